Source: an optimization exercise on an open RTL-to-GDS flow (aim: small area). Production flows keep margins and buffers that such runs may drop. Where RTL was checked, it was by simulation tests only, not by an equivalence proof against the original. Order is by start time. A run may have started before the one above it ended, and the first run may already hold edits. Some runs may be left out. An edit can pass the tests and still lose a function that they never use. The RTL of runs 6, 7, 14 and 22 was laid out without a check of its function. The clock port is modelled as an ideal driver; clocking choices that lean on that would not hold on a real chip. No activity file was given, so power comes from the tool's default toggle rates.

File: flow/run.sh
#!/bin/bash
# synth_recipe.tcl (not shown) runs the flow's synth.tcl, then flattens the netlist and writes it again
# the make line also repeats each setting of config.mk as NAME=value (left out here)
make -C /OpenROAD-flow-scripts/flow DESIGN_CONFIG=/design/flow/config.mk WORK_HOME=/design/flow/orfs CLKGATE_MAP_FILE= SYNTH_SCRIPT=/design/flow/synth_recipe.tcl finish
File: flow/config.mk
export PLATFORM = sky130hd
export DESIGN_NAME = TOP_image_and_mouse
export DESIGN_NICKNAME = TOP_image_and_mouse
export VERILOG_FILES = /design/flow/design.v
export SDC_FILE = /design/flow/constraint.sdc
export NUM_CORES = 4
export LEC_CHECK = 0
export CAP_MARGIN = 20
export CORE_MARGIN = 2
export CORE_UTILIZATION = 40
export SLEW_MARGIN = 20
File: flow/constraint.sdc
create_clock -name core_clock -period 10.0 [get_ports {clk}]
set_input_delay 2.0000 -clock core_clock [delete_from_list [all_inputs] [get_ports {clk}]]
set_output_delay 2.0000 -clock core_clock [all_outputs]
set_load 0.01 [all_outputs]
File: flow/design.v
`timescale 1ns / 1ps
module edge_detector_n (clk, reset_p, cp, p_edge, n_edge);
    input clk, reset_p, cp;
    output   p_edge, n_edge;
    reg ff_cur, ff_old;       
    always @ (posedge clk, posedge reset_p) begin
            if(reset_p) begin
                ff_cur <= 0;
                ff_old <= 0;
            end
            else begin
                ff_cur <= cp;                   
                ff_old <= ff_cur;
            end
    end
    assign p_edge = ({ff_cur, ff_old} == 2'b10) ? 1: 0;
    assign n_edge = ({ff_cur, ff_old} == 2'b01) ? 1: 0;
endmodule
module edge_detector_p (clk, reset_p, cp, p_edge, n_edge);
input clk, reset_p, cp;
output   p_edge, n_edge;
 reg ff_cur, ff_old;       
    always @ (posedge clk, posedge reset_p) begin
            if(reset_p) begin
                ff_cur <= 0;
                ff_old <= 0;
            end
            else begin
                ff_cur <= cp;                   
                ff_old <= ff_cur;
            end
    end
    assign p_edge = ({ff_cur, ff_old} == 2'b10) ? 1: 0;
     assign n_edge = ({ff_cur, ff_old} == 2'b01) ? 1: 0;
endmodule
`timescale 1ns / 1ps
module pixel_clock_generator (
    input clk, reset_p,
    output pixel_clock_pulse);
    parameter SYSCLK_FREQ = 100_000_000;
    parameter TARGET_FREQ =  25_000_000;
    localparam DIVIDER_VALUE = SYSCLK_FREQ / TARGET_FREQ;
    reg [6:0] count_sysclk;
    wire cp_div_100;
    always @ (posedge clk, posedge reset_p) begin
        if (reset_p) count_sysclk <= 0;
        else begin
            if (count_sysclk >= (DIVIDER_VALUE - 1) ) begin 
                count_sysclk <= 0;
                end
            else begin
                count_sysclk <= count_sysclk +1;
            end
        end
    end
    assign cp_div_100 = (count_sysclk < (DIVIDER_VALUE / 2) ) ? 0 : 1;
    edge_detector_n  edge_usec (.clk(clk), .reset_p(reset_p), .cp(cp_div_100), .n_edge(pixel_clock_pulse));
endmodule
`timescale 1ns / 1ps
module h_sync_generator(
    input clk, reset_p,
    input p_clk_cp,
    output reg Hsync, H_display_on,
    output [9:0] count_h);
    parameter H_ACTIVE = 10'd640;
    parameter H_FRONT_PORCH = 10'd656;
    parameter H_SYNC = 10'd752;
    parameter H_BACK_PORCH = 10'd800;
    reg [9:0] count;
    reg [9:0] n_count;
    reg n_Hsync, n_H_display_on;
    always @(*) begin
        n_count = count;
        n_Hsync = Hsync;
        n_H_display_on = H_display_on;
        if (n_count >= H_BACK_PORCH) begin
            n_count = 0;
        end
        else begin
            n_count = n_count +1;
        end
        if (n_count < H_ACTIVE) begin
            n_Hsync = 1;
            n_H_display_on = 1;
        end
        else if (n_count < H_FRONT_PORCH) begin
            n_Hsync = 1;
            n_H_display_on = 0;
        end
        else if (n_count < H_SYNC) begin
            n_Hsync = 0;
            n_H_display_on = 0;
        end
        else if (n_count < H_BACK_PORCH) begin
            n_Hsync = 1;
            n_H_display_on = 0;
        end
    end
    always @ (posedge clk, posedge reset_p) begin
        if(reset_p) begin
            count <= 10'd799;
            Hsync <= 1;
            H_display_on <= 0;
        end
        else if (p_clk_cp) begin
            count <= n_count;
            Hsync <= n_Hsync;
            H_display_on <= n_H_display_on;
        end
    end
    assign count_h = (count < H_ACTIVE) ? count : 0;
endmodule
`timescale 1ns / 1ps
module v_sync_generator(
    input clk, reset_p,
    input h_sync_cp,
    output reg Vsync, V_display_on,
    output [9:0] count_v);
    parameter V_ACTIVE = 10'd480;
    parameter V_FRONT_PORCH = 10'd491;
    parameter V_SYNC = 10'd493;
    parameter V_BACK_PORCH = 10'd524;
    reg [9:0] count;
    reg [9:0] n_count;
    reg n_Vsync, n_V_display_on;
    always @(*) begin
        n_count = count;
        n_Vsync = Vsync;
        n_V_display_on = V_display_on;
        if (n_count >= V_BACK_PORCH) begin
            n_count = 0;
        end
        else begin
            n_count = n_count +1;
        end
        if (n_count < V_ACTIVE) begin
            n_Vsync = 1;
            n_V_display_on = 1;
        end
        else if (n_count < V_FRONT_PORCH) begin
            n_Vsync = 1;
            n_V_display_on = 0;
        end
        else if (n_count < V_SYNC) begin
            n_Vsync = 0;
            n_V_display_on = 0;
        end
        else if (n_count < V_BACK_PORCH) begin
            n_Vsync = 1;
            n_V_display_on = 0;
        end
    end
    always @ (posedge clk, posedge reset_p) begin
        if(reset_p) begin
            count <= 523;
            Vsync <= 1;
            V_display_on <= 0;
        end
        else if (h_sync_cp) begin
            count <= n_count;
            Vsync <= n_Vsync;
            V_display_on <= n_V_display_on;
        end
    end
    assign count_v = (count < V_ACTIVE) ? count : 0;
endmodule
`timescale 1ns / 1ps
module VGA_controller(
    input clk, reset_p,
    input pixel_clock_pulse,
    input [3:0] in_vgaRed, in_vgaGreen, in_vgaBlue,
    output  Hsync, Vsync, out_display_on,
    output reg [3:0] out_vgaRed, out_vgaGreen, out_vgaBlue,
    output [9:0] count_h, count_v
    );
    wire H_display_on, V_display_on;
    wire h_sync_nedge;
    edge_detector_n edge_usec (.clk(clk), .reset_p(reset_p), .cp(Hsync), .n_edge(h_sync_nedge));
    h_sync_generator h_sync_module(
                            .clk(clk), .reset_p(reset_p),
                            .p_clk_cp(pixel_clock_pulse),
                            .Hsync(Hsync), .H_display_on(H_display_on),
                            .count_h (count_h) );
    v_sync_generator v_sync_module(
                            .clk(clk), .reset_p(reset_p),
                            .h_sync_cp(h_sync_nedge),
                            .Vsync(Vsync), .V_display_on(V_display_on),
                            .count_v (count_v) );
    always @(posedge clk, posedge reset_p) begin
        if (reset_p) begin
            out_vgaRed  <= 0; 
            out_vgaGreen <= 0;
            out_vgaBlue <= 0;            
        end
        else begin
            if(out_display_on) begin
                out_vgaRed  <= in_vgaRed; 
                out_vgaGreen <= in_vgaGreen;
                out_vgaBlue <= in_vgaBlue;
            end
            else begin
                out_vgaRed  <= 0; 
                out_vgaGreen <= 0;
                out_vgaBlue <= 0;                 
            end
        end    
    end
    assign out_display_on = H_display_on && V_display_on;
endmodule
module pixel_coord_converter
    (input [9:0] addr_x, addr_y,
     output [9:0] addr_x_scaler, addr_y_scaler);
    parameter scale_factor = 2;
    localparam bit_shift = $clog2(scale_factor);
    assign addr_x_scaler = addr_x>>bit_shift;
    assign addr_y_scaler = addr_y>>bit_shift;
endmodule
`timescale 1ns / 1ps
module BRAM_320x240_controller(
    input clk, reset_p,
    input write_enable,
    input [9:0] porta_addr_x, porta_addr_y,
    input [3:0] porta_vgaRed, porta_vgaGreen, porta_vgaBlue,
    input [9:0] portb_addr_x, portb_addr_y,
    output [3:0] portb_vgaRed, portb_vgaGreen, portb_vgaBlue,
    output fb_we,
    output [16:0] fb_waddr,
    output [11:0] fb_wdata,
    output [16:0] fb_raddr,
    input  [11:0] fb_rdata
);
    wire [9:0] portb_addr_x_oneahead =  portb_addr_x[8:0] + 1;
    wire [16:0] porta_addr_1d = {porta_addr_y[7:0], porta_addr_x[8:0]};
    wire [16:0] portb_addr_1d = {portb_addr_y[7:0], portb_addr_x_oneahead[8:0]};    
    assign fb_we    = write_enable;
    assign fb_waddr = porta_addr_1d;
    assign fb_wdata = {porta_vgaRed, porta_vgaGreen, porta_vgaBlue};
    assign fb_raddr = portb_addr_1d;
    assign {portb_vgaRed, portb_vgaGreen, portb_vgaBlue} = fb_rdata;
endmodule
`timescale 1ns / 1ps
module UART_rx_byte(
    input clk, reset_p,
    input uart_rx,
    output reg [7:0] byte_out,
    output reg busy
    );
    parameter BAUDRATE = 9600;
    localparam SYSCLK_HZ = 100_000_000;
    localparam SYSCLK_COUNT_PER_BITS = SYSCLK_HZ / BAUDRATE;
    wire uart_rx_pedge, uart_rx_nedge;
    edge_detector_p uart_rx_edge_detector(
        clk, reset_p, 
        uart_rx, 
        uart_rx_pedge, 
        uart_rx_nedge
    );
    parameter ST_IDLE = 3'b0001;         
    parameter ST_START = 3'b0010;
    parameter ST_DATA = 3'b0100;
    reg [2:0] state, next_state;
    always @(posedge clk or posedge reset_p) begin
        if (reset_p) state <= ST_IDLE;
        else state <= next_state;
    end
    reg [3:0] bit_count;
    reg [15:0] baud_count;
    reg [2:0] n_next_state;
    reg [7:0] n_byte_out;
    reg n_busy;
    reg [3:0] n_bit_count;
    reg [15:0] n_baud_count;
    always @(*) begin
        n_next_state = next_state;
        n_byte_out = byte_out;
        n_busy = busy;
        n_bit_count = bit_count;
        n_baud_count = baud_count;
        case (state)
            ST_IDLE: begin
                n_busy = 0;
                if (uart_rx_nedge) begin
                    n_next_state = ST_START;
                end
            end
            ST_START: begin
                n_busy = 1;
                n_baud_count = n_baud_count + 1;
                if (n_baud_count == SYSCLK_COUNT_PER_BITS) begin
                    n_baud_count = 0;
                    n_next_state = ST_DATA;
                end
            end
            ST_DATA: begin
                n_busy = 1;
                n_baud_count = n_baud_count + 1;
                if (n_baud_count >= SYSCLK_COUNT_PER_BITS) begin           
                    n_baud_count = 0;
                    n_bit_count = n_bit_count + 1;
                end
                if (n_bit_count >= 8) begin        
                    n_next_state = ST_IDLE;
                    n_baud_count = 0;
                    n_bit_count = 0;
                end
                if (n_baud_count == SYSCLK_COUNT_PER_BITS >> 1) begin     
                    n_byte_out = {uart_rx, n_byte_out[7:1]};
                end
            end
            default: ;
        endcase
    end
    always @(posedge clk or posedge reset_p) begin
        if (reset_p) begin
            next_state <= ST_IDLE;
            byte_out <= 0;
            busy <= 0;
            bit_count <= 0;
            baud_count <= 0;
        end
        else begin
            next_state <= n_next_state;
            byte_out <= n_byte_out;
            busy <= n_busy;
            bit_count <= n_bit_count;
            baud_count <= n_baud_count;
        end
    end 
endmodule
`timescale 1ns / 1ps
module UART_Rx_pixel_data_addr_and_rgb(
    input clk, reset_p,
    input uart_rx,
    output reg write_enable,
    output [9:0] pixel_addr_x, pixel_addr_y,
    output [3:0] pixel_red, pixel_green, pixel_blue
    );
    wire [7:0] byte_out;
    wire rx_busy;
    UART_rx_byte #(.BAUDRATE(115200)) module_UART_rx_byte(
        .clk (clk),
        .reset_p (reset_p),
        .uart_rx (uart_rx),
        .byte_out (byte_out),
        .busy (rx_busy)
    );
    reg [1:0] byte_count;
    wire byte_count_overflow;
    wire rx_busy_nedge;
    edge_detector_p busy_edge_detector(
        clk, reset_p, 
        rx_busy, 
        ,  
        rx_busy_nedge
    );
    edge_detector_p byte_count_overflow_detector(
        clk, reset_p, 
        byte_count[1], 
        ,  
        byte_count_overflow  
    );
    reg [7:0] pixel_buffer_0, pixel_buffer_1, pixel_buffer_2, pixel_buffer_3;
    reg [7:0] pixel_output_0, pixel_output_1, pixel_output_2, pixel_output_3;
    always @(posedge clk or posedge reset_p) begin
        if (reset_p) begin
            pixel_buffer_0 <= 0;
            pixel_buffer_1 <= 0;
            pixel_buffer_2 <= 0;
            pixel_buffer_3 <= 0;
            byte_count <= 0;
        end
        else begin
            if (rx_busy_nedge) begin
                case (byte_count)
                    2'd0: pixel_buffer_0 <= byte_out;
                    2'd1: pixel_buffer_1 <= byte_out;
                    2'd2: pixel_buffer_2 <= byte_out;
                    2'd3: pixel_buffer_3 <= byte_out;
                endcase
                byte_count <= byte_count + 1;
            end
        end
    end
    always @(posedge clk or posedge reset_p) begin
        if (reset_p) begin
            pixel_output_0 <= 0;
            pixel_output_1 <= 0;
            pixel_output_2 <= 0;
            pixel_output_3 <= 0;
            write_enable <= 0;
        end
        else begin
            if (byte_count_overflow) begin
                pixel_output_0 <= pixel_buffer_0;
                pixel_output_1 <= pixel_buffer_1;
                pixel_output_2 <= pixel_buffer_2;
                pixel_output_3 <= pixel_buffer_3;
                write_enable <= 1;
            end
            else begin
                write_enable <= 0;
            end
        end
    end
    assign pixel_addr_x = {pixel_output_1[1:0], pixel_output_0[7:0]};
    assign pixel_addr_y = {pixel_output_2[3:0], pixel_output_1[7:2]};
    assign pixel_red = pixel_output_3[7:4];
    assign pixel_green = pixel_output_3[3:0];
    assign pixel_blue = pixel_output_2[7:4];
endmodule
module mouse_sipo(
    input clk, reset_p,
    input data,
    input data_clk,
    output reg data_finish_flag,
    output [10:0] signal_1, signal_2, signal_3, signal_4);
    reg [43:0] sipo;
    reg [43:0] buffer;
    reg [5:0] count;
    reg mouse_data;
    wire data_clk_nedge;
    edge_detector_n right_click_edge ( .clk(clk), .reset_p(reset_p), .cp(data_clk), .n_edge(data_clk_nedge));
    assign signal_1 =  sipo[43:33];
    assign signal_2 =  sipo[32:22];
    assign signal_3 =  sipo[21:11];
    assign signal_4 =  sipo[10:0];
    always @(posedge clk, posedge reset_p) begin
        if (reset_p) begin
            sipo <= 0;
            buffer <= 0;
            mouse_data <= 0;
            count <= 0;
            data_finish_flag <= 0;
        end
        else begin
            mouse_data <= data;
            if (data_clk_nedge) begin
                buffer <= {buffer[42:0], mouse_data};
                count <= count + 1;
            end
            if (count >= 6'd44) begin
                sipo <= buffer;
                buffer <= 0;
                count <= 0;
                data_finish_flag <= 1;
            end
            else begin
                sipo <= 0;
                data_finish_flag <= 0;
            end
        end
    end
endmodule
module mouse_data_origin_Word(
    input clk, reset_p,
    input [10:0] signal_1, signal_2, signal_3, signal_4,
    output reg mouse_left_click, mouse_right_click, 
    output reg mouse_right_left_cursor, mouse_up_down_cursor,
    output reg mouse_x_overflow, mouse_y_overflow,
    output reg signed [7:0] mouse_move_x, mouse_move_y);
    always @ (posedge clk, posedge reset_p) begin
        if (reset_p) begin
            mouse_left_click <= 0;
            mouse_right_click <= 0;
            mouse_right_left_cursor <= 0;
            mouse_up_down_cursor <= 0;
            mouse_x_overflow <= 0;
            mouse_y_overflow <= 0;
            mouse_move_x <= 0;
            mouse_move_y <= 0;
        end
        else begin
            mouse_left_click        <= signal_1[9];
            mouse_right_click       <= signal_1[8];
            mouse_right_left_cursor <= signal_1[5];
            mouse_up_down_cursor    <= signal_1[4];
            mouse_x_overflow        <= signal_1[3];
            mouse_y_overflow        <= signal_1[2];
            mouse_move_x            <= {signal_2[2], signal_2[3], signal_2[4], signal_2[5], signal_2[6], signal_2[7], signal_2[8], signal_2[9]};
            mouse_move_y            <= {signal_3[2], signal_3[3], signal_3[4], signal_3[5], signal_3[6], signal_3[7], signal_3[8], signal_3[9]};
        end
    end
endmodule
`timescale 1ns / 1ps
module mouse_controller_in_vga(
    input clk, reset_p,
    input data,
    input data_clk,
    output mouse_left_click, mouse_right_click,
    output [9:0] value_x, value_y);
    parameter MAX_ADDR_X = 320;
    parameter MAX_ADDR_Y = 240;
    wire data_finish_flag;
    wire [10:0] signal_1, signal_2, signal_3;
    wire signed [7:0] mouse_move_x, mouse_move_y;
    wire mouse_x_overflow, mouse_y_overflow;
    wire mouse_right_left_cursor, mouse_up_down_cursor;
    mouse_sipo ps2_mouse(
                        .clk(clk), .reset_p(reset_p),
                        .data(data),
                        .data_clk(data_clk),
                        .data_finish_flag(data_finish_flag),
                        .signal_1(signal_1), .signal_2(signal_2), .signal_3(signal_3));
    mouse_data_origin_Word valid_data_div(
                                .clk(clk), .reset_p(reset_p),
                                .signal_1(signal_1), .signal_2(signal_2), .signal_3(signal_3),
                                .mouse_left_click(mouse_left_click), .mouse_right_click(mouse_right_click), 
                                .mouse_right_left_cursor(mouse_right_left_cursor), .mouse_up_down_cursor(mouse_up_down_cursor),
                                .mouse_x_overflow (mouse_x_overflow), .mouse_y_overflow (mouse_y_overflow),
                                .mouse_move_x(mouse_move_x), .mouse_move_y(mouse_move_y));
    reg signed [7:0] int_move_x, int_move_y;
    reg signed [15:0] coord_buffer_x, coord_buffer_y;
    reg signed [15:0] n_coord_x, n_coord_y;
    always @(*) begin
        n_coord_x = coord_buffer_x;
        n_coord_y = coord_buffer_y;
        if (mouse_x_overflow) begin
            if (mouse_right_left_cursor) int_move_x = 127;
            else int_move_x = -127;
        end
        else int_move_x = mouse_move_x;
        if (mouse_y_overflow) begin
            if (mouse_up_down_cursor) int_move_y = 127;
            else int_move_y = -127;
        end
        else int_move_y = mouse_move_y;
        n_coord_x = n_coord_x + int_move_x;       
        n_coord_y = n_coord_y - int_move_y;        
        if (n_coord_x < 0) n_coord_x = 0;
        else if (n_coord_x[12:3] >= MAX_ADDR_X) n_coord_x[12:3] = MAX_ADDR_X - 1;
        if (n_coord_y < 0) n_coord_y = 0;
        else if (n_coord_y[12:3] >= MAX_ADDR_Y) n_coord_y[12:3] = MAX_ADDR_Y - 1;
    end
    always @(posedge clk, posedge reset_p) begin
        if (reset_p) begin
            coord_buffer_x <= 0;
            coord_buffer_y <= 0;
        end
        else begin
            coord_buffer_x <= n_coord_x;
            coord_buffer_y <= n_coord_y;
        end
    end
    assign value_x = coord_buffer_x[12:3];
    assign value_y = coord_buffer_y[12:3];
endmodule
`timescale 1ns / 1ps
module TOP_image_and_mouse(
    input clk, reset_p,
    input data,
    input data_clk,
    input RsRx,
    input [0:0] sw,
    output Hsync, Vsync,
    output [3:0] V2M_Red, V2M_Green, V2M_Blue,
    output fb_we,
    output [16:0] fb_waddr,
    output [11:0] fb_wdata,
    output [16:0] fb_raddr,
    input  [11:0] fb_rdata);
    parameter MAX_BRAM_ADDR_X = 320;
    parameter MAX_BRAM_ADDR_Y = 240;
    wire pixel_clock_pulse;
    pixel_clock_generator PCG (
        .clk(clk), .reset_p(reset_p),
        .pixel_clock_pulse(pixel_clock_pulse)
    );
    wire out_display_on;
    wire [3:0] B2V_Red, B2V_Green, B2V_Blue;
    wire [3:0] B2V_Red_blended, B2V_Green_blended, B2V_Blue_blended;
    wire [3:0] B2V_Red_withmouse, B2V_Green_withmouse, B2V_Blue_withmouse;
    wire [9:0] pixel_coord_x, pixel_coord_y;
    VGA_controller VC(
        .clk(clk), .reset_p(reset_p),
        .pixel_clock_pulse(pixel_clock_pulse),
        .in_vgaRed(B2V_Red_withmouse), .in_vgaGreen(B2V_Green_withmouse), .in_vgaBlue(B2V_Blue_withmouse),
        .Hsync(Hsync), .Vsync(Vsync), .out_display_on(out_display_on),
        .out_vgaRed(V2M_Red), .out_vgaGreen(V2M_Green), .out_vgaBlue(V2M_Blue),
        .count_h (pixel_coord_x),
        .count_v (pixel_coord_y)
    );
    reg [3:0] last_BRAM_red, last_BRAM_green, last_BRAM_blue;
    reg [4:0] temp_B2V_Red_blended, temp_B2V_Green_blended, temp_B2V_Blue_blended;
    assign B2V_Red_blended = temp_B2V_Red_blended[4:1];      
    assign B2V_Green_blended = temp_B2V_Green_blended[4:1];
    assign B2V_Blue_blended = temp_B2V_Blue_blended[4:1];
    always @(posedge clk or posedge reset_p) begin
        if (reset_p) begin
            last_BRAM_red <= 0;
            last_BRAM_green <= 0;
            last_BRAM_blue <= 0;
            temp_B2V_Red_blended <= 0;
            temp_B2V_Green_blended <= 0;
            temp_B2V_Blue_blended <= 0;
        end
        else begin
            if (pixel_clock_pulse) begin
                if (sw[0]) begin
                    if (pixel_coord_x[0]) begin     
                        last_BRAM_red <= B2V_Red;
                        last_BRAM_green <= B2V_Green;
                        last_BRAM_blue <= B2V_Blue;
                        temp_B2V_Red_blended <= {B2V_Red, 1'b0};
                        temp_B2V_Green_blended <= {B2V_Green, 1'b0};
                        temp_B2V_Blue_blended <= {B2V_Blue, 1'b0};
                    end
                    else begin
                        temp_B2V_Red_blended <= (last_BRAM_red + B2V_Red);
                        temp_B2V_Green_blended <= (last_BRAM_green + B2V_Green);
                        temp_B2V_Blue_blended <= (last_BRAM_blue + B2V_Blue);
                    end
                end
                else begin
                    temp_B2V_Red_blended <= {B2V_Red, 1'b0};
                    temp_B2V_Green_blended <= {B2V_Green, 1'b0};
                    temp_B2V_Blue_blended <= {B2V_Blue, 1'b0};
                end
            end
        end
    end
    wire [9:0] addr_x_scaler, addr_y_scaler;
    pixel_coord_converter PCC(
        .addr_x(pixel_coord_x), .addr_y(pixel_coord_y),
        .addr_x_scaler(addr_x_scaler), .addr_y_scaler(addr_y_scaler)
    );
    wire write_enable;
    wire [9:0] gen_addr_x, gen_addr_y;
    wire [3:0] gen_vgaRed, gen_vgaGreen, gen_vgaBlue;
    BRAM_320x240_controller BC(
        .clk(clk), .reset_p(reset_p),
        .write_enable(write_enable),
        .porta_addr_x(gen_addr_x), .portb_addr_x(addr_x_scaler),
        .porta_addr_y(gen_addr_y), .portb_addr_y(addr_y_scaler),
        .porta_vgaRed(gen_vgaRed), .porta_vgaGreen(gen_vgaGreen), .porta_vgaBlue(gen_vgaBlue),
        .portb_vgaRed(B2V_Red), .portb_vgaGreen(B2V_Green), .portb_vgaBlue(B2V_Blue),
        .fb_we(fb_we), .fb_waddr(fb_waddr), .fb_wdata(fb_wdata),
        .fb_raddr(fb_raddr), .fb_rdata(fb_rdata)
    );
    wire img_write_enable;
    UART_Rx_pixel_data_addr_and_rgb image_receiver(
        .clk (clk),
        .reset_p (reset_p),
        .uart_rx (RsRx),
        .write_enable (img_write_enable),
        .pixel_addr_x (gen_addr_x),
        .pixel_addr_y (gen_addr_y),
        .pixel_red(gen_vgaRed),
        .pixel_green (gen_vgaGreen),
        .pixel_blue (gen_vgaBlue)
    );
    assign write_enable = ( (gen_addr_x < MAX_BRAM_ADDR_X) && (gen_addr_y < MAX_BRAM_ADDR_Y) ) ? img_write_enable : 0;
    wire [9:0] value_x, value_y;
    wire mouse_left_click, mouse_right_click;
    mouse_controller_in_vga #(.MAX_ADDR_X (640), .MAX_ADDR_Y(480)) test_monitor(
                                    .clk(clk), .reset_p(reset_p),
                                    .data(data),
                                    .data_clk(data_clk),
                                    .mouse_left_click(mouse_left_click), .mouse_right_click(mouse_right_click),
                                    .value_x(value_x), .value_y(value_y));
    assign {B2V_Red_withmouse, B2V_Green_withmouse, B2V_Blue_withmouse}  = 
                                    ( (pixel_coord_x == value_x ||
                                         pixel_coord_x == value_x + 1 ||
                                         pixel_coord_x == value_x + 2 ||
                                         pixel_coord_x == value_x + 3 ||
                                         pixel_coord_x == value_x + 4 ||
                                         pixel_coord_x == value_x + 5 ||
                                         pixel_coord_x == value_x + 6)
                                && (pixel_coord_y == value_y ||
                                        pixel_coord_y == value_y + 1 ||
                                        pixel_coord_y == value_y + 2 ||
                                        pixel_coord_y == value_y + 3 ||
                                        pixel_coord_y == value_y + 4 ||
                                        pixel_coord_y == value_y + 5 ||
                                        pixel_coord_y == value_y + 6)
                               ) 
                               ? {4'hf, 4'h0, 4'h0} : {B2V_Red_blended, B2V_Green_blended, B2V_Blue_blended};
endmodule
==> results.yml, run 1 <==
outcome:
  status: "complete, no violations"
setup_path:
  arrival_ps: 3340
  worstSetupStartpoint: "VC.h_sync_module.count[7]"
  cp.required_ps: 8000
  crit_path_max_fanout: 19
  setup.worst_path.class: "reg2out"
  r2r-start: "test_monitor.valid_data_div.mouse_x_overflow"
  crit_path_end_kind: "output pin"
  cp-start-kind: "flip-flop"
drt:
  drc: 0
  via_per_inst: 5.462
  vias: 12749
  ant_nets: 0
  avgRoutedWirePerCell_um: 15.86
  firstDrtPassIters: 5
  first_iter_violations: 936
  wirelength_um: 37030
flow_run:
  cap_violations: 0
cts:
  cts_buffer_depth: 3
  h-tree-depth: 1
  clk_pin_slew_ps: 60
  holdBufCountCts: 0
  cts.sinks: 297
  cts_buffers: 31
  postCtsSetupRepairBufs: 0
  cts_root_buffer: "clkbuf_16"
  cts_resized: 0
  clk_latency_ps: 560
  cts_tree: "yes"
placement:
  place_area_um2: 17840
  portBuffers: 78
  dp_hpwl_um: 25900
  gp_routability_congestion: 0.9085
die:
  initial_utilization: 0.4036
  pin_count: 79
  die_area_um2: 43790
  num_rows: 75
  fp.dieW_um: 209.3
  core_area_um2: 41760
  die_y_um: 209.3
timing:
  rsz0062_at_grt: "no"
  fin_skew_ps: 13.37
  hold_viol_final: 0
  setup_violations: 0
  finalSetupTns_ps: 0
  hold_slack_ps: 346.1
  period_share: 0.5337
  finalCriticalPeriod_ps: 5337
  relSlewSlack: 0.2717
  slew_viol_final: 0
  tightest_slew_ps: 1085
  max_freq_ghz: 0.1874
global_routing:
  grt_pass1_wl_um: 62060
  grt_overflow_total: 0
  grt_max_degree: 78
  grt_pass1_vias: 12196
  groute.usage.overall: 0.1679
  antenna_found_initial: 0
power_and_ir_drop:
  swShare: 0.3302
  p_seq_frac: 0.408
  p_leak_nw: 8.249
  power_mw: 3.568
  ir_drop_mv: 0.1184
  switchingPower_mw: 1.178
  p_int_mw: 2.390
  pwr-share-comb: 0.275
  power.density_nw_per_um2: 188.9
  power_frac_clock: 0.317
synth:
  synth_edf_count: 0
  async_flop_share: 1.000
  synth_ff_type: "dfrtp_1"
  synth_seq_cells: 297
  synth_area_per_cell_um2: 9.543
  synth_cell_types: 85
  synth_warnings: 12
  syn_inst: 1766
  synth_area_um2: 16850
  seq_area_frac_synth: 0.4421
min_path:
  hp-class: "reg2reg"
  min_from: "test_monitor.ps2_mouse.sipo[36]"
final_layout:
  ff_latch_area_um2: 7451
  layout_common_cells: "dfrtp_1, nand2_1, o21ai_0, a21oi_1, nor2_1"
  multiInputGateArea_um2: 8656
  areaGrowthSynthToFinish_pct: 12.06
  antennaDiodeCount: 0
  final_layout_size_suffix_gt1_frac: 0.1075
  fin_area_um2: 18880
  final_core_util: 0.4522
  fillers: 3913
  layout.nets: 1867
  mostFrequentLayoutCell: "dfrtp_1"
[cell usage after synthesis (6+ instances only)]
library cell,instances,area share
a2111oi_0,8,0.0042
a211oi_1,8,0.0036
a21o_1,16,0.0071
a21oi_1,119,0.035
a31o_2,6,0.0031
a31oi_1,21,0.0078
and2_1,35,0.013
and3_1,11,0.0041
buf_2,13,0.0039
buf_4,20,0.0089
clkbuf_1,74,0.016
dfrtp_1,282,0.42
dfstp_2,15,0.023
ha_1,68,0.050
inv_1,60,0.013
mux2_2,83,0.055
mux2i_1,11,0.0065
nand2_1,217,0.048
nand2b_1,31,0.012
nand3_1,46,0.014
nand3b_1,7,0.0031
nand4_1,22,0.0082
nor2_1,101,0.022
nor2b_1,31,0.012
nor3_1,34,0.010
nor4_1,10,0.0037
nor4b_1,7,0.0036
o211ai_1,19,0.0085
o21a_1,13,0.0058
o21ai_0,120,0.036
o21bai_1,6,0.0027
o22ai_1,14,0.0052
o31ai_1,15,0.0067
o41ai_1,7,0.0036
or2_2,10,0.0037
or3_1,6,0.0022
xnor2_1,52,0.027
xor2_1,44,0.023
[power groups by stage]
stage / sequential [mW] / combinational, mW / clock, mW
floorplan: 1.39 / 0.811 / 0
global placement: 1.48 / 0.958 / 0
detailed placement: 1.48 / 0.965 / 0
CTS: 1.46 / 0.972 / 1.16
global route: 1.48 / 1.09 / 1.22
finish: 1.46 / 0.980 / 1.13
[worst max-delay path, cell delays in order, from the launching register on]
cell             delay, ps
dfrtp_1                580
o21ai_1                630
nand2_1                190
inv_1                  100
ha_1                   260
and3_1                 250
nand2_1                 70
o22ai_1                130
clkdlybuf4s50_1        570
[worst paths after layout]
check	end	slack, ps	cells past startpoint
max in group asynchronous	test_monitor.ps2_mouse.buffer[27]	6350	4
worst min register to register	test_monitor.valid_data_div.mouse_x_overflow	350	0
worst max register to register	test_monitor.coord_buffer_x[11]	6170	12
worst min-delay path	test_monitor.valid_data_div.mouse_x_overflow	350	0
worst max-delay path	fb_raddr[6]	4660	8
min in group asynchronous	image_receiver.module_UART_rx_byte.baud_count[2]	1740	2
[area by class of cell]
class,count,share of cell area
Multi-Input combinational cell,1298,0.4584
Sequential cell,297,0.3946
Clock buffer,44,0.04790
Timing Repair Buffer,87,0.04598
Tap cell,539,0.03571
Inverter,61,0.01239
Clock inverter,8,0.005102
[metal layers]
metal | routed length, µm | global-route usage | share of wire | vias to the layer above
met2 | 17590 | 0.2787 | 0.47 | 265
met3 | 1359 | 0.02065 | 0.037 | 65
met4 | 949 | 0.04458 | 0.026 | 0
met1 | 17130 | 0.2331 | 0.46 | 6204
li1 | - | - | - | 6215
met5 | 0 | 0 | 0 | -
[registers in the layout, indices dropped and copies added, names as in the netlist, 10 cells and up, named ones only]
register                                       count
VC.h_sync_module.count                            10
VC.v_sync_module.count                            10
image_receiver.module_UART_rx_byte.baud_count     16
test_monitor.coord_buffer_x                       15
test_monitor.coord_buffer_y                       15
test_monitor.ps2_mouse.buffer                     39
test_monitor.ps2_mouse.sipo                       20
[kinds of logic (layout without fill, tap and decap cells)]
family	after synthesis	in the layout	share of synthesized area
and+or+nand+nor	598	598	0.1751
other	1	6	0.0002225
DFF	297	297	0.4421
buffers and inverters	176	200	0.04700
adders and majority gates	73	73	0.05643
xor gates and xnor gates	102	102	0.05821
AOI/OAI and AO/OA	425	425	0.1589
muxes	94	94	0.06199
[metrics by stage]
step,setup slack [ps],cells
after floorplan,4067,1771
after global placement,5348,2281
after detailed placement,5269,2281
after CTS,4657,2333
after global routing,4448,2334
final,4663,2334
==> inputs of run 2 (changes only) <==
==> flow/design.v (replaced) <==
`timescale 1ns / 1ps
module TOP_image_and_mouse(
    input clk, reset_p,
    input data,
    input data_clk,
    input RsRx,
    input [0:0] sw,
    output Hsync, Vsync,
    output [3:0] V2M_Red, V2M_Green, V2M_Blue,
    output fb_we,
    output [16:0] fb_waddr,
    output [11:0] fb_wdata,
    output [16:0] fb_raddr,
    input  [11:0] fb_rdata);
    reg [1:0] pc;
    always @(posedge clk or posedge reset_p)
        if (reset_p) pc <= 2'd0;
        else         pc <= pc + 2'd1;
    wire tick = (pc == 2'd1);
    reg [9:0] hc, vc;
    always @(posedge clk or posedge reset_p)
        if (reset_p) hc <= 10'd800;
        else if (tick) hc <= (hc == 10'd802) ? 10'd2 : hc + 10'd1;
    wire vtick = (pc == 2'd3) && (hc == 10'd658);
    always @(posedge clk or posedge reset_p)
        if (reset_p) vc <= 10'd523;
        else if (vtick) vc <= (vc == 10'd524) ? 10'd0 : vc + 10'd1;
    wire h_on = (hc < 10'd642);
    wire v_on = (vc < 10'd480);
    wire disp = h_on && v_on;
    assign Hsync = !((hc >= 10'd658) && (hc <= 10'd753));
    assign Vsync = !((vc == 10'd491) || (vc == 10'd492));
    assign fb_raddr = {(v_on ? vc[8:1] : 8'd0), (h_on ? hc[9:1] : 9'd1)};
    wire px0 = h_on & hc[0];
    reg [11:0] last;
    reg [11:0] temp;      
    always @(posedge clk or posedge reset_p)
        if (reset_p) last <= 12'd0;
        else if (tick && sw[0] && px0) last <= fb_rdata;
    wire [4:0] sr = last[11:8] + fb_rdata[11:8];
    wire [4:0] sg = last[7:4]  + fb_rdata[7:4];
    wire [4:0] sb = last[3:0]  + fb_rdata[3:0];
    always @(posedge clk)
        if (tick) temp <= (sw[0] && !px0) ? {sr[4:1], sg[4:1], sb[4:1]} : fb_rdata;
    reg mc1, mc2;
    always @(posedge clk or posedge reset_p)
        if (reset_p) begin mc1 <= 1'b0; mc2 <= 1'b0; end
        else begin mc1 <= data_clk; mc2 <= mc1; end
    wire mnedge = mc2 & ~mc1;           
    wire mpre   = mc1 & ~data_clk;      
    reg [5:0] mcnt;
    reg f1, f2;
    always @(posedge clk or posedge reset_p)
        if (reset_p) begin mcnt <= 6'd0; f1 <= 1'b0; f2 <= 1'b0; end
        else begin
            if (mcnt == 6'd44) mcnt <= 6'd0;
            else if (mnedge) mcnt <= mcnt + 6'd1;
            f1 <= (mcnt == 6'd44);
            f2 <= f1;
        end
    reg [3:0] fl;         
    reg [7:0] mx, my;     
    wire cap_fl = mpre && (mcnt >= 6'd5)  && (mcnt <= 6'd8);
    wire cap_x  = mpre && (mcnt >= 6'd12) && (mcnt <= 6'd19);
    wire cap_y  = mpre && (mcnt >= 6'd23) && (mcnt <= 6'd30);
    wire jx0 = (mcnt == 6'd12), jx7 = (mcnt == 6'd19);
    wire jy0 = (mcnt == 6'd23), jy7 = (mcnt == 6'd30);
    wire bx = fl[2] ? (jx0 ? 1'b1 : jx7 ? ~fl[0] : fl[0]) : data;
    wire by = fl[3] ? (jy0 ? 1'b1 : jy7 ? ~fl[1] : fl[1]) : data;
    always @(posedge clk) begin
        if (cap_fl) fl <= {data, fl[3:1]};
        if (cap_x)  mx <= {bx, mx[7:1]};
        if (cap_y)  my <= {by, my[7:1]};
    end
    reg [12:0] cx;        
    reg [11:0] cy;        
    wire [13:0] nx = {1'b0, cx} + {{6{mx[7]}}, mx};
    wire [13:0] ny = {2'b0, cy} - {{6{my[7]}}, my};
    always @(posedge clk or posedge reset_p)
        if (reset_p) begin cx <= 13'd0; cy <= 12'd0; end
        else if (f2) begin
            if (nx[13]) cx <= 13'd0;
            else if (nx[12:3] >= 10'd640) cx <= {10'd639, nx[2:0]};
            else cx <= nx[12:0];
            if (ny[13]) cy <= 12'd0;
            else if (ny[12:3] >= 10'd480) cy <= {9'd479, ny[2:0]};
            else cy <= ny[11:0];
        end
    wire [9:0] vx = cx[12:3];
    wire [9:0] vy = {1'b0, cy[11:3]};
    wire [9:0] dx = hc + ~vx;
    wire [9:0] dy = vc - vy;
    wire cur = (dx[9:3] == 7'd0) && (dx[2:0] != 3'd0) &&
               (dy[9:3] == 7'd0) && (dy[2:0] != 3'd7);
    reg [11:0] rgb;
    always @(posedge clk or posedge reset_p)
        if (reset_p) rgb <= 12'd0;
        else if (!disp) rgb <= 12'd0;
        else rgb <= cur ? 12'hf00 : temp;
    assign {V2M_Red, V2M_Green, V2M_Blue} = rgb;
    reg rxd;
    wire upre = rxd & ~RsRx;    
    reg run;
    reg [3:0] ph;
    reg [9:0] baud;
    reg [1:0] bcnt;
    wire bwrap = (baud == 10'd867);
    always @(posedge clk or posedge reset_p)
        if (reset_p) begin
            rxd <= 1'b0; run <= 1'b0; ph <= 4'd15; baud <= 10'd1022; bcnt <= 2'd0;
        end
        else begin
            rxd <= RsRx;
            if (ph == 4'd8) begin
                baud <= 10'd1023;
                ph <= 4'd9;
                run <= upre;
                bcnt <= bcnt + 2'd1;
            end
            else if (!ph[3]) begin
                if (bwrap) begin baud <= 10'd0; ph <= ph + 4'd1; end
                else baud <= baud + 10'd1;
            end
            else begin
                if (ph != 4'd15) ph <= ph + 4'd1;
                if (run) begin
                    if (bwrap) begin baud <= 10'd0; ph <= 4'd0; end
                    else baud <= baud + 10'd1;
                end
                else if (upre) run <= 1'b1;
            end
        end
    reg [31:0] sh;        
    always @(posedge clk)
        if (!ph[3] && baud == 10'd433) sh <= {RsRx, sh[31:1]};
    wire x_ok = !sh[9] && !(sh[8] && (sh[7] || sh[6]));
    wire y_ok = !sh[19] && !sh[18] && !(&sh[17:14]);
    assign fb_we    = (ph == 4'd14) && (bcnt == 2'd0) && x_ok && y_ok;
    assign fb_waddr = {sh[17:10], sh[8:0]};
    assign fb_wdata = sh[31:20];
endmodule
==> run 2 against run 1 <==
  * Still clean
  * Sequential power shrank 48%
  * Core utilization grew 1.7 points
  * Combinational power shrank 79%
  * Clock skew down 2.4 ps
  * Fmax grew 14%
  * Critical path type unchanged
  * Critical endpoint is now fb_raddr[13]
==> results.yml, run 2 <==
timing:
  tightest_slew_ps: 1010
  setup_violations: 0
  finalSetupTns_ps: 0
  finalCriticalPeriod_ps: 4681
  fin_skew_ps: 10.96
  max_freq_ghz: 0.2136
  hold_viol_final: 0
  rsz0062_at_grt: "no"
  slew_viol_final: 0
  relSlewSlack: 0.3267
  period_share: 0.4681
final_layout:
  fillers: 2196
  fin_area_um2: 10990
  regMostFlops: "sh"
  largest_register_ffs: 32
  ff_latch_area_um2: 4424
  final_layout_size_suffix_gt1_frac: 0.08806
  layout_common_cells: "dfrtp_1, clkdlybuf4s50_1, nand2_1"
  final_cells: 1307
  layout.nets: 1071
  reg_top3: "sh x32, cx x13"
  mostFrequentLayoutCell: "dfrtp_1"
  antennaDiodeCount: 0
  multiInputGateArea_um2: 4527
  areaGrowthSynthToFinish_pct: 15.66
drt:
  ant_nets: 0
  drc: 0
  firstDrtPassIters: 5
  via_per_inst: 5.166
  wirelength_um: 19500
  avgRoutedWirePerCell_um: 14.92
  first_iter_violations: 387
  vias: 6752
synth:
  synth_top_area_cell: "dfrtp_1"
  synth_warnings: 1
  seq_area_frac_synth: 0.4657
  synth_area_um2: 9500
  synth_cell_types: 68
  synth.most_common_cell: "dfrtp_1"
  synth_area_per_cell_um2: 10.27
  yosys.area.top_type_share: 0.2081
  synth_common_cells: "dfrtp_1, nand2_1, ha_1, inv_1, edfxtp_1"
  synth_seq_cells: 163
  synth_edf_count: 64
  async_flop_share: 0.6074
  synth_ff_type: "dfrtp_1"
  yosys-top-cells-area: "dfrtp_1, edfxtp_1, ha_1, dfstp_2, o21ai_0"
  syn_inst: 925
cts:
  clk_pin_slew_ps: 70
  cts_buffers: 17
  clk_latency_ps: 420
  postCtsSetupRepairBufs: 0
  cts_buffer_depth: 2
  cts_resized: 0
  holdBufCountCts: 0
  cts.sinks: 163
  cts_root_buffer: "clkbuf_16"
  cts_tree: "yes"
  h-tree-depth: 4
global_routing:
  grt_overflow_total: 0
  grt_pass1_wl_um: 32530
  use_met3: 0.03039
  antenna_found_initial: 0
  grt-busiest-layer: "met2"
  groute.usage.overall: 0.1633
  grt_max_degree: 61
  grt_use_met2: 0.2429
  grt_use_met1: 0.2404
  grt_pass1_vias: 6381
die:
  core_area_um2: 23400
  initial_utilization: 0.4060
  pin_count: 79
  die_area_um2: 25000
  num_rows: 56
  fp.dieW_um: 158.1
  die_y_um: 158.1
setup_path:
  setup.worst_path.class: "reg2out"
  crit_path_end_kind: "output pin"
  r2r_setup_slack_ps: 6610
  crit_path_max_fanout: 10
  cp.required_ps: 8000
  cp-start-kind: "flip-flop"
  arrival_ps: 2680
placement:
  place_area_um2: 10410
  gp_routability_congestion: 0.8330
  portBuffers: 78
  placedCellCount: 1275
  dp_hpwl_um: 14040
power_and_ir_drop:
  ir_drop_mv: 0.07143
  p_leak_nw: 4.462
  power.density_nw_per_um2: 145.2
outcome:
  status: "complete, no violations"
flow_run:
  cap_violations: 0
min_path:
  hp-class: "reg2reg"
## run 2: cell count changes after synthesis, sizes merged, moves of 28 or more
cell,previous run,this run
a21oi,120,44
clkbuf,75,19
edfxtp,0,64
nand2,219,76
dfrtp,282,79
nand3,46,18
mux2,83,11
nor2,101,60
xnor2,52,24
o21ai,122,57
## run 2: power by group
group / switching [mW] / leakage, nW / internal, mW / total, mW
registers: 0.0310 / 1.81 / 0.724 / 0.755
logic: 0.112 / 2.38 / 0.0913 / 0.204
clock network: 0.286 / 0.273 / 0.351 / 0.637
## run 2: logic make-up (layout without fill, tap and decap cells)
group | count (synthesis) | in the layout | synth area share
fa+ha+maj | 78 | 78 | 0.1083
flops | 163 | 163 | 0.4657
simple gates | 292 | 292 | 0.1582
compound gates | 209 | 209 | 0.1446
xor+xnor | 49 | 49 | 0.04596
mux | 16 | 16 | 0.01831
buf+inv | 118 | 181 | 0.05900
## run 2: per-stage QoR
step                hold slack (ps)    util  total power, mW  worst slack, ps
floorplan                     331.2       -           0.9185             5301
global placement              332.9  0.4448           0.9680             5784
detailed placement            334.7  0.4448           0.9707             5733
CTS                           349.6  0.4693            1.620             5323
global route                  374.8  0.4695            1.679             5220
finish                        349.0  0.4695            1.596             5319
## run 2: cell type report
class	count	share of cell area
well taps	319	0.03632
multi-input cells	644	0.4120
repair buffers	82	0.07379
inverters	67	0.02312
flip-flops and latches	163	0.4026
clock inverters	14	0.01310
clock buffers	18	0.03906
## run 2: per-layer routing
| layer | wire length, µm | vias to the layer above |
|---|---|---|
| met5 | 0 | - |
| met4 | 299 | 0 |
| met3 | 727 | 20 |
| met2 | 8276 | 133 |
| met1 | 10200 | 3201 |
| li1 | - | 3398 |
## run 2: final timing paths
| check | to | cells past startpoint | start |
|---|---|---|---|
| setup / recovery | fb_raddr[13] | 4 | vc[7] |
| hold / removal | f2 | 0 | f1 |
| setup reg to reg | rgb[7] | 9 | hc[8] |
| hold reg to reg | f2 | 0 | f1 |
| max in group asynchronous | cy[5] | 3 | reset_p |
| min in group asynchronous | rgb[2] | 2 | reset_p |
## run 2: critical path, stage by stage, from the launching register on
cell and delay, ps:
dfrtp_1 430, and3_1 240, a21oi_1 810, and2_1 230, clkdlybuf4s50_1 560
==> inputs of run 3 (changes only) <==
--- a/flow/design.v
+++ b/flow/design.v
@@ -37,11 +37,17 @@
     always @(posedge clk or posedge reset_p)
         if (reset_p) last <= 12'd0;
         else if (tick && sw[0] && px0) last <= fb_rdata;
-    wire [4:0] sr = last[11:8] + fb_rdata[11:8];
-    wire [4:0] sg = last[7:4]  + fb_rdata[7:4];
-    wire [4:0] sb = last[3:0]  + fb_rdata[3:0];
+    wire [12:0] bc;
+    wire [11:0] bs;
+    genvar i;
+    generate for (i = 0; i < 12; i = i + 1) begin : g_bl
+        wire ci = (i % 4 == 0) ? 1'b0 : bc[i];
+        assign bs[i] = last[i] ^ fb_rdata[i] ^ ci;
+        assign bc[i+1] = (last[i] & fb_rdata[i]) | (ci & (last[i] ^ fb_rdata[i]));
+    end endgenerate
+    wire [11:0] blend = {bc[12], bs[11:9], bc[8], bs[7:5], bc[4], bs[3:1]};
     always @(posedge clk)
-        if (tick) temp <= (sw[0] && !px0) ? {sr[4:1], sg[4:1], sb[4:1]} : fb_rdata;
+        if (tick) temp <= (sw[0] && !px0) ? blend : fb_rdata;
     reg mc1, mc2;
     always @(posedge clk or posedge reset_p)
         if (reset_p) begin mc1 <= 1'b0; mc2 <= 1'b0; end
@@ -74,22 +80,40 @@
     end
     reg [12:0] cx;        
     reg [11:0] cy;        
-    wire [13:0] nx = {1'b0, cx} + {{6{mx[7]}}, mx};
-    wire [13:0] ny = {2'b0, cy} - {{6{my[7]}}, my};
+    wire [13:0] xa = {1'b0, cx}, xb = {{6{mx[7]}}, mx};
+    wire [13:0] ya = {2'b0, cy}, yb = ~{{6{my[7]}}, my};
+    wire [14:0] xc, yc;
+    wire [13:0] nx, ny;
+    assign xc[0] = 1'b0;
+    assign yc[0] = 1'b1;
+    generate for (i = 0; i < 14; i = i + 1) begin : g_mv
+        assign nx[i] = xa[i] ^ xb[i] ^ xc[i];
+        assign xc[i+1] = (xa[i] & xb[i]) | (xc[i] & (xa[i] ^ xb[i]));
+        assign ny[i] = ya[i] ^ yb[i] ^ yc[i];
+        assign yc[i+1] = (ya[i] & yb[i]) | (yc[i] & (ya[i] ^ yb[i]));
+    end endgenerate
     always @(posedge clk or posedge reset_p)
         if (reset_p) begin cx <= 13'd0; cy <= 12'd0; end
         else if (f2) begin
             if (nx[13]) cx <= 13'd0;
-            else if (nx[12:3] >= 10'd640) cx <= {10'd639, nx[2:0]};
+            else if (nx[12] & (nx[11] | nx[10])) cx <= {10'd639, nx[2:0]};
             else cx <= nx[12:0];
             if (ny[13]) cy <= 12'd0;
-            else if (ny[12:3] >= 10'd480) cy <= {9'd479, ny[2:0]};
+            else if (ny[11] & ny[10] & ny[9] & ny[8]) cy <= {9'd479, ny[2:0]};
             else cy <= ny[11:0];
         end
     wire [9:0] vx = cx[12:3];
     wire [9:0] vy = {1'b0, cy[11:3]};
-    wire [9:0] dx = hc + ~vx;
-    wire [9:0] dy = vc - vy;
+    wire [10:0] dxc, dyc;
+    wire [9:0] dx, dy;
+    assign dxc[0] = 1'b0;
+    assign dyc[0] = 1'b1;
+    generate for (i = 0; i < 10; i = i + 1) begin : g_cur
+        assign dx[i] = hc[i] ^ ~vx[i] ^ dxc[i];
+        assign dxc[i+1] = (hc[i] & ~vx[i]) | (dxc[i] & (hc[i] ^ ~vx[i]));
+        assign dy[i] = vc[i] ^ ~vy[i] ^ dyc[i];
+        assign dyc[i+1] = (vc[i] & ~vy[i]) | (dyc[i] & (vc[i] ^ ~vy[i]));
+    end endgenerate
     wire cur = (dx[9:3] == 7'd0) && (dx[2:0] != 3'd0) &&
                (dy[9:3] == 7'd0) && (dy[2:0] != 3'd7);
     reg [11:0] rgb;
@@ -104,35 +128,37 @@
     reg [3:0] ph;
     reg [9:0] baud;
     reg [1:0] bcnt;
-    wire bwrap = (baud == 10'd867);
+    wire bwrap = (baud == 10'b0110011001);        
+    wire bmid  = (baud == 10'b1000000101);        
+    wire [9:0] bnext = {baud[8:0], ~(baud[9] ^ baud[6])};
     always @(posedge clk or posedge reset_p)
         if (reset_p) begin
-            rxd <= 1'b0; run <= 1'b0; ph <= 4'd15; baud <= 10'd1022; bcnt <= 2'd0;
+            rxd <= 1'b0; run <= 1'b0; ph <= 4'd15; baud <= 10'd0; bcnt <= 2'd0;
         end
         else begin
             rxd <= RsRx;
             if (ph == 4'd8) begin
-                baud <= 10'd1023;
+                baud <= 10'b0000000001;
                 ph <= 4'd9;
                 run <= upre;
                 bcnt <= bcnt + 2'd1;
             end
             else if (!ph[3]) begin
-                if (bwrap) begin baud <= 10'd0; ph <= ph + 4'd1; end
-                else baud <= baud + 10'd1;
+                if (bwrap) begin baud <= 10'b0000000011; ph <= ph + 4'd1; end
+                else baud <= bnext;
             end
             else begin
                 if (ph != 4'd15) ph <= ph + 4'd1;
                 if (run) begin
-                    if (bwrap) begin baud <= 10'd0; ph <= 4'd0; end
-                    else baud <= baud + 10'd1;
+                    if (bwrap) begin baud <= 10'b0000000011; ph <= 4'd0; end
+                    else baud <= bnext;
                 end
                 else if (upre) run <= 1'b1;
             end
         end
     reg [31:0] sh;        
     always @(posedge clk)
-        if (!ph[3] && baud == 10'd433) sh <= {RsRx, sh[31:1]};
+        if (!ph[3] && bmid) sh <= {RsRx, sh[31:1]};
     wire x_ok = !sh[9] && !(sh[8] && (sh[7] || sh[6]));
     wire y_ok = !sh[19] && !sh[18] && !(&sh[17:14]);
     assign fb_we    = (ph == 4'd14) && (bcnt == 2'd0) && x_ok && y_ok;
==> run 3 against run 2 <==
  * Clock-buffer cell count up 3
  * First-iteration DRC count decreased by 6.7%
  * Flip-flop and latch count unchanged
  * Register-to-register slack lost 1900 ps
  * Wire length fell by 20%
  * Clock skew shrank 2.9 ps
  * Critical endpoint is now cx[6]
  * Via count shrank 26%
  * Worst hold slack lost 4.0 ps
  * Synthesized cell count shrank 26%
  * Clock power fell by 1%
  * Sequential power about the same
  * Critical path type is now reg2reg
==> results.yml, run 3 <==
timing:
  tightest_slew_ps: 904.9
  fin_skew_ps: 8.055
  hold_viol_final: 0
  max_freq_ghz: 0.1885
  period_share: 0.5306
  setup_violations: 0
  finalSetupTns_ps: 0
  relSlewSlack: 0.3967
  rsz0062_at_grt: "no"
  slew_viol_final: 0
  finalCriticalPeriod_ps: 5306
setup_path:
  worstRegToRegCells: 23
  arrival_ps: 5640
  worstSetupStartpoint: "mx[0]"
  cp-start-kind: "flip-flop"
  crit_path_end_kind: "flip-flop"
  rr_endpoint: "cx[6]"
  setup.worst_path.class: "reg2reg"
  crit_path_max_fanout: 7
  r2r-start: "mx[0]"
  r2r_setup_slack_ps: 4690
  cp.required_ps: 10330
final_layout:
  final_layout_size_suffix_gt1_frac: 0.09479
  mostFrequentLayoutCell: "inv_1"
  fin_area_um2: 9798
  layout_common_cells: "inv_1, dfrtp_1, clkdlybuf4s50_1"
  final_cells: 1019
  ff_latch_area_um2: 4413
  final_core_util: 0.4811
  regMostFlops: "sh"
  fillers: 1781
  multiInputGateArea_um2: 3321
  antennaDiodeCount: 0
  layout.nets: 822
  areaGrowthSynthToFinish_pct: 17.07
  reg_top3: "sh x32, cx x13"
  largest_register_ffs: 32
min_path:
  holdPathStages: 0
  min_from: "f1"
  hp-class: "reg2reg"
  min_to: "f2"
global_routing:
  grt_overflow_total: 0
  grt_max_degree: 82
  grt_pass1_vias: 5152
  grt_pass1_wl_um: 26470
  antenna_found_initial: 0
  groute.usage.overall: 0.1528
die:
  fp.dieW_um: 148.7
  initial_utilization: 0.4110
  pin_count: 79
  die_y_um: 148.7
  num_rows: 52
  core_area_um2: 20360
  die_area_um2: 22100
cts:
  postCtsSetupRepairBufs: 0
  holdBufCountCts: 0
  cts.sinks: 163
  cts_buffers: 17
  cts_resized: 0
  clk_latency_ps: 430
  cts_buffer_depth: 2
  cts_tree: "yes"
  clk_pin_slew_ps: 60
  cts_root_buffer: "clkbuf_16"
  h-tree-depth: 4
placement:
  placedCellCount: 988
  gp_routability_congestion: 0.8549
  dp_hpwl_um: 11420
  place_area_um2: 9218
  portBuffers: 78
synth:
  synth_cell_types: 66
  synth_top_area_cell: "dfrtp_1"
  synth_area_per_cell_um2: 12.27
  syn_inst: 682
  synth_common_cells: "inv_1, dfrtp_1, edfxtp_1, fa_1, nor2_1"
  synth_ff_type: "dfrtp_1"
  synth_edf_count: 64
  synth_warnings: 1
  yosys.area.top_type_share: 0.2631
  yosys-top-cells-area: "dfrtp_1, edfxtp_1, fa_1, inv_1, dfstp_2"
  synth_seq_cells: 163
  synth.most_common_cell: "inv_1"
  synth_area_um2: 8369
  seq_area_frac_synth: 0.5273
  async_flop_share: 0.6074
drt:
  first_iter_violations: 361
  via_per_inst: 4.915
  vias: 5008
  firstDrtPassIters: 4
  ant_nets: 0
  wirelength_um: 15620
  drc: 0
  avgRoutedWirePerCell_um: 15.33
power_and_ir_drop:
  swShare: 0.2436
  ir_drop_mv: 0.1035
  pwr-share-comb: 0.086
  p_int_mw: 1.144
  power_mw: 1.512
  switchingPower_mw: 0.3684
  p_seq_frac: 0.498
  power.density_nw_per_um2: 154.3
  power_frac_clock: 0.417
  p_leak_nw: 3.996
outcome:
  status: "complete, no violations"
flow_run:
  cap_violations: 0
## run 3: cell types whose count changed in the layout (fill, tap and decap cells not counted), sizes merged, moves of 17 or more
cell / previous run / this run
a21oi: 44 / 8
fa: 7 / 48
ha: 71 / 19
inv: 73 / 97
nand2: 76 / 40
nand2b: 24 / 3
nor2: 60 / 43
o21ai: 57 / 20
xor2: 25 / 5
## run 3: power by group through the flow
stage	clock, mW	sequential [mW]	combinational, mW
3_3_place_gp	0	0.764	0.126
5_1_grt	0.675	0.757	0.150
4_1_cts	0.649	0.753	0.131
2_1_floorplan	0	0.751	0.107
6_report	0.630	0.753	0.129
3_5_place_dp	0	0.766	0.130
## run 3: per-stage QoR
step	hold WS [ps]	worst slack [ps]
after floorplan	331.2	5016
after global routing	364.0	4383
after CTS	343.9	4662
after global placement	335.3	4856
final	345.0	4694
after detailed placement	334.7	4695
## run 3: worst max-delay path, cell delays in order (launching register included)
cell	delay, ps
edfxtp_1	370
ha_1	200
inv_1	60
fa_1	170
fa_1	160
inv_1	40
fa_1	350
inv_1	70
fa_1	170
fa_1	160
inv_1	50
fa_1	370
fa_1	380
fa_1	390
fa_1	380
inv_1	70
fa_1	150
inv_1	50
fa_1	370
fa_1	540
inv_1	70
a21oi_1	390
nor2_1	100
o22ai_1	150
## run 3: worst max-delay path by stage
stage               depth (start not counted)    end  slack (ps)
global route                               23  cx[3]        4380
detailed placement                         23  cx[4]        4690
CTS                                        23  cx[6]        4660
floorplan                                  23  cx[3]        5020
finish                                     23  cx[6]        4690
global placement                           23  cx[5]        4860
## run 3: layout make-up
cell class              count  share of cell area
clock buffers              21             0.04801
well taps                 270             0.03448
flip-flops and latches    163              0.4504
clock inverters            10             0.01034
inverters                  94             0.03627
multi-input cells         381              0.3389
repair buffers             80             0.08160
## run 3: kinds of logic after synthesis
group,Yosys count,share of synthesized area
compound gates,87,0.07669
xor+xnor,22,0.02482
fa+ha+maj,67,0.1432
buf+inv,138,0.07729
flops,163,0.5273
mux,26,0.03498
simple gates,179,0.1157
## run 3: layer usage
metal / GRT usage / vias to the layer above / share of wire
li1: - / 2399 / -
met1: 0.2120 / 2487 / 0.47
met2: 0.2405 / 105 / 0.48
met3: 0.03129 / 17 / 0.038
met4: 0.05381 / 0 / 0.013
met5: 0 / - / 0
==> inputs of run 4 (changes only) <==
==> flow/flow/run.sh (new file) <==
#!/bin/bash
# Own layout flow: the standard flow (standard synthesis unchanged), with
# minimum-size port buffers and a clock tree of small buffers without dummy loads.
set -euo pipefail
export BUFFER_PORTS_ARGS="-buffer_cell sky130_fd_sc_hd__buf_1"
export CTS_ARGS="-sink_clustering_enable -repair_clock_nets -buf_list sky130_fd_sc_hd__clkbuf_8 -dont_use_dummy_load"
bash standard.sh synth > synth.log 2>&1
bash standard.sh > layout.log 2>&1
==> flow/standard.sh (new file) <==
#!/bin/bash
# synth_recipe.tcl (not shown) runs the flow's synth.tcl, then flattens the netlist and writes it again
# the make line also repeats each setting of config.mk as NAME=value (left out here)
make -C /OpenROAD-flow-scripts/flow DESIGN_CONFIG=/design/flow/config.mk WORK_HOME=/design/flow/orfs CLKGATE_MAP_FILE= SYNTH_SCRIPT=/design/flow/synth_recipe.tcl "${@:-finish}"
removed: flow/run.sh
==> run 4 against run 3 <==
  * Clock-buffer cell count is 4 lower
  * Global-route usage hardly changed
  * Register-to-register slack got worse by 130 ps
  * Wire length hardly changed
  * Combinational power is essentially flat
  * Still clean on timing, DRC and antenna
  * Final area is 8.5% lower
  * Largest cell class unchanged
  * Clock skew grew 18 ps
  * Largest power group unchanged
  * Critical path depth unchanged
  * Non-clock buffer count unchanged
  * Cell count shrank 1.4%
  * Via count increased by 0.94%
  * Area after synthesis unchanged
==> results.yml, run 4 <==
die:
  core_area_um2: 20360
  num_rows: 52
  die_area_um2: 22100
  pin_count: 79
  die_y_um: 148.7
  initial_utilization: 0.4110
  fp.dieW_um: 148.7
setup_path:
  setup.worst_path.class: "reg2reg"
  crit_path_max_fanout: 7
  worstRegToRegCells: 23
  cp-start-kind: "flip-flop"
  crit_path_end_kind: "flip-flop"
  crit_end: "cx[4]"
  r2r-start: "mx[0]"
  worstSetupStartpoint: "mx[0]"
  cp.required_ps: 10340
  r2r_setup_slack_ps: 4560
  rr_endpoint: "cx[4]"
  arrival_ps: 5780
cts:
  cts_tree: "yes"
  cts_resized: 0
  cts.sinks: 163
  postCtsSetupRepairBufs: 0
  cts_buffers: 17
  holdBufCountCts: 0
  h-tree-depth: 4
  cts_root_buffer: "clkbuf_8"
  clk_latency_ps: 440
  cts_buffer_depth: 2
  clk_pin_slew_ps: 80
placement:
  preCtsSetupSlack_ps: 4591
  gp_routability_congestion: 0.8859
  dp_hpwl_um: 11520
  placedCellCount: 988
  portBuffers: 78
timing:
  max_freq_ghz: 0.1840
  period_share: 0.5436
  tightest_slew_ps: 858.2
  hold_viol_final: 0
  relSlewSlack: 0.4278
  finalSetupTns_ps: 0
  finalWorstSetupSlack_ps: 4564
  hold_slack_ps: 358.5
  finalCriticalPeriod_ps: 5436
  rsz0062_at_grt: "no"
  fin_skew_ps: 25.86
  setup_violations: 0
  slew_viol_final: 0
drt:
  drc: 0
  vias: 5055
  via_per_inst: 5.030
  first_iter_violations: 298
  ant_nets: 0
  firstDrtPassIters: 4
  avgRoutedWirePerCell_um: 15.54
  wirelength_um: 15620
synth:
  yosys.area.top_type_share: 0.2631
  synth_edf_count: 64
  synth_cell_types: 66
  synth.area.mux_share: 0.03498
  yosys-top-cells-area: "dfrtp_1, edfxtp_1, fa_1, inv_1, dfstp_2"
  synthAdderAreaFrac: 0.1432
  synth_ff_type: "dfrtp_1"
  synth.most_common_cell: "inv_1"
  synth_common_cells: "inv_1, dfrtp_1, edfxtp_1, fa_1, nor2_1"
  synth_compound_area_frac: 0.07669
  synth_area_per_cell_um2: 12.27
  synth_seq_cells: 163
  synth_top_area_cell: "dfrtp_1"
  synth_warnings: 1
  synth_xor_area_frac: 0.02482
  synth_area_um2: 8369
  syn_inst: 682
  synth_top_family_by_area: "adder cells"
  async_flop_share: 0.6074
  seq_area_frac_synth: 0.5273
  synth-simple-area-share: 0.1157
final_layout:
  layout_common_cells: "inv_1, dfrtp_1, buf_1"
  final_cells: 1005
  antennaDiodeCount: 0
  largest_register_ffs: 32
  regMostFlops: "sh"
  multiInputGateArea_um2: 3321
  reg_top3: "sh x32, cx x13"
  areaGrowthSynthToFinish_pct: 7.161
  ff_latch_area_um2: 4413
  layout.nets: 822
  final_layout_size_suffix_gt1_frac: 0.08027
  fillers: 1921
  mostFrequentLayoutCell: "inv_1"
global_routing:
  grt_max_degree: 67
  grt_pass1_vias: 5218
  groute.usage.overall: 0.1525
  grt_pass1_wl_um: 26550
  grt_overflow_total: 0
  antenna_found_initial: 0
power_and_ir_drop:
  p_leak_nw: 3.635
  ir_drop_mv: 0.06747
  power.density_nw_per_um2: 137.5
  power_mw: 1.233
min_path:
  hp-class: "reg2reg"
flow_run:
  cap_violations: 0
outcome:
  status: "complete, no violations"
run 4: cell count changes in the layout (fill, tap and decap cells not counted), sizes merged:
| cell | delta |
|---|---|
| buf | +78 |
| bufinv | -1 |
| clkbuf | -4 |
| clkdlybuf4s50 | -78 |
| clkinv | -4 |
| clkinvlp | -2 |
| inv | -3 |
run 4: cell families (layout without fill, tap and decap cells):
group                      after synthesis  after routing
and+or+nand+nor                        179            179
muxes                                   26             26
xor gates and xnor gates                22             22
adders and majority gates               67             67
DFF                                    163            163
buffers and inverters                  138            191
AOI/OAI and AO/OA                       87             87
run 4: cell type report:
| type | count | share of cell area |
|---|---|---|
| Sequential cell | 163 | 0.4920 |
| Multi-Input combinational cell | 381 | 0.3703 |
| Inverter | 94 | 0.03962 |
| Tap cell | 270 | 0.03767 |
| Timing Repair Buffer | 80 | 0.03432 |
| Clock buffer | 17 | 0.02609 |
run 4: worst min path at each step:
stage               from  to  slack [ps]  depth (start not counted)
floorplan             f1  f2         330                          0
global placement      f1  f2         330                          0
detailed placement    f1  f2         340                          0
CTS                   f1  f2         360                          0
global route          f1  f2         360                          0
finish                f1  f2         360                          0
run 4: per-layer routing:
metal | up-vias | track usage | part of all wire
met5 | - | 0 | 0
met4 | 0 | 0.05714 | 0.023
met3 | 24 | 0.03374 | 0.044
met2 | 122 | 0.2382 | 0.46
met1 | 2533 | 0.2102 | 0.47
li1 | 2376 | - | -
run 4: through the flow:
step | utilization | instance area (µm²)
after floorplan | - | 8369
after global placement | 0.4287 | 8730
after detailed placement | 0.4287 | 8730
after CTS | 0.4402 | 8964
after global routing | 0.4404 | 8969
final | 0.4404 | 8969
run 4: worst max-delay path: stages, from the launching register on:
cell and delay [ps]:
edfxtp_1 380, ha_1 200, inv_1 70, fa_1 190, fa_1 160, inv_1 50
fa_1 350, inv_1 80, fa_1 170, fa_1 160, inv_1 50, fa_1 380
fa_1 380, fa_1 390, fa_1 370, inv_1 70, fa_1 160, inv_1 50
fa_1 370, fa_1 550, inv_1 80, a21oi_1 450, nor2b_1 110, o22ai_1 150
run 4: where the power goes:
part / switching [mW] / leakage [nW] / total (mW) / internal (mW)
Sequential: 0.0309 / 1.84 / 0.752 / 0.721
Clock: 0.205 / 0.122 / 0.356 / 0.150
Combinational: 0.0722 / 1.68 / 0.126 / 0.0536
==> inputs of run 5 (changes only) <==
==> flow/flow/run.sh (replaced) <==
#!/bin/bash
# Own layout flow: the standard flow (the standard synthesis unchanged),
# with minimum-size port buffers, a clock tree of clkbuf_8 without dummy
# loads, and logic cells downsized before the placement repair.
set -euo pipefail
here=$(pwd)
export BUFFER_PORTS_ARGS="-buffer_cell sky130_fd_sc_hd__buf_1"
export CTS_ARGS="-sink_clustering_enable -repair_clock_nets -buf_list sky130_fd_sc_hd__clkbuf_8 -dont_use_dummy_load"
export PRE_RESIZE_TCL="$here/flow/downsize.tcl"
bash standard.sh synth > "$here/synth.log" 2>&1
bash standard.sh > "$here/layout.log" 2>&1
==> flow/flow/downsize.tcl (new file) <==
# Before the placement repair: give every logic cell the smallest drive
# strength of its function; repair_design then fixes any slew, capacitance
# or fanout violation this causes.
set db [ord::get_db]
set block [ord::get_db_block]
set dont_use $::env(DONT_USE_CELLS)
set n 0
foreach inst [$block getInsts] {
  set m [$inst getMaster]
  if { [$m getType] ne "CORE" } { continue }
  set name [$m getName]
  if { ![regexp {^(sky130_fd_sc_hd__[a-z0-9]+)_([0-9]+)$} $name -> base ds] } { continue }
  set best $name
  set barea [expr { [$m getWidth] * [$m getHeight] }]
  foreach d {0 1 2 4 6 8 12 16} {
    set cand "${base}_$d"
    if { $cand eq $name || [lsearch -exact $dont_use $cand] >= 0 } { continue }
    set cm [$db findMaster $cand]
    if { $cm eq "NULL" } { continue }
    set a [expr { [$cm getWidth] * [$cm getHeight] }]
    if { $a < $barea } { set best $cand; set barea $a }
  }
  if { $best ne $name } {
    replace_cell [$inst getName] $best
    incr n
  }
}
puts "downsize: $n cells downsized"
==> run 5 against run 4 <==
  * Sequential power hardly changed
  * Area after synthesis stayed put
  * Still clean on timing, DRC and antenna
  * Power fell by 0.25%
  * Wire length down 0.60%
  * Fmax is 1.1% higher
  * Largest cell class unchanged
==> results.yml, run 5 <==
die:
  initial_utilization: 0.4110
  die_y_um: 148.7
  pin_count: 79
  die_area_um2: 22100
  num_rows: 52
  fp.dieW_um: 148.7
  core_area_um2: 20360
setup_path:
  r2r-start: "cx[0]"
  critical_path.most_common_cell: "fa_1"
  crit_path_max_fanout: 7
  slowest_stage: "fa_1"
  critPathMaxStageDelay_ps: 550
  cp_top_family: "adder cells"
  cp.required_ps: 10340
  crit_path_end_kind: "flip-flop"
  arrival_ps: 5710
  path_cells: "ha_1 > inv_1 > fa_1 > fa_1 > inv_1 > fa_1 > inv_1 > fa_1 > fa_1 > inv_1 > fa_1 > fa_1 > fa_1 > fa_1 > inv_1 > fa_1 > inv_1 > fa_1 > fa_1 > inv_1 > a21oi_1 > nor2b_1 > o22ai_1"
  critPathBufInv: 7
  worstRegToRegCells: 23
  cp_num_cells: 23
  cp-start-kind: "flip-flop"
  worstSetupStartpoint: "cx[0]"
  setup.worst_path.class: "reg2reg"
timing:
  setup_violations: 0
  relSlewSlack: 0.4101
  finalCriticalPeriod_ps: 5376
  period_share: 0.5376
  max_freq_ghz: 0.1860
  finalWorstSetupSlack_ps: 4624
  rsz0062_at_grt: "no"
  hold_viol_final: 0
  finalSetupTns_ps: 0
  hold_slack_ps: 350.6
  fin_skew_ps: 28.13
  tightest_slew_ps: 884.8
  slew_viol_final: 0
placement:
  placedCellCount: 991
  gp_routability_congestion: 0.8859
  preCtsSetupSlack_ps: 4631
  dp_hpwl_um: 11640
  portBuffers: 78
cts:
  holdBufCountCts: 0
  cts_buffer_depth: 2
  cts.sinks: 163
  clk_latency_ps: 450
  postCtsSetupRepairBufs: 0
  h-tree-depth: 4
  clk_pin_slew_ps: 70
  cts_resized: 0
  cts_buffers: 17
  cts_root_buffer: "clkbuf_8"
  cts_tree: "yes"
synth:
  yosys.area.top_type_share: 0.2631
  synth.most_common_cell: "inv_1"
  synth_ff_type: "dfrtp_1"
  seq_area_frac_synth: 0.5273
  synth_top_area_cell: "dfrtp_1"
  synth_area_um2: 8369
  yosys-top-cells-area: "dfrtp_1, edfxtp_1, fa_1, inv_1, dfstp_2"
  synth_warnings: 1
  async_flop_share: 0.6074
  synth_seq_cells: 163
  syn_inst: 682
  synth_area_per_cell_um2: 12.27
  synth_cell_types: 66
  synth_edf_count: 64
  synth_common_cells: "inv_1, dfrtp_1, edfxtp_1, fa_1, nor2_1"
min_path:
  min_from: "f1"
  holdPathStages: 0
  hp-class: "reg2reg"
drt:
  topRoutingLayerUsed: "met4"
  wl_met3_um: 603
  wirelength_um: 15520
  vias: 5062
  firstDrtPassIters: 4
  via_per_inst: 5.022
  route.met2.wl_um: 7217
  avgRoutedWirePerCell_um: 15.40
  ant_nets: 0
  first_iter_violations: 271
  drt-met1-wl_um: 7381
  drc: 0
global_routing:
  grt_pass1_vias: 5216
  grt_pass1_wl_um: 26320
  grt_overflow_total: 0
  grt_max_degree: 35
  antenna_found_initial: 0
  groute.usage.overall: 0.1506
power_and_ir_drop:
  p_leak_nw: 3.635
  power.density_nw_per_um2: 137.8
  ir_drop_mv: 0.06392
final_layout:
  largest_register_ffs: 32
  antennaDiodeCount: 0
  regMostFlops: "sh"
  areaGrowthSynthToFinish_pct: 6.638
  reg_top3: "sh x32, cx x13"
  final_core_util: 0.4383
  layout.nets: 825
  mostFrequentLayoutCell: "inv_1"
  final_cells: 1008
  final_layout_size_suffix_gt1_frac: 0.06504
  layout_common_cells: "inv_1, dfrtp_1, buf_1"
outcome:
  status: "complete, no violations"
flow_run:
  cap_violations: 0
[run 5: cell count changes in the layout (fill, tap and decap cells not counted), moves of 2 or more]
cell and delta:
mux2_4 -5, nor4b_2 -3, buf_12 +2, nor4b_1 +3, mux2_1 +5, buf_2 +2
[run 5: final timing paths]
path                       slack [ps]     end
min reg2reg                       350      f2
max                              4620   cx[4]
min in group asynchronous        1640  rgb[2]
max reg2reg                      4620   cx[4]
max in group asynchronous        7260   vc[1]
min                               350      f2
[run 5: area by class of cell]
cell class | instances | area [µm²]
clock buffer | 17 | 234.0
inverter | 94 | 352.8
multi-input combinational | 381 | 3237
tap | 270 | 337.8
sequential | 163 | 4413
fill | 1899 | 11440
timing repair buffer | 83 | 350.3
[run 5: where the power goes]
| group | switching [mW] | internal (mW) |
|---|---|---|
| logic | 0.0709 | 0.0525 |
| clock network | 0.205 | 0.150 |
| registers | 0.0306 | 0.721 |
| total | 0.307 | 0.924 |
[run 5: logic make-up after synthesis]
logic type,share of synthesized area
AO/OA/AOI/OAI,0.07669
XOR/XNOR,0.02482
adder cells (fa/ha/maj),0.1432
buffers and inverters,0.07729
flip-flops,0.5273
multiplexers,0.03498
AND/OR/NAND/NOR,0.1157
[run 5: metrics by stage]
stage	area, µm²	total power, mW
global route	8925	1.301
global placement	8730	0.8841
floorplan	8369	0.8578
finish	8925	1.230
CTS	8920	1.247
detailed placement	8686	0.8897
[run 5: worst reg2reg max path, stage by stage, from the launching register on]
cell and delay (ps):
dfrtp_1 400, ha_1 180, inv_1 60, fa_1 200, fa_1 170, inv_1 40, fa_1 350, inv_1 70
fa_1 170, fa_1 160, inv_1 50, fa_1 370, fa_1 380, fa_1 390, fa_1 370, inv_1 80
fa_1 160, inv_1 50, fa_1 370, fa_1 550, inv_1 80, a21oi_1 410, nor2b_1 90, o22ai_1 130
[run 5: per-layer routing]
layer / vias to the layer above / GRT usage
met5: - / 0
met2: 102 / 0.2405
met1: 2546 / 0.2058
li1: 2393 / -
met4: 0 / 0.05095
met3: 21 / 0.03252
==> inputs of run 6 (changes only) <==
--- a/flow/design.v
+++ b/flow/design.v
@@ -43,7 +43,7 @@
     generate for (i = 0; i < 12; i = i + 1) begin : g_bl
         wire ci = (i % 4 == 0) ? 1'b0 : bc[i];
         assign bs[i] = last[i] ^ fb_rdata[i] ^ ci;
-        assign bc[i+1] = (last[i] & fb_rdata[i]) | (ci & (last[i] ^ fb_rdata[i]));
+        assign bc[i+1] = (last[i] & fb_rdata[i]) | (last[i] & ci) | (fb_rdata[i] & ci);
     end endgenerate
     wire [11:0] blend = {bc[12], bs[11:9], bc[8], bs[7:5], bc[4], bs[3:1]};
     always @(posedge clk)
@@ -71,48 +71,48 @@
     wire cap_y  = mpre && (mcnt >= 6'd23) && (mcnt <= 6'd30);
     wire jx0 = (mcnt == 6'd12), jx7 = (mcnt == 6'd19);
     wire jy0 = (mcnt == 6'd23), jy7 = (mcnt == 6'd30);
-    wire bx = fl[2] ? (jx0 ? 1'b1 : jx7 ? ~fl[0] : fl[0]) : data;
+    wire bx = fl[2] ? (jx0 ? 1'b0 : jx7 ? fl[0] : ~fl[0]) : ~data;
     wire by = fl[3] ? (jy0 ? 1'b1 : jy7 ? ~fl[1] : fl[1]) : data;
     always @(posedge clk) begin
         if (cap_fl) fl <= {data, fl[3:1]};
         if (cap_x)  mx <= {bx, mx[7:1]};
         if (cap_y)  my <= {by, my[7:1]};
     end
-    reg [12:0] cx;        
-    reg [11:0] cy;        
-    wire [13:0] xa = {1'b0, cx}, xb = {{6{mx[7]}}, mx};
-    wire [13:0] ya = {2'b0, cy}, yb = ~{{6{my[7]}}, my};
+    reg [12:0] ncx;
+    reg [11:0] ncy;
+    wire [13:0] xa = {1'b1, ncx}, xb = {{6{mx[7]}}, mx};
+    wire [13:0] ya = {2'b11, ncy}, yb = {{6{my[7]}}, my};
     wire [14:0] xc, yc;
     wire [13:0] nx, ny;
-    assign xc[0] = 1'b0;
-    assign yc[0] = 1'b1;
+    assign xc[0] = 1'b1;
+    assign yc[0] = 1'b0;
     generate for (i = 0; i < 14; i = i + 1) begin : g_mv
         assign nx[i] = xa[i] ^ xb[i] ^ xc[i];
-        assign xc[i+1] = (xa[i] & xb[i]) | (xc[i] & (xa[i] ^ xb[i]));
+        assign xc[i+1] = (xa[i] & xb[i]) | (xa[i] & xc[i]) | (xb[i] & xc[i]);
         assign ny[i] = ya[i] ^ yb[i] ^ yc[i];
-        assign yc[i+1] = (ya[i] & yb[i]) | (yc[i] & (ya[i] ^ yb[i]));
+        assign yc[i+1] = (ya[i] & yb[i]) | (ya[i] & yc[i]) | (yb[i] & yc[i]);
     end endgenerate
     always @(posedge clk or posedge reset_p)
-        if (reset_p) begin cx <= 13'd0; cy <= 12'd0; end
+        if (reset_p) begin ncx <= 13'h1fff; ncy <= 12'hfff; end
         else if (f2) begin
-            if (nx[13]) cx <= 13'd0;
-            else if (nx[12] & (nx[11] | nx[10])) cx <= {10'd639, nx[2:0]};
-            else cx <= nx[12:0];
-            if (ny[13]) cy <= 12'd0;
-            else if (ny[11] & ny[10] & ny[9] & ny[8]) cy <= {9'd479, ny[2:0]};
-            else cy <= ny[11:0];
+            if (!nx[13]) ncx <= 13'h1fff;
+            else if (!nx[12] & (!nx[11] | !nx[10])) ncx <= {~10'd639, nx[2:0]};
+            else ncx <= nx[12:0];
+            if (!ny[13]) ncy <= 12'hfff;
+            else if (ny[11:8] == 4'd0) ncy <= {~9'd479, ny[2:0]};
+            else ncy <= ny[11:0];
         end
-    wire [9:0] vx = cx[12:3];
-    wire [9:0] vy = {1'b0, cy[11:3]};
+    wire [9:0] nvx = ncx[12:3];           
+    wire [9:0] nvy = {1'b1, ncy[11:3]};   
     wire [10:0] dxc, dyc;
     wire [9:0] dx, dy;
     assign dxc[0] = 1'b0;
     assign dyc[0] = 1'b1;
     generate for (i = 0; i < 10; i = i + 1) begin : g_cur
-        assign dx[i] = hc[i] ^ ~vx[i] ^ dxc[i];
-        assign dxc[i+1] = (hc[i] & ~vx[i]) | (dxc[i] & (hc[i] ^ ~vx[i]));
-        assign dy[i] = vc[i] ^ ~vy[i] ^ dyc[i];
-        assign dyc[i+1] = (vc[i] & ~vy[i]) | (dyc[i] & (vc[i] ^ ~vy[i]));
+        assign dx[i] = hc[i] ^ nvx[i] ^ dxc[i];
+        assign dxc[i+1] = (hc[i] & nvx[i]) | (hc[i] & dxc[i]) | (nvx[i] & dxc[i]);
+        assign dy[i] = vc[i] ^ nvy[i] ^ dyc[i];
+        assign dyc[i+1] = (vc[i] & nvy[i]) | (vc[i] & dyc[i]) | (nvy[i] & dyc[i]);
     end endgenerate
     wire cur = (dx[9:3] == 7'd0) && (dx[2:0] != 3'd0) &&
                (dy[9:3] == 7'd0) && (dy[2:0] != 3'd7);
--- a/flow/flow/run.sh
+++ b/flow/flow/run.sh
@@ -5,7 +5,7 @@
 set -euo pipefail
 here=$(pwd)
 export BUFFER_PORTS_ARGS="-buffer_cell sky130_fd_sc_hd__buf_1"
-export CTS_ARGS="-sink_clustering_enable -repair_clock_nets -buf_list sky130_fd_sc_hd__clkbuf_8 -dont_use_dummy_load"
+export CTS_ARGS="-sink_clustering_enable -repair_clock_nets -buf_list sky130_fd_sc_hd__clkbuf_8 -dont_use_dummy_load -sink_clustering_size 24 -sink_clustering_max_diameter 80"
 export PRE_RESIZE_TCL="$here/flow/downsize.tcl"
 bash standard.sh synth > "$here/synth.log" 2>&1
 bash standard.sh > "$here/layout.log" 2>&1
==> run 6 against run 5 <==
  * Still clean on timing, DRC and antenna
  * Global-route usage shrank 0.39 points
  * Register-to-register slack lost 410 ps
  * Power grew 0.58%
  * Flip-flop and latch count is the same
  * Fmax shrank 7.1%
  * Critical endpoint is now ncx[4]
==> results.yml, run 6 <==
outcome:
  status: "complete, no violations"
drt:
  firstDrtPassIters: 4
  topRoutingLayerUsed: "met4"
  first_iter_violations: 239
  via_per_inst: 5.014
  ant_nets: 0
  avgRoutedWirePerCell_um: 15.41
  wl_met3_um: 574
  drc: 0
  vias: 4959
  wirelength_um: 15240
  route.met2.wl_um: 7416
  drt-met1-wl_um: 7079
final_layout:
  largest_register_ffs: 32
  fin_area_um2: 8962
  mostFrequentLayoutCell: "buf_1"
  antennaDiodeCount: 0
  areaGrowthSynthToFinish_pct: 6.735
  layout_common_cells: "buf_1, edfxtp_1, dfrtp_1"
  reg_top3: "sh x32, ncx x13"
  final_layout_size_suffix_gt1_frac: 0.1148
  regMostFlops: "sh"
  layout.nets: 802
placement:
  dp_hpwl_um: 11220
  gp_routability_congestion: 0.7906
  portBuffers: 78
  place_area_um2: 8726
timing:
  tightest_slew_ps: 1078
  relSlewSlack: 0.2745
  hold_viol_final: 0
  fin_skew_ps: 29.72
  hold_slack_ps: 354.7
  setup_violations: 0
  slew_viol_final: 0
  finalCriticalPeriod_ps: 5785
  max_freq_ghz: 0.1728
  period_share: 0.5785
  rsz0062_at_grt: "no"
  finalSetupTns_ps: 0
power_and_ir_drop:
  p_int_mw: 0.9341
  power_frac_clock: 0.284
  p_leak_nw: 3.508
  swShare: 0.2450
  switchingPower_mw: 0.3032
  ir_drop_mv: 0.06699
  pwr-share-comb: 0.104
  power_mw: 1.237
  p_seq_frac: 0.612
  power.density_nw_per_um2: 138.1
cts:
  cts_buffers: 17
  cts_resized: 0
  postCtsSetupRepairBufs: 0
  clk_latency_ps: 450
  cts_buffer_depth: 2
  cts.sinks: 163
  holdBufCountCts: 0
  cts_tree: "yes"
  cts_root_buffer: "clkbuf_8"
  clk_pin_slew_ps: 80
  h-tree-depth: 4
setup_path:
  crit_path_max_fanout: 7
  cp.required_ps: 10350
  cp-start-kind: "flip-flop"
  arrival_ps: 6130
  crit_path_end_kind: "flip-flop"
  setup.worst_path.class: "reg2reg"
die:
  initial_utilization: 0.4033
  pin_count: 79
  die_y_um: 148.9
  num_rows: 53
  core_area_um2: 20820
  die_area_um2: 22170
  fp.dieW_um: 148.9
synth:
  synth_warnings: 1
  synth_area_um2: 8397
  yosys.area.top_type_share: 0.2289
  synth.most_common_cell: "edfxtp_1"
  seq_area_frac_synth: 0.5293
  syn_inst: 661
  synth_seq_cells: 163
  synth_common_cells: "edfxtp_1, dfrtp_1, inv_1, fa_1, nor2_1"
  synth_area_per_cell_um2: 12.70
  synth_ff_type: "edfxtp_1"
  synth_cell_types: 63
  yosys-top-cells-area: "edfxtp_1, dfrtp_1, fa_1, dfstp_2, ha_1"
  synth_top_area_cell: "edfxtp_1"
  async_flop_share: 0.6074
  synth_edf_count: 64
flow_run:
  cap_violations: 0
global_routing:
  grt_pass1_wl_um: 25600
  grt_pass1_vias: 5111
  grt_overflow_total: 0
  antenna_found_initial: 0
  grt_max_degree: 35
  groute.usage.overall: 0.1467
min_path:
  hp-class: "reg2reg"
run 6: cell type report:
cell class                      instances  area [µm²]
Clock buffer                           17       234.0
Fill cell                            1993       11860
Inverter                               63       236.5
Multi-Input combinational cell        385        3328
Sequential cell                       163        4444
Tap cell                              275       344.1
Timing Repair Buffer                   86       375.4
run 6: final timing paths:
path / slack, ps / startpoint / endpoint / cells past startpoint
worst max register to register: 4210 / ncx[0] / ncx[4] / 20
worst max-delay path: 4210 / ncx[0] / ncx[4] / 20
max in group asynchronous: 7490 / reset_p / vc[1] / 6
min in group asynchronous: 1390 / reset_p / rgb[5] / 2
worst min-delay path: 350 / f1 / f2 / 0
worst min register to register: 350 / f1 / f2 / 0
run 6: power by group through the flow:
| stage | registers [mW] | logic, mW | clock network, mW |
|---|---|---|---|
| 2_1_floorplan | 0.755 | 0.106 | 0 |
| 3_3_place_gp | 0.769 | 0.121 | 0 |
| 3_5_place_dp | 0.770 | 0.130 | 0 |
| 4_1_cts | 0.757 | 0.130 | 0.372 |
| 5_1_grt | 0.762 | 0.149 | 0.395 |
| 6_report | 0.758 | 0.128 | 0.352 |
run 6: stage by stage:
stage,util,std cells,setup WS (ps)
2_1_floorplan,-,661,4469
3_3_place_gp,0.4200,969,4405
3_5_place_dp,0.4191,972,4224
4_1_cts,0.4303,989,4217
5_1_grt,0.4304,989,3920
6_report,0.4304,989,4215
run 6: layer usage:
metal / vias to the layer above / track usage
li1: 2350 / -
met1: 2490 / 0.2013
met2: 105 / 0.2329
met3: 14 / 0.03394
met4: 0 / 0.04524
met5: - / 0
run 6: critical path: stages, from the launching register on:
cell and delay (ps):
dfstp_2 530, inv_1 40, ha_1 170, inv_1 70, fa_1 170, fa_1 160
inv_1 50, fa_1 380, fa_1 390, fa_1 390, fa_1 380, fa_1 390
fa_1 400, fa_1 410, fa_1 380, inv_1 80, fa_1 180, fa_1 460
a21oi_1 430, nor2_1 80, o22a_1 180
run 6: cells by family after synthesis:
family	after synthesis	share of synthesized area
AO/OA/AOI/OAI	80	0.06750
XOR/XNOR	21	0.02369
adder cells (fa/ha/maj)	68	0.1442
buffers and inverters	113	0.06795
flip-flops	163	0.5293
multiplexers	34	0.04336
AND/OR/NAND/NOR	182	0.1240
==> inputs of run 7 (changes only) <==
==> flow/flow/run.sh (replaced) <==
#!/bin/bash
# Own layout flow: the standard flow (the standard synthesis unchanged),
# with minimum-size port buffers, a clock tree of clkbuf_8 without dummy
# loads, and logic cells downsized before the placement repair.
set -euo pipefail
here=$(pwd)
export BUFFER_PORTS_ARGS="-buffer_cell sky130_fd_sc_hd__buf_1"
export CTS_ARGS='-sink_clustering_enable -repair_clock_nets -buf_list {sky130_fd_sc_hd__clkbuf_4 sky130_fd_sc_hd__clkbuf_8} -dont_use_dummy_load'
export PRE_RESIZE_TCL="$here/flow/downsize.tcl"
bash standard.sh synth > "$here/synth.log" 2>&1
bash standard.sh > "$here/layout.log" 2>&1
==> run 7 against run 6 <==
  * Global-route usage unchanged
  * Register-to-register slack about the same
  * Clock skew unchanged
  * Sequential power about the same
  * Clock power about the same
  * Critical endpoint unchanged
  * Largest cell class unchanged
  * Largest power group unchanged
==> results.yml, run 7 <==
cts:
  cts_resized: 0
  cts.sinks: 163
  holdBufCountCts: 0
  postCtsSetupRepairBufs: 0
  cts_buffer_depth: 2
  h-tree-depth: 4
  cts_tree: "yes"
  cts_root_buffer: "clkbuf_8"
  clk_latency_ps: 450
  cts_buffers: 17
  clk_pin_slew_ps: 80
timing:
  setup_violations: 0
  tightest_slew_ps: 1078
  finalCriticalPeriod_ps: 5785
  relSlewSlack: 0.2745
  max_freq_ghz: 0.1728
  finalWorstSetupSlack_ps: 4215
  finalSetupTns_ps: 0
  hold_viol_final: 0
  slew_viol_final: 0
  hold_slack_ps: 354.7
  fin_skew_ps: 29.72
  rsz0062_at_grt: "no"
  period_share: 0.5785
die:
  die_area_um2: 22170
  num_rows: 53
  initial_utilization: 0.4033
  fp.dieW_um: 148.9
  die_y_um: 148.9
  pin_count: 79
  core_area_um2: 20820
final_layout:
  layout.nets: 802
  final_core_util: 0.4304
  final_layout_size_suffix_gt1_frac: 0.1148
  areaGrowthSynthToFinish_pct: 6.735
  regMostFlops: "sh"
  reg_top3: "sh x32, ncx x13"
  layout_common_cells: "buf_1, edfxtp_1, dfrtp_1"
  mostFrequentLayoutCell: "buf_1"
  antennaDiodeCount: 0
  largest_register_ffs: 32
min_path:
  hp-class: "reg2reg"
  min_from: "f1"
  holdPathStages: 0
drt:
  via_per_inst: 5.014
  vias: 4959
  avgRoutedWirePerCell_um: 15.41
  wirelength_um: 15240
  first_iter_violations: 239
  ant_nets: 0
  drc: 0
  firstDrtPassIters: 4
setup_path:
  crit_path_max_fanout: 7
  crit_end: "ncx[4]"
  cp.required_ps: 10350
  r2r_setup_slack_ps: 4210
  crit_path_end_kind: "flip-flop"
  cp_num_cells: 20
  cp_top_family: "adder cells"
  r2r-start: "ncx[0]"
  rr_endpoint: "ncx[4]"
  setup.worst_path.class: "reg2reg"
  worstRegToRegCells: 20
  cp-start-kind: "flip-flop"
  arrival_ps: 6130
  critPathMaxStageDelay_ps: 530
  worstSetupStartpoint: "ncx[0]"
  critical_path.most_common_cell: "fa_1"
  critPathBufInv: 4
  path_cells: "inv_1 > ha_1 > inv_1 > fa_1 > fa_1 > inv_1 > fa_1 > fa_1 > fa_1 > fa_1 > fa_1 > fa_1 > fa_1 > fa_1 > inv_1 > fa_1 > fa_1 > a21oi_1 > nor2_1 > o22a_1"
  slowest_stage: "dfstp_2"
placement:
  gp_routability_congestion: 0.7906
  dp_hpwl_um: 11220
  portBuffers: 78
  preCtsSetupSlack_ps: 4224
synth:
  syn_inst: 661
  async_flop_share: 0.6074
  synth.most_common_cell: "edfxtp_1"
  synth_seq_cells: 163
  synth_area_per_cell_um2: 12.70
  synth_top_area_cell: "edfxtp_1"
  seq_area_frac_synth: 0.5293
  yosys.area.top_type_share: 0.2289
  synth_area_um2: 8397
  yosys-top-cells-area: "edfxtp_1, dfrtp_1, fa_1, dfstp_2, ha_1"
  synth_ff_type: "edfxtp_1"
  synth_warnings: 1
  synth_common_cells: "edfxtp_1, dfrtp_1, inv_1, fa_1, nor2_1"
  synth_edf_count: 64
  synth_cell_types: 63
global_routing:
  grt_overflow_total: 0
  antenna_found_initial: 0
  grt_max_degree: 35
  grt_pass1_vias: 5111
  grt_pass1_wl_um: 25600
  groute.usage.overall: 0.1467
power_and_ir_drop:
  power_mw: 1.237
  p_leak_nw: 3.508
  power.density_nw_per_um2: 138.1
  ir_drop_mv: 0.06699
flow_run:
  cap_violations: 0
outcome:
  status: "complete, no violations"
==> run 7: cell counts in the layout (fill, tap and decap cells not counted) <==
No cell type changed its count.
==> run 7: power breakdown <==
part | switching, mW | leakage [nW] | internal [mW] | total (mW)
sequential | 0.0321 | 1.74 | 0.725 | 0.758
clock | 0.202 | 0.122 | 0.150 | 0.352
combinational | 0.0695 | 1.64 | 0.0587 | 0.128
==> run 7: cells by family (layout without fill, tap and decap cells) <==
logic type / after synthesis / after routing / share of synthesized area
mux: 34 / 34 / 0.04336
flops: 163 / 163 / 0.5293
fa+ha+maj: 68 / 68 / 0.1442
compound gates: 80 / 80 / 0.06750
xor+xnor: 21 / 21 / 0.02369
simple gates: 182 / 182 / 0.1240
buf+inv: 113 / 166 / 0.06795
==> run 7: area by class of cell <==
| class | instances | area [µm²] |
|---|---|---|
| fill | 1993 | 11860 |
| sequential | 163 | 4444 |
| multi-input combinational | 385 | 3328 |
| tap | 275 | 344.1 |
| clock buffer | 17 | 234.0 |
| timing repair buffer | 86 | 375.4 |
| inverter | 63 | 236.5 |
==> run 7: stage by stage <==
| stage | instances | area [µm²] |
|---|---|---|
| after CTS | 989 | 8960 |
| after global routing | 989 | 8962 |
| after global placement | 969 | 8745 |
| after floorplan | 661 | 8397 |
| final | 989 | 8962 |
| after detailed placement | 972 | 8726 |
==> run 7: how the worst min path moves through the flow <==
stage          endpoint  slack, ps
6_report             f2        350
4_1_cts              f2        360
5_1_grt              f2        360
3_5_place_dp         f2        340
2_1_floorplan        f2        330
3_3_place_gp         f2        340
==> run 7: routing by layer <==
layer  vias up  GRT usage  part of all wire
met5         -          0                 0
met4         0    0.04524             0.011
met3        14    0.03394             0.038
met2       105     0.2329              0.49
met1      2490     0.2013              0.46
li1       2350          -                 -
==> inputs of run 8 (changes only) <==
--- a/flow/design.v
+++ b/flow/design.v
@@ -13,15 +13,13 @@
     output [16:0] fb_raddr,
     input  [11:0] fb_rdata);
     reg [1:0] pc;
+    reg [9:0] hc, vc;
+    wire tick = (pc == 2'd3);
     always @(posedge clk or posedge reset_p)
-        if (reset_p) pc <= 2'd0;
-        else         pc <= pc + 2'd1;
-    wire tick = (pc == 2'd1);
-    reg [9:0] hc, vc;
-    always @(posedge clk or posedge reset_p)
-        if (reset_p) hc <= 10'd800;
-        else if (tick) hc <= (hc == 10'd802) ? 10'd2 : hc + 10'd1;
-    wire vtick = (pc == 2'd3) && (hc == 10'd658);
+        if (reset_p) {hc, pc} <= {10'd800, 2'd2};
+        else if (tick && hc == 10'd802) {hc, pc} <= {10'd2, 2'd0};
+        else {hc, pc} <= {hc, pc} + 12'd1;
+    wire vtick = (pc == 2'd1) && (hc == 10'd658);
     always @(posedge clk or posedge reset_p)
         if (reset_p) vc <= 10'd523;
         else if (vtick) vc <= (vc == 10'd524) ? 10'd0 : vc + 10'd1;
@@ -80,8 +78,9 @@
     end
     reg [12:0] ncx;
     reg [11:0] ncy;
-    wire [13:0] xa = {1'b1, ncx}, xb = {{6{mx[7]}}, mx};
-    wire [13:0] ya = {2'b11, ncy}, yb = {{6{my[7]}}, my};
+    wire [7:0] gx = mx | {8{~f2}}, gy = my & {8{f2}};
+    wire [13:0] xa = {1'b1, ncx}, xb = {{6{gx[7]}}, gx};
+    wire [13:0] ya = {2'b11, ncy}, yb = {{6{gy[7]}}, gy};
     wire [14:0] xc, yc;
     wire [13:0] nx, ny;
     assign xc[0] = 1'b1;
@@ -94,7 +93,7 @@
     end endgenerate
     always @(posedge clk or posedge reset_p)
         if (reset_p) begin ncx <= 13'h1fff; ncy <= 12'hfff; end
-        else if (f2) begin
+        else begin
             if (!nx[13]) ncx <= 13'h1fff;
             else if (!nx[12] & (!nx[11] | !nx[10])) ncx <= {~10'd639, nx[2:0]};
             else ncx <= nx[12:0];
--- a/flow/flow/run.sh
+++ b/flow/flow/run.sh
@@ -5,7 +5,7 @@
 set -euo pipefail
 here=$(pwd)
 export BUFFER_PORTS_ARGS="-buffer_cell sky130_fd_sc_hd__buf_1"
-export CTS_ARGS='-sink_clustering_enable -repair_clock_nets -buf_list {sky130_fd_sc_hd__clkbuf_4 sky130_fd_sc_hd__clkbuf_8} -dont_use_dummy_load'
+export CTS_ARGS="-sink_clustering_enable -repair_clock_nets -buf_list sky130_fd_sc_hd__clkbuf_8 -dont_use_dummy_load"
 export PRE_RESIZE_TCL="$here/flow/downsize.tcl"
 bash standard.sh synth > "$here/synth.log" 2>&1
 bash standard.sh > "$here/layout.log" 2>&1
--- a/flow/config.mk
+++ b/flow/config.mk
@@ -7,5 +7,5 @@
 export LEC_CHECK = 0
 export CAP_MARGIN = 20
 export CORE_MARGIN = 2
-export CORE_UTILIZATION = 40
+export CORE_UTILIZATION = 60
 export SLEW_MARGIN = 20
==> run 8 against run 7 <==
  * Register-to-register slack got worse by 780 ps
  * Setup slack got worse by 780 ps
  * Cell count decreased by 11%
  * Wire length decreased by 8.6%
  * Critical path type unchanged
  * Critical endpoint is now ncx[10]
  * Highest routed layer unchanged
==> results.yml, run 8 <==
outcome:
  status: "complete, no violations"
final_layout:
  final_layout_size_suffix_gt1_frac: 0.1163
  mostFrequentLayoutCell: "buf_1"
  regMostFlops: "sh"
  layout.nets: 789
  antennaDiodeCount: 0
  layout_common_cells: "buf_1, edfxtp_1, dfrtp_1"
  largest_register_ffs: 32
  areaGrowthSynthToFinish_pct: 6.015
  reg_top3: "sh x32, ncx x13"
placement:
  preCtsSetupSlack_ps: 3379
  dp_hpwl_um: 10230
  gp_routability_congestion: 0.8824
  portBuffers: 78
min_path:
  holdPathStages: 0
  min_to: "f2"
  min_from: "f1"
  hp-class: "reg2reg"
synth:
  synth.most_common_cell: "edfxtp_1"
  synth_cell_types: 59
  syn_inst: 651
  synth_seq_cells: 163
  synth_edf_count: 64
  yosys-top-cells-area: "edfxtp_1, dfrtp_1, dfstp_2, fa_1, buf_4"
  synth_area_per_cell_um2: 12.62
  synth_top_area_cell: "edfxtp_1"
  async_flop_share: 0.6074
  synth_area_um2: 8217
  synth_ff_type: "edfxtp_1"
  synth_warnings: 1
  yosys.area.top_type_share: 0.2339
  synth_common_cells: "edfxtp_1, dfrtp_1, inv_1, fa_1, nand2_1"
  seq_area_frac_synth: 0.5410
timing:
  rsz0062_at_grt: "no"
  setup_violations: 0
  fin_skew_ps: 18.73
  finalCriticalPeriod_ps: 6563
  finalSetupTns_ps: 0
  slew_viol_final: 0
  finalWorstSetupSlack_ps: 3437
  tightest_slew_ps: 1066
  hold_viol_final: 0
  relSlewSlack: 0.2843
  period_share: 0.6563
  max_freq_ghz: 0.1524
setup_path:
  crit_path_end_kind: "flip-flop"
  crit_path_max_fanout: 16
  cp.required_ps: 10330
  setup.worst_path.class: "reg2reg"
  cp-start-kind: "flip-flop"
  arrival_ps: 6890
  r2r-start: "f2"
  worstRegToRegCells: 21
  r2r_setup_slack_ps: 3440
  rr_endpoint: "ncx[10]"
cts:
  cts_resized: 0
  cts_root_buffer: "clkbuf_8"
  holdBufCountCts: 0
  cts_buffer_depth: 2
  clk_pin_slew_ps: 70
  clk_latency_ps: 440
  cts_tree: "yes"
  cts_buffers: 17
  postCtsSetupRepairBufs: 0
  h-tree-depth: 4
  cts.sinks: 163
drt:
  route.met2.wl_um: 6702
  ant_nets: 0
  firstDrtPassIters: 5
  vias: 4769
  drc: 0
  drt-met1-wl_um: 6567
  wl_met3_um: 552
  avgRoutedWirePerCell_um: 15.81
  wirelength_um: 13930
  first_iter_violations: 237
  via_per_inst: 5.413
  topRoutingLayerUsed: "met4"
die:
  fp.dieW_um: 121.0
  pin_count: 79
  initial_utilization: 0.6180
  die_area_um2: 14650
  core_area_um2: 13300
  die_y_um: 121.0
  num_rows: 42
power_and_ir_drop:
  ir_drop_mv: 0.1279
  pwr-share-comb: 0.107
  p_leak_nw: 3.520
  power_frac_clock: 0.275
  p_int_mw: 0.9493
  power.density_nw_per_um2: 144.2
  swShare: 0.2445
  p_seq_frac: 0.617
  switchingPower_mw: 0.3072
flow_run:
  cap_violations: 0
global_routing:
  grt_max_degree: 36
  grt_pass1_wl_um: 23680
  grt_overflow_total: 0
  antenna_found_initial: 0
  groute.usage.overall: 0.2101
  grt_pass1_vias: 4874
## run 8: worst max-delay path, cell delays in order, from the launching register on
cell      delay (ps)
dfrtp_1          600
nor2b_1          210
ha_1             160
inv_1             50
fa_1             350
inv_1             70
fa_1             160
inv_1             50
fa_1             370
fa_1             390
fa_1             400
fa_1             390
fa_1             390
fa_1             410
fa_1             410
fa_1             370
inv_1             70
fa_1             160
inv_1             50
fa_1             370
xnor2_1          860
nand3b_1         180
## run 8: power groups by stage
stage / Clock, mW / Sequential [mW] / Combinational, mW
after detailed placement: 0 / 0.789 / 0.135
after global placement: 0 / 0.787 / 0.126
after global routing: 0.385 / 0.782 / 0.159
after floorplan: 0 / 0.770 / 0.113
after CTS: 0.362 / 0.776 / 0.136
final: 0.346 / 0.776 / 0.135
## run 8: worst max-delay path by stage
stage          from  endpoint  slack, ps  cells past startpoint
6_report         f2   ncx[10]       3440                     21
5_1_grt          f2   ncx[10]       3080                     21
4_1_cts          f2   ncx[10]       3400                     21
3_5_place_dp     f2   ncx[10]       3380                     21
3_3_place_gp     f2   ncx[11]       3760                     21
2_1_floorplan    f2   ncx[11]       4060                     23
## run 8: area by class of cell
class                           instances  area [µm²]
Fill cell                            1059        4584
Sequential cell                       163        4446
Multi-Input combinational cell        385        3251
Timing Repair Buffer                   83       346.6
Clock buffer                           17       234.0
Tap cell                              176       220.2
Inverter                               57       214.0
## run 8: kinds of logic (layout without fill, tap and decap cells)
family | Yosys count | after routing | synth area share
and+or+nand+nor | 201 | 201 | 0.1358
DFF | 163 | 163 | 0.5410
buffers and inverters | 103 | 157 | 0.06274
AOI/OAI and AO/OA | 68 | 68 | 0.05680
adders and majority gates | 64 | 64 | 0.1413
muxes | 28 | 28 | 0.03670
xor gates and xnor gates | 24 | 24 | 0.02558
## run 8: metrics by stage
stage	cell area, µm²	hold WS (ps)	power (mW)	std cells	util
after floorplan	8217	331.2	0.8831	651	-
after global placement	8458	333.0	0.9135	862	0.6362
after detailed placement	8464	341.8	0.9236	864	0.6366
after CTS	8698	367.1	1.275	881	0.6542
after global routing	8711	381.6	1.326	881	0.6552
final	8711	357.8	1.257	881	0.6552
## run 8: layer usage
metal / vias to the layer above / track usage
li1: 2277 / -
met1: 2384 / 0.2943
met2: 100 / 0.3272
met3: 8 / 0.05122
met4: 0 / 0.06759
met5: - / 0
==> inputs of run 9 (changes only) <==
--- a/flow/config.mk
+++ b/flow/config.mk
@@ -7,5 +7,5 @@
 export LEC_CHECK = 0
 export CAP_MARGIN = 20
 export CORE_MARGIN = 2
-export CORE_UTILIZATION = 60
+export CORE_UTILIZATION = 40
 export SLEW_MARGIN = 20
==> run 9 against run 8 <==
  * Via count grew 1.0%
  * Clock skew grew 15 ps
  * Die area grew 48%
  * Setup slack gained 100 ps
  * Still clean
  * Critical path depth is the same
  * First-iteration DRC count shrank 36%
  * Sequential share of layout area shrank 0.61 points
  * Clock power grew 1%
  * Wire length grew 4.5%
  * Clock-buffer cell count is the same
  * Largest cell class unchanged
  * Core utilization shrank 22 points
==> results.yml, run 9 <==
drt:
  firstDrtPassIters: 4
  ant_nets: 0
  drc: 0
  avgRoutedWirePerCell_um: 14.93
  via_per_inst: 4.941
  wirelength_um: 14560
  first_iter_violations: 151
  vias: 4817
synth:
  synth_cell_types: 59
  async_flop_share: 0.6074
  syn_inst: 651
  seq_area_frac_synth: 0.5410
  synth.most_common_cell: "edfxtp_1"
  synth_area_per_cell_um2: 12.62
  synth_warnings: 1
  synth_area_um2: 8217
  synth_ff_type: "edfxtp_1"
  synth_common_cells: "edfxtp_1, dfrtp_1, inv_1, fa_1, nand2_1"
  synth_edf_count: 64
  synth_seq_cells: 163
  yosys.area.top_type_share: 0.2339
  yosys-top-cells-area: "edfxtp_1, dfrtp_1, dfstp_2, fa_1, buf_4"
  synth_top_area_cell: "edfxtp_1"
timing:
  relSlewSlack: 0.3240
  period_share: 0.6458
  finalCriticalPeriod_ps: 6458
  hold_viol_final: 0
  tightest_slew_ps: 1007
  finalSetupTns_ps: 0
  fin_skew_ps: 33.46
  max_freq_ghz: 0.1548
  rsz0062_at_grt: "no"
  setup_violations: 0
  slew_viol_final: 0
  finalWorstSetupSlack_ps: 3542
flow_run:
  cap_violations: 0
global_routing:
  grt-busiest-layer: "met2"
  groute.usage.overall: 0.1459
  grt_overflow_total: 0
  grt_use_met2: 0.2360
  grt_max_degree: 33
  antenna_found_initial: 0
  grt_pass1_wl_um: 25130
  grt_use_met1: 0.1938
  use_met3: 0.03261
  grt_pass1_vias: 5053
final_layout:
  areaGrowthSynthToFinish_pct: 7.294
  final_core_util: 0.4371
  final_layout_size_suffix_gt1_frac: 0.1121
  mostFrequentLayoutCell: "buf_1"
  layout.nets: 789
  largest_register_ffs: 32
  layout_common_cells: "buf_1, edfxtp_1, dfrtp_1"
  regMostFlops: "sh"
  antennaDiodeCount: 0
  reg_top3: "sh x32, ncx x13"
cts:
  cts_tree: "yes"
  h-tree-depth: 4
  cts_buffer_depth: 2
  holdBufCountCts: 0
  cts_buffers: 17
  clk_pin_slew_ps: 80
  postCtsSetupRepairBufs: 0
  clk_latency_ps: 450
  cts_root_buffer: "clkbuf_8"
  cts_resized: 0
  cts.sinks: 163
power_and_ir_drop:
  swShare: 0.2456
  p_leak_nw: 3.521
  power.density_nw_per_um2: 142.7
  p_int_mw: 0.9493
  power_frac_clock: 0.279
  switchingPower_mw: 0.3091
  pwr-share-comb: 0.106
  ir_drop_mv: 0.05964
  power_mw: 1.258
  p_seq_frac: 0.616
setup_path:
  r2r_setup_slack_ps: 3540
  crit_path_end_kind: "flip-flop"
  arrival_ps: 6790
  cp-start-kind: "flip-flop"
  r2r-start: "f2"
  worstRegToRegCells: 21
  rr_endpoint: "ncx[11]"
  cp.required_ps: 10330
  setup.worst_path.class: "reg2reg"
  crit_path_max_fanout: 16
die:
  fp.dieW_um: 147.3
  die_area_um2: 21700
  core_area_um2: 20170
  pin_count: 79
  initial_utilization: 0.4074
  die_y_um: 147.3
  num_rows: 52
outcome:
  status: "complete, no violations"
min_path:
  min_from: "f1"
  min_to: "f2"
  hp-class: "reg2reg"
  holdPathStages: 0
placement:
  dp_hpwl_um: 10900
  portBuffers: 78
  preCtsSetupSlack_ps: 3461
  gp_routability_congestion: 0.8020
==> run 9: cell counts after synthesis <==
No cell type changed its count.
==> run 9: logic make-up after synthesis <==
logic type               share of synthesized area
XOR/XNOR                                   0.02558
flip-flops                                  0.5410
multiplexers                               0.03670
AO/OA/AOI/OAI                              0.05680
adder cells (fa/ha/maj)                     0.1413
buffers and inverters                      0.06274
AND/OR/NAND/NOR                             0.1358
==> run 9: worst max-delay path by stage <==
stage | start | endpoint | slack (ps) | depth (start not counted)
finish | f2 | ncx[11] | 3540 | 21
global placement | f2 | ncx[11] | 3800 | 21
detailed placement | f2 | ncx[11] | 3460 | 21
CTS | f2 | ncx[11] | 3470 | 21
global route | f2 | ncx[6] | 3110 | 21
floorplan | f2 | ncx[11] | 4060 | 23
==> run 9: cell type report <==
class                   count  area, µm²
clock buffers              17      234.0
fillers                  1894      11350
inverters                  57      214.0
multi-input cells         385       3238
flip-flops and latches    163       4446
well taps                 270      337.8
repair buffers             83      346.6
==> run 9: metal layers <==
metal,share of wire,up-vias
met1,0.46,2426
met4,0.017,0
met2,0.49,96
met3,0.037,16
li1,-,2279
met5,0,-
==> run 9: per-stage QoR <==
stage	instances	cell area (µm²)	hold slack [ps]
6_report	975	8816	341.4
5_1_grt	975	8816	358.6
4_1_cts	975	8816	348.9
3_5_place_dp	958	8582	342.4
3_3_place_gp	956	8576	340.4
2_1_floorplan	651	8217	331.2
==> run 9: worst max-delay path, stage by stage (launching register included) <==
cell and delay (ps):
dfrtp_1 610, nor2b_1 200, ha_1 160, inv_1 50, fa_1 350, inv_1 70, fa_1 160, inv_1 50
fa_1 370, fa_1 390, fa_1 400, fa_1 390, fa_1 400, fa_1 390, fa_1 390, fa_1 360
inv_1 80, fa_1 160, inv_1 50, fa_1 370, xnor2_1 780, nand3_1 160
==> run 9: power by group through the flow <==
| stage | sequential (mW) | combinational, mW | clock, mW |
|---|---|---|---|
| finish | 0.775 | 0.133 | 0.350 |
| global route | 0.781 | 0.157 | 0.396 |
| CTS | 0.776 | 0.136 | 0.368 |
| detailed placement | 0.788 | 0.135 | 0 |
| global placement | 0.787 | 0.126 | 0 |
| floorplan | 0.770 | 0.113 | 0 |
==> inputs of run 10 (changes only) <==
--- a/flow/flow/run.sh
+++ b/flow/flow/run.sh
@@ -5,7 +5,7 @@
 set -euo pipefail
 here=$(pwd)
 export BUFFER_PORTS_ARGS="-buffer_cell sky130_fd_sc_hd__buf_1"
-export CTS_ARGS="-sink_clustering_enable -repair_clock_nets -buf_list sky130_fd_sc_hd__clkbuf_8 -dont_use_dummy_load"
+export CTS_ARGS='-repair_clock_nets -buf_list sky130_fd_sc_hd__clkbuf_16 -dont_use_dummy_load'
 export PRE_RESIZE_TCL="$here/flow/downsize.tcl"
 bash standard.sh synth > "$here/synth.log" 2>&1
 bash standard.sh > "$here/layout.log" 2>&1
==> run 10 against run 9 <==
  * Still clean on timing, DRC and antenna
  * Critical path type unchanged
  * Fmax about the same
  * Cell count unchanged
  * Wire length grew 0.28%
==> results.yml, run 10 <==
synth:
  seq_area_frac_synth: 0.5410
  yosys.area.top_type_share: 0.2339
  synth_cell_types: 59
  synth.most_common_cell: "edfxtp_1"
  syn_inst: 651
  synth_top_area_cell: "edfxtp_1"
  synth_seq_cells: 163
  synth_edf_count: 64
  async_flop_share: 0.6074
  synth_ff_type: "edfxtp_1"
  yosys-top-cells-area: "edfxtp_1, dfrtp_1, dfstp_2, fa_1, buf_4"
  synth_area_per_cell_um2: 12.62
  synth_warnings: 1
  synth_area_um2: 8217
  synth_common_cells: "edfxtp_1, dfrtp_1, inv_1, fa_1, nand2_1"
final_layout:
  layout_common_cells: "buf_1, edfxtp_1, dfrtp_1"
  reg_top3: "sh x32, ncx x13"
  fin_area_um2: 9007
  antennaDiodeCount: 0
  largest_register_ffs: 32
  mostFrequentLayoutCell: "buf_1"
  layout.nets: 789
  regMostFlops: "sh"
  final_layout_size_suffix_gt1_frac: 0.1121
  areaGrowthSynthToFinish_pct: 9.624
setup_path:
  arrival_ps: 6770
  crit_path_max_fanout: 16
  slowest_stage: "xnor2_1"
  cp.required_ps: 10310
  r2r-start: "f2"
  critPathMaxStageDelay_ps: 790
  critPathBufInv: 5
  crit_path_end_kind: "flip-flop"
  cp_top_family: "adder cells"
  setup.worst_path.class: "reg2reg"
  critical_path.most_common_cell: "fa_1"
  path_cells: "nor2b_1 > ha_1 > inv_1 > fa_1 > inv_1 > fa_1 > inv_1 > fa_1 > fa_1 > fa_1 > fa_1 > fa_1 > fa_1 > fa_1 > fa_1 > inv_1 > fa_1 > inv_1 > fa_1 > xnor2_1 > nand3_1"
  cp-start-kind: "flip-flop"
  worstSetupStartpoint: "f2"
flow_run:
  cap_violations: 0
power_and_ir_drop:
  switchingPower_mw: 0.3297
  ir_drop_mv: 0.08384
  p_seq_frac: 0.545
  p_int_mw: 1.095
  swShare: 0.2315
  p_leak_nw: 3.608
  power_mw: 1.424
  pwr-share-comb: 0.093
  power_frac_clock: 0.362
  power.density_nw_per_um2: 158.1
global_routing:
  grt_pass1_wl_um: 25160
  antenna_found_initial: 0
  groute.usage.overall: 0.1463
  grt_overflow_total: 0
  grt_pass1_vias: 5027
  grt_max_degree: 33
drt:
  wirelength_um: 14600
  avgRoutedWirePerCell_um: 14.97
  first_iter_violations: 177
  drc: 0
  vias: 4793
  via_per_inst: 4.916
  ant_nets: 0
  firstDrtPassIters: 4
cts:
  h-tree-depth: 4
  cts_resized: 0
  cts_buffers: 17
  cts_tree: "yes"
  postCtsSetupRepairBufs: 0
  clk_latency_ps: 420
  cts_buffer_depth: 2
  clk_pin_slew_ps: 60
  holdBufCountCts: 0
  cts_root_buffer: "clkbuf_16"
  cts.sinks: 163
die:
  num_rows: 52
  fp.dieW_um: 147.3
  die_area_um2: 21700
  core_area_um2: 20170
  die_y_um: 147.3
  pin_count: 79
  initial_utilization: 0.4074
placement:
  dp_hpwl_um: 10900
  place_area_um2: 8582
  gp_routability_congestion: 0.8020
  portBuffers: 78
  preCtsSetupSlack_ps: 3461
timing:
  fin_skew_ps: 22.45
  max_freq_ghz: 0.1548
  hold_viol_final: 0
  slew_viol_final: 0
  finalCriticalPeriod_ps: 6461
  period_share: 0.6461
  finalSetupTns_ps: 0
  relSlewSlack: 0.3335
  finalWorstSetupSlack_ps: 3539
  tightest_slew_ps: 993.0
  rsz0062_at_grt: "no"
  setup_violations: 0
outcome:
  status: "complete, no violations"
min_path:
  min_from: "f1"
  hp-class: "reg2reg"
[run 10: cell counts after synthesis]
Identical to the previous run, type by type.
[run 10: cell families after synthesis]
group | count (synthesis) | synth area share
and+or+nand+nor | 201 | 0.1358
DFF | 163 | 0.5410
xor gates and xnor gates | 24 | 0.02558
adders and majority gates | 64 | 0.1413
buffers and inverters | 103 | 0.06274
muxes | 28 | 0.03670
AOI/OAI and AO/OA | 68 | 0.05680
[run 10: worst register-to-register path: stages, from the launching register on]
cell     delay (ps)
dfrtp_1         600
nor2b_1         200
ha_1            160
inv_1            50
fa_1            350
inv_1            70
fa_1            160
inv_1            50
fa_1            370
fa_1            390
fa_1            400
fa_1            390
fa_1            400
fa_1            390
fa_1            390
fa_1            360
inv_1            80
fa_1            160
inv_1            50
fa_1            370
xnor2_1         790
nand3_1         160
[run 10: path summary, 6_finish.rpt]
path	end	cells past startpoint	slack, ps
worst max-delay path	ncx[11]	21	3540
worst min-delay path	f2	0	340
worst max register to register	ncx[11]	21	3540
worst min register to register	f2	0	340
max in group asynchronous	ncx[2]	4	6830
min in group asynchronous	rgb[1]	2	1760
[run 10: cell type report]
type                    instances  area, µm²
clock buffers                  17      425.4
well taps                     270      337.8
repair buffers                 83      346.6
inverters                      57      214.0
fillers                      1876      11160
multi-input cells             385       3238
flip-flops and latches        163       4446
[run 10: stage by stage]
step,hold slack (ps),util,std cells
5_1_grt,359.9,0.4466,975
3_3_place_gp,340.4,0.4252,956
4_1_cts,348.6,0.4466,975
6_report,344.0,0.4466,975
2_1_floorplan,331.2,-,651
3_5_place_dp,342.4,0.4255,958
[run 10: power groups by stage]
| stage | Clock, mW | Sequential [mW] | Combinational, mW |
|---|---|---|---|
| floorplan | 0 | 0.770 | 0.113 |
| global placement | 0 | 0.787 | 0.126 |
| detailed placement | 0 | 0.788 | 0.135 |
| CTS | 0.532 | 0.777 | 0.136 |
| global route | 0.563 | 0.782 | 0.157 |
| finish | 0.515 | 0.776 | 0.133 |
[run 10: layer usage]
| metal | vias up | wire (µm) | global-route usage | share of wire |
|---|---|---|---|---|
| li1 | 2277 | - | - | - |
| met1 | 2419 | 6791 | 0.1950 | 0.47 |
| met2 | 82 | 7092 | 0.2353 | 0.49 |
| met3 | 15 | 436 | 0.03261 | 0.030 |
| met4 | 0 | 276 | 0.05577 | 0.019 |
| met5 | - | 0 | 0 | 0 |
==> inputs of run 11 (changes only) <==
--- a/flow/flow/run.sh
+++ b/flow/flow/run.sh
@@ -5,7 +5,7 @@
 set -euo pipefail
 here=$(pwd)
 export BUFFER_PORTS_ARGS="-buffer_cell sky130_fd_sc_hd__buf_1"
-export CTS_ARGS='-repair_clock_nets -buf_list sky130_fd_sc_hd__clkbuf_16 -dont_use_dummy_load'
+export CTS_ARGS='-sink_clustering_enable -repair_clock_nets -buf_list sky130_fd_sc_hd__clkbuf_8 -dont_use_dummy_load -sink_clustering_size 30 -sink_clustering_max_diameter 100 -sink_clustering_levels 1'
 export PRE_RESIZE_TCL="$here/flow/downsize.tcl"
 bash standard.sh synth > "$here/synth.log" 2>&1
 bash standard.sh > "$here/layout.log" 2>&1
==> run 11 against run 10 <==
  * Wire length decreased by 0.28%
  * Die area unchanged
  * Sequential share of layout area increased by 1.1 points
  * Area after synthesis unchanged
  * Largest power group unchanged
==> results.yml, run 11 <==
cts:
  holdBufCountCts: 0
  cts.sinks: 163
  postCtsSetupRepairBufs: 0
  cts_buffer_depth: 2
  cts_tree: "yes"
  cts_root_buffer: "clkbuf_8"
  clk_pin_slew_ps: 80
  cts_buffers: 17
  h-tree-depth: 4
  clk_latency_ps: 450
  cts_resized: 0
synth:
  yosys.area.top_type_share: 0.2339
  async_flop_share: 0.6074
  synth_area_per_cell_um2: 12.62
  yosys-top-cells-area: "edfxtp_1, dfrtp_1, dfstp_2, fa_1, buf_4"
  synth_top_area_cell: "edfxtp_1"
  synth_warnings: 1
  synth.most_common_cell: "edfxtp_1"
  synth_common_cells: "edfxtp_1, dfrtp_1, inv_1, fa_1, nand2_1"
  synth_seq_cells: 163
  synth_area_um2: 8217
  synth_cell_types: 59
  synth_edf_count: 64
  seq_area_frac_synth: 0.5410
  synth_ff_type: "edfxtp_1"
  syn_inst: 651
power_and_ir_drop:
  pwr-share-comb: 0.106
  p_int_mw: 0.9493
  power_frac_clock: 0.279
  p_leak_nw: 3.521
  p_seq_frac: 0.616
  swShare: 0.2456
  power.density_nw_per_um2: 142.7
  switchingPower_mw: 0.3091
  ir_drop_mv: 0.05964
placement:
  portBuffers: 78
  dp_hpwl_um: 10900
  gp_routability_congestion: 0.8020
  preCtsSetupSlack_ps: 3461
global_routing:
  grt_max_degree: 33
  grt_pass1_vias: 5053
  grt_overflow_total: 0
  groute.usage.overall: 0.1459
  antenna_found_initial: 0
  grt_pass1_wl_um: 25130
final_layout:
  mostFrequentLayoutCell: "buf_1"
  reg_top3: "sh x32, ncx x13"
  largest_register_ffs: 32
  layout.nets: 789
  fillers: 1894
  regMostFlops: "sh"
  layout_common_cells: "buf_1, edfxtp_1, dfrtp_1"
  areaGrowthSynthToFinish_pct: 7.294
  antennaDiodeCount: 0
  final_layout_size_suffix_gt1_frac: 0.1121
die:
  core_area_um2: 20170
  die_y_um: 147.3
  die_area_um2: 21700
  num_rows: 52
  fp.dieW_um: 147.3
  initial_utilization: 0.4074
  pin_count: 79
timing:
  setup_violations: 0
  tightest_slew_ps: 1007
  slew_viol_final: 0
  max_freq_ghz: 0.1548
  fin_skew_ps: 33.46
  finalCriticalPeriod_ps: 6458
  finalSetupTns_ps: 0
  finalWorstSetupSlack_ps: 3542
  period_share: 0.6458
  relSlewSlack: 0.3240
  hold_viol_final: 0
  rsz0062_at_grt: "no"
setup_path:
  crit_path_end_kind: "flip-flop"
  arrival_ps: 6790
  cp-start-kind: "flip-flop"
  critPathBufInv: 5
  crit_path_max_fanout: 16
  worstSetupStartpoint: "f2"
  r2r-start: "f2"
  crit_end: "ncx[11]"
  critical_path.most_common_cell: "fa_1"
  critPathMaxStageDelay_ps: 780
  slowest_stage: "xnor2_1"
  path_cells: "nor2b_1 > ha_1 > inv_1 > fa_1 > inv_1 > fa_1 > inv_1 > fa_1 > fa_1 > fa_1 > fa_1 > fa_1 > fa_1 > fa_1 > fa_1 > inv_1 > fa_1 > inv_1 > fa_1 > xnor2_1 > nand3_1"
  worstRegToRegCells: 21
  cp_top_family: "adder cells"
  cp_num_cells: 21
  setup.worst_path.class: "reg2reg"
  r2r_setup_slack_ps: 3540
  rr_endpoint: "ncx[11]"
  cp.required_ps: 10330
drt:
  first_iter_violations: 151
  ant_nets: 0
  firstDrtPassIters: 4
  wirelength_um: 14560
  via_per_inst: 4.941
  avgRoutedWirePerCell_um: 14.93
  drc: 0
  vias: 4817
flow_run:
  cap_violations: 0
min_path:
  hp-class: "reg2reg"
outcome:
  status: "complete, no violations"
## run 11: cell types whose count changed in the layout (fill, tap and decap cells not counted)
cell / change
clkbuf_16: -17
clkbuf_8: +17
## run 11: layer usage
metal | part of all wire | vias up | track usage
li1 | - | 2279 | -
met1 | 0.46 | 2426 | 0.1938
met2 | 0.49 | 96 | 0.2360
met3 | 0.037 | 16 | 0.03261
met4 | 0.017 | 0 | 0.05433
met5 | 0 | - | 0
## run 11: how the worst min path moves through the flow
stage	start	to	slack, ps	cells past startpoint
2_1_floorplan	f1	f2	330	0
3_3_place_gp	f1	f2	340	0
3_5_place_dp	f1	f2	340	0
4_1_cts	f1	f2	350	0
5_1_grt	f1	f2	360	0
6_report	f1	f2	340	0
## run 11: cells by family (layout without fill, tap and decap cells)
| group | Yosys count | after routing | share of synthesized area |
|---|---|---|---|
| fa+ha+maj | 64 | 64 | 0.1413 |
| mux | 28 | 28 | 0.03670 |
| compound gates | 68 | 68 | 0.05680 |
| simple gates | 201 | 201 | 0.1358 |
| buf+inv | 103 | 157 | 0.06274 |
| flops | 163 | 163 | 0.5410 |
| xor+xnor | 24 | 24 | 0.02558 |
## run 11: power groups by stage
stage	Sequential [mW]	Clock (mW)	Combinational [mW]
floorplan	0.770	0	0.113
global placement	0.787	0	0.126
detailed placement	0.788	0	0.135
CTS	0.776	0.368	0.136
global route	0.781	0.396	0.157
finish	0.775	0.350	0.133
## run 11: worst reg2reg max path, cell delays in order, from the launching register on
cell	delay, ps
dfrtp_1	610
nor2b_1	200
ha_1	160
inv_1	50
fa_1	350
inv_1	70
fa_1	160
inv_1	50
fa_1	370
fa_1	390
fa_1	400
fa_1	390
fa_1	400
fa_1	390
fa_1	390
fa_1	360
inv_1	80
fa_1	160
inv_1	50
fa_1	370
xnor2_1	780
nand3_1	160
## run 11: final cells by class
class                           instances  area, µm²  share of cell area
Clock buffer                           17      234.0             0.02654
Sequential cell                       163       4446              0.5043
Tap cell                              270      337.8             0.03832
Inverter                               57      214.0             0.02427
Timing Repair Buffer                   83      346.6             0.03931
Multi-Input combinational cell        385       3238              0.3673
## run 11: stage by stage
step	utilization	std cells	cell area (µm²)	hold WS, ps	power (mW)
final	0.4371	975	8816	341.4	1.258
after global routing	0.4371	975	8816	358.6	1.333
after CTS	0.4371	975	8816	348.9	1.279
after detailed placement	0.4255	958	8582	342.4	0.9229
after global placement	0.4252	956	8576	340.4	0.9128
after floorplan	-	651	8217	331.2	0.8831
==> inputs of run 12 (changes only) <==
==> flow/flow/run.sh (replaced) <==
#!/bin/bash
# Own layout flow: the standard flow (the standard synthesis unchanged),
# with minimum-size port buffers, a clock tree of clkbuf_8 without dummy
# loads, and logic cells downsized before the placement repair.
set -euo pipefail
here=$(pwd)
export BUFFER_PORTS_ARGS="-buffer_cell sky130_fd_sc_hd__buf_1"
export CTS_ARGS="-sink_clustering_enable -repair_clock_nets -buf_list sky130_fd_sc_hd__clkbuf_8 -dont_use_dummy_load"
export PRE_RESIZE_TCL="$here/flow/downsize.tcl"
bash standard.sh synth > "$here/synth.log" 2>&1
bash standard.sh > "$here/layout.log" 2>&1
--- a/flow/config.mk
+++ b/flow/config.mk
@@ -5,7 +5,7 @@
 export SDC_FILE = /design/flow/constraint.sdc
 export NUM_CORES = 4
 export LEC_CHECK = 0
-export CAP_MARGIN = 20
+export CAP_MARGIN = 0
 export CORE_MARGIN = 2
 export CORE_UTILIZATION = 40
-export SLEW_MARGIN = 20
+export SLEW_MARGIN = 0
==> run 12 against run 11 <==
  * Still clean
  * Clock skew shrank 0.81 ps
  * Die area did not move
  * Worst hold slack improved by 17 ps
  * Sequential power barely moved
  * Fmax increased by 0.24%
  * Power shrank 0.33%
  * Setup slack improved by 15 ps
  * First-iteration DRC count up 41%
  * Critical path type unchanged
==> results.yml, run 12 <==
timing:
  max_freq_ghz: 0.1552
  slew_viol_final: 0
  hold_viol_final: 0
  period_share: 0.6443
  tightest_slew_ps: 989.4
  setup_violations: 0
  finalCriticalPeriod_ps: 6443
  finalWorstSetupSlack_ps: 3557
  hold_slack_ps: 358.2
  rsz0062_at_grt: "no"
  fin_skew_ps: 32.65
  finalSetupTns_ps: 0
  relSlewSlack: 0.3360
placement:
  portBuffers: 78
  preCtsSetupSlack_ps: 3488
  dp_hpwl_um: 10860
  gp_routability_congestion: 0.8020
drt:
  drc: 0
  via_per_inst: 4.852
  ant_nets: 0
  first_iter_violations: 213
  avgRoutedWirePerCell_um: 14.94
  firstDrtPassIters: 4
  vias: 4726
  wirelength_um: 14550
global_routing:
  grt_pass1_vias: 5057
  grt_use_met2: 0.2390
  grt-busiest-layer: "met2"
  grt_pass1_wl_um: 25080
  antenna_found_initial: 0
  grt_max_degree: 41
  grt_use_met1: 0.1952
  groute.usage.overall: 0.1461
  grt_overflow_total: 0
  use_met3: 0.03540
final_layout:
  fillers: 1913
  final_layout_size_suffix_gt1_frac: 0.1108
  reg_top3: "sh x32, ncx x13"
  mostFrequentLayoutCell: "buf_1"
  layout.nets: 788
  layout_common_cells: "buf_1, edfxtp_1, dfrtp_1"
  largest_register_ffs: 32
  regMostFlops: "sh"
  areaGrowthSynthToFinish_pct: 7.050
  antennaDiodeCount: 0
synth:
  synth_common_cells: "edfxtp_1, dfrtp_1, inv_1, fa_1, nand2_1"
  synth_ff_type: "edfxtp_1"
  synth_seq_cells: 163
  yosys-top-cells-area: "edfxtp_1, dfrtp_1, dfstp_2, fa_1, buf_4"
  synth_cell_types: 59
  synth_top_area_cell: "edfxtp_1"
  synth_edf_count: 64
  synth_warnings: 1
  yosys.area.top_type_share: 0.2339
  seq_area_frac_synth: 0.5410
  syn_inst: 651
  synth_area_per_cell_um2: 12.62
  synth_area_um2: 8217
  synth.most_common_cell: "edfxtp_1"
  async_flop_share: 0.6074
setup_path:
  r2r_setup_slack_ps: 3560
  crit_path_end_kind: "flip-flop"
  r2r-start: "f2"
  arrival_ps: 6770
  crit_path_max_fanout: 16
  setup.worst_path.class: "reg2reg"
  cp-start-kind: "flip-flop"
  cp.required_ps: 10320
  worstSetupStartpoint: "f2"
cts:
  holdBufCountCts: 0
  h-tree-depth: 4
  cts_tree: "yes"
  cts_buffers: 17
  cts_root_buffer: "clkbuf_8"
  clk_latency_ps: 450
  cts.sinks: 163
  clk_pin_slew_ps: 80
  cts_resized: 0
  cts_buffer_depth: 2
  postCtsSetupRepairBufs: 0
die:
  initial_utilization: 0.4074
  num_rows: 52
  die_area_um2: 21700
  pin_count: 79
  fp.dieW_um: 147.3
  core_area_um2: 20170
  die_y_um: 147.3
power_and_ir_drop:
  ir_drop_mv: 0.08241
  p_leak_nw: 3.512
  power_mw: 1.254
  power.density_nw_per_um2: 142.6
min_path:
  min_from: "f1"
  hp-class: "reg2reg"
outcome:
  status: "complete, no violations"
flow_run:
  cap_violations: 0
run 12: cell counts after synthesis:
No cell type changed its count.
run 12: cell type report:
type | instances | area, µm² | share of cell area
flip-flops and latches | 163 | 4446 | 0.5054
multi-input cells | 385 | 3238 | 0.3681
well taps | 270 | 337.8 | 0.03841
repair buffers | 82 | 326.6 | 0.03713
clock buffers | 17 | 234.0 | 0.02660
inverters | 57 | 214.0 | 0.02432
run 12: final timing paths:
| kind | end | depth (start not counted) |
|---|---|---|
| worst max-delay path | ncx[11] | 21 |
| worst min-delay path | f2 | 0 |
| worst max register to register | ncx[11] | 21 |
| worst min register to register | f2 | 0 |
| max in group asynchronous | ph[1] | 4 |
| min in group asynchronous | rgb[1] | 2 |
run 12: worst max-delay path, cell delays in order (launching register included):
cell and delay [ps]:
dfrtp_1 610, nor2b_1 200, ha_1 160, inv_1 50, fa_1 350, inv_1 70
fa_1 160, inv_1 50, fa_1 370, fa_1 390, fa_1 390, fa_1 390
fa_1 400, fa_1 390, fa_1 390, fa_1 370, inv_1 80, fa_1 160
inv_1 50, fa_1 380, xnor2_1 760, nand3_1 160
run 12: cell families after synthesis:
family / share of synthesized area
xor+xnor: 0.02558
compound gates: 0.05680
fa+ha+maj: 0.1413
simple gates: 0.1358
flops: 0.5410
buf+inv: 0.06274
mux: 0.03670
run 12: where the power goes:
| group | total [mW] | internal [mW] | switching, mW | leakage (nW) |
|---|---|---|---|---|
| Clock | 0.347 | 0.150 | 0.197 | 0.122 |
| Sequential | 0.775 | 0.739 | 0.0366 | 1.72 |
| Combinational | 0.132 | 0.0599 | 0.0719 | 1.67 |
| Total | 1.25 | 0.948 | 0.306 | 3.51 |
run 12: routing by layer:
metal  up-vias  wire length (µm)  share of wire
met5         -                 0              0
met4         0               153          0.011
met3         8               636          0.044
met2        88              7146           0.49
met1      2357              6615           0.45
li1       2273                 -              -
run 12: metrics by stage:
stage,instance area [µm²],util,instances
after floorplan,8217,-,651
after global placement,8576,0.4252,956
after detailed placement,8562,0.4245,957
after CTS,8796,0.4361,974
after global routing,8796,0.4361,974
final,8796,0.4361,974
==> inputs of run 13 (changes only) <==
==> flow/flow/run.sh (replaced) <==
#!/bin/bash
# Own layout flow: the standard flow (the standard synthesis unchanged),
# with minimum-size port buffers, logic cells downsized before the placement
# repair, and a clock tree of clkbuf_4 (no dummy loads) in which only the
# buffers whose loads would see too slow a clock edge are made larger.
set -euo pipefail
here=$(pwd)
export BUFFER_PORTS_ARGS="-buffer_cell sky130_fd_sc_hd__buf_1"
export CTS_ARGS="-sink_clustering_enable -repair_clock_nets -buf_list sky130_fd_sc_hd__clkbuf_4 -dont_use_dummy_load"
export PRE_RESIZE_TCL="$here/flow/downsize.tcl"
export POST_CTS_TCL="$here/flow/clkfix.tcl"
bash standard.sh synth > "$here/synth.log" 2>&1
bash standard.sh > "$here/layout.log" 2>&1
==> flow/flow/clkfix.tcl (new file) <==
# After clock tree synthesis with clkbuf_4: give each clock buffer whose
# loads see a slew above the target the next larger clkbuf, until none does,
# then legalize the placement again.
set target 0.110
set block [ord::get_db_block]
for {set iter 0} {$iter < 6} {incr iter} {
  estimate_parasitics -placement
  set changed 0
  foreach inst [$block getInsts] {
    set m [[$inst getMaster] getName]
    if { ![string match "sky130_fd_sc_hd__clkbuf_*" $m] } { continue }
    set onet [[$inst findITerm X] getNet]
    if { $onet eq "NULL" } { continue }
    set worst 0
    foreach it [$onet getITerms] {
      if { [$it getInst] eq $inst } { continue }
      set p [get_pins -quiet "[[$it getInst] getName]/[[$it getMTerm] getName]"]
      if { $p eq "" } { continue }
      set s [get_property $p slew_max]
      if { $s > $worst } { set worst $s }
    }
    if { $worst > $target } {
      set next ""
      switch -- $m {
        sky130_fd_sc_hd__clkbuf_1 { set next sky130_fd_sc_hd__clkbuf_2 }
        sky130_fd_sc_hd__clkbuf_2 { set next sky130_fd_sc_hd__clkbuf_4 }
        sky130_fd_sc_hd__clkbuf_4 { set next sky130_fd_sc_hd__clkbuf_8 }
        sky130_fd_sc_hd__clkbuf_8 { set next sky130_fd_sc_hd__clkbuf_16 }
      }
      if { $next ne "" } { replace_cell [$inst getName] $next; incr changed }
    }
  }
  puts "clkfix: pass $iter, $changed clock buffers upsized"
  if { $changed == 0 } { break }
}
detailed_placement
check_placement -verbose
estimate_parasitics -placement
--- a/flow/config.mk
+++ b/flow/config.mk
@@ -5,7 +5,7 @@
 export SDC_FILE = /design/flow/constraint.sdc
 export NUM_CORES = 4
 export LEC_CHECK = 0
-export CAP_MARGIN = 0
+export CAP_MARGIN = 20
 export CORE_MARGIN = 2
 export CORE_UTILIZATION = 40
-export SLEW_MARGIN = 0
+export SLEW_MARGIN = 20
==> run 13 against run 12 <==
  * Still clean on timing, DRC and antenna
  * Fmax shrank 0.26%
  * Register-to-register slack lost 20 ps
  * Non-clock buffer count grew 1
  * Clock skew shrank 6.6 ps
  * Critical endpoint unchanged
==> results.yml, run 13 <==
global_routing:
  grt_use_met1: 0.1927
  groute.usage.overall: 0.1447
  grt_pass1_wl_um: 25040
  antenna_found_initial: 0
  grt_use_met2: 0.2353
  grt_overflow_total: 0
  grt_pass1_vias: 5033
  grt-busiest-layer: "met2"
  use_met3: 0.03075
  grt_max_degree: 33
final_layout:
  layout_common_cells: "buf_1, edfxtp_1, dfrtp_1"
  regMostFlops: "sh"
  multiInputGateArea_um2: 3238
  largest_register_ffs: 32
  layout.nets: 789
  final_core_util: 0.4349
  reg_top3: "sh x32, ncx x13"
  final_cells: 975
  ff_latch_area_um2: 4446
  final_layout_size_suffix_gt1_frac: 0.1121
  antennaDiodeCount: 0
  fillers: 1899
  mostFrequentLayoutCell: "buf_1"
  areaGrowthSynthToFinish_pct: 6.746
timing:
  max_freq_ghz: 0.1548
  relSlewSlack: 0.3288
  slew_viol_final: 0
  finalSetupTns_ps: 0
  finalWorstSetupSlack_ps: 3540
  setup_violations: 0
  finalCriticalPeriod_ps: 6460
  rsz0062_at_grt: "no"
  tightest_slew_ps: 1000
  hold_viol_final: 0
  period_share: 0.6460
  fin_skew_ps: 26.04
min_path:
  hp-class: "reg2reg"
placement:
  placedCellCount: 958
  portBuffers: 78
  dp_hpwl_um: 10900
  preCtsSetupSlack_ps: 3461
  gp_routability_congestion: 0.8020
synth:
  yosys-top-cells-area: "edfxtp_1, dfrtp_1, dfstp_2, fa_1, buf_4"
  synth.most_common_cell: "edfxtp_1"
  synth_top_area_cell: "edfxtp_1"
  yosys.area.top_type_share: 0.2339
  synth_area_um2: 8217
  syn_inst: 651
  synth_ff_type: "edfxtp_1"
  async_flop_share: 0.6074
  synth_edf_count: 64
  synth_seq_cells: 163
  synth_area_per_cell_um2: 12.62
  synth_common_cells: "edfxtp_1, dfrtp_1, inv_1, fa_1, nand2_1"
  synth_warnings: 1
  synth_cell_types: 59
  seq_area_frac_synth: 0.5410
power_and_ir_drop:
  ir_drop_mv: 0.06075
  p_leak_nw: 3.503
  power.density_nw_per_um2: 139.5
die:
  fp.dieW_um: 147.3
  num_rows: 52
  pin_count: 79
  core_area_um2: 20170
  initial_utilization: 0.4074
  die_area_um2: 21700
  die_y_um: 147.3
drt:
  vias: 4786
  via_per_inst: 4.909
  firstDrtPassIters: 4
  drc: 0
  wirelength_um: 14440
  first_iter_violations: 164
  avgRoutedWirePerCell_um: 14.81
  ant_nets: 0
setup_path:
  cp-start-kind: "flip-flop"
  cp.required_ps: 10240
  crit_path_end_kind: "flip-flop"
  crit_path_max_fanout: 16
  arrival_ps: 6700
  setup.worst_path.class: "reg2reg"
  r2r_setup_slack_ps: 3540
cts:
  cts_tree: "yes"
  clk_pin_slew_ps: 80
  cts.sinks: 163
  clk_latency_ps: 370
flow_run:
  cap_violations: 0
outcome:
  status: "complete, no violations"
run 13: layout make-up:
class	count	area share
flip-flops and latches	163	0.5068
inverters	57	0.02439
well taps	270	0.03852
repair buffers	83	0.03951
multi-input cells	385	0.3692
clock buffers	17	0.02154
run 13: per-layer routing:
layer  vias to the layer above  wire length, µm
met5                         -                0
met4                         0              270
met3                        18              527
met2                        89             6976
met1                      2400             6662
li1                       2279                -
run 13: path summary, 6_finish.rpt:
check / to / depth (start not counted) / from
worst max-delay path: ncx[11] / 21 / f2
worst min-delay path: f2 / 0 / f1
worst max register to register: ncx[11] / 21 / f2
worst min register to register: f2 / 0 / f1
max in group asynchronous: ncx[9] / 4 / reset_p
min in group asynchronous: rgb[1] / 2 / reset_p
run 13: where the power goes:
part | switching (mW) | total, mW | internal, mW
clock | 0.193 | 0.316 | 0.123
sequential | 0.0364 | 0.774 | 0.738
combinational | 0.0722 | 0.133 | 0.0607
run 13: critical path: stages, from the launching register on:
cell and delay, ps:
dfrtp_1 610, nor2b_1 200, ha_1 160, inv_1 50
fa_1 350, inv_1 70, fa_1 160, inv_1 50
fa_1 370, fa_1 390, fa_1 400, fa_1 390
fa_1 400, fa_1 390, fa_1 390, fa_1 360
inv_1 80, fa_1 160, inv_1 50, fa_1 370
xnor2_1 780, nand3_1 160
run 13: kinds of logic (layout without fill, tap and decap cells):
group | Yosys count | in the layout | synth area share
DFF | 163 | 163 | 0.5410
muxes | 28 | 28 | 0.03670
xor gates and xnor gates | 24 | 24 | 0.02558
adders and majority gates | 64 | 64 | 0.1413
AOI/OAI and AO/OA | 68 | 68 | 0.05680
and+or+nand+nor | 201 | 201 | 0.1358
buffers and inverters | 103 | 157 | 0.06274
run 13: per-stage QoR:
| step | hold WS (ps) | area (µm²) | total power, mW |
|---|---|---|---|
| 6_report | 343.4 | 8771 | 1.224 |
| 3_5_place_dp | 342.4 | 8582 | 0.9229 |
| 3_3_place_gp | 340.4 | 8576 | 0.9128 |
| 2_1_floorplan | 331.2 | 8217 | 0.8831 |
| 5_1_grt | 358.3 | 8771 | 1.298 |
==> inputs of run 14 (changes only) <==
--- a/flow/design.v
+++ b/flow/design.v
@@ -155,12 +155,23 @@
                 else if (upre) run <= 1'b1;
             end
         end
-    reg [31:0] sh;        
-    always @(posedge clk)
-        if (!ph[3] && bmid) sh <= {RsRx, sh[31:1]};
-    wire x_ok = !sh[9] && !(sh[8] && (sh[7] || sh[6]));
-    wire y_ok = !sh[19] && !sh[18] && !(&sh[17:14]);
-    assign fb_we    = (ph == 4'd14) && (bcnt == 2'd0) && x_ok && y_ok;
-    assign fb_waddr = {sh[17:10], sh[8:0]};
-    assign fb_wdata = sh[31:20];
+    reg [7:0] b0;         
+    reg [6:0] b1;         
+    reg [5:0] b2;         
+    reg [7:0] b3;         
+    reg big;              
+    wire smp = !ph[3] && bmid;
+    always @(posedge clk) begin
+        if (smp && bcnt == 2'd0) b0 <= {RsRx, b0[7:1]};
+        if (smp && bcnt == 2'd1 && ph != 4'd1) b1 <= {RsRx, b1[6:1]};
+        if (smp && bcnt == 2'd2 && ph[2:1] != 2'b01) b2 <= {RsRx, b2[5:1]};
+        if (smp && bcnt == 2'd3) b3 <= {RsRx, b3[7:1]};
+        if (smp && bcnt == 2'd1 && ph == 4'd1) big <= RsRx;
+        if (smp && bcnt == 2'd2 && ph[2:1] == 2'b01) big <= big | RsRx;
+    end
+    wire x_ok = !(b1[0] && (b0[7] || b0[6]));
+    wire y_ok = !(&{b2[1:0], b1[6:5]});
+    assign fb_we    = (ph == 4'd14) && (bcnt == 2'd0) && !big && x_ok && y_ok;
+    assign fb_waddr = {b2[1:0], b1[6:1], b1[0], b0};
+    assign fb_wdata = {b3, b2[5:2]};
 endmodule
==> run 14 against run 13 <==
  * Highest routed layer unchanged
  * Final area grew 0.29%
  * Still clean on timing, DRC and antenna
  * Power is 3.4% lower
  * Worst hold slack better by 13 ps
  * Sequential power down 2%
  * Global-route usage increased by 0.23 points
  * Combinational power down 16%
  * Non-clock buffer count is the same
  * Flip-flop and latch count shrank 2
  * Clock-buffer cell count stayed put
==> results.yml, run 14 <==
global_routing:
  grt_pass1_wl_um: 25360
  grt_pass1_vias: 5137
  groute.usage.overall: 0.1471
  grt_overflow_total: 0
  antenna_found_initial: 0
  grt_max_degree: 27
synth:
  synth_ff_type: "edfxtp_1"
  yosys.area.top_type_share: 0.2311
  synth.area.mux_share: 0.03604
  synth_warnings: 1
  synthAdderAreaFrac: 0.1488
  synth.most_common_cell: "inv_1"
  synth_seq_cells: 161
  async_flop_share: 0.6149
  synth_area_um2: 8055
  synth_cell_types: 65
  syn_inst: 630
  synth_xor_area_frac: 0.02827
  yosys-top-cells-area: "edfxtp_1, dfrtp_1, dfstp_2, fa_1, inv_1"
  synth_common_cells: "inv_1, dfrtp_1, edfxtp_1, fa_1, nand2_1"
  synth_area_per_cell_um2: 12.79
  synth_top_family_by_area: "adder cells"
  synth_compound_area_frac: 0.05530
  seq_area_frac_synth: 0.5444
  synth_edf_count: 62
  synth_top_area_cell: "edfxtp_1"
  synth-simple-area-share: 0.1440
die:
  die_area_um2: 21290
  die_y_um: 145.9
  pin_count: 79
  initial_utilization: 0.4112
  num_rows: 51
  fp.dieW_um: 145.9
  core_area_um2: 19590
timing:
  slew_viol_final: 0
  finalSetupTns_ps: 0
  relSlewSlack: 0.2822
  max_freq_ghz: 0.1553
  period_share: 0.6439
  finalCriticalPeriod_ps: 6439
  setup_violations: 0
  hold_viol_final: 0
  fin_skew_ps: 37.26
  tightest_slew_ps: 1068
  rsz0062_at_grt: "no"
cts:
  cts_tree: "yes"
  clk_pin_slew_ps: 100
  clk_latency_ps: 370
  cts.sinks: 161
power_and_ir_drop:
  p_leak_nw: 3.483
  ir_drop_mv: 0.06242
  power_mw: 1.183
  power.density_nw_per_um2: 134.5
setup_path:
  setup.worst_path.class: "reg2reg"
  cp-start-kind: "flip-flop"
  crit_path_max_fanout: 16
  arrival_ps: 6700
  crit_path_end_kind: "flip-flop"
  cp.required_ps: 10260
drt:
  vias: 4863
  wirelength_um: 14650
  via_per_inst: 4.977
  route.met2.wl_um: 7171
  drc: 0
  wl_met3_um: 529
  avgRoutedWirePerCell_um: 14.99
  topRoutingLayerUsed: "met4"
  ant_nets: 0
  drt-met1-wl_um: 6790
  firstDrtPassIters: 6
  first_iter_violations: 237
flow_run:
  cap_violations: 0
final_layout:
  largest_register_ffs: 13
  mostFrequentLayoutCell: "buf_1"
  layout.nets: 799
  layout_common_cells: "buf_1, inv_1, edfxtp_1, dfrtp_1, fa_1"
  final_layout_size_suffix_gt1_frac: 0.1110
  areaGrowthSynthToFinish_pct: 9.195
  final_core_util: 0.4490
  fillers: 1797
  antennaDiodeCount: 0
  regMostFlops: "ncx"
placement:
  dp_hpwl_um: 11070
  portBuffers: 78
  gp_routability_congestion: 0.8339
outcome:
  status: "complete, no violations"
min_path:
  hp-class: "reg2reg"
==> run 14: worst max-delay path, stage by stage, from the launching register on <==
cell and delay [ps]:
dfrtp_1 600, nor2b_1 210, ha_1 160, inv_1 50, fa_1 350, inv_1 70
fa_1 150, inv_1 50, fa_1 370, fa_1 390, fa_1 390, fa_1 390
fa_1 390, fa_1 390, fa_1 410, fa_1 370, inv_1 80, fa_1 160
inv_1 50, fa_1 370, xnor2_1 790, nand3_1 150
==> run 14: path summary, 6_finish.rpt <==
path / from / depth (start not counted) / slack (ps) / to
min in group asynchronous: reset_p / 2 / 1740 / last[7]
setup reg to reg: f2 / 21 / 3560 / ncx[11]
max in group asynchronous: reset_p / 5 / 6850 / ncx[6]
setup / recovery: f2 / 21 / 3560 / ncx[11]
hold reg to reg: f1 / 0 / 360 / f2
hold / removal: f1 / 0 / 360 / f2
==> run 14: report_power, final <==
group          internal, mW  switching, mW  leakage, nW  total [mW]
Combinational        0.0509         0.0613         1.67       0.112
Sequential            0.722         0.0324         1.71       0.755
Clock                 0.123          0.193        0.104       0.316
Total                 0.896          0.286         3.48        1.18
==> run 14: per-layer routing <==
metal / vias to the layer above / GRT usage
met1: 2465 / 0.1955
met5: - / 0
met4: 0 / 0.04510
li1: 2296 / -
met3: 11 / 0.03793
met2: 91 / 0.2380
==> run 14: layout make-up <==
class                      instances  area, µm²  area share
clock buffer                      17      188.9     0.02148
inverter                          66      247.7     0.02817
multi-input combinational        385       3266      0.3713
sequential                       161       4385      0.4986
tap                              265      331.6     0.03770
timing repair buffer              83      376.6     0.04282
==> run 14: cells by family (layout without fill, tap and decap cells) <==
| group | Yosys count | in the layout |
|---|---|---|
| and+or+nand+nor | 201 | 201 |
| DFF | 161 | 161 |
| buffers and inverters | 84 | 166 |
| adders and majority gates | 67 | 67 |
| AOI/OAI and AO/OA | 64 | 64 |
| muxes | 27 | 27 |
| xor gates and xnor gates | 26 | 26 |
==> run 14: metrics by stage <==
step / setup WS, ps / cells / hold WS (ps) / area (µm²)
2_1_floorplan: 4056 / 630 / 331.2 / 8055
3_3_place_gp: 3734 / 957 / 336.3 / 8597
3_5_place_dp: 3468 / 960 / 336.4 / 8607
5_1_grt: 3060 / 977 / 365.9 / 8796
6_report: 3561 / 977 / 356.4 / 8796
==> inputs of run 15 (changes only) <==
--- a/flow/design.v
+++ b/flow/design.v
@@ -155,23 +155,12 @@
                 else if (upre) run <= 1'b1;
             end
         end
-    reg [7:0] b0;         
-    reg [6:0] b1;         
-    reg [5:0] b2;         
-    reg [7:0] b3;         
-    reg big;              
-    wire smp = !ph[3] && bmid;
-    always @(posedge clk) begin
-        if (smp && bcnt == 2'd0) b0 <= {RsRx, b0[7:1]};
-        if (smp && bcnt == 2'd1 && ph != 4'd1) b1 <= {RsRx, b1[6:1]};
-        if (smp && bcnt == 2'd2 && ph[2:1] != 2'b01) b2 <= {RsRx, b2[5:1]};
-        if (smp && bcnt == 2'd3) b3 <= {RsRx, b3[7:1]};
-        if (smp && bcnt == 2'd1 && ph == 4'd1) big <= RsRx;
-        if (smp && bcnt == 2'd2 && ph[2:1] == 2'b01) big <= big | RsRx;
-    end
-    wire x_ok = !(b1[0] && (b0[7] || b0[6]));
-    wire y_ok = !(&{b2[1:0], b1[6:5]});
-    assign fb_we    = (ph == 4'd14) && (bcnt == 2'd0) && !big && x_ok && y_ok;
-    assign fb_waddr = {b2[1:0], b1[6:1], b1[0], b0};
-    assign fb_wdata = {b3, b2[5:2]};
+    reg [31:0] sh;        
+    always @(posedge clk)
+        if (!ph[3] && bmid) sh <= {RsRx, sh[31:1]};
+    wire x_ok = !sh[9] && !(sh[8] && (sh[7] || sh[6]));
+    wire y_ok = !sh[19] && !sh[18] && !(&sh[17:14]);
+    assign fb_we    = (ph == 4'd14) && (bcnt == 2'd0) && x_ok && y_ok;
+    assign fb_waddr = {sh[17:10], sh[8:0]};
+    assign fb_wdata = sh[31:20];
 endmodule
--- a/flow/config.mk
+++ b/flow/config.mk
@@ -7,5 +7,5 @@
 export LEC_CHECK = 0
 export CAP_MARGIN = 20
 export CORE_MARGIN = 2
-export CORE_UTILIZATION = 40
+export CORE_UTILIZATION = 30
 export SLEW_MARGIN = 20
==> run 15 against run 14 <==
  * Still clean on timing, DRC and antenna
  * Cell count increased by 7.1%
  * Via count decreased by 2.2%
  * Worst hold slack worse by 2.0 ps
  * Combinational power grew 17%
  * Clock skew shrank 5.3 ps
  * Sequential power increased by 3%
  * Critical path depth did not move
  * Wire length increased by 3.2%
  * Clock-buffer cell count did not move
  * Largest cell class unchanged
==> results.yml, run 15 <==
timing:
  fin_skew_ps: 31.92
  slew_viol_final: 0
  relSlewSlack: 0.3408
  tightest_slew_ps: 982.2
  hold_viol_final: 0
  rsz0062_at_grt: "no"
  finalSetupTns_ps: 0
  setup_violations: 0
  finalCriticalPeriod_ps: 6203
  hold_slack_ps: 354.4
  max_freq_ghz: 0.1612
  period_share: 0.6203
drt:
  first_iter_violations: 343
  avgRoutedWirePerCell_um: 14.44
  via_per_inst: 4.548
  wirelength_um: 15110
  vias: 4757
  ant_nets: 0
  drc: 0
  firstDrtPassIters: 4
synth:
  synth_cell_types: 59
  synth-simple-area-share: 0.1358
  synth.area.mux_share: 0.03670
  synth_top_area_cell: "edfxtp_1"
  syn_inst: 651
  synthAdderAreaFrac: 0.1413
  synth_common_cells: "edfxtp_1, dfrtp_1, inv_1, fa_1, nand2_1"
  synth.most_common_cell: "edfxtp_1"
  async_flop_share: 0.6074
  synth_ff_type: "edfxtp_1"
  synth_compound_area_frac: 0.05680
  yosys-top-cells-area: "edfxtp_1, dfrtp_1, dfstp_2, fa_1, buf_4"
  synth_area_per_cell_um2: 12.62
  synth_area_um2: 8217
  synth_xor_area_frac: 0.02558
  synth_seq_cells: 163
  synth_edf_count: 64
  synth_top_family_by_area: "adder cells"
  synth_warnings: 1
  yosys.area.top_type_share: 0.2339
  seq_area_frac_synth: 0.5410
setup_path:
  crit_path_max_fanout: 16
  worstRegToRegCells: 21
  crit_end: "ncx[11]"
  arrival_ps: 6490
  r2r_setup_slack_ps: 3800
  cp-start-kind: "flip-flop"
  rr_endpoint: "ncx[11]"
  r2r-start: "f2"
  cp.required_ps: 10290
  worstSetupStartpoint: "f2"
  setup.worst_path.class: "reg2reg"
  crit_path_end_kind: "flip-flop"
die:
  fp.dieW_um: 169.5
  core_area_um2: 26950
  num_rows: 60
  die_area_um2: 28730
  pin_count: 79
  die_y_um: 169.5
  initial_utilization: 0.3049
placement:
  gp_routability_congestion: 0.7789
  dp_hpwl_um: 11200
  placedCellCount: 1029
  portBuffers: 78
final_layout:
  final_layout_size_suffix_gt1_frac: 0.1149
  layout_common_cells: "buf_1, edfxtp_1, dfrtp_1"
  layout.nets: 789
  final_cells: 1046
  largest_register_ffs: 32
  reg_top3: "sh x32, ncx x13"
  multiInputGateArea_um2: 3246
  areaGrowthSynthToFinish_pct: 7.995
  antennaDiodeCount: 0
  ff_latch_area_um2: 4446
  fillers: 2650
  mostFrequentLayoutCell: "buf_1"
  regMostFlops: "sh"
outcome:
  status: "complete, no violations"
cts:
  clk_latency_ps: 380
  cts.sinks: 163
  clk_pin_slew_ps: 100
  cts_tree: "yes"
global_routing:
  grt_pass1_wl_um: 24970
  grt_overflow_total: 0
  groute.usage.overall: 0.1103
  grt_max_degree: 34
  grt_pass1_vias: 4790
  antenna_found_initial: 0
min_path:
  hp-class: "reg2reg"
power_and_ir_drop:
  p_leak_nw: 3.509
  ir_drop_mv: 0.07130
  power.density_nw_per_um2: 139.3
flow_run:
  cap_violations: 0
==> run 15: cell count changes in the layout (fill, tap and decap cells not counted), moves of 4 or more <==
| cell | change |
|---|---|
| a31oi_1 | +5 |
| and2_1 | +4 |
| inv_1 | -10 |
| nand3_1 | -5 |
| nor2_1 | +4 |
==> run 15: where the power goes <==
group / switching (mW) / internal, mW
sequential: 0.0363 / 0.738
clock: 0.203 / 0.128
combinational: 0.0719 / 0.0594
==> run 15: cells by family after synthesis <==
logic type	after synthesis
AO/OA/AOI/OAI	68
XOR/XNOR	24
adder cells (fa/ha/maj)	64
buffers and inverters	103
flip-flops	163
multiplexers	28
AND/OR/NAND/NOR	201
==> run 15: how the worst min path moves through the flow <==
stage                     startpoint  endpoint  slack [ps]  cells past startpoint
after floorplan                   f1        f2         330                      0
after global placement            f1        f2         340                      0
after detailed placement          f1        f2         340                      0
after global routing              f1        f2         380                      0
final                             f1        f2         350                      0
==> run 15: layout make-up <==
cell class	count	share of cell area
Clock buffer	17	0.02200
Inverter	57	0.02411
Sequential cell	163	0.5010
Tap cell	341	0.04808
Multi-Input combinational cell	385	0.3658
Timing Repair Buffer	83	0.03906
==> run 15: worst max-delay path, stage by stage (launching register included) <==
cell	delay, ps
dfrtp_1	590
nor2b_1	190
ha_1	150
inv_1	40
fa_1	350
inv_1	70
fa_1	150
inv_1	50
fa_1	370
fa_1	390
fa_1	400
fa_1	400
fa_1	390
fa_1	390
fa_1	390
fa_1	370
inv_1	70
fa_1	180
inv_1	60
fa_1	400
xnor2_2	550
nand3_1	170
==> run 15: metrics by stage <==
stage | power (mW) | worst slack [ps] | cell area [µm²] | util
5_1_grt | 1.308 | 3431 | 8874 | 0.3292
3_5_place_dp | 0.9204 | 3517 | 8671 | 0.3217
2_1_floorplan | 0.8831 | 4055 | 8217 | -
6_report | 1.236 | 3797 | 8874 | 0.3292
3_3_place_gp | 0.9175 | 3674 | 8665 | 0.3215
==> run 15: metal layers <==
metal  wire [µm]  GRT usage  vias up
met3         671    0.03172       11
met4         111    0.03233        0
li1            -          -     2280
met2        7079     0.1736       77
met5           0          0        -
met1        7245     0.1484     2389
==> inputs of run 16 (changes only) <==
--- a/flow/config.mk
+++ b/flow/config.mk
@@ -7,5 +7,5 @@
 export LEC_CHECK = 0
 export CAP_MARGIN = 20
 export CORE_MARGIN = 2
-export CORE_UTILIZATION = 30
+export CORE_UTILIZATION = 50
 export SLEW_MARGIN = 20
==> run 16 against run 15 <==
  * Still clean
  * Critical path depth is the same
  * First-iteration DRC count shrank 40%
  * Clock skew grew 1.2 ps
  * Synthesized cell count is the same
  * Power shrank 0.28%
  * Sequential power is essentially flat
  * Flip-flop and latch count is the same
  * Critical path type unchanged
  * Largest cell class unchanged
==> results.yml, run 16 <==
timing:
  rsz0062_at_grt: "no"
  relSlewSlack: 0.3401
  hold_viol_final: 0
  tightest_slew_ps: 982.8
  setup_violations: 0
  period_share: 0.6400
  max_freq_ghz: 0.1562
  finalSetupTns_ps: 0
  fin_skew_ps: 33.15
  hold_slack_ps: 357.0
  slew_viol_final: 0
  finalCriticalPeriod_ps: 6400
synth:
  synth_warnings: 1
  synth_ff_type: "edfxtp_1"
  syn_inst: 651
  synth_compound_area_frac: 0.05680
  synth_seq_cells: 163
  synth.most_common_cell: "edfxtp_1"
  synth_cell_types: 59
  yosys-top-cells-area: "edfxtp_1, dfrtp_1, dfstp_2, fa_1, buf_4"
  yosys.area.top_type_share: 0.2339
  synth-simple-area-share: 0.1358
  synth_xor_area_frac: 0.02558
  async_flop_share: 0.6074
  synth_edf_count: 64
  synth.area.mux_share: 0.03670
  seq_area_frac_synth: 0.5410
  synth_area_um2: 8217
  synth_area_per_cell_um2: 12.62
  synthAdderAreaFrac: 0.1413
  synth_top_area_cell: "edfxtp_1"
  synth_top_family_by_area: "adder cells"
  synth_common_cells: "edfxtp_1, dfrtp_1, inv_1, fa_1, nand2_1"
drt:
  ant_nets: 0
  via_per_inst: 5.204
  first_iter_violations: 205
  firstDrtPassIters: 5
  vias: 4793
  wirelength_um: 14340
  drc: 0
  avgRoutedWirePerCell_um: 15.57
final_layout:
  final_layout_size_suffix_gt1_frac: 0.1149
  multiInputGateArea_um2: 3244
  fillers: 1400
  final_core_util: 0.5447
  regMostFlops: "sh"
  mostFrequentLayoutCell: "buf_1"
  areaGrowthSynthToFinish_pct: 6.076
  reg_top3: "sh x32, ncx x13"
  fin_area_um2: 8716
  ff_latch_area_um2: 4446
  layout.nets: 789
  layout_common_cells: "buf_1, edfxtp_1, dfrtp_1"
  antennaDiodeCount: 0
  final_cells: 921
  largest_register_ffs: 32
setup_path:
  crit_path_end_kind: "flip-flop"
  r2r-start: "f2"
  worstRegToRegCells: 21
  setup.worst_path.class: "reg2reg"
  worstSetupStartpoint: "f2"
  r2r_setup_slack_ps: 3600
  arrival_ps: 6640
  crit_end: "ncx[11]"
  crit_path_max_fanout: 16
  rr_endpoint: "ncx[11]"
  cp.required_ps: 10240
  cp-start-kind: "flip-flop"
placement:
  place_area_um2: 8514
  dp_hpwl_um: 10360
  placedCellCount: 904
  gp_routability_congestion: 0.8697
  portBuffers: 78
global_routing:
  groute.usage.overall: 0.1766
  grt_max_degree: 35
  grt_overflow_total: 0
  antenna_found_initial: 0
  grt_pass1_vias: 4941
  grt_pass1_wl_um: 24580
power_and_ir_drop:
  ir_drop_mv: 0.08353
  power.density_nw_per_um2: 141.4
  p_leak_nw: 3.506
die:
  core_area_um2: 16000
  num_rows: 46
  pin_count: 79
  initial_utilization: 0.5135
  fp.dieW_um: 132.2
  die_y_um: 132.2
  die_area_um2: 17470
cts:
  cts_tree: "yes"
  clk_latency_ps: 380
  cts.sinks: 163
  clk_pin_slew_ps: 70
min_path:
  hp-class: "reg2reg"
outcome:
  status: "complete, no violations"
flow_run:
  cap_violations: 0
==> run 16: changes by cell type in the layout (fill, tap and decap cells not counted) <==
cell | previous run | this run
a311oi_1 | 1 | 0
a311oi_2 | 0 | 1
xnor2_2 | 1 | 0
xnor2_1 | 15 | 16
==> run 16: cell type report <==
| class | instances | share of cell area |
|---|---|---|
| Sequential cell | 163 | 0.5100 |
| Clock buffer | 17 | 0.02239 |
| Inverter | 57 | 0.02455 |
| Tap cell | 216 | 0.03101 |
| Multi-Input combinational cell | 385 | 0.3722 |
| Timing Repair Buffer | 83 | 0.03976 |
==> run 16: layer usage <==
layer,part of all wire,up-vias,track usage
met5,0,-,0
met2,0.47,90,0.2726
met1,0.48,2413,0.2528
met4,0.0094,0,0.04779
li1,-,2278,-
met3,0.039,12,0.04344
==> run 16: logic make-up after synthesis <==
family	after synthesis
AND/OR/NAND/NOR	201
buffers and inverters	103
flip-flops	163
adder cells (fa/ha/maj)	64
AO/OA/AOI/OAI	68
XOR/XNOR	24
multiplexers	28
==> run 16: power breakdown <==
group | total (mW) | leakage [nW] | internal (mW) | switching, mW
sequential | 0.774 | 1.72 | 0.738 | 0.0358
clock | 0.326 | 0.107 | 0.127 | 0.199
combinational | 0.133 | 1.68 | 0.0603 | 0.0723
==> run 16: how the worst min path moves through the flow <==
stage / startpoint / endpoint / slack (ps) / cells past startpoint
after floorplan: f1 / f2 / 330 / 0
after global placement: f1 / f2 / 340 / 0
after detailed placement: f1 / f2 / 340 / 0
after global routing: f1 / f2 / 370 / 0
final: f1 / f2 / 360 / 0
==> run 16: critical path, stage by stage (launching register included) <==
cell and delay [ps]:
dfrtp_1 600, nor2b_1 190, ha_1 150, inv_1 50
fa_1 350, inv_1 80, fa_1 160, inv_1 50
fa_1 370, fa_1 380, fa_1 380, fa_1 380
fa_1 380, fa_1 390, fa_1 390, fa_1 360
inv_1 70, fa_1 150, inv_1 50, fa_1 360
xnor2_1 800, nand3_1 180
==> run 16: through the flow <==
stage,setup WS [ps],power [mW]
floorplan,4055,0.8831
global placement,3795,0.9140
detailed placement,3572,0.9223
global route,3072,1.303
finish,3600,1.233
==> inputs of run 17 (changes only) <==
--- a/flow/flow/clkfix.tcl
+++ b/flow/flow/clkfix.tcl
@@ -1,7 +1,7 @@
 # After clock tree synthesis with clkbuf_4: give each clock buffer whose
 # loads see a slew above the target the next larger clkbuf, until none does,
 # then legalize the placement again.
-set target 0.110
+set target 0.118
 set block [ord::get_db_block]
 for {set iter 0} {$iter < 6} {incr iter} {
   estimate_parasitics -placement
--- a/flow/config.mk
+++ b/flow/config.mk
@@ -5,7 +5,7 @@
 export SDC_FILE = /design/flow/constraint.sdc
 export NUM_CORES = 4
 export LEC_CHECK = 0
-export CAP_MARGIN = 20
+export CAP_MARGIN = 0
 export CORE_MARGIN = 2
-export CORE_UTILIZATION = 50
-export SLEW_MARGIN = 20
+export CORE_UTILIZATION = 40
+export SLEW_MARGIN = 0
==> run 17 against run 16 <==
  * Critical path depth is the same
  * Wire length is 1.7% higher
  * Clock-buffer cell count stayed put
  * Setup slack worse by 27 ps
  * Fmax is 0.42% lower
  * Critical path type unchanged
  * Via count is 1.7% lower
==> results.yml, run 17 <==
die:
  die_y_um: 147.3
  num_rows: 52
  die_area_um2: 21700
  initial_utilization: 0.4074
  core_area_um2: 20170
  pin_count: 79
  fp.dieW_um: 147.3
timing:
  hold_slack_ps: 357.9
  slew_viol_final: 0
  hold_viol_final: 0
  tightest_slew_ps: 999.3
  relSlewSlack: 0.3293
  finalSetupTns_ps: 0
  setup_violations: 0
  max_freq_ghz: 0.1556
  rsz0062_at_grt: "no"
  fin_skew_ps: 36.43
  period_share: 0.6427
  finalCriticalPeriod_ps: 6427
drt:
  firstDrtPassIters: 4
  ant_nets: 0
  vias: 4710
  via_per_inst: 4.836
  drc: 0
  first_iter_violations: 185
  avgRoutedWirePerCell_um: 14.97
  wirelength_um: 14580
power_and_ir_drop:
  pwr-share-comb: 0.109
  p_leak_nw: 3.488
  power.density_nw_per_um2: 138.7
  switchingPower_mw: 0.2994
  p_seq_frac: 0.639
  power_frac_clock: 0.252
  ir_drop_mv: 0.08132
  swShare: 0.2470
  power_mw: 1.212
  p_int_mw: 0.9125
synth:
  synth.most_common_cell: "edfxtp_1"
  async_flop_share: 0.6074
  yosys-top-cells-area: "edfxtp_1, dfrtp_1, dfstp_2, fa_1, buf_4"
  synth_cell_types: 59
  seq_area_frac_synth: 0.5410
  syn_inst: 651
  synth_seq_cells: 163
  synth.area.mux_share: 0.03670
  yosys.area.top_type_share: 0.2339
  synth_area_per_cell_um2: 12.62
  synth_xor_area_frac: 0.02558
  synth_top_area_cell: "edfxtp_1"
  synth_area_um2: 8217
  synth_edf_count: 64
  synth_common_cells: "edfxtp_1, dfrtp_1, inv_1, fa_1, nand2_1"
  synth_top_family_by_area: "adder cells"
  synth_warnings: 1
  synth_compound_area_frac: 0.05680
  synth_ff_type: "edfxtp_1"
  synthAdderAreaFrac: 0.1413
  synth-simple-area-share: 0.1358
setup_path:
  critPathMaxStageDelay_ps: 760
  cp_top_family: "adder cells"
  arrival_ps: 6670
  crit_path_end_kind: "flip-flop"
  path_cells: "nor2b_1 > ha_1 > inv_1 > fa_1 > inv_1 > fa_1 > inv_1 > fa_1 > fa_1 > fa_1 > fa_1 > fa_1 > fa_1 > fa_1 > fa_1 > inv_1 > fa_1 > inv_1 > fa_1 > xnor2_1 > nand3b_1"
  critical_path.most_common_cell: "fa_1"
  cp.required_ps: 10250
  cp-start-kind: "flip-flop"
  setup.worst_path.class: "reg2reg"
  critPathBufInv: 5
  slowest_stage: "xnor2_1"
  crit_path_max_fanout: 16
cts:
  cts_tree: "yes"
  clk_pin_slew_ps: 80
  clk_latency_ps: 370
  cts.sinks: 163
placement:
  gp_routability_congestion: 0.8020
  dp_hpwl_um: 10860
  portBuffers: 78
  placedCellCount: 957
final_layout:
  mostFrequentLayoutCell: "buf_1"
  antennaDiodeCount: 0
  layout.nets: 788
  layout_common_cells: "buf_1, edfxtp_1, dfrtp_1"
  final_cells: 974
  reg_top3: "sh x32, ncx x13"
  areaGrowthSynthToFinish_pct: 6.350
  final_layout_size_suffix_gt1_frac: 0.1108
  regMostFlops: "sh"
  largest_register_ffs: 32
  fillers: 1921
  final_core_util: 0.4333
global_routing:
  grt_pass1_wl_um: 25090
  groute.usage.overall: 0.1458
  antenna_found_initial: 0
  grt_max_degree: 41
  grt_overflow_total: 0
  grt_pass1_vias: 5046
flow_run:
  cap_violations: 0
outcome:
  status: "complete, no violations"
min_path:
  hp-class: "reg2reg"
run 17: cell counts after synthesis:
No cell type changed its count.
run 17: worst paths after layout:
| path | from | to | slack (ps) | cells after the start |
|---|---|---|---|---|
| max | f2 | ncx[10] | 3570 | 21 |
| min | f1 | f2 | 360 | 0 |
| max reg2reg | f2 | ncx[10] | 3570 | 21 |
| min reg2reg | f1 | f2 | 360 | 0 |
| max in group asynchronous | reset_p | ph[1] | 6540 | 4 |
| min in group asynchronous | reset_p | rgb[6] | 1800 | 2 |
run 17: layer usage:
layer / part of all wire / track usage / up-vias / routed length, µm
li1: - / - / 2273 / -
met1: 0.46 / 0.1958 / 2341 / 6732
met2: 0.49 / 0.2386 / 91 / 7128
met3: 0.042 / 0.04099 / 5 / 618
met4: 0.0069 / 0.03077 / 0 / 100
met5: 0 / 0 / - / 0
run 17: cells by family after synthesis:
family,after synthesis
multiplexers,28
AND/OR/NAND/NOR,201
flip-flops,163
AO/OA/AOI/OAI,68
buffers and inverters,103
XOR/XNOR,24
adder cells (fa/ha/maj),64
run 17: layout make-up:
| type | count | area (µm²) | area share |
|---|---|---|---|
| Sequential cell | 163 | 4446 | 0.5087 |
| Clock buffer | 17 | 176.4 | 0.02019 |
| Timing Repair Buffer | 82 | 326.6 | 0.03737 |
| Inverter | 57 | 214.0 | 0.02448 |
| Multi-Input combinational cell | 385 | 3238 | 0.3706 |
| Tap cell | 270 | 337.8 | 0.03866 |
run 17: through the flow:
step / setup WS [ps] / instance area [µm²]
6_report: 3573 / 8738
5_1_grt: 3113 / 8738
3_5_place_dp: 3488 / 8562
2_1_floorplan: 4055 / 8217
3_3_place_gp: 3795 / 8576
run 17: power by group through the flow:
stage          combinational [mW]  sequential (mW)  clock, mW
6_report                    0.132            0.775      0.305
5_1_grt                     0.156            0.781      0.353
3_5_place_dp                0.134            0.788          0
3_3_place_gp                0.126            0.787          0
2_1_floorplan               0.113            0.770          0
==> inputs of run 18 (changes only) <==
--- a/flow/flow/clkfix.tcl
+++ b/flow/flow/clkfix.tcl
@@ -1,7 +1,7 @@
-# After clock tree synthesis with clkbuf_4: give each clock buffer whose
-# loads see a slew above the target the next larger clkbuf, until none does,
-# then legalize the placement again.
-set target 0.118
+# After clock tree synthesis with clkbuf_4: give each clock buffer that
+# drives a flip-flop clock pin with a slew above the target the next larger
+# clkbuf, until none does, then legalize the placement again.
+set target 0.110
 set block [ord::get_db_block]
 for {set iter 0} {$iter < 6} {incr iter} {
   estimate_parasitics -placement
@@ -13,7 +13,7 @@
     if { $onet eq "NULL" } { continue }
     set worst 0
     foreach it [$onet getITerms] {
-      if { [$it getInst] eq $inst } { continue }
+      if { [$it getInst] eq $inst || [[$it getMTerm] getName] ne "CLK" } { continue }
       set p [get_pins -quiet "[[$it getInst] getName]/[[$it getMTerm] getName]"]
       if { $p eq "" } { continue }
       set s [get_property $p slew_max]
==> run 18 against run 17 <==
  * Setup slack got worse by 7.3 ps
  * Worst hold slack gained 0.52 ps
  * Critical path depth did not move
  * Non-clock buffer count did not move
  * Power down 0.52%
  * Sequential share of layout area did not move
  * Flip-flop and latch count is the same
  * Largest power group unchanged
  * Highest routed layer unchanged
==> results.yml, run 18 <==
drt:
  vias: 4700
  via_per_inst: 4.816
  first_iter_violations: 208
  drc: 0
  firstDrtPassIters: 4
  wirelength_um: 14610
  ant_nets: 0
  avgRoutedWirePerCell_um: 14.97
synth:
  synth_ff_type: "edfxtp_1"
  synth_common_cells: "edfxtp_1, dfrtp_1, inv_1, fa_1, nand2_1"
  seq_area_frac_synth: 0.5410
  synth_top_area_cell: "edfxtp_1"
  yosys-top-cells-area: "edfxtp_1, dfrtp_1, dfstp_2, fa_1, buf_4"
  synth_seq_cells: 163
  synth_warnings: 1
  synth_area_um2: 8217
  synth_cell_types: 59
  synth.most_common_cell: "edfxtp_1"
  yosys.area.top_type_share: 0.2339
  synth_area_per_cell_um2: 12.62
  syn_inst: 651
  synth_edf_count: 64
  async_flop_share: 0.6074
outcome:
  status: "complete, no violations"
timing:
  max_freq_ghz: 0.1554
  slew_viol_final: 0
  hold_viol_final: 0
  fin_skew_ps: 33.90
  rsz0062_at_grt: "no"
  setup_violations: 0
  finalSetupTns_ps: 0
  finalCriticalPeriod_ps: 6434
  relSlewSlack: 0.3348
  period_share: 0.6434
  hold_slack_ps: 358.4
  tightest_slew_ps: 991.0
setup_path:
  path_cells: "nor2b_1 > ha_1 > inv_1 > fa_1 > inv_1 > fa_1 > inv_1 > fa_1 > fa_1 > fa_1 > fa_1 > fa_1 > fa_1 > fa_1 > fa_1 > inv_1 > fa_1 > inv_1 > fa_1 > xnor2_1 > nand3b_1"
  crit_path_end_kind: "flip-flop"
  slowest_stage: "xnor2_1"
  cp.required_ps: 10420
  cp-start-kind: "flip-flop"
  arrival_ps: 6860
  crit_path_max_fanout: 16
  rr_endpoint: "ncx[10]"
  worstRegToRegCells: 21
  r2r_setup_slack_ps: 3570
  critPathMaxStageDelay_ps: 760
  r2r-start: "f2"
  setup.worst_path.class: "reg2reg"
  critical_path.most_common_cell: "fa_1"
power_and_ir_drop:
  power.density_nw_per_um2: 138.0
  p_leak_nw: 3.486
  ir_drop_mv: 0.08065
global_routing:
  antenna_found_initial: 1
  grt_overflow_total: 0
  grt_max_degree: 41
  groute.usage.overall: 0.1457
  grt_pass1_vias: 5054
  grt_pass1_wl_um: 25100
final_layout:
  final_layout_size_suffix_gt1_frac: 0.1108
  areaGrowthSynthToFinish_pct: 6.350
  layout_common_cells: "buf_1, edfxtp_1, dfrtp_1"
  layout.nets: 788
  largest_register_ffs: 32
  reg_top3: "sh x32, ncx x13"
  regMostFlops: "sh"
  mostFrequentLayoutCell: "buf_1"
placement:
  portBuffers: 78
  gp_routability_congestion: 0.8020
  dp_hpwl_um: 10860
die:
  core_area_um2: 20170
  initial_utilization: 0.4074
  pin_count: 79
  die_area_um2: 21700
  die_y_um: 147.3
  num_rows: 52
  fp.dieW_um: 147.3
cts:
  cts_tree: "yes"
  cts.sinks: 163
  clk_pin_slew_ps: 90
  clk_latency_ps: 540
min_path:
  hp-class: "reg2reg"
  holdPathStages: 0
  min_from: "f1"
  min_to: "f2"
flow_run:
  cap_violations: 0
run 18: critical path, delay by kind of cell, from the launching register on:
family                     cells  cell delay [ps]
xor gates and xnor gates       1              760
adders and majority gates     13             4300
buffers and inverters          5              300
DFF                            1              610
and+or+nand+nor                2              360
run 18: worst max-delay path by stage:
stage / start / to / slack [ps] / cells after the start
floorplan: f2 / ncx[11] / 4060 / 23
finish: f2 / ncx[10] / 3570 / 21
global placement: f2 / ncx[11] / 3800 / 21
global route: f2 / ncx[10] / 3100 / 21
detailed placement: f2 / ncx[11] / 3490 / 21
run 18: stage by stage:
step	utilization	setup WS, ps	instance area [µm²]	power (mW)	instances
finish	0.4333	3566	8738	1.206	976
floorplan	-	4055	8217	0.8831	651
global route	0.4333	3095	8738	1.284	976
global placement	0.4252	3795	8576	0.9128	956
detailed placement	0.4245	3488	8562	0.9220	957
run 18: layer usage:
| metal | GRT usage | wire (µm) | vias up |
|---|---|---|---|
| met5 | 0 | 0 | - |
| met3 | 0.04006 | 624 | 5 |
| met1 | 0.1958 | 6715 | 2339 |
| met4 | 0.03077 | 104 | 0 |
| li1 | - | - | 2276 |
| met2 | 0.2390 | 7162 | 80 |
run 18: cell families (layout without fill, tap and decap cells):
family	count (synthesis)	after routing	synth area share
other	0	2	0
adders and majority gates	64	64	0.1413
muxes	28	28	0.03670
DFF	163	163	0.5410
buffers and inverters	103	156	0.06274
AOI/OAI and AO/OA	68	68	0.05680
xor gates and xnor gates	24	24	0.02558
and+or+nand+nor	201	201	0.1358
run 18: final cells by class:
class,count,area [µm²]
multi-input cells,385,3238
well taps,270,337.8
flip-flops and latches,163,4446
repair buffers,82,326.6
fillers,1918,11430
inverters,57,214.0
diodes,2,5.005
clock buffers,17,171.4
run 18: power by group:
group | leakage, nW | total [mW] | internal (mW) | switching [mW]
clock network | 0.0963 | 0.299 | 0.107 | 0.192
logic | 1.67 | 0.132 | 0.0599 | 0.0719
registers | 1.72 | 0.775 | 0.738 | 0.0365
==> inputs of run 19 (changes only) <==
--- a/flow/flow/run.sh
+++ b/flow/flow/run.sh
@@ -9,5 +9,6 @@
 export CTS_ARGS="-sink_clustering_enable -repair_clock_nets -buf_list sky130_fd_sc_hd__clkbuf_4 -dont_use_dummy_load"
 export PRE_RESIZE_TCL="$here/flow/downsize.tcl"
 export POST_CTS_TCL="$here/flow/clkfix.tcl"
+export POST_FLOORPLAN_TCL="$here/flow/restructure.tcl"
 bash standard.sh synth > "$here/synth.log" 2>&1
 bash standard.sh > "$here/layout.log" 2>&1
==> flow/flow/restructure.tcl (new file) <==
# After the floorplan: resynthesize the combinational logic between the
# registers for area with ABC (the registers themselves are not touched).
set lib [lindex $::env(LIB_FILES) 0]
set wd [file join $::env(OBJECTS_DIR) restructure]
file mkdir $wd
proc core_area {} {
  set a 0
  foreach inst [[ord::get_db_block] getInsts] {
    set m [$inst getMaster]
    if { [$m getType] eq "CORE" } { set a [expr { $a + [$m getWidth] * [$m getHeight] / 1e6 }] }
  }
  return $a
}
puts "restructure: cell area before [core_area]"
restructure -liberty_file $lib -target area \
  -tiehi_port {sky130_fd_sc_hd__conb_1 HI} -tielo_port {sky130_fd_sc_hd__conb_1 LO} \
  -work_dir $wd -abc_logfile [file join $wd abc.log]
puts "restructure: cell area after [core_area]"
==> run 19 against run 18 <==
  * Cell count is 20% higher
  * Final area fell by 1.8%
  * Clock power grew 7.0%
  * Still clean
==> results.yml, run 19 <==
timing:
  fin_skew_ps: 35.73
  finalSetupTns_ps: 0
  setup_violations: 0
  finalCriticalPeriod_ps: 5747
  rsz0062_at_grt: "no"
  hold_viol_final: 0
  relSlewSlack: 0.2733
  max_freq_ghz: 0.1740
  period_share: 0.5747
  slew_viol_final: 0
  tightest_slew_ps: 1088
drt:
  drc: 0
  ant_nets: 0
  firstDrtPassIters: 5
  via_per_inst: 5.066
  avgRoutedWirePerCell_um: 13.54
  wirelength_um: 15830
  first_iter_violations: 315
  vias: 5922
global_routing:
  antenna_found_initial: 1
  grt_pass1_vias: 5535
  grt_pass1_wl_um: 26680
  grt_overflow_total: 0
  groute.usage.overall: 0.1521
  grt_max_degree: 40
synth:
  synth_warnings: 1
  synth_top_area_cell: "edfxtp_1"
  synth_area_um2: 8217
  synth_cell_types: 59
  synth_ff_type: "edfxtp_1"
  synth_seq_cells: 163
  synth_edf_count: 64
  yosys-top-cells-area: "edfxtp_1, dfrtp_1, dfstp_2, fa_1, buf_4"
  async_flop_share: 0.6074
  synth_area_per_cell_um2: 12.62
  yosys.area.top_type_share: 0.2339
  synth.most_common_cell: "edfxtp_1"
  syn_inst: 651
  synth_common_cells: "edfxtp_1, dfrtp_1, inv_1, fa_1, nand2_1"
  seq_area_frac_synth: 0.5410
die:
  die_area_um2: 21700
  core_area_um2: 20170
  num_rows: 52
  pin_count: 79
  fp.dieW_um: 147.3
  initial_utilization: 0.4074
  die_y_um: 147.3
cts:
  clk_latency_ps: 560
  cts.sinks: 163
  clk_pin_slew_ps: 80
  cts_tree: "yes"
setup_path:
  crit_path_max_fanout: 25
  critical_path.most_common_cell: "o21ai_0"
  arrival_ps: 6200
  setup.worst_path.class: "reg2reg"
  slowest_stage: "nor3_1"
  cp-start-kind: "flip-flop"
  cp.required_ps: 10450
  cp_top_family: "compound AO/OA/AOI/OAI gates"
  crit_path_end_kind: "flip-flop"
  cp_num_cells: 25
  critPathMaxStageDelay_ps: 500
  critPathBufInv: 3
  worstRegToRegCells: 25
power_and_ir_drop:
  power.density_nw_per_um2: 148.1
  p_leak_nw: 2.994
  swShare: 0.2692
  pwr-share-comb: 0.134
  p_int_mw: 0.9288
  ir_drop_mv: 0.07767
  power_frac_clock: 0.252
  switchingPower_mw: 0.3422
  p_seq_frac: 0.613
final_layout:
  final_layout_size_suffix_gt1_frac: 0.06466
  mostFrequentLayoutCell: "clkinv_1"
  regMostFlops: "sh"
  layout_common_cells: "clkinv_1, o21ai_0, nor2_1"
  largest_register_ffs: 32
  fin_area_um2: 8583
  final_core_util: 0.4256
  areaGrowthSynthToFinish_pct: 4.462
  reg_top3: "sh x32, ncx x13"
  layout.nets: 917
placement:
  gp_routability_congestion: 0.8086
  dp_hpwl_um: 11480
  portBuffers: 78
  place_area_um2: 8368
min_path:
  hp-class: "reg2reg"
  holdPathStages: 0
outcome:
  status: "complete, no violations"
flow_run:
  cap_violations: 0
==> run 19: cell count changes in the layout (fill, tap and decap cells not counted), sizes merged, moves of 17 or more <==
cell and change:
a21oi +34, and2 -29, clkinv +127, fa -48, inv -57, mux2 -17
nor2 +51, o21ai +81, o22ai +33
==> run 19: area by class of cell <==
type / instances / area (µm²)
Multi-Input combinational cell: 506 / 2778
Tap cell: 270 / 337.8
Clock buffer: 17 / 190.2
Fill cell: 2017 / 11590
Timing Repair Buffer: 84 / 350.3
Inverter: 127 / 476.7
Antenna cell: 2 / 5.005
Sequential cell: 163 / 4446
==> run 19: path summary, 6_finish.rpt <==
path	slack, ps	to	from
setup / recovery	4250	ncx[6]	f2
hold / removal	360	mc2	mc1
setup reg to reg	4250	ncx[6]	f2
hold reg to reg	360	mc2	mc1
max in group asynchronous	7410	hc[8]	reset_p
min in group asynchronous	1330	bcnt[1]	reset_p
==> run 19: logic make-up (layout without fill, tap and decap cells) <==
logic type                 Yosys count  in the layout  share of synthesized area
AOI/OAI and AO/OA                   68            263                    0.05680
adders and majority gates           64              0                     0.1413
muxes                               28              0                    0.03670
buffers and inverters              103            228                    0.06274
xor gates and xnor gates            24              5                    0.02558
other                                0              2                          0
and+or+nand+nor                    201            238                     0.1358
DFF                                163            163                     0.5410
==> run 19: routing by layer <==
metal | part of all wire | vias up | wire length, µm | GRT usage
met3 | 0.035 | 18 | 554 | 0.03199
met5 | 0 | - | 0 | 0
met2 | 0.47 | 88 | 7382 | 0.2449
met4 | 0.014 | 0 | 227 | 0.04904
li1 | - | 3059 | - | -
met1 | 0.48 | 2757 | 7667 | 0.2068
==> run 19: per-stage QoR <==
stage	std cells	total power [mW]	hold WS [ps]	setup slack, ps
detailed placement	1149	0.9636	355.6	4329
floorplan	651	0.8831	331.2	4055
global route	1169	1.350	370.9	3334
finish	1169	1.271	364.3	4253
global placement	1148	0.9613	368.8	4666
==> run 19: power by group through the flow <==
stage / Sequential, mW / Combinational [mW] / Clock (mW)
3_3_place_gp: 0.792 / 0.169 / 0
6_report: 0.780 / 0.171 / 0.320
2_1_floorplan: 0.770 / 0.113 / 0
5_1_grt: 0.787 / 0.197 / 0.366
3_5_place_dp: 0.792 / 0.171 / 0
==> inputs of run 20 (changes only) <==
--- a/flow/flow/restructure.tcl
+++ b/flow/flow/restructure.tcl
@@ -11,6 +11,7 @@
   }
   return $a
 }
+remove_buffers
 puts "restructure: cell area before [core_area]"
 restructure -liberty_file $lib -target area \
   -tiehi_port {sky130_fd_sc_hd__conb_1 HI} -tielo_port {sky130_fd_sc_hd__conb_1 LO} \
==> run 20 against run 19 <==
  * Wire length increased by 0.31%
  * Flip-flop and latch count unchanged
  * Cell count about the same
  * Critical path type unchanged
  * Clock skew shrank 7.5 ps
==> results.yml, run 20 <==
power_and_ir_drop:
  power.density_nw_per_um2: 148.8
  ir_drop_mv: 0.07599
  p_leak_nw: 3.012
global_routing:
  groute.usage.overall: 0.1535
  grt_pass1_wl_um: 26940
  antenna_found_initial: 1
  grt_max_degree: 37
  grt_overflow_total: 0
  grt_pass1_vias: 5494
final_layout:
  layout.nets: 918
  reg_top3: "sh x32, ncx x13"
  areaGrowthSynthToFinish_pct: 4.949
  final_layout_size_suffix_gt1_frac: 0.06570
  fin_area_um2: 8623
  largest_register_ffs: 32
  mostFrequentLayoutCell: "clkinv_1"
  regMostFlops: "sh"
  layout_common_cells: "clkinv_1, o21ai_0, nor2_1"
drt:
  ant_nets: 0
  firstDrtPassIters: 5
  drc: 0
  avgRoutedWirePerCell_um: 13.57
  first_iter_violations: 282
  vias: 5955
  wirelength_um: 15880
  via_per_inst: 5.090
placement:
  gp_routability_congestion: 0.7786
  portBuffers: 78
  dp_hpwl_um: 11500
  place_area_um2: 8396
setup_path:
  critPathMaxStageDelay_ps: 510
  critical_path.most_common_cell: "o21ai_0"
  critPathBufInv: 3
  crit_path_end_kind: "flip-flop"
  arrival_ps: 6160
  slowest_stage: "nor3_1"
  cp.required_ps: 10510
  setup.worst_path.class: "reg2reg"
  crit_path_max_fanout: 25
  r2r-start: "f2"
  cp_top_family: "compound AO/OA/AOI/OAI gates"
  cp-start-kind: "flip-flop"
  worstSetupStartpoint: "f2"
die:
  num_rows: 52
  core_area_um2: 20170
  pin_count: 79
  die_y_um: 147.3
  die_area_um2: 21700
  fp.dieW_um: 147.3
  initial_utilization: 0.4074
synth:
  syn_inst: 651
  synth_common_cells: "edfxtp_1, dfrtp_1, inv_1, fa_1, nand2_1"
  synth.most_common_cell: "edfxtp_1"
  synth_cell_types: 59
  synth_edf_count: 64
  async_flop_share: 0.6074
  yosys-top-cells-area: "edfxtp_1, dfrtp_1, dfstp_2, fa_1, buf_4"
  seq_area_frac_synth: 0.5410
  synth_ff_type: "edfxtp_1"
  yosys.area.top_type_share: 0.2339
  synth_area_per_cell_um2: 12.62
  synth_area_um2: 8217
  synth_top_area_cell: "edfxtp_1"
  synth_seq_cells: 163
  synth_warnings: 1
timing:
  rsz0062_at_grt: "no"
  fin_skew_ps: 28.18
  period_share: 0.5651
  setup_violations: 0
  finalCriticalPeriod_ps: 5651
  relSlewSlack: 0.2435
  finalSetupTns_ps: 0
  hold_viol_final: 0
  max_freq_ghz: 0.1770
  slew_viol_final: 0
  tightest_slew_ps: 1132
cts:
  clk_latency_ps: 580
  cts.sinks: 163
  clk_pin_slew_ps: 90
  cts_tree: "yes"
outcome:
  status: "complete, no violations"
min_path:
  min_from: "f1"
  hp-class: "reg2reg"
flow_run:
  cap_violations: 0
-- run 20: final cells by class --
cell class	count	area (µm²)
multi-input combinational	506	2778
timing repair buffer	85	385.4
fill	1999	11550
inverter	127	476.7
sequential	163	4446
antenna	2	5.005
tap	270	337.8
clock buffer	17	195.2
-- run 20: path summary, 6_finish.rpt --
kind,endpoint,slack [ps],depth (start not counted)
setup / recovery,ncx[5],4350,25
hold / removal,f2,350,0
setup reg to reg,ncx[5],4350,25
hold reg to reg,f2,350,0
max in group asynchronous,ncy[11],7520,5
min in group asynchronous,baud[7],1330,2
-- run 20: cells by family after synthesis --
group                      Yosys count  share of synthesized area
AOI/OAI and AO/OA                   68                    0.05680
buffers and inverters              103                    0.06274
xor gates and xnor gates            24                    0.02558
DFF                                163                     0.5410
and+or+nand+nor                    201                     0.1358
muxes                               28                    0.03670
adders and majority gates           64                     0.1413
-- run 20: worst reg2reg max path, cell delays in order, from the launching register on --
cell and delay [ps]:
dfrtp_1 390, clkinv_1 470, nor3_1 510, clkinv_1 140
o21ai_0 170, o21ai_0 130, nor3_1 200, o21ai_0 140
nor3_1 190, o21ai_0 130, nor3_1 220, o21ai_0 160
nor3_1 200, o21ai_0 140, nor3_1 200, o21ai_0 220
o21a_1 270, o21a_1 200, o21ai_0 260, nor2_1 100
nand3_1 110, a21boi_0 240, a2bb2oi_1 280, clkinv_1 120
o21a_1 180, o21ai_0 200
-- run 20: where the power goes --
group	leakage, nW	total, mW	switching [mW]	internal [mW]
clock	0.107	0.328	0.204	0.124
combinational	1.18	0.176	0.112	0.0638
sequential	1.73	0.779	0.0325	0.747
-- run 20: routing by layer --
layer | vias to the layer above | routed length [µm] | GRT usage
met2 | 102 | 7326 | 0.2376
met3 | 16 | 534 | 0.02640
li1 | 3057 | - | -
met4 | 0 | 221 | 0.05288
met5 | - | 0 | 0
met1 | 2780 | 7799 | 0.2192
-- run 20: metrics by stage --
step	power, mW	instances	utilization	hold slack, ps	setup slack (ps)
after floorplan	0.8831	651	-	331.2	4055
after global placement	0.9619	1148	0.4149	345.1	4666
after detailed placement	0.9663	1150	0.4163	336.3	4450
after global routing	1.356	1170	0.4275	388.1	3270
final	1.283	1170	0.4275	353.1	4349
==> inputs of run 21 (changes only) <==
--- a/flow/design.v
+++ b/flow/design.v
@@ -31,7 +31,7 @@
     assign fb_raddr = {(v_on ? vc[8:1] : 8'd0), (h_on ? hc[9:1] : 9'd1)};
     wire px0 = h_on & hc[0];
     reg [11:0] last;
-    reg [11:0] temp;      
+    reg [11:0] ntemp;     
     always @(posedge clk or posedge reset_p)
         if (reset_p) last <= 12'd0;
         else if (tick && sw[0] && px0) last <= fb_rdata;
@@ -45,7 +45,7 @@
     end endgenerate
     wire [11:0] blend = {bc[12], bs[11:9], bc[8], bs[7:5], bc[4], bs[3:1]};
     always @(posedge clk)
-        if (tick) temp <= (sw[0] && !px0) ? blend : fb_rdata;
+        if (tick) ntemp <= ~((sw[0] && !px0) ? blend : fb_rdata);
     reg mc1, mc2;
     always @(posedge clk or posedge reset_p)
         if (reset_p) begin mc1 <= 1'b0; mc2 <= 1'b0; end
@@ -53,15 +53,13 @@
     wire mnedge = mc2 & ~mc1;           
     wire mpre   = mc1 & ~data_clk;      
     reg [5:0] mcnt;
-    reg f1, f2;
     always @(posedge clk or posedge reset_p)
-        if (reset_p) begin mcnt <= 6'd0; f1 <= 1'b0; f2 <= 1'b0; end
-        else begin
-            if (mcnt == 6'd44) mcnt <= 6'd0;
-            else if (mnedge) mcnt <= mcnt + 6'd1;
-            f1 <= (mcnt == 6'd44);
-            f2 <= f1;
-        end
+        if (reset_p) mcnt <= 6'd0;
+        else if (mcnt == 6'd44) mcnt <= 6'd45;
+        else if (mcnt == 6'd45) mcnt <= mnedge ? 6'd47 : 6'd46;
+        else if (mcnt[5:1] == 5'b10111) mcnt <= (mnedge | mcnt[0]) ? 6'd1 : 6'd0;
+        else if (mnedge) mcnt <= mcnt + 6'd1;
+    wire f2 = (mcnt[5:1] == 5'b10111);
     reg [3:0] fl;         
     reg [7:0] mx, my;     
     wire cap_fl = mpre && (mcnt >= 6'd5)  && (mcnt <= 6'd8);
@@ -80,14 +78,18 @@
     reg [11:0] ncy;
     wire [7:0] gx = mx | {8{~f2}}, gy = my & {8{f2}};
     wire [13:0] xa = {1'b1, ncx}, xb = {{6{gx[7]}}, gx};
-    wire [13:0] ya = {2'b11, ncy}, yb = {{6{gy[7]}}, gy};
-    wire [14:0] xc, yc;
-    wire [13:0] nx, ny;
+    wire [12:0] ya = {1'b1, ncy}, yb = {{5{gy[7]}}, gy};
+    wire [14:0] xc;
+    wire [13:0] nx;
+    wire [13:0] yc;
+    wire [12:0] ny;         
     assign xc[0] = 1'b1;
     assign yc[0] = 1'b0;
-    generate for (i = 0; i < 14; i = i + 1) begin : g_mv
+    generate for (i = 0; i < 14; i = i + 1) begin : g_mx
         assign nx[i] = xa[i] ^ xb[i] ^ xc[i];
         assign xc[i+1] = (xa[i] & xb[i]) | (xa[i] & xc[i]) | (xb[i] & xc[i]);
+    end endgenerate
+    generate for (i = 0; i < 13; i = i + 1) begin : g_my
         assign ny[i] = ya[i] ^ yb[i] ^ yc[i];
         assign yc[i+1] = (ya[i] & yb[i]) | (ya[i] & yc[i]) | (yb[i] & yc[i]);
     end endgenerate
@@ -97,7 +99,7 @@
             if (!nx[13]) ncx <= 13'h1fff;
             else if (!nx[12] & (!nx[11] | !nx[10])) ncx <= {~10'd639, nx[2:0]};
             else ncx <= nx[12:0];
-            if (!ny[13]) ncy <= 12'hfff;
+            if (!ny[12]) ncy <= 12'hfff;
             else if (ny[11:8] == 4'd0) ncy <= {~9'd479, ny[2:0]};
             else ncy <= ny[11:0];
         end
@@ -119,7 +121,7 @@
     always @(posedge clk or posedge reset_p)
         if (reset_p) rgb <= 12'd0;
         else if (!disp) rgb <= 12'd0;
-        else rgb <= cur ? 12'hf00 : temp;
+        else rgb <= cur ? 12'hf00 : ~ntemp;
     assign {V2M_Red, V2M_Green, V2M_Blue} = rgb;
     reg rxd;
     wire upre = rxd & ~RsRx;    
==> flow/flow/filter_lib.py (new file) <==
#!/usr/bin/env python3
"""Copy a liberty file without the cells named on the command line (fnmatch
patterns), so that ABC in restructure cannot map to the platform's don't-use
cells.  usage: filter_lib.py IN OUT PATTERN..."""
import fnmatch
import re
import sys

src, dst, pats = sys.argv[1], sys.argv[2], sys.argv[3:]
text = open(src).read()
out = []
pos = 0
cell_re = re.compile(r'\n\s*cell\s*\(\s*"?([A-Za-z0-9_]+)"?\s*\)\s*\{')
dropped = 0
while True:
    m = cell_re.search(text, pos)
    if not m:
        out.append(text[pos:])
        break
    # find the end of this cell group by brace matching
    depth = 0
    i = m.end() - 1
    while True:
        c = text[i]
        if c == '{':
            depth += 1
        elif c == '}':
            depth -= 1
            if depth == 0:
                break
        i += 1
    name = m.group(1)
    out.append(text[pos:m.start()])
    if any(fnmatch.fnmatch(name, p) for p in pats):
        dropped += 1
    else:
        out.append(text[m.start():i + 1])
    pos = i + 1
open(dst, 'w').write(''.join(out))
print(f"filter_lib: dropped {dropped} cells")
==> flow/flow/restructure.tcl (replaced) <==
# After the floorplan: resynthesize the combinational logic between the
# registers for area with ABC (the registers themselves are not touched).
# ABC maps to a copy of the liberty file without the platform's don't-use
# cells.
set lib [lindex $::env(LIB_FILES) 0]
set wd [file join $::env(OBJECTS_DIR) restructure]
file mkdir $wd
set flib [file join $wd abc_cells.lib]
puts [exec python3 [file join [file dirname [info script]] filter_lib.py] $lib $flib {*}$::env(DONT_USE_CELLS)]
proc core_area {} {
  set a 0
  foreach inst [[ord::get_db_block] getInsts] {
    set m [$inst getMaster]
    if { [$m getType] eq "CORE" } { set a [expr { $a + [$m getWidth] * [$m getHeight] / 1e6 }] }
  }
  return $a
}
remove_buffers
puts "restructure: cell area before [core_area]"
restructure -liberty_file $flib -target area \
  -tiehi_port {sky130_fd_sc_hd__conb_1 HI} -tielo_port {sky130_fd_sc_hd__conb_1 LO} \
  -work_dir $wd -abc_logfile [file join $wd abc.log]
puts "restructure: cell area after [core_area]"
foreach inst [[ord::get_db_block] getInsts] {
  if { [lsearch -exact $::env(DONT_USE_CELLS) [[$inst getMaster] getName]] >= 0 } {
    error "restructure: don't-use cell [[$inst getMaster] getName] in the netlist"
  }
}
==> run 21 against run 20 <==
  * Power rose by 11%
  * Sequential power grew 7.3%
  * Non-clock buffer count shrank 3
  * Setup slack worse by 2400 ps
  * First-iteration DRC count grew 37%
  * Register-to-register slack got worse by 2400 ps
  * Core utilization decreased by 1.2 points
  * Clock power fell by about 10%
  * Sequential share of layout area grew 0.42 points
  * Die area increased by 1.5%
  * Critical path type unchanged
  * Largest cell class unchanged
==> results.yml, run 21 <==
power_and_ir_drop:
  switchingPower_mw: 0.4310
  p_seq_frac: 0.586
  swShare: 0.3024
  power.density_nw_per_um2: 168.5
  p_leak_nw: 2.929
  power_frac_clock: 0.207
  pwr-share-comb: 0.206
  ir_drop_mv: 0.06340
  power_mw: 1.425
  p_int_mw: 0.9943
placement:
  dp_hpwl_um: 11920
  gp_routability_congestion: 0.8491
  placedCellCount: 1152
  preCtsSetupSlack_ps: 1972
  portBuffers: 78
  place_area_um2: 8289
final_layout:
  final_core_util: 0.4153
  final_cells: 1170
  layout_common_cells: "clkinv_1, nor2_1, o21ai_0"
  layout.nets: 919
  reg_top3: "sh x32, ncx x13"
  regMostFlops: "sh"
  ff_latch_area_um2: 4395
  areaGrowthSynthToFinish_pct: 1.410
  fin_area_um2: 8457
  multiInputGateArea_um2: 2753
  fillers: 1993
  largest_register_ffs: 32
  final_layout_size_suffix_gt1_frac: 0.06452
  mostFrequentLayoutCell: "clkinv_1"
timing:
  hold_viol_final: 0
  finalCriticalPeriod_ps: 8091
  finalWorstSetupSlack_ps: 1909
  period_share: 0.8091
  relSlewSlack: 0.2268
  slew_viol_final: 0
  tightest_slew_ps: 1155
  hold_slack_ps: 399.7
  rsz0062_at_grt: "no"
  fin_skew_ps: 30.85
  finalSetupTns_ps: 0
  setup_violations: 0
  max_freq_ghz: 0.1236
setup_path:
  cp.required_ps: 10450
  crit_end: "ncx[9]"
  crit_path_end_kind: "flip-flop"
  worstRegToRegCells: 32
  critical_path.most_common_cell: "o21ai_0"
  arrival_ps: 8540
  r2r_setup_slack_ps: 1910
  slowest_stage: "a21boi_0"
  worstSetupStartpoint: "mcnt[3]"
  crit_path_max_fanout: 26
  r2r-start: "mcnt[3]"
  cp-start-kind: "flip-flop"
  rr_endpoint: "ncx[9]"
  setup.worst_path.class: "reg2reg"
  critPathMaxStageDelay_ps: 670
drt:
  wirelength_um: 15900
  vias: 6044
  via_per_inst: 5.166
  ant_nets: 0
  firstDrtPassIters: 5
  avgRoutedWirePerCell_um: 13.59
  first_iter_violations: 386
  drc: 0
synth:
  synth_edf_count: 64
  synth_ff_type: "edfxtp_1"
  seq_area_frac_synth: 0.5271
  synth_seq_cells: 161
  syn_inst: 676
  yosys-top-cells-area: "edfxtp_1, dfrtp_1, dfstp_2, fa_1, inv_1"
  synth_warnings: 1
  synth_top_area_cell: "edfxtp_1"
  synth_area_um2: 8339
  yosys.area.top_type_share: 0.2305
  async_flop_share: 0.6025
  synth_cell_types: 69
  synth_common_cells: "inv_1, edfxtp_1, dfrtp_1, nand2_1, fa_1"
  synth.most_common_cell: "inv_1"
  synth_area_per_cell_um2: 12.34
global_routing:
  groute.usage.overall: 0.1513
  grt_pass1_vias: 5564
  grt_overflow_total: 0
  antenna_found_initial: 1
  grt_max_degree: 40
  grt_pass1_wl_um: 26600
cts:
  clk_pin_slew_ps: 90
  cts_tree: "yes"
  clk_latency_ps: 560
  cts.sinks: 161
die:
  die_y_um: 148.4
  initial_utilization: 0.4095
  die_area_um2: 22020
  fp.dieW_um: 148.4
  num_rows: 52
  pin_count: 79
  core_area_um2: 20360
outcome:
  status: "complete, no violations"
min_path:
  min_from: "mc1"
  hp-class: "reg2reg"
flow_run:
  cap_violations: 0
-- run 21: cell types whose count changed in the layout (fill, tap and decap cells not counted), sizes merged, moves of 11 or more --
cell and delta:
nor2 +28, nand2 -16, o22ai +14, nand2b -13, or2 +11
-- run 21: cell type report --
class	count	area share
clock buffer	17	0.01953
antenna	1	0.0002959
timing repair buffer	82	0.03862
tap	270	0.03995
sequential	161	0.5198
inverter	127	0.05637
multi-input combinational	512	0.3255
-- run 21: critical path, delay by kind of cell (launching register included) --
| kind | cells | cell delay (ps) |
|---|---|---|
| AOI/OAI and AO/OA | 15 | 3450 |
| buffers and inverters | 6 | 1360 |
| DFF | 1 | 420 |
| and+or+nand+nor | 11 | 2770 |
-- run 21: cells by family (layout without fill, tap and decap cells) --
family	Yosys count	after routing	share of synthesized area
mux	28	0	0.03766
xor+xnor	21	3	0.02206
buf+inv	120	226	0.07202
simple gates	213	250	0.1436
fa+ha+maj	64	0	0.1392
flops	161	161	0.5271
other cells	0	1	0
compound gates	69	259	0.05837
-- run 21: per-layer routing --
| layer | share of wire | up-vias | routed length [µm] | track usage |
|---|---|---|---|---|
| met5 | 0 | - | 0 | 0 |
| met4 | 0.018 | 0 | 285 | 0.05714 |
| met3 | 0.053 | 19 | 848 | 0.04049 |
| met2 | 0.43 | 135 | 6866 | 0.2255 |
| met1 | 0.50 | 2803 | 7902 | 0.2120 |
| li1 | - | 3087 | - | - |
-- run 21: power by group through the flow --
| stage | Sequential (mW) | Combinational, mW | Clock [mW] |
|---|---|---|---|
| global placement | 0.847 | 0.290 | 0 |
| detailed placement | 0.849 | 0.293 | 0 |
| finish | 0.836 | 0.294 | 0.295 |
| global route | 0.847 | 0.339 | 0.339 |
| floorplan | 0.843 | 0.246 | 0 |
-- run 21: worst min-delay path by stage --
stage                     endpoint  slack [ps]  depth (start not counted)
final                          mc2         400                          0
after global placement         mc2         370                          0
after floorplan                mc2         380                          0
after global routing           mc2         410                          0
after detailed placement       mc2         370                          0
==> inputs of run 22 (changes only) <==
--- a/flow/design.v
+++ b/flow/design.v
@@ -46,20 +46,20 @@
     wire [11:0] blend = {bc[12], bs[11:9], bc[8], bs[7:5], bc[4], bs[3:1]};
     always @(posedge clk)
         if (tick) ntemp <= ~((sw[0] && !px0) ? blend : fb_rdata);
-    reg mc1, mc2;
+    reg mc1;
     always @(posedge clk or posedge reset_p)
-        if (reset_p) begin mc1 <= 1'b0; mc2 <= 1'b0; end
-        else begin mc1 <= data_clk; mc2 <= mc1; end
-    wire mnedge = mc2 & ~mc1;           
-    wire mpre   = mc1 & ~data_clk;      
+        if (reset_p) mc1 <= 1'b0;
+        else mc1 <= data_clk;
+    wire mpre = mc1 & ~data_clk;
     reg [5:0] mcnt;
     always @(posedge clk or posedge reset_p)
         if (reset_p) mcnt <= 6'd0;
         else if (mcnt == 6'd44) mcnt <= 6'd45;
-        else if (mcnt == 6'd45) mcnt <= mnedge ? 6'd47 : 6'd46;
-        else if (mcnt[5:1] == 5'b10111) mcnt <= (mnedge | mcnt[0]) ? 6'd1 : 6'd0;
-        else if (mnedge) mcnt <= mcnt + 6'd1;
-    wire f2 = (mcnt[5:1] == 5'b10111);
+        else if (mcnt == 6'd45) mcnt <= mpre ? 6'd47 : 6'd46;
+        else if (mcnt[5:1] == 5'b10111) mcnt <= (mpre | mcnt[0]) ? 6'd49 : 6'd48;
+        else if (mcnt[5:1] == 5'b11000) mcnt <= {4'd0, mcnt[0] & mpre, mcnt[0] ^ mpre};
+        else if (mpre) mcnt <= mcnt + 6'd1;
+    wire f2 = (mcnt[5:1] == 5'b11000);
     reg [3:0] fl;         
     reg [7:0] mx, my;     
     wire cap_fl = mpre && (mcnt >= 6'd5)  && (mcnt <= 6'd8);
==> run 22 against run 21 <==
  * Highest routed layer unchanged
  * Critical path depth shrank 6
  * Sequential power shrank 5.0%
  * Largest cell class unchanged
  * Final area grew 0.36%
  * Non-clock buffer count grew 1
  * Wire length grew 0.97%
  * Worst hold slack lost 1.4 ps
  * Global-route usage grew 0.33 points
  * Clock skew is essentially flat
  * Clock power grew 5%
  * Critical path type unchanged
  * Still clean on timing, DRC and antenna
  * Synthesized cell count grew 0.74%
  * Cell count is essentially flat
==> results.yml, run 22 <==
drt:
  avgRoutedWirePerCell_um: 13.71
  via_per_inst: 5.058
  ant_nets: 0
  vias: 5923
  firstDrtPassIters: 5
  first_iter_violations: 264
  wirelength_um: 16060
  drc: 0
synth:
  synth_area_um2: 8322
  syn_inst: 681
  synth_ff_type: "edfxtp_1"
  synth.most_common_cell: "inv_1"
  yosys.area.top_type_share: 0.2309
  synth_cell_types: 65
  synth_seq_cells: 160
  synth_common_cells: "inv_1, edfxtp_1, dfrtp_1, fa_1, nand2_1"
  seq_area_frac_synth: 0.5252
  async_flop_share: 0.6000
  yosys-top-cells-area: "edfxtp_1, dfrtp_1, dfstp_2, fa_1, inv_1"
  synth_edf_count: 64
  synth_area_per_cell_um2: 12.22
  synth_warnings: 1
  synth_top_area_cell: "edfxtp_1"
cts:
  clk_pin_slew_ps: 90
  cts.sinks: 160
  clk_latency_ps: 550
  cts_tree: "yes"
min_path:
  min_from: "ntemp[2]"
  holdPathStages: 1
  hp-class: "reg2reg"
  min_to: "rgb[2]"
setup_path:
  worstRegToRegCells: 26
  r2r-start: "mcnt[4]"
  rr_endpoint: "ncx[0]"
  arrival_ps: 7390
  r2r_setup_slack_ps: 3070
  setup.worst_path.class: "reg2reg"
  crit_path_end_kind: "flip-flop"
  cp-start-kind: "flip-flop"
  cp.required_ps: 10460
  crit_path_max_fanout: 25
final_layout:
  reg_top3: "sh x32, ncx x13"
  regMostFlops: "sh"
  mostFrequentLayoutCell: "nor2_1"
  fin_area_um2: 8487
  layout_common_cells: "nor2_1, clkinv_1, o21ai_0"
  largest_register_ffs: 32
  final_layout_size_suffix_gt1_frac: 0.06556
  areaGrowthSynthToFinish_pct: 1.985
  layout.nets: 920
die:
  die_y_um: 148.2
  pin_count: 79
  die_area_um2: 21970
  core_area_um2: 20300
  num_rows: 52
  initial_utilization: 0.4099
  fp.dieW_um: 148.2
timing:
  rsz0062_at_grt: "no"
  hold_viol_final: 0
  slew_viol_final: 0
  finalWorstSetupSlack_ps: 3075
  finalCriticalPeriod_ps: 6925
  setup_violations: 0
  max_freq_ghz: 0.1444
  tightest_slew_ps: 1015
  hold_slack_ps: 398.2
  relSlewSlack: 0.3183
  period_share: 0.6925
  finalSetupTns_ps: 0
  fin_skew_ps: 30.70
outcome:
  status: "complete, no violations"
power_and_ir_drop:
  ir_drop_mv: 0.09685
  power.density_nw_per_um2: 164.3
  p_leak_nw: 2.953
  power_mw: 1.394
placement:
  place_area_um2: 8302
  gp_routability_congestion: 0.9166
  dp_hpwl_um: 11960
  portBuffers: 78
  preCtsSetupSlack_ps: 3157
global_routing:
  grt_max_degree: 33
  grt_pass1_wl_um: 27180
  groute.usage.overall: 0.1546
  antenna_found_initial: 1
  grt_pass1_vias: 5537
  grt_overflow_total: 0
flow_run:
  cap_violations: 0
==> run 22: cell count changes in the layout (fill, tap and decap cells not counted), sizes merged, moves of 4 or more <==
| cell | before | now |
|---|---|---|
| nand3 | 8 | 16 |
| nor3 | 33 | 25 |
| o21a | 10 | 16 |
| clkinv | 126 | 110 |
| nand2 | 43 | 56 |
| nor4 | 8 | 12 |
| a211oi | 6 | 10 |
| nor2b | 20 | 12 |
| or4 | 1 | 5 |
| o22ai | 48 | 41 |
| nor2 | 109 | 113 |
==> run 22: stage by stage <==
step / utilization / cells
3_3_place_gp: 0.4079 / 1151
6_report: 0.4181 / 1171
5_1_grt: 0.4181 / 1171
3_5_place_dp: 0.4090 / 1153
2_1_floorplan: - / 681
==> run 22: worst max path at each step <==
stage | from | to | slack, ps | cells past startpoint
global placement | mcnt[4] | ncx[0] | 3490 | 26
global route | mcnt[4] | ncx[0] | 1810 | 26
finish | mcnt[4] | ncx[0] | 3070 | 26
floorplan | mcnt[1] | ncx[11] | 3540 | 24
detailed placement | mcnt[4] | ncx[0] | 3160 | 26
==> run 22: final cells by class <==
type	count	area (µm²)
fillers	2032	11810
flip-flops and latches	160	4370
multi-input cells	529	2830
inverters	111	416.7
repair buffers	83	346.6
well taps	270	337.8
clock buffers	17	182.7
diodes	1	2.502
==> run 22: critical path, cell delays in order, from the launching register on <==
cell and delay, ps:
dfrtp_1 440, clkinv_1 190, nor4_1 790, nand2_1 640
nor3_1 530, clkinv_1 150, o21ai_0 160, o21ai_0 120
nor3_1 200, o21ai_0 140, nor3_1 190, o21ai_0 140
nor3_1 210, o21ai_0 140, nor3_1 210, o21ai_0 130
nor3_1 200, o21ai_0 230, o21a_1 270, o21a_1 200
o21ai_0 290, nor2_1 100, nand3_1 120, o31ai_1 80
o21ai_0 310, clkinv_1 300, or3_1 360
==> run 22: cells by family (layout without fill, tap and decap cells) <==
| group | count (synthesis) | count (layout) | share of synthesized area |
|---|---|---|---|
| flops | 160 | 160 | 0.5252 |
| other cells | 0 | 1 | 0 |
| xor+xnor | 24 | 4 | 0.02526 |
| compound gates | 80 | 264 | 0.06766 |
| simple gates | 207 | 261 | 0.1368 |
| mux | 27 | 0 | 0.03458 |
| fa+ha+maj | 66 | 0 | 0.1425 |
| buf+inv | 117 | 211 | 0.06796 |
==> run 22: power by group <==
group	internal [mW]	leakage (nW)	switching (mW)
clock network	0.115	0.101	0.194
logic	0.106	1.16	0.186
registers	0.743	1.69	0.0504
total	0.964	2.95	0.430
==> run 22: metal layers <==
layer | vias up | GRT usage | share of wire
li1 | 3103 | - | -
met1 | 2686 | 0.2175 | 0.50
met2 | 120 | 0.2340 | 0.44
met3 | 14 | 0.04356 | 0.051
met4 | 0 | 0.04476 | 0.011
met5 | - | 0 | 0

==> port drivers added, routing unchanged <==
No port has a modelled driver above. Below, the same layouts with a new extraction and two added sets of constraints.
Step 1: set_driving_cell puts a clkbuf_16 on clk and a buf_2 on each other input, an assumption about the parent block.
Step 2 adds t to the input delays and takes it off the output delays; t is the mean of the earliest and latest rising clock arrival at the registers after step 1. Input paths then give back, and output paths get back, about the clock's delay inside the block.
Three values: ideal, step 1, step 2; two values: the first two.
| run | shift t [ns] | setup WS [ns] | worst hold slack (ns) | latest minus earliest clock arrival (ns) | slew at the worst register clock pin (ns) |
|---|---|---|---|---|---|
| run 1 | 0.604 | 4.663 / 4.612 / 5.216 | 0.346 / 0.346 / 0.346 | 0.014 / 0.014 | 0.07 / 0.07 |
| run 2 | 0.462 | 5.319 / 5.275 / 5.737 | 0.349 / 0.349 / 0.349 | 0.013 / 0.012 | 0.07 / 0.07 |
| run 3 | 0.465 | 4.694 / 4.694 / 4.694 | 0.345 / 0.345 / 0.345 | 0.009 / 0.009 | 0.06 / 0.06 |
| run 4 | 0.470 | 4.564 / 4.564 / 4.564 | 0.359 / 0.359 / 0.359 | 0.032 / 0.033 | 0.09 / 0.09 |
| run 5 | 0.472 | 4.624 / 4.624 / 4.624 | 0.351 / 0.351 / 0.351 | 0.032 / 0.032 | 0.09 / 0.09 |
| run 6 | 0.472 | 4.215 / 4.215 / 4.215 | 0.355 / 0.355 / 0.355 | 0.030 / 0.030 | 0.09 / 0.09 |
| run 7 | 0.472 | 4.215 / 4.215 / 4.215 | 0.355 / 0.355 / 0.355 | 0.030 / 0.030 | 0.09 / 0.09 |
| run 8 | 0.474 | 3.437 / 3.437 / 3.437 | 0.358 / 0.358 / 0.358 | 0.020 / 0.021 | 0.08 / 0.08 |
| run 9 | 0.476 | 3.542 / 3.542 / 3.542 | 0.341 / 0.341 / 0.341 | 0.038 / 0.038 | 0.10 / 0.10 |
| run 10 | 0.461 | 3.539 / 3.539 / 3.539 | 0.344 / 0.344 / 0.344 | 0.027 / 0.027 | 0.07 / 0.07 |
| run 11 | 0.476 | 3.542 / 3.542 / 3.542 | 0.341 / 0.341 / 0.341 | 0.038 / 0.038 | 0.10 / 0.10 |
| run 12 | 0.470 | 3.557 / 3.557 / 3.557 | 0.358 / 0.358 / 0.358 | 0.048 / 0.048 | 0.10 / 0.10 |
| run 13 | 0.402 | 3.540 / 3.540 / 3.540 | 0.343 / 0.343 / 0.343 | 0.029 / 0.029 | 0.10 / 0.10 |
| run 14 | 0.395 | 3.561 / 3.561 / 3.561 | 0.356 / 0.356 / 0.356 | 0.038 / 0.038 | 0.11 / 0.11 |
| run 15 | 0.403 | 3.797 / 3.797 / 3.797 | 0.354 / 0.354 / 0.354 | 0.033 / 0.032 | 0.10 / 0.10 |
| run 16 | 0.404 | 3.600 / 3.600 / 3.600 | 0.357 / 0.357 / 0.357 | 0.034 / 0.034 | 0.11 / 0.11 |
| run 17 | 0.394 | 3.573 / 3.573 / 3.573 | 0.358 / 0.358 / 0.358 | 0.036 / 0.037 | 0.10 / 0.10 |
| run 18 | 0.567 | 3.566 / 3.566 / 3.566 | 0.358 / 0.358 / 0.358 | 0.034 / 0.034 | 0.10 / 0.10 |
| run 19 | 0.575 | 4.253 / 4.253 / 4.253 | 0.364 / 0.364 / 0.364 | 0.036 / 0.036 | 0.10 / 0.10 |
| run 20 | 0.613 | 4.349 / 4.349 / 4.349 | 0.353 / 0.353 / 0.353 | 0.030 / 0.030 | 0.10 / 0.10 |
| run 21 | 0.583 | 1.909 / 1.909 / 1.909 | 0.400 / 0.400 / 0.400 | 0.031 / 0.031 | 0.10 / 0.10 |
| run 22 | 0.579 | 3.075 / 3.075 / 3.075 | 0.398 / 0.398 / 0.398 | 0.033 / 0.033 | 0.10 / 0.10 |
After both steps every run listed still meets setup and hold.
